Source: an optimization exercise on an open RTL-to-GDS flow (aim: small area). Production flows keep margins and buffers that such runs may drop.
RTL that was checked went through simulation tests only; none was proved equivalent to the original.
Order is by start time. A run may have started before the one above it ended, and the first run may already hold edits.
Not every run is shown, and edits may drop behaviour that the tests do not exercise.
Only the layout flow was run in runs 2 to 7, 17, 18, 20, 21, 26, 30 and 36; the RTL was not checked for function there.
The clock cells of runs 13, 14, 16 to 21, 23 and 25 to 36 come from the design's own scripts or RTL, not from TritonCTS.
No driver is modelled on the clock port, so clock power and skew are understated where the tree is cut down; a real chip needs a root buffer or a tree.

### config.mk
export PLATFORM = sky130hd
export DESIGN_NAME = seg_595_dynamic
export DESIGN_NICKNAME = seg_595_dynamic
export VERILOG_FILES = /design/flow/design.v
export SDC_FILE = /design/flow/constraint.sdc
export NUM_CORES = 4
export LEC_CHECK = 0
export CAP_MARGIN = 20
export CORE_MARGIN = 2
export CORE_UTILIZATION = 40
export SLEW_MARGIN = 20
### design.v
module bcd_8421 (
    input wire sys_clk,
    input wire sys_rst_n,
    input wire [13:0] data,
    output reg [3:0] unit,
    output reg [3:0] ten,
    output reg [3:0] hun,
    output reg [3:0] tho
);
reg [3:0] cnt_shift;  
reg [29:0] data_shift;  
reg shift_flag;
always@(posedge sys_clk or negedge sys_rst_n)
    if(sys_rst_n == 1'b0)
        cnt_shift <= 4'd0;
    else if((cnt_shift == 4'd15) && (shift_flag == 1'b1))
        cnt_shift <= 4'd0;
    else if(shift_flag == 1'b1)
        cnt_shift <= cnt_shift + 1'b1;
    else 
        cnt_shift <= cnt_shift;
always@(posedge sys_clk or negedge sys_rst_n)
    if(sys_rst_n == 1'b0)
        data_shift <= 30'b0;
    else if(cnt_shift == 4'd0)
        data_shift <= {16'b0,data};
    else if((cnt_shift <= 14) && (shift_flag == 1'b0))
        begin 
            data_shift[17:14] <= (data_shift[17:14] > 4) ? (data_shift[17:14] + 2'd3) : (data_shift[17:14]);
            data_shift[21:18] <= (data_shift[21:18] > 4) ? (data_shift[21:18] + 2'd3) : (data_shift[21:18]);
            data_shift[25:22] <= (data_shift[25:22] > 4) ? (data_shift[25:22] + 2'd3) : (data_shift[25:22]);
            data_shift[29:26] <= (data_shift[29:26] > 4) ? (data_shift[29:26] + 2'd3) : (data_shift[29:26]);
        end
    else if((cnt_shift <= 14) && (shift_flag == 1'b1))
        data_shift <= data_shift << 1;
    else 
        data_shift <= data_shift;
always@(posedge sys_clk or negedge sys_rst_n)
    if(sys_rst_n == 1'b0)
        shift_flag <= 1'b0;
    else
        shift_flag <= ~shift_flag;
always@(posedge sys_clk or negedge sys_rst_n)
    if(sys_rst_n ==1'b0)
        begin 
            unit <= 4'b0;
            ten <= 4'b0;
            hun <= 4'b0;
            tho <= 4'b0;
        end
    else if(cnt_shift == 4'd15)
        begin
            unit <= data_shift[17:14];
            ten <= data_shift[21:18];
            hun <= data_shift[25:22];
            tho <= data_shift[29:26];
        end
endmodule
module seg_dynamic
(
    input wire sys_clk,
    input wire sys_rst_n,
    input wire [3:0] point,
    input wire [13:0] data,
    input wire sign,
    input wire seg_en,
    output reg [3:0] sel,
    output reg [7:0] seg
);
parameter CNT_MAX = 16'd49_999;
wire [3:0] unit;
wire [3:0] ten;
wire [3:0] hun;
wire [3:0] tho;
reg [15:0] data_reg;
reg [15:0] cnt_1ms;
reg flag_1ms;
reg [2:0] cnt_sel;
reg [3:0] sel_reg;
reg [3:0] data_disp;
reg dot_disp;
always@(posedge sys_clk or negedge sys_rst_n)
    if(sys_rst_n == 1'b0)
        data_reg <= 15'b0;
    else if((tho) || point[3])  
        data_reg <= {tho,hun,ten,unit};
    else if(((hun) || point[2]) && (sign == 1'b1))
        data_reg <= {4'd10,hun,ten,unit};
    else if((hun) || point[2] && (sign == 1'b0))
        data_reg <= {4'd11,hun,ten,unit};
    else if(((ten) || point[1]) && (sign == 1'b1))
        data_reg <= {4'd11,4'd10,ten,unit};
    else if(((ten) || point[1]) && (sign == 1'b0))
        data_reg <= {4'd11,4'd11,ten,unit};
    else if(((unit) || point[0]) && (sign == 1'b1))
        data_reg <= {4'd11,4'd11,4'd10,unit};
    else
        data_reg <= {4'd11,4'd11,4'd11,unit};
always@(posedge sys_clk or negedge sys_rst_n)
    if(sys_rst_n == 1'b0)
        cnt_1ms <= 16'd0;
    else if(cnt_1ms == CNT_MAX)
        cnt_1ms <= 16'd0;
    else 
        cnt_1ms <= cnt_1ms + 1'b1;
always@(posedge sys_clk or negedge sys_rst_n)
    if(sys_rst_n == 1'b0)
        flag_1ms <= 1'b0;
    else if(cnt_1ms == CNT_MAX - 1'b1)
        flag_1ms <= 1'b1;
    else 
        flag_1ms <= 1'b0;
always@(posedge sys_clk or negedge sys_rst_n)
    if(sys_rst_n == 1'b0)
        cnt_sel <= 3'd0;
    else if((cnt_sel == 3'd5) && (flag_1ms == 1'b1))
        cnt_sel <= 3'd0;
    else if(flag_1ms == 1'b1)
        cnt_sel <= cnt_sel + 1'b1;
    else 
        cnt_sel <= cnt_sel;
always@(posedge sys_clk or negedge sys_rst_n)
    if(sys_rst_n == 1'b0)
        sel_reg <= 4'b0000;
    else if((cnt_sel == 3'd0) && (flag_1ms == 1'b1))
        sel_reg <= 4'b0001;
    else if(flag_1ms == 1'b1)
        sel_reg <= sel_reg << 1;
    else 
        sel_reg <= sel_reg;
always@(posedge sys_clk or negedge sys_rst_n)
    if(sys_rst_n == 1'b0)
        data_disp <= 4'b0;
    else if((seg_en == 1'b1) && (flag_1ms == 1'b1))
        case(cnt_sel)
        3'd0: data_disp <= data_reg[3:0];
        3'd1: data_disp <= data_reg[7:4];
        3'd2: data_disp <= data_reg[11:8];
        3'd3: data_disp <= data_reg[15:12];
        default : data_disp <= 4'b0;
        endcase
    else 
        data_disp <= data_disp;
always@(posedge sys_clk or negedge sys_rst_n)
    if(sys_rst_n == 1'b0)
        dot_disp <= 1'b1;
    else if(flag_1ms == 1'b1)
        dot_disp <= (cnt_sel < 3'd4) ? ~point[cnt_sel[1:0]] : 1'b1;
    else 
        dot_disp <= dot_disp;
always@(posedge sys_clk or negedge sys_rst_n)
    if(sys_rst_n == 1'b0)
        seg <= 8'b1111_1111;
    else 
        case(data_disp)
            4'd0: seg <= {dot_disp,7'b100_0000};
            4'd1: seg <= {dot_disp,7'b111_1001};
            4'd2: seg <= {dot_disp,7'b010_0100};
            4'd3: seg <= {dot_disp,7'b011_0000};
            4'd4: seg <= {dot_disp,7'b001_1001};
            4'd5: seg <= {dot_disp,7'b001_0010};
            4'd6: seg <= {dot_disp,7'b000_0010};
            4'd7: seg <= {dot_disp,7'b111_1000};
            4'd8: seg <= {dot_disp,7'b000_0000};
            4'd9: seg <= {dot_disp,7'b001_0000};
            4'd10: seg <= 8'b1011_1111;  
            4'd11: seg <= 8'b1111_1111;  
            default: seg <= 8'b1100_0000;
        endcase
always@(posedge sys_clk or negedge sys_rst_n)
    if(sys_rst_n == 1'b0)
        sel <= 4'b0000;
    else 
        sel <= sel_reg;
bcd_8421 bcd_8421_inst
(
    .sys_clk(sys_clk),
    .sys_rst_n(sys_rst_n),
    .data(data),
    .unit(unit),
    .ten(ten),
    .hun(hun),
    .tho(tho)
);
endmodule
module hc595_ctrl
(
    input wire sys_clk,
    input wire sys_rst_n,
    input wire [3:0] sel,
    input wire [7:0] seg,
    output reg stcp,
    output reg shcp,
    output reg ds,
    output wire oe
);
reg [1:0] cnt_4;
reg [3:0] cnt_bit;
wire [11:0] data;
assign data = {seg[0],seg[1],seg[2],seg[3],seg[4],seg[5],seg[6],seg[7],sel};
assign oe = ~sys_rst_n;
always@(posedge sys_clk or negedge sys_rst_n)
    if(sys_rst_n == 1'b0)
        cnt_4 <= 2'b0;
    else if(cnt_4 == 2'd3)
        cnt_4 <= 2'd0;
    else 
        cnt_4 <= cnt_4 + 1'b1;
always@(posedge sys_clk or negedge sys_rst_n)
    if(sys_rst_n == 1'b0)
        cnt_bit <= 4'd0;
    else if(cnt_4 == 2'd3 && cnt_bit == 4'd11)
        cnt_bit <= 4'd0;
    else if(cnt_4 == 2'd3)
        cnt_bit <= cnt_bit + 1'b1;
    else 
        cnt_bit <= cnt_bit;
always@(posedge sys_clk or negedge sys_rst_n)
    if(sys_rst_n == 1'b0)
        stcp <= 1'b0;
    else if(cnt_bit == 4'd11 && cnt_4 == 2'd3)
        stcp <= 1'b1;
    else 
        stcp <= 1'b0;
always@(posedge sys_clk or negedge sys_rst_n)
    if(sys_rst_n == 1'b0)
        shcp <= 1'b0;
    else if(cnt_4 >= 4'd2)
        shcp <= 1'b1;
    else 
        shcp <= 1'b0;
always@(posedge sys_clk or negedge sys_rst_n)
    if(sys_rst_n == 1'b0)
        ds <= 1'b0;
    else if(cnt_4 == 2'd0)
        ds <= data[cnt_bit];
    else
        ds <= ds;
endmodule
module seg_595_dynamic 
(
    input wire sys_clk,
    input wire sys_rst_n,
    input wire [13:0] data,
    input wire [3:0] point,
    input wire seg_en,
    input wire sign,
    output wire stcp,
    output wire shcp,
    output wire ds,
    output wire oe
);
wire [3:0] sel;
wire [7:0] seg;
seg_dynamic seg_dynamic_inst
(
    .sys_clk(sys_clk),
    .sys_rst_n(sys_rst_n),
    .data(data),
    .point(point),
    .seg_en(seg_en),
    .sign(sign),
    .sel(sel),
    .seg(seg)
);
hc595_ctrl hc595_ctrl_inst
(
    .sys_clk(sys_clk),
    .sys_rst_n(sys_rst_n),
    .sel(sel),
    .seg(seg),
    .stcp(stcp),
    .shcp(shcp),
    .ds(ds),
    .oe(oe)
);
endmodule
### run.sh
#!/bin/bash
# synth_recipe.tcl (not shown) runs the flow's synth.tcl, then flattens the netlist and writes it again
# the make line also repeats each setting of config.mk as NAME=value (left out here)
make -C /OpenROAD-flow-scripts/flow DESIGN_CONFIG=/design/flow/config.mk WORK_HOME=/design/flow/orfs CLKGATE_MAP_FILE= SYNTH_SCRIPT=/design/flow/synth_recipe.tcl finish
### constraint.sdc
create_clock -name core_clock -period 10.0 [get_ports {sys_clk}]
set_input_delay 2.0000 -clock core_clock [delete_from_list [all_inputs] [get_ports {sys_clk}]]
set_output_delay 2.0000 -clock core_clock [all_outputs]
set_load 0.01 [all_outputs]
==> results.py, run 1 <==
metrics = {
    "status": {
        "status": "timing/DRC/antenna clean",
    },
    "synth": {
        "syn-num-nets": 574,
        "netlist_area_um2": 5600,
        "avgSynthCellArea_um2": 10.5,
        "yosysTopAreaCell": "dfrtp_1",
        "synth-seq-cells": 117,
        "async_flop_share_pct": 100,
        "synth_edf_count": 0,
        "synthTopCellsByArea": "dfrtp_1 48%, o21ai_0 4.8%, ha_1 4.7%, dfstp_2 4.2%, nand2_1 3.5%",
        "yosysSeqAreaShare_pct": 52.5,
        "synthCells": 531,
        "synthFlopType": "dfrtp_1",
        "yosys.area.top_type_share_pct": 48.3,
        "synth-warning-count": 3,
        "synth_cell_type_count": 57,
    },
    "route": {
        "drc": 0,
        "wl_per_cell_um": 14.6,
        "finalWirelength_mm": 10.9,
        "vias": 3934,
        "ant_nets": 0,
        "first_pass_iters": 5,
        "drt_iter0_drc": 254,
        "vias_per_cell": 5.28,
    },
    "worst_setup_path": {
        "crit_path_end_kind": "primary output",
        "cpMaxStageDelayCell": "buf_4",
        "critical_path_class": "in -> out",
        "cp_cell_sequence": "buf_4 > inv_1 > clkdlybuf4s50_1",
        "arrival_ns": 3.07,
        "worst_setup_path_start_kind": "input pin",
        "reg2reg_from": "seg_dynamic_inst.bcd_8421_inst.cnt_shift[0]$_DFFE_PN0P_",
        "cp_num_buf_inv": 3,
        "worstPathRequired_ns": 8.00,
        "setup.worst_path.start": "sys_rst_n",
        "critical_path.max_fanout": 50,
        "crit_family": "buffers and inverters",
        "max_stage_delay_ns": 0.49,
    },
    "worst_hold_path": {
        "hp-class": "reg -> reg",
        "worstHoldStart": "seg_dynamic_inst.sel_reg[3]$_DFFE_PN0P_",
    },
    "final_layout": {
        "antennaDiodeCount": 0,
        "regArea_um2": 2940,
        "multiInputGateArea_um2": 2460,
        "fin_nets": 595,
        "mostFrequentLayoutCell": "dfrtp_1",
        "final_cell_mix": "108 x dfrtp_1, 54 x o21ai_0, 52 x nand2_1",
        "drive_gt1_share_pct": 13.5,
        "area_growth_pct": 18.3,
        "final.fill_count": 1287,
        "largest_reg_flops": 30,
    },
    "timing": {
        "tns_ns": 0,
        "hold_ws_ns": 0.388,
        "period_share_pct": 50.7,
        "tightest_slew_ns": 0.947,
        "fin_crit_ns": 5.07,
        "layout_setup_ws_ns": 4.93,
        "slew_headroom_pct": 36.7,
        "grt_setup_unrepaired": "false",
        "finalMaxSlewViolations": 0,
        "finalHoldViolations": 0,
        "skew_ns": 0.00843,
        "max_freq_mhz": 197,
        "setup_viol": 0,
    },
    "clock_network": {
        "ctsResizeCount": 0,
        "cts.sinks": 117,
        "cts_buffers": 17,
        "hold_buffers": 0,
        "post-cts-setup-buffers": 0,
        "root_buffer": "clkbuf_16",
        "clock_path_buffers": 2,
        "h-tree-depth": 4,
        "clk_latency_ns": 0.41,
        "clk_pin_slew_ns": 0.05,
        "cts_tree": "done",
    },
    "global_routing": {
        "grt_pass1_wl_mm": 18.5,
        "gr-total-overflow": 0,
        "grt_usage_pct": 15.8,
        "antenna_found_initial": 0,
        "grt_max_degree": 70,
        "grt_pass1_vias": 3876,
    },
    "floorplanning": {
        "fp.dieArea_um2": 15000,
        "num_rows": 43,
        "core_region_area_um2": 13800,
        "die_y_um": 122,
        "ios": 26,
        "start_util_pct": 40.7,
        "die_w_um": 122,
    },
    "placed_design": {
        "dpl.hpwl_mm": 7.25,
        "port-buffer-count": 25,
        "gp_congestion": 0.792,
        "place_ws_ns": 4.87,
    },
    "flow_run": {
        "maxCapViolations": 0,
    },
}
==> logic make-up after synthesis <==
kind of cell	synth area share [%]
and+or+nand+nor	15.7
AOI/OAI and AO/OA	15.1
DFF	52.5
buffers and inverters	3.66
muxes	6.06
adders and majority gates	4.69
xor gates and xnor gates	2.35
==> cell usage after synthesis (6+ instances only) <==
master,count
clkbuf_1,20
nand3_1,14
a31oi_1,6
xnor2_1,11
o22ai_1,7
mux2_2,11
nor2_1,31
or2_2,9
nor4_1,6
dfrtp_1,108
mux2i_1,17
ha_1,21
dfstp_2,9
nand2b_1,9
a21oi_1,20
nand2_1,52
a22o_1,7
nor3_1,11
o21ai_0,54
inv_1,26
==> per-layer routing <==
layer | vias to the layer above | routed length (µm) | GRT usage [%] | share of wire, %
met4 | 0 | 82 | 5.10 | 0.75
met5 | - | 0 | 0 | 0
met1 | 1904 | 5030 | 20.0 | 46
li1 | 1952 | - | - | -
met2 | 68 | 5400 | 25.9 | 50
met3 | 10 | 366 | 4.88 | 3.4
==> per-stage QoR <==
| stage | area, µm² | utilization, % | std cells |
|---|---|---|---|
| finish | 6630 | 48.1 | 745 |
| floorplan | 5600 | - | 531 |
| global route | 6630 | 48.1 | 745 |
| detailed placement | 5990 | 43.5 | 713 |
| CTS | 6630 | 48.1 | 745 |
| global placement | 5990 | 43.5 | 713 |
==> cell type report <==
cell class                      instances  area share (%)
Sequential cell                       117            44.4
Multi-Input combinational cell        362            37.1
Clock buffer                           22            7.31
Timing Repair Buffer                   28            4.08
Tap cell                              180            3.40
Clock inverter                         10            2.27
Inverter                               26            1.47
==> path summary, 6_finish.rpt <==
path / endpoint / slack, ns / cells after the start
setup / recovery: oe / 4.93 / 3
hold / removal: seg_dynamic_inst.sel[3]$_DFF_PN0_ / 0.39 / 0
setup reg to reg: seg_dynamic_inst.bcd_8421_inst.data_shift[19]$_DFFE_PN0P_ / 7.66 / 6
hold reg to reg: seg_dynamic_inst.sel[3]$_DFF_PN0_ / 0.39 / 0
max in group asynchronous: seg_dynamic_inst.cnt_1ms[3]$_DFF_PN0_ / 7.09 / 2
min in group asynchronous: seg_dynamic_inst.bcd_8421_inst.data_shift[3]$_DFFE_PN0P_ / 1.62 / 1
Power of run 1 is not shown: the default activity estimate is doubtful for this run.
==> inputs of run 2 (changes only) <==
==> design.v (replaced) <==
module seg_dynamic
(
    input wire sys_clk,
    input wire sys_rst_n,
    input wire [13:0] data,
    input wire [3:0] point,
    input wire seg_en,
    input wire sign,
    output wire stcp,
    output reg shcp,
    output reg ds
);
reg [3:0]  a;
reg [1:0]  q;
reg [11:0] w;
reg [2:0]  cs;     
wire wtop = w[11] & w[10] & w[5] & w[4];    
wire wend = wtop & w[2];                    
wire ewin = wtop & ~w[2];                   
wire [1:0] wl = w[1:0];
always @(posedge sys_clk or negedge sys_rst_n)
    if (!sys_rst_n) begin
        a <= 4'd1;
        q <= 2'd0;
        w <= 12'd3124;
    end else begin
        a <= a + 1'b1;
        if (a[1:0] == 2'd3)
            q <= (q == 2'd2) ? 2'd0 : q + 1'b1;
        if (a == 4'd15)
            w <= wend ? 12'd0 : w + 1'b1;
    end
wire flag = wend & (a == 4'd0);    
always @(posedge sys_clk or negedge sys_rst_n)
    if (!sys_rst_n)
        cs <= 3'd0;
    else if (flag)
        cs <= (cs == 3'd5) ? 3'd0 : cs + 1'b1;
wire codd = cs[0];
reg [13:0] r;
reg [3:0]  rem;
reg        qf;     
reg        pf;     
reg        pk;     
reg        pz;     
wire [1:0] v = codd ? wl : wl - 1'b1;
wire load  = ewin & (a == 4'd2) & (v == 2'd0) & (codd | wl[0]);
wire start = ewin & (((v == 2'd0) & (a == 4'd3)) | ((v == 2'd1) & (a == 4'd1)) |
                     ((v == 2'd1) & (a == 4'd15)) | ((v == 2'd2) & (a == 4'd13)));
reg  hold;
always @(*)
    case (cs[1:0])
        2'd0: hold = (wl == 2'd3) | ((wl == 2'd2) & (a != 4'd0));
        2'd1: hold = wl[1] | ((wl == 2'd1) & (a == 4'd15));
        2'd2: hold = (wl == 2'd3) & (a >= 4'd13);
        default: hold = (wl == 2'd3) & (a >= 4'd11);
    endcase
wire [3:0] rin  = start ? 4'd0 : rem;
wire [4:0] dbl  = {rin, r[13]};
wire       qbit = (dbl >= 5'd10);
wire [3:0] rnx  = qbit ? (dbl - 5'd10) : dbl[3:0];
always @(posedge sys_clk) begin
    r <= load ? data : {r[12:0], qbit};
    if (!(hold & ewin)) begin
        rem <= rnx;
        qf  <= start ? qbit : (qf | qbit);
        if (start)
            pf <= (rem != 4'd0);
    end
end
wire [3:0] pc;   
wire [3:0] pl;   
assign pc = {point[3], |point[3:2], |point[3:1], |point[3:0]};
reg  kc, kl;
always @(*)
    case (cs)
        3'd1: begin kc = pc[1]; kl = pc[0]; end
        3'd2: begin kc = pc[2]; kl = pc[1]; end
        default: begin kc = pc[3]; kl = pc[2]; end
    endcase
wire nzc = qf | (rem != 4'd0);
always @(posedge sys_clk) begin
    pk <= (cs[1:0] == 2'd0) | nzc | kc;
    pz <= (pf | kl) & sign;
end
wire [3:0] nib = cs[2] ? 4'd0 : pk ? rem : {3'b101, ~pz};
reg [3:0] dd;
reg       dot;
always @(posedge sys_clk or negedge sys_rst_n)
    if (!sys_rst_n) begin
        dd  <= 4'd0;
        dot <= 1'b1;
    end else if (flag) begin
        if (seg_en)
            dd <= nib;
        dot <= (cs[2]) ? 1'b1 : ~point[cs[1:0]];
    end
reg [7:0] seg;
always @(*)
    case (dd)
        4'd0: seg = {dot, 7'b100_0000};
        4'd1: seg = {dot, 7'b111_1001};
        4'd2: seg = {dot, 7'b010_0100};
        4'd3: seg = {dot, 7'b011_0000};
        4'd4: seg = {dot, 7'b001_1001};
        4'd5: seg = {dot, 7'b001_0010};
        4'd6: seg = {dot, 7'b000_0010};
        4'd7: seg = {dot, 7'b111_1000};
        4'd8: seg = {dot, 7'b000_0000};
        4'd9: seg = {dot, 7'b001_0000};
        4'd10: seg = 8'b1011_1111;
        4'd11: seg = 8'b1111_1111;
        default: seg = 8'b1100_0000;
    endcase
wire [3:0] sel = (cs == 3'd1) ? 4'b0001 :
                 (cs == 3'd2) ? 4'b0010 :
                 (cs == 3'd3) ? 4'b0100 :
                 (cs == 3'd4) ? 4'b1000 : 4'b0000;
wire [11:0] frame = {seg[0], seg[1], seg[2], seg[3], seg[4], seg[5], seg[6], seg[7], sel};
reg [3:0] idx;
always @(*)
    case ({a[3:2], q})
        4'b00_00: idx = 4'd0;
        4'b01_01: idx = 4'd1;
        4'b10_10: idx = 4'd2;
        4'b11_00: idx = 4'd3;
        4'b00_01: idx = 4'd4;
        4'b01_10: idx = 4'd5;
        4'b10_00: idx = 4'd6;
        4'b11_01: idx = 4'd7;
        4'b00_10: idx = 4'd8;
        4'b01_00: idx = 4'd9;
        4'b10_01: idx = 4'd10;
        default:  idx = 4'd11;
    endcase
reg ds_pre;
always @(posedge sys_clk or negedge sys_rst_n)
    if (!sys_rst_n) begin
        ds_pre <= 1'b0;
        ds     <= 1'b0;
        shcp   <= 1'b0;
    end else begin
        ds_pre <= frame[idx];
        if (a[1:0] == 2'd1)
            ds <= ds_pre;
        shcp <= a[1] ~^ a[0];
    end
assign stcp = shcp & (a == 4'd1) & (q == 2'd0);
endmodule
module seg_595_dynamic
(
    input wire sys_clk,
    input wire sys_rst_n,
    input wire [13:0] data,
    input wire [3:0] point,
    input wire seg_en,
    input wire sign,
    output wire stcp,
    output wire shcp,
    output wire ds,
    output wire oe
);
seg_dynamic seg_dynamic_inst
(
    .sys_clk(sys_clk),
    .sys_rst_n(sys_rst_n),
    .data(data),
    .point(point),
    .seg_en(seg_en),
    .sign(sign),
    .stcp(stcp),
    .shcp(shcp),
    .ds(ds)
);
assign oe = ~sys_rst_n;
endmodule
==> run 2 against run 1 <==
First-iteration DRC count shrank 72%. Register-to-register slack worse by 0.82 ns. Clock-buffer cell count shrank 17. Synthesized area is 48% lower. Utilization decreased by 0.24 points. Highest routed layer unchanged.
==> results.py, run 2 <==
metrics = {
    "timing": {
        "slew_headroom_pct": 52.8,
        "skew_ns": 0.00579,
        "tns_ns": 0,
        "period_share_pct": 53.7,
        "fin_crit_ns": 5.37,
        "finalHoldViolations": 0,
        "max_freq_mhz": 186,
        "setup_viol": 0,
        "tightest_slew_ns": 0.708,
        "grt_setup_unrepaired": "false",
        "finalMaxSlewViolations": 0,
    },
    "floorplanning": {
        "fp.dieArea_um2": 7910,
        "ios": 26,
        "start_util_pct": 42.0,
        "core_region_area_um2": 6870,
        "die_y_um": 88.9,
        "die_w_um": 88.9,
        "num_rows": 30,
    },
    "route": {
        "drc": 0,
        "finalWirelength_mm": 5.39,
        "ant_nets": 0,
        "wl_per_cell_um": 13.2,
        "vias": 2115,
        "vias_per_cell": 5.17,
        "first_pass_iters": 4,
        "drt_iter0_drc": 72,
    },
    "placed_design": {
        "dpl.hpwl_mm": 3.87,
        "port-buffer-count": 25,
        "gp_congestion": 0.794,
    },
    "worst_setup_path": {
        "critical_path_class": "in -> out",
        "cpMaxStageDelayCell": "clkdlybuf4s50_1",
        "crit_end": "oe",
        "reg2reg_slack_ns": 6.84,
        "max_stage_delay_ns": 0.48,
        "arrival_ns": 3.37,
        "crit_path_end_kind": "primary output",
        "cpMostUsedCell": "clkdlybuf4s50_1",
        "cp_cell_sequence": "clkdlybuf4s50_1 > buf_4 > inv_1 > clkdlybuf4s50_1",
        "critical_path.max_fanout": 30,
        "worstPathRequired_ns": 8.00,
        "timing.rr.end": "seg_dynamic_inst.rem[2]$_DFFE_PN_",
        "setup.worst_path.start": "sys_rst_n",
        "reg2reg_from": "seg_dynamic_inst.w[0]$_DFFE_PN0N_",
        "rr_worst_depth": 12,
        "worst_setup_path_start_kind": "input pin",
    },
    "global_routing": {
        "grt_usage_pct": 15.2,
        "gr-total-overflow": 0,
        "antenna_found_initial": 0,
        "grt_pass1_vias": 1993,
        "grt_max_degree": 31,
        "grt_pass1_wl_mm": 9.46,
    },
    "synth": {
        "yosys.area.top_type_share_pct": 19.1,
        "synth-seq-cells": 51,
        "synthTopCellsByArea": "dfrtp_1 19%, dfxtp_1 11%, ha_1 6.5%, dfstp_2 6.4%, edfxtp_1 6.2%",
        "syn-num-nets": 330,
        "synth_cell_type_count": 57,
        "yosysTopAreaCell": "dfrtp_1",
        "yosysSeqAreaShare_pct": 42.8,
        "synthCells": 293,
        "avgSynthCellArea_um2": 9.85,
        "async_flop_share_pct": 56.9,
        "synth.most_common_cell": "nand2_1",
        "synth_edf_count": 6,
        "netlist_area_um2": 2890,
        "synth_common_cells": "30 x nand2_1, 22 x dfrtp_1, 20 x nor2_1, 20 x o21ai_0, 17 x a21oi_1",
        "synth-warning-count": 1,
        "synthFlopType": "dfrtp_1",
    },
    "final_layout": {
        "drive_gt1_share_pct": 11.8,
        "final.fill_count": 641,
        "multiInputGateArea_um2": 1510,
        "regArea_um2": 1230,
        "mostFrequentLayoutCell": "nand2_1",
        "area_growth_pct": 14.0,
        "max_flop_register": "seg_dynamic_inst.r",
        "final_cell_mix": "30 x nand2_1, 25 x clkdlybuf4s50_1, 22 x dfrtp_1",
        "fin_nets": 349,
        "largest_reg_flops": 14,
        "antennaDiodeCount": 0,
    },
    "worst_hold_path": {
        "hp-class": "reg -> reg",
        "hold_depth": 1,
    },
    "clock_network": {
        "ctsResizeCount": 0,
        "clock_path_buffers": 2,
        "cts.sinks": 51,
        "root_buffer": "clkbuf_8",
        "h-tree-depth": 2,
        "clk_pin_slew_ns": 0.10,
        "hold_buffers": 0,
        "cts_buffers": 5,
        "post-cts-setup-buffers": 0,
        "clk_latency_ns": 0.31,
        "cts_tree": "done",
    },
    "flow_run": {
        "maxCapViolations": 0,
    },
    "status": {
        "status": "timing/DRC/antenna clean",
    },
}
-- run 2: cell count changes after synthesis, moves of 10 or more --
cell,previous run,this run
mux2i_1,17,3
nand2_1,52,30
nor2_1,31,20
dfxtp_1,0,16
clkbuf_1,20,6
inv_1,26,16
o21ai_0,54,20
mux2_4,0,10
dfrtp_1,108,22
-- run 2: cells by family (layout without fill, tap and decap cells) --
kind of cell / count (synthesis) / count (layout) / synth area share [%]
xor gates and xnor gates: 12 / 12 / 3.64
AOI/OAI and AO/OA: 66 / 66 / 14.6
buffers and inverters: 31 / 51 / 4.73
and+or+nand+nor: 97 / 97 / 18.0
DFF: 51 / 51 / 42.8
adders and majority gates: 15 / 15 / 6.50
muxes: 21 / 21 / 9.76
-- run 2: routing by layer --
| layer | GRT usage, % | vias up | wire, µm |
|---|---|---|---|
| met3 | 3.32 | 7 | 188 |
| li1 | - | 1077 | - |
| met4 | 5.16 | 0 | 78 |
| met2 | 24.1 | 38 | 2460 |
| met5 | 0 | - | 0 |
| met1 | 20.6 | 993 | 2660 |
-- run 2: layout make-up --
type	count	area share [%]
flip-flops and latches	51	37.6
clock buffers	5	2.09
clock inverters	3	0.875
inverters	17	1.94
repair buffers	26	7.84
well taps	96	3.65
multi-input cells	211	46.0
-- run 2: critical path: cells and delay by family --
family / cells / cell delay [ns]
buffers and inverters: 4 / 1.35
-- run 2: how the worst min path moves through the flow --
stage | start | endpoint | slack [ns]
CTS | seg_dynamic_inst.r[1]$_DFF_P_ | seg_dynamic_inst.r[2]$_DFF_P_ | 0.45
global placement | seg_dynamic_inst.r[1]$_DFF_P_ | seg_dynamic_inst.r[2]$_DFF_P_ | 0.43
detailed placement | seg_dynamic_inst.r[1]$_DFF_P_ | seg_dynamic_inst.r[2]$_DFF_P_ | 0.43
floorplan | seg_dynamic_inst.r[12]$_DFF_P_ | seg_dynamic_inst.r[13]$_DFF_P_ | 0.42
finish | seg_dynamic_inst.r[1]$_DFF_P_ | seg_dynamic_inst.r[2]$_DFF_P_ | 0.45
global route | seg_dynamic_inst.r[1]$_DFF_P_ | seg_dynamic_inst.r[2]$_DFF_P_ | 0.47
-- run 2: stage by stage --
step	worst slack (ns)	area [µm²]	hold slack [ns]	util, %	cells
final	4.63	3290	0.448	47.9	409
after CTS	4.61	3290	0.453	47.9	409
after global placement	4.61	3190	0.427	46.4	401
after detailed placement	4.61	3190	0.428	46.4	401
after floorplan	5.93	2890	0.417	-	293
after global routing	4.52	3290	0.473	47.9	409
Power of run 2 is not shown: the default activity estimate is doubtful for this run.
==> inputs of run 3 (changes only) <==
--- a/design.v
+++ b/design.v
@@ -56,10 +56,19 @@
         default: hold = (wl == 2'd3) & (a >= 4'd11);
     endcase
-wire [3:0] rin  = start ? 4'd0 : rem;
-wire [4:0] dbl  = {rin, r[13]};
-wire       qbit = (dbl >= 5'd10);
-wire [3:0] rnx  = qbit ? (dbl - 5'd10) : dbl[3:0];
+wire [3:0] rin  = (start | ~ewin) ? 4'd0 : rem;
+wire       qbit = rin[3] | (rin[2] & (rin[1] | rin[0]));    
+reg  [2:0] rm5;                                             
+always @(*)
+    case (rin)
+        4'd0, 4'd5: rm5 = 3'd0;
+        4'd1, 4'd6: rm5 = 3'd1;
+        4'd2, 4'd7: rm5 = 3'd2;
+        4'd3, 4'd8: rm5 = 3'd3;
+        4'd4, 4'd9: rm5 = 3'd4;
+        default:    rm5 = {1'b0, rin[1:0]};
+    endcase
+wire [3:0] rnx = {rm5, r[13]};
 always @(posedge sys_clk) begin
-    r <= load ? data : {r[12:0], qbit};
+    r <= {r[12:0], qbit} | ({14{load}} & data);
     if (!(hold & ewin)) begin
         rem <= rnx;
==> run 3 against run 2 <==
Still clean on timing, DRC and antenna. Maximum frequency rose by 0.32%. Setup slack improved by 0.017 ns. Via count rose by 1.9%. Global-route usage rose by 0.36 points. Design area fell by 1.9%. Wire length rose by 1.6%. Non-clock buffer count did not move. Critical path depth did not move. Clock-buffer cell count did not move. Die area fell by 1.5%.
==> results.py, run 3 <==
metrics = {
    "status": {
        "status": "timing/DRC/antenna clean",
    },
    "synth": {
        "synthCells": 297,
        "yosysTopAreaCell": "dfrtp_1",
        "async_flop_share_pct": 56.9,
        "synth_cell_type_count": 67,
        "synthFlopType": "dfrtp_1",
        "syn-num-nets": 333,
        "yosys.area.top_type_share_pct": 19.4,
        "synth-seq-cells": 51,
        "synthTopCellsByArea": "dfrtp_1 19%, dfxtp_1 11%, dfstp_2 6.5%, edfxtp_1 6.3%, ha_1 6.2%",
        "avgSynthCellArea_um2": 9.56,
        "synth_common_cells": "26 x nor2_1, 24 x nand2_1, 22 x dfrtp_1",
        "synth.most_common_cell": "nor2_1",
        "netlist_area_um2": 2840,
        "synth-warning-count": 1,
        "synth_edf_count": 6,
        "yosysSeqAreaShare_pct": 43.5,
    },
    "floorplanning": {
        "num_rows": 30,
        "ios": 26,
        "die_y_um": 88.2,
        "start_util_pct": 41.6,
        "die_w_um": 88.2,
        "core_region_area_um2": 6830,
        "fp.dieArea_um2": 7790,
    },
    "final_layout": {
        "max_flop_register": "seg_dynamic_inst.r",
        "fin_nets": 350,
        "multiInputGateArea_um2": 1470,
        "final_cell_mix": "26 x nor2_1, 25 x clkdlybuf4s50_1, 24 x nand2_1",
        "final.fill_count": 693,
        "antennaDiodeCount": 0,
        "instances_no_fill": 411,
        "drive_gt1_share_pct": 9.52,
        "largest_reg_flops": 14,
        "mostFrequentLayoutCell": "nor2_1",
        "area_growth_pct": 13.6,
        "final_area_um2": 3230,
        "regArea_um2": 1230,
    },
    "clock_network": {
        "post-cts-setup-buffers": 0,
        "cts_tree": "done",
        "clock_path_buffers": 2,
        "clk_pin_slew_ns": 0.10,
        "clk_latency_ns": 0.31,
        "ctsResizeCount": 0,
        "cts.sinks": 51,
        "cts_buffers": 5,
        "root_buffer": "clkbuf_8",
        "hold_buffers": 0,
        "h-tree-depth": 2,
    },
    "worst_setup_path": {
        "arrival_ns": 3.35,
        "critical_path.max_fanout": 30,
        "crit_path_end_kind": "primary output",
        "critical_path_class": "in -> out",
        "worst_setup_path_start_kind": "input pin",
        "worstPathRequired_ns": 8.00,
    },
    "placed_design": {
        "place_area_um2": 3130,
        "port-buffer-count": 25,
        "gp_congestion": 0.797,
        "dpl.hpwl_mm": 3.91,
        "dp.cells": 403,
    },
    "global_routing": {
        "grt_usage_pct": 15.5,
        "grt_pass1_vias": 2091,
        "antenna_found_initial": 0,
        "use_met3_pct": 3.26,
        "busiest_layer": "met2",
        "use_met1_pct": 20.3,
        "gr-total-overflow": 0,
        "grt_pass1_wl_mm": 9.67,
        "grt_max_degree": 31,
        "grt_util_met2_pct": 26.2,
    },
    "route": {
        "drt_iter0_drc": 70,
        "finalWirelength_mm": 5.48,
        "ant_nets": 0,
        "first_pass_iters": 4,
        "vias": 2155,
        "wl_per_cell_um": 13.3,
        "drc": 0,
        "vias_per_cell": 5.24,
    },
    "timing": {
        "setup_viol": 0,
        "grt_setup_unrepaired": "false",
        "hold_ws_ns": 0.411,
        "tns_ns": 0,
        "max_freq_mhz": 187,
        "finalHoldViolations": 0,
        "period_share_pct": 53.5,
        "tightest_slew_ns": 0.739,
        "finalMaxSlewViolations": 0,
        "skew_ns": 0.00898,
        "fin_crit_ns": 5.35,
        "slew_headroom_pct": 50.5,
    },
    "worst_hold_path": {
        "hp-class": "reg -> reg",
    },
    "flow_run": {
        "maxCapViolations": 0,
    },
}
-- run 3: cell types whose count changed in the layout (fill, tap and decap cells not counted), moves of 4 or more --
cell | previous run | this run
nor2_1 | 20 | 26
a21o_1 | 1 | 16
o21ai_1 | 0 | 7
o21ai_0 | 20 | 16
and3_1 | 2 | 6
nand4_1 | 7 | 2
nand2_1 | 30 | 24
mux2_4 | 10 | 1
o211ai_1 | 5 | 1
-- run 3: logic make-up after synthesis --
logic type               share of synthesized area (%)
AND/OR/NAND/NOR                                   20.0
XOR/XNOR                                          3.08
buffers and inverters                             4.89
adder cells (fa/ha/maj)                           6.17
AO/OA/AOI/OAI                                     19.2
multiplexers                                      3.22
flip-flops                                        43.5
-- run 3: worst max-delay path: stages --
cell and delay [ns]:
clkdlybuf4s50_1 0.45, buf_4 0.34, inv_1 0.07, clkdlybuf4s50_1 0.48
-- run 3: per-stage QoR --
step | utilization, % | setup slack (ns)
final | 47.2 | 4.65
after global placement | 45.8 | 4.61
after global routing | 47.2 | 4.54
after detailed placement | 45.8 | 4.60
after CTS | 47.2 | 4.60
after floorplan | - | 5.93
-- run 3: per-layer routing --
metal / vias up / part of all wire (%) / wire length [µm]
li1: 1095 / - / -
met1: 1019 / 48 / 2650
met5: - / 0 / 0
met4: 0 / 0.93 / 51
met3: 4 / 2.9 / 158
met2: 37 / 48 / 2620
-- run 3: final timing paths --
| kind | startpoint | end | slack, ns | depth (start not counted) |
|---|---|---|---|---|
| min in group asynchronous | sys_rst_n | seg_dynamic_inst.cs[0]$_DFFE_PN0P_ | 2.06 | 2 |
| hold / removal | seg_dynamic_inst.r[12]$_DFF_P_ | seg_dynamic_inst.r[13]$_DFF_P_ | 0.41 | 1 |
| setup reg to reg | seg_dynamic_inst.a[2]$_DFF_PN0_ | seg_dynamic_inst.pf$_DFFE_PP_ | 7.62 | 5 |
| setup / recovery | sys_rst_n | oe | 4.65 | 4 |
| hold reg to reg | seg_dynamic_inst.r[12]$_DFF_P_ | seg_dynamic_inst.r[13]$_DFF_P_ | 0.41 | 1 |
| max in group asynchronous | sys_rst_n | seg_dynamic_inst.w[10]$_DFFE_PN1N_ | 7.62 | 2 |
-- run 3: final cells by class --
type / count / area share, %
Clock buffer: 5 / 2.13
Clock inverter: 3 / 0.815
Inverter: 14 / 1.63
Multi-Input combinational cell: 216 / 45.4
Sequential cell: 51 / 38.3
Tap cell: 96 / 3.72
Timing Repair Buffer: 26 / 7.99
Power of run 3 is not shown: the default activity estimate is doubtful for this run.
==> inputs of run 4 (changes only) <==
--- a/design.v
+++ b/design.v
@@ -11,6 +11,7 @@
     output reg ds
 );
-reg [3:0]  a;
-reg [1:0]  q;
+reg [1:0]  a2;
+reg [3:0]  m;
+wire [3:0] a = {m[1:0], a2};    
 reg [11:0] w;
 reg [2:0]  cs;     
@@ -21,11 +22,11 @@
 always @(posedge sys_clk or negedge sys_rst_n)
     if (!sys_rst_n) begin
-        a <= 4'd1;
-        q <= 2'd0;
+        a2 <= 2'd1;
+        m <= 4'd0;
         w <= 12'd3124;
     end else begin
-        a <= a + 1'b1;
-        if (a[1:0] == 2'd3)
-            q <= (q == 2'd2) ? 2'd0 : q + 1'b1;
+        a2 <= a2 + 1'b1;
+        if (a2 == 2'd3)
+            m <= (m == 4'd11) ? 4'd0 : m + 1'b1;
         if (a == 4'd15)
             w <= wend ? 12'd0 : w + 1'b1;
@@ -127,20 +128,4 @@
                  (cs == 3'd4) ? 4'b1000 : 4'b0000;
 wire [11:0] frame = {seg[0], seg[1], seg[2], seg[3], seg[4], seg[5], seg[6], seg[7], sel};
-reg [3:0] idx;
-always @(*)
-    case ({a[3:2], q})
-        4'b00_00: idx = 4'd0;
-        4'b01_01: idx = 4'd1;
-        4'b10_10: idx = 4'd2;
-        4'b11_00: idx = 4'd3;
-        4'b00_01: idx = 4'd4;
-        4'b01_10: idx = 4'd5;
-        4'b10_00: idx = 4'd6;
-        4'b11_01: idx = 4'd7;
-        4'b00_10: idx = 4'd8;
-        4'b01_00: idx = 4'd9;
-        4'b10_01: idx = 4'd10;
-        default:  idx = 4'd11;
-    endcase
 reg ds_pre;
 always @(posedge sys_clk or negedge sys_rst_n)
@@ -150,10 +135,10 @@
         shcp   <= 1'b0;
     end else begin
-        ds_pre <= frame[idx];
+        ds_pre <= frame[m];
         if (a[1:0] == 2'd1)
             ds <= ds_pre;
         shcp <= a[1] ~^ a[0];
     end
-assign stcp = shcp & (a == 4'd1) & (q == 2'd0);
+assign stcp = shcp & (a2 == 2'd1) & (m == 4'd0);
 endmodule
 module seg_595_dynamic
==> flow/run.sh (new file) <==
#!/bin/bash
set -euo pipefail
export BUFFER_PORTS_ARGS="-buffer_cell sky130_fd_sc_hd__buf_1"
bash standard.sh > standard_flow.log 2>&1
==> standard.sh (new file) <==
#!/bin/bash
# synth_recipe.tcl (not shown) runs the flow's synth.tcl, then flattens the netlist and writes it again
# the make line also repeats each setting of config.mk as NAME=value (left out here)
make -C /OpenROAD-flow-scripts/flow DESIGN_CONFIG=/design/flow/config.mk WORK_HOME=/design/flow/orfs CLKGATE_MAP_FILE= SYNTH_SCRIPT=/design/flow/synth_recipe.tcl "${@:-finish}"
--- a/config.mk
+++ b/config.mk
@@ -8,4 +8,5 @@
 export CAP_MARGIN = 20
 export CORE_MARGIN = 2
-export CORE_UTILIZATION = 40
+export CORE_UTILIZATION = 60
+export CTS_BUF_LIST = sky130_fd_sc_hd__clkbuf_4 sky130_fd_sc_hd__clkbuf_8
 export SLEW_MARGIN = 20
removed: run.sh
==> run 4 against run 3 <==
Flip-flop and latch count unchanged. Final cell count down 14%. First-iteration DRC count is 130% higher. Via count down 6.5%. Clock-buffer cell count is the same. Sequential share of layout area increased by 3.9 points. Die area fell by 34%. Critical path depth is 1 lower. Clock skew down 0.0025 ns. Wire length decreased by 8.9%. Synthesized cell count down 5.4%. Utilization is 20 points higher.
==> results.py, run 4 <==
metrics = {
    "floorplanning": {
        "fp.dieArea_um2": 5110,
        "die_w_um": 71.5,
        "num_rows": 24,
        "start_util_pct": 62.7,
        "ios": 26,
        "core_region_area_um2": 4350,
        "die_y_um": 71.5,
    },
    "final_layout": {
        "largest_reg_flops": 14,
        "multiInputGateArea_um2": 1360,
        "antennaDiodeCount": 0,
        "final.fill_count": 368,
        "drive_gt1_share_pct": 10.3,
        "fin_nets": 334,
        "final_cell_mix": "28 x nor2_1, 24 x buf_1, 22 x dfrtp_1",
        "mostFrequentLayoutCell": "nor2_1",
        "max_flop_register": "seg_dynamic_inst.r",
        "area_growth_pct": 7.33,
        "regArea_um2": 1230,
    },
    "status": {
        "status": "timing/DRC/antenna clean",
    },
    "clock_network": {
        "root_buffer": "clkbuf_8",
        "post-cts-setup-buffers": 0,
        "cts.sinks": 51,
        "ctsResizeCount": 0,
        "cts_tree": "done",
        "h-tree-depth": 2,
        "cts_buffers": 5,
        "clk_latency_ns": 0.30,
        "hold_buffers": 0,
        "clock_path_buffers": 2,
        "clk_pin_slew_ns": 0.09,
    },
    "timing": {
        "skew_ns": 0.00648,
        "grt_setup_unrepaired": "false",
        "setup_viol": 0,
        "finalMaxSlewViolations": 0,
        "fin_crit_ns": 4.80,
        "slew_headroom_pct": 41.5,
        "finalHoldViolations": 0,
        "tightest_slew_ns": 0.871,
        "max_freq_mhz": 208,
        "period_share_pct": 48.0,
        "tns_ns": 0,
    },
    "synth": {
        "synthTopCellsByArea": "dfrtp_1 20%, dfxtp_1 12%, dfstp_2 6.7%, edfxtp_1 6.6%, ha_1 5.5%",
        "synth-seq-cells": 51,
        "synth_cell_type_count": 55,
        "async_flop_share_pct": 56.9,
        "synth_common_cells": "28 x nor2_1, 22 x dfrtp_1, 21 x nand2_1",
        "yosysTopAreaCell": "dfrtp_1",
        "synth-warning-count": 1,
        "syn-num-nets": 315,
        "synthFlopType": "dfrtp_1",
        "yosys.area.top_type_share_pct": 20.2,
        "synth.most_common_cell": "nor2_1",
        "synth_edf_count": 6,
        "synthCells": 281,
        "yosysSeqAreaShare_pct": 45.2,
        "netlist_area_um2": 2730,
        "avgSynthCellArea_um2": 9.72,
    },
    "worst_setup_path": {
        "crit_family": "buffers and inverters",
        "worst_setup_path_start_kind": "input pin",
        "arrival_ns": 2.80,
        "critical_path.max_fanout": 30,
        "max_stage_delay_ns": 0.56,
        "cp_cell_sequence": "clkbuf_2 > inv_1 > buf_1",
        "crit_path_end_kind": "primary output",
        "cp_num_buf_inv": 3,
        "worstPathRequired_ns": 8.00,
        "cpMaxStageDelayCell": "clkbuf_2",
        "critical_path_class": "in -> out",
    },
    "global_routing": {
        "antenna_found_initial": 0,
        "grt_usage_pct": 21.5,
        "grt_pass1_vias": 1900,
        "grt_max_degree": 31,
        "gr-total-overflow": 0,
        "grt_pass1_wl_mm": 8.63,
    },
    "placed_design": {
        "port-buffer-count": 25,
        "dpl.hpwl_mm": 3.56,
        "gp_congestion": 0.785,
    },
    "route": {
        "vias": 2015,
        "wl_per_cell_um": 14.1,
        "drt_iter0_drc": 159,
        "vias_per_cell": 5.71,
        "first_pass_iters": 4,
        "finalWirelength_mm": 4.99,
        "drc": 0,
        "ant_nets": 0,
    },
    "worst_hold_path": {
        "hp-class": "reg -> reg",
    },
    "flow_run": {
        "maxCapViolations": 0,
    },
}
## run 4: cell type report
class	instances	share of cell area (%)
Timing Repair Buffer	25	3.25
Clock inverter	3	1.49
Multi-Input combinational cell	199	46.2
Clock buffer	5	2.35
Inverter	18	2.31
Sequential cell	51	42.1
Tap cell	52	2.22
## run 4: worst reg2reg max path, delay by kind of cell, from the launching register on
| family | cells | cell delay, ns |
|---|---|---|
| and+or+nand+nor | 3 | 1.18 |
| DFF | 1 | 0.63 |
| adders and majority gates | 1 | 0.50 |
## run 4: final timing paths
kind                            cells after the start  slack [ns]                               from                                 end
worst max-delay path                                3        5.20                          sys_rst_n                                  oe
worst min-delay path                                1        0.41     seg_dynamic_inst.r[10]$_DFF_P_      seg_dynamic_inst.r[11]$_DFF_P_
worst max register to register                      4        7.55  seg_dynamic_inst.m[1]$_DFFE_PN0N_   seg_dynamic_inst.w[6]$_DFFE_PN0P_
worst min register to register                      1        0.41     seg_dynamic_inst.r[10]$_DFF_P_      seg_dynamic_inst.r[11]$_DFF_P_
max in group asynchronous                           1        7.79                          sys_rst_n  seg_dynamic_inst.cs[0]$_DFFE_PN0P_
min in group asynchronous                           1        1.74                          sys_rst_n   seg_dynamic_inst.w[9]$_DFFE_PN0P_
## run 4: kinds of logic (layout without fill, tap and decap cells)
group           count (synthesis)  count (layout)  synth area share, %
simple gates                   90              90                 17.2
compound gates                 77              77                 18.9
flops                          51              51                 45.2
mux                             9               9                 4.45
xor+xnor                       11              11                 3.53
buf+inv                        31              51                 5.13
fa+ha+maj                      12              12                 5.50
## run 4: metal layers
metal,share of wire [%],vias up,global-route usage (%)
met2,45,38,32.2
met5,0,-,0
met3,4.4,5,4.64
met1,49,939,30.8
met4,1.2,0,7.97
li1,-,1033,-
## run 4: through the flow
stage	hold slack, ns	util (%)	instances	instance area [µm²]	setup WS, ns
floorplan	0.382	-	281	2730	5.93
global placement	0.388	64.7	345	2820	5.16
detailed placement	0.392	64.7	345	2820	5.15
CTS	0.415	67.3	353	2930	5.15
global route	0.437	67.3	353	2930	5.06
finish	0.412	67.3	353	2930	5.20
Power of run 4 is not shown: the default activity estimate is doubtful for this run.
==> inputs of run 5 (changes only) <==
--- a/design.v
+++ b/design.v
@@ -39,22 +39,21 @@
         cs <= (cs == 3'd5) ? 3'd0 : cs + 1'b1;
 wire codd = cs[0];
-reg [13:0] r;
+reg [15:0] r;
 reg [3:0]  rem;
 reg        qf;     
 reg        pf;     
-reg        pk;     
-reg        pz;     
-wire [1:0] v = codd ? wl : wl - 1'b1;
-wire load  = ewin & (a == 4'd2) & (v == 2'd0) & (codd | wl[0]);
-wire start = ewin & (((v == 2'd0) & (a == 4'd3)) | ((v == 2'd1) & (a == 4'd1)) |
-                     ((v == 2'd1) & (a == 4'd15)) | ((v == 2'd2) & (a == 4'd13)));
-reg  hold;
+wire [1:0] W = wl;
+wire load  = ewin & (a == 4'd2) & (W == {1'b0, ~codd});
+wire start = ewin & (((W == 2'd0) & (a == 4'd3)) | ((W == 2'd1) & (a == 4'd3)) |
+                     ((W == 2'd2) & (a == 4'd2)) | ((W == 2'd3) & (a == 4'd1)));
+wire tap16 = ewin & ((W == 2'd0) | ((W == 2'd1) & (a < 4'd3)));
+reg  rot;
 always @(*)
-    case (cs[1:0])
-        2'd0: hold = (wl == 2'd3) | ((wl == 2'd2) & (a != 4'd0));
-        2'd1: hold = wl[1] | ((wl == 2'd1) & (a == 4'd15));
-        2'd2: hold = (wl == 2'd3) & (a >= 4'd13);
-        default: hold = (wl == 2'd3) & (a >= 4'd11);
+    case (cs)
+        3'd0: rot = ewin & ((W != 2'd3) | (a == 4'd0));
+        3'd1: rot = ewin & (~W[1] | ((W == 2'd2) & (a < 4'd2)));
+        default: rot = 1'b0;
     endcase
+wire       top  = tap16 ? r[15] : r[14];
 wire [3:0] rin  = (start | ~ewin) ? 4'd0 : rem;
 wire       qbit = rin[3] | (rin[2] & (rin[1] | rin[0]));    
@@ -69,17 +68,12 @@
         default:    rm5 = {1'b0, rin[1:0]};
     endcase
-wire [3:0] rnx = {rm5, r[13]};
 always @(posedge sys_clk) begin
-    r <= {r[12:0], qbit} | ({14{load}} & data);
-    if (!(hold & ewin)) begin
-        rem <= rnx;
-        qf  <= start ? qbit : (qf | qbit);
-        if (start)
-            pf <= (rem != 4'd0);
-    end
+    r   <= {r[14:0], rot ? top : qbit} | {2'b00, {14{load}} & data};
+    rem <= {rm5, top};
+    qf  <= start ? qbit : (qf | qbit);
+    if (start)
+        pf <= (rem != 4'd0);
 end
-wire [3:0] pc;   
-wire [3:0] pl;   
-assign pc = {point[3], |point[3:2], |point[3:1], |point[3:0]};
+wire [3:0] pc = {point[3], |point[3:2], |point[3:1], |point[3:0]};    
 reg  kc, kl;
 always @(*)
@@ -89,10 +83,12 @@
         default: begin kc = pc[3]; kl = pc[2]; end
     endcase
-wire nzc = qf | (rem != 4'd0);
+reg kc_d, kls_d, sg_d;
 always @(posedge sys_clk) begin
-    pk <= (cs[1:0] == 2'd0) | nzc | kc;
-    pz <= (pf | kl) & sign;
+    kc_d  <= kc;
+    kls_d <= kl & sign;
+    sg_d  <= sign;
 end
-wire [3:0] nib = cs[2] ? 4'd0 : pk ? rem : {3'b101, ~pz};
+wire show = (cs[1:0] == 2'd0) | qf | (rem != 4'd0) | kc_d;
+wire [3:0] nib = cs[2] ? 4'd0 : show ? rem : {3'b101, ~(kls_d | (pf & sg_d))};
 reg [3:0] dd;
 reg       dot;
==> flow/run.sh (replaced) <==
#!/bin/bash
set -euo pipefail
export BUFFER_PORTS_ARGS="-buffer_cell sky130_fd_sc_hd__buf_1"
export CTS_ARGS="-sink_clustering_enable -repair_clock_nets -dont_use_dummy_load -buf_list {sky130_fd_sc_hd__clkbuf_8}"
bash standard.sh > standard_flow.log 2>&1
--- a/config.mk
+++ b/config.mk
@@ -9,4 +9,3 @@
 export CORE_MARGIN = 2
 export CORE_UTILIZATION = 60
-export CTS_BUF_LIST = sky130_fd_sc_hd__clkbuf_4 sky130_fd_sc_hd__clkbuf_8
 export SLEW_MARGIN = 20
==> run 5 against run 4 <==
Flip-flop and latch count increased by 3. First-iteration DRC count decreased by 0.63%. Critical path depth increased by 1. Global-route usage increased by 0.41 points. Wire length increased by 2.1%. Utilization decreased by 1.3 points. Largest cell class unchanged.
==> results.py, run 5 <==
metrics = {
    "final_layout": {
        "mostFrequentLayoutCell": "nand2_1",
        "final_area_um2": 2850,
        "antennaDiodeCount": 0,
        "fin_nets": 331,
        "max_flop_register": "seg_dynamic_inst.r",
        "final_util_pct": 66.0,
        "area_growth_pct": 6.14,
        "largest_reg_flops": 16,
        "final_cell_mix": "28 x nand2_1, 26 x nor2_1, 25 x buf_1",
        "drive_gt1_share_pct": 10.5,
    },
    "route": {
        "wl_per_cell_um": 14.6,
        "vias_per_cell": 5.79,
        "vias": 2014,
        "drc": 0,
        "drt_iter0_drc": 158,
        "first_pass_iters": 4,
        "finalWirelength_mm": 5.10,
        "ant_nets": 0,
    },
    "synth": {
        "synthFlopType": "dfxtp_1",
        "yosys.area.top_type_share_pct": 20.5,
        "synth-seq-cells": 54,
        "yosysTopAreaCell": "dfrtp_1",
        "synthCells": 277,
        "syn-num-nets": 310,
        "netlist_area_um2": 2690,
        "avgSynthCellArea_um2": 9.71,
        "yosysSeqAreaShare_pct": 46.3,
        "async_flop_share_pct": 53.7,
        "synth_cell_type_count": 56,
        "synth-warning-count": 1,
        "synth.most_common_cell": "nand2_1",
        "synth_edf_count": 1,
        "synthTopCellsByArea": "dfrtp_1 20%, dfxtp_1 18%, dfstp_2 6.8%, ha_1 5.1%, nand2_1 3.9%",
        "synth_common_cells": "28 x nand2_1, 26 x nor2_1, 24 x dfxtp_1",
    },
    "clock_network": {
        "hold_buffers": 0,
        "clk_latency_ns": 0.31,
        "clk_pin_slew_ns": 0.09,
        "clock_path_buffers": 2,
        "cts.sinks": 54,
        "cts_buffers": 5,
        "cts_tree": "done",
        "post-cts-setup-buffers": 0,
        "root_buffer": "clkbuf_8",
        "ctsResizeCount": 0,
        "h-tree-depth": 2,
    },
    "timing": {
        "layout_setup_ws_ns": 5.37,
        "finalHoldViolations": 0,
        "setup_viol": 0,
        "max_freq_mhz": 216,
        "finalMaxSlewViolations": 0,
        "skew_ns": 0.0226,
        "tightest_slew_ns": 0.701,
        "period_share_pct": 46.3,
        "tns_ns": 0,
        "slew_headroom_pct": 53.1,
        "grt_setup_unrepaired": "false",
        "fin_crit_ns": 4.63,
    },
    "global_routing": {
        "grt_usage_pct": 21.9,
        "grt_max_degree": 31,
        "grt_pass1_vias": 1921,
        "busiest_layer": "met2",
        "use_met3_pct": 4.84,
        "grt_pass1_wl_mm": 8.73,
        "gr-total-overflow": 0,
        "grt_util_met2_pct": 36.8,
        "antenna_found_initial": 0,
        "use_met1_pct": 28.9,
    },
    "worst_setup_path": {
        "reg2reg_from": "seg_dynamic_inst.m[0]$_DFFE_PN0N_",
        "critical_path_class": "in -> out",
        "crit_path_end_kind": "primary output",
        "arrival_ns": 2.63,
        "worstPathRequired_ns": 8.00,
        "timing.rr.end": "seg_dynamic_inst.r[0]$_DFF_P_",
        "reg2reg_slack_ns": 7.83,
        "rr_worst_depth": 6,
        "worst_setup_path_start_kind": "input pin",
        "critical_path.max_fanout": 30,
    },
    "placed_design": {
        "dpl.hpwl_mm": 3.63,
        "place_area_um2": 2790,
        "place_ws_ns": 5.36,
        "port-buffer-count": 25,
        "gp_congestion": 0.819,
    },
    "floorplanning": {
        "start_util_pct": 62.2,
        "fp.dieArea_um2": 5030,
        "die_y_um": 70.9,
        "num_rows": 24,
        "ios": 26,
        "die_w_um": 70.9,
        "core_region_area_um2": 4320,
    },
    "worst_hold_path": {
        "worstHoldStart": "seg_dynamic_inst.r[13]$_DFF_P_",
        "hold_depth": 0,
        "hp-class": "reg -> reg",
        "hold_end": "seg_dynamic_inst.r[14]$_DFF_P_",
    },
    "flow_run": {
        "maxCapViolations": 0,
    },
    "status": {
        "status": "timing/DRC/antenna clean",
    },
}
run 5: area by class of cell:
type                       count  area [µm²]
clock buffer                   5        68.8
inverter                      13        48.8
multi-input combinational    198        1330
tap                           52        65.1
fill                         372        1470
sequential                    54        1240
timing repair buffer          26         101
run 5: worst max path at each step:
stage / endpoint / startpoint / slack [ns]
floorplan: oe / sys_rst_n / 5.93
global placement: oe / sys_rst_n / 5.36
detailed placement: oe / sys_rst_n / 5.36
CTS: oe / sys_rst_n / 5.35
global route: oe / sys_rst_n / 5.29
finish: oe / sys_rst_n / 5.37
run 5: logic make-up (layout without fill, tap and decap cells):
family | count (synthesis) | after routing | share of synthesized area, %
AND/OR/NAND/NOR | 96 | 96 | 19.0
multiplexers | 6 | 6 | 2.88
XOR/XNOR | 13 | 13 | 4.23
flip-flops | 54 | 54 | 46.3
AO/OA/AOI/OAI | 72 | 72 | 18.1
buffers and inverters | 25 | 44 | 4.42
adder cells (fa/ha/maj) | 11 | 11 | 5.12
run 5: critical path, cell delays in order:
cell and delay, ns:
buf_1 0.07, buf_4 0.34, inv_1 0.07, buf_1 0.13
run 5: per-stage QoR:
stage	instances	hold slack (ns)
2_1_floorplan	277	0.310
3_3_place_gp	343	0.311
3_5_place_dp	343	0.325
4_1_cts	348	0.342
5_1_grt	348	0.352
6_report	348	0.333
run 5: layer usage:
metal	vias up	part of all wire, %	wire length (µm)
li1	1015	-	-
met1	955	46	2340
met2	36	49	2510
met3	8	3.4	174
met4	0	1.5	74
met5	-	0	0
Power of run 5 is not shown: the default activity estimate is doubtful for this run.
==> inputs of run 6 (changes only) <==
==> flow/run.sh (replaced) <==
#!/bin/bash
set -euo pipefail
export BUFFER_PORTS_ARGS="-buffer_cell sky130_fd_sc_hd__buf_1"
export CTS_ARGS="-repair_clock_nets -dont_use_dummy_load -buf_list {sky130_fd_sc_hd__clkbuf_16}"
bash standard.sh > standard_flow.log 2>&1
==> run 6 against run 5 <==
Hold slack lost 0.0012 ns. Design area increased by 2.0%. Non-clock buffer count unchanged. Flip-flop and latch count unchanged. Clock-buffer cell count did not move. Synthesized cell count is the same. Register-to-register slack hardly changed. Via count rose by 0.55%. Die area stayed put. Sequential share of layout area shrank 0.84 points. Largest cell class unchanged. Highest routed layer unchanged.
==> results.py, run 6 <==
metrics = {
    "timing": {
        "setup_viol": 0,
        "grt_setup_unrepaired": "false",
        "period_share_pct": 46.2,
        "skew_ns": 0.0117,
        "slew_headroom_pct": 54.8,
        "finalHoldViolations": 0,
        "tightest_slew_ns": 0.675,
        "fin_crit_ns": 4.62,
        "tns_ns": 0,
        "max_freq_mhz": 216,
        "finalMaxSlewViolations": 0,
        "hold_ws_ns": 0.332,
    },
    "final_layout": {
        "drive_gt1_share_pct": 10.5,
        "mostFrequentLayoutCell": "nand2_1",
        "final_cell_mix": "28 x nand2_1, 26 x nor2_1, 25 x buf_1",
        "largest_reg_flops": 16,
        "fin_nets": 331,
        "max_flop_register": "seg_dynamic_inst.r",
        "area_growth_pct": 8.24,
        "final.fill_count": 364,
        "final_util_pct": 67.3,
        "antennaDiodeCount": 0,
    },
    "route": {
        "ant_nets": 0,
        "top_layer_used": "met4",
        "first_pass_iters": 4,
        "vias_per_cell": 5.82,
        "met3_length_um": 160,
        "wl_per_cell_um": 14.7,
        "drc": 0,
        "vias": 2025,
        "finalWirelength_mm": 5.12,
        "drt_iter0_drc": 166,
        "met1_length_mm": 2.34,
        "met2_length_mm": 2.56,
    },
    "floorplanning": {
        "fp.dieArea_um2": 5030,
        "die_y_um": 70.9,
        "start_util_pct": 62.2,
        "num_rows": 24,
        "ios": 26,
        "core_region_area_um2": 4320,
        "die_w_um": 70.9,
    },
    "global_routing": {
        "antenna_found_initial": 0,
        "gr-total-overflow": 0,
        "grt_pass1_vias": 1938,
        "grt_pass1_wl_mm": 8.80,
        "grt_usage_pct": 22.2,
        "grt_max_degree": 31,
    },
    "placed_design": {
        "gp_congestion": 0.819,
        "dpl.hpwl_mm": 3.63,
        "port-buffer-count": 25,
    },
    "worst_setup_path": {
        "timing.rr.end": "seg_dynamic_inst.r[0]$_DFF_P_",
        "worstPathRequired_ns": 8.00,
        "reg2reg_slack_ns": 7.82,
        "worst_setup_path_start_kind": "input pin",
        "crit_end": "oe",
        "critical_path.max_fanout": 30,
        "rr_worst_depth": 6,
        "critical_path_class": "in -> out",
        "arrival_ns": 2.62,
        "crit_path_end_kind": "primary output",
        "reg2reg_from": "seg_dynamic_inst.m[0]$_DFFE_PN0N_",
        "setup.worst_path.start": "sys_rst_n",
    },
    "clock_network": {
        "root_buffer": "clkbuf_16",
        "post-cts-setup-buffers": 0,
        "clk_latency_ns": 0.29,
        "clk_pin_slew_ns": 0.07,
        "cts.sinks": 54,
        "hold_buffers": 0,
        "cts_buffers": 5,
        "ctsResizeCount": 0,
        "clock_path_buffers": 2,
        "cts_tree": "done",
        "h-tree-depth": 2,
    },
    "synth": {
        "netlist_area_um2": 2690,
        "async_flop_share_pct": 53.7,
        "synth.most_common_cell": "nand2_1",
        "synth-warning-count": 1,
        "synth_common_cells": "28 x nand2_1, 26 x nor2_1, 24 x dfxtp_1",
        "synth_edf_count": 1,
        "yosys.area.top_type_share_pct": 20.5,
        "synth_cell_type_count": 56,
        "syn-num-nets": 310,
        "synthTopCellsByArea": "dfrtp_1 20%, dfxtp_1 18%, dfstp_2 6.8%, ha_1 5.1%, nand2_1 3.9%",
        "synth-seq-cells": 54,
        "yosysSeqAreaShare_pct": 46.3,
        "yosysTopAreaCell": "dfrtp_1",
        "synthFlopType": "dfxtp_1",
        "avgSynthCellArea_um2": 9.71,
        "synthCells": 277,
    },
    "worst_hold_path": {
        "hp-class": "reg -> reg",
    },
    "flow_run": {
        "maxCapViolations": 0,
    },
    "status": {
        "status": "timing/DRC/antenna clean",
    },
}
==> run 6: cell counts after synthesis <==
No cell type changed its count.
==> run 6: logic make-up (layout without fill, tap and decap cells) <==
kind of cell	after synthesis	in the layout	share of synthesized area, %
compound gates	72	72	18.1
mux	6	6	2.88
xor+xnor	13	13	4.23
simple gates	96	96	19.0
buf+inv	25	44	4.42
flops	54	54	46.3
fa+ha+maj	11	11	5.12
==> run 6: worst min path at each step <==
stage	start	end	slack [ns]	cells past startpoint
floorplan	seg_dynamic_inst.r[13]$_DFF_P_	seg_dynamic_inst.r[14]$_DFF_P_	0.31	0
global placement	seg_dynamic_inst.r[13]$_DFF_P_	seg_dynamic_inst.r[14]$_DFF_P_	0.31	0
detailed placement	seg_dynamic_inst.r[13]$_DFF_P_	seg_dynamic_inst.r[14]$_DFF_P_	0.32	0
CTS	seg_dynamic_inst.r[13]$_DFF_P_	seg_dynamic_inst.r[14]$_DFF_P_	0.34	0
global route	seg_dynamic_inst.r[13]$_DFF_P_	seg_dynamic_inst.r[14]$_DFF_P_	0.35	0
finish	seg_dynamic_inst.r[13]$_DFF_P_	seg_dynamic_inst.r[14]$_DFF_P_	0.33	0
==> run 6: layer usage <==
metal	vias to the layer above	track usage (%)
met1	973	28.9
met5	-	0
met4	0	8.39
li1	1018	-
met2	27	37.4
met3	7	3.56
==> run 6: final cells by class <==
type | count | area (µm²) | share of cell area (%)
clock buffer | 5 | 125 | 4.30
inverter | 13 | 48.8 | 1.68
multi-input combinational | 198 | 1330 | 45.5
sequential | 54 | 1240 | 42.8
tap | 52 | 65.1 | 2.24
timing repair buffer | 26 | 101 | 3.48
==> run 6: per-stage QoR <==
stage	area, µm²	std cells	worst slack [ns]
6_report	2910	348	5.38
3_5_place_dp	2790	343	5.36
2_1_floorplan	2690	277	5.93
4_1_cts	2910	348	5.35
3_3_place_gp	2790	343	5.36
5_1_grt	2910	348	5.29
==> run 6: critical path: stages <==
cell,delay (ns)
buf_1,0.07
buf_4,0.33
inv_1,0.07
buf_1,0.13
Power of run 6 is not shown: the default activity estimate is doubtful for this run.
==> inputs of run 7 (changes only) <==
--- a/design.v
+++ b/design.v
@@ -20,4 +20,5 @@
 wire ewin = wtop & ~w[2];                   
 wire [1:0] wl = w[1:0];
+wire [11:0] winc = w + 1'b1;    
 always @(posedge sys_clk or negedge sys_rst_n)
     if (!sys_rst_n) begin
@@ -30,5 +31,5 @@
             m <= (m == 4'd11) ? 4'd0 : m + 1'b1;
         if (a == 4'd15)
-            w <= wend ? 12'd0 : w + 1'b1;
+            w <= winc & ~({12{wend}} & 12'b1100_0011_0101);
     end
 wire flag = wend & (a == 4'd0);    
@@ -83,12 +84,11 @@
         default: begin kc = pc[3]; kl = pc[2]; end
     endcase
-reg kc_d, kls_d, sg_d;
+reg kc_d, z_d;
 always @(posedge sys_clk) begin
-    kc_d  <= kc;
-    kls_d <= kl & sign;
-    sg_d  <= sign;
+    kc_d <= kc;
+    z_d  <= (pf | kl) & sign;    
 end
 wire show = (cs[1:0] == 2'd0) | qf | (rem != 4'd0) | kc_d;
-wire [3:0] nib = cs[2] ? 4'd0 : show ? rem : {3'b101, ~(kls_d | (pf & sg_d))};
+wire [3:0] nib = cs[2] ? 4'd0 : show ? rem : {3'b101, ~z_d};
 reg [3:0] dd;
 reg       dot;
@@ -124,15 +124,15 @@
                  (cs == 3'd4) ? 4'b1000 : 4'b0000;
 wire [11:0] frame = {seg[0], seg[1], seg[2], seg[3], seg[4], seg[5], seg[6], seg[7], sel};
-reg ds_pre;
+reg ds_pre;    
+always @(posedge sys_clk)
+    ds_pre <= frame[m];
 always @(posedge sys_clk or negedge sys_rst_n)
     if (!sys_rst_n) begin
-        ds_pre <= 1'b0;
-        ds     <= 1'b0;
-        shcp   <= 1'b0;
+        ds   <= 1'b0;
+        shcp <= 1'b0;
     end else begin
-        ds_pre <= frame[m];
-        if (a[1:0] == 2'd1)
+        if ((a2 == 2'd1) & shcp)    
             ds <= ds_pre;
-        shcp <= a[1] ~^ a[0];
+        shcp <= a2[1] ~^ a2[0];    
     end
 assign stcp = shcp & (a2 == 2'd1) & (m == 4'd0);
==> flow/run.sh (replaced) <==
#!/bin/bash
set -euo pipefail
export BUFFER_PORTS_ARGS="-buffer_cell sky130_fd_sc_hd__buf_1"
export CTS_ARGS="-sink_clustering_enable -sink_clustering_size 60 -sink_clustering_max_diameter 500 -repair_clock_nets -dont_use_dummy_load -buf_list {sky130_fd_sc_hd__clkbuf_16}"
bash standard.sh > standard_flow.log 2>&1
==> run 7 against run 6 <==
Sequential share of layout area decreased by 0.40 points. Utilization decreased by 0.72 points. Hold slack got worse by 0.0034 ns. Wire length decreased by 7.1%. Via count decreased by 2.0%. Final cell count decreased by 1.1%. Maximum frequency about the same. First-iteration DRC count decreased by 42%. Flip-flop and latch count decreased by 1. Die area decreased by 0.62%. Largest cell class unchanged.
==> results.py, run 7 <==
metrics = {
    "final_layout": {
        "multiInputGateArea_um2": 1320,
        "final.fill_count": 383,
        "max_flop_register": "seg_dynamic_inst.r",
        "largest_reg_flops": 16,
        "mostFrequentLayoutCell": "nand2_1",
        "drive_gt1_share_pct": 8.90,
        "regArea_um2": 1220,
        "area_growth_pct": 7.78,
        "antennaDiodeCount": 0,
        "fin_nets": 327,
        "final_cell_mix": "28 x nand2_1, 25 x buf_1, 24 x dfxtp_1",
    },
    "worst_setup_path": {
        "critical_path_class": "in -> out",
        "worst_setup_path_start_kind": "input pin",
        "setup.worst_path.start": "sys_rst_n",
        "critical_path.max_fanout": 29,
        "arrival_ns": 2.62,
        "reg2reg_from": "seg_dynamic_inst.m[0]$_DFFE_PN0N_",
        "rr_worst_depth": 7,
        "cp_cell_sequence": "buf_1 > buf_4 > inv_1 > buf_1",
        "cpMostUsedCell": "buf_1",
        "worstPathRequired_ns": 8.00,
        "reg2reg_slack_ns": 7.91,
        "cpMaxStageDelayCell": "buf_4",
        "crit_path_end_kind": "primary output",
        "max_stage_delay_ns": 0.34,
        "timing.rr.end": "seg_dynamic_inst.r[0]$_DFF_P_",
    },
    "synth": {
        "synth-seq-cells": 53,
        "synth-xor-area-share_pct": 3.28,
        "syn-num-nets": 308,
        "synth-warning-count": 1,
        "synth.most_common_cell": "nand2_1",
        "avgSynthCellArea_um2": 9.71,
        "synthCells": 275,
        "synth_edf_count": 1,
        "yosys.area_share.simple_pct": 20.4,
        "synth_top_family_by_area": "simple AND/OR/NAND/NOR gates",
        "synthFlopType": "dfxtp_1",
        "async_flop_share_pct": 52.8,
        "synth_common_cells": "28 x nand2_1, 24 x dfxtp_1, 21 x dfrtp_1",
        "netlist_area_um2": 2670,
        "synth-compound-area-share_pct": 17.7,
        "synth_cell_type_count": 55,
        "synthTopCellsByArea": "dfrtp_1 20%, dfxtp_1 18%, dfstp_2 6.9%, ha_1 5.2%, a21o_1 4.5%",
        "synth_mux_area_share_pct": 2.95,
        "synthAdderAreaFrac_pct": 5.15,
        "yosys.area.top_type_share_pct": 19.7,
        "yosysTopAreaCell": "dfrtp_1",
        "yosysSeqAreaShare_pct": 45.7,
    },
    "global_routing": {
        "grt_max_degree": 30,
        "grt_pass1_vias": 1891,
        "gr-total-overflow": 0,
        "grt_pass1_wl_mm": 8.24,
        "grt_usage_pct": 20.6,
        "antenna_found_initial": 0,
    },
    "clock_network": {
        "clk_latency_ns": 0.28,
        "ctsResizeCount": 0,
        "post-cts-setup-buffers": 0,
        "h-tree-depth": 2,
        "cts_buffers": 5,
        "cts.sinks": 53,
        "clock_path_buffers": 2,
        "cts_tree": "done",
        "root_buffer": "clkbuf_16",
        "hold_buffers": 0,
        "clk_pin_slew_ns": 0.07,
    },
    "floorplanning": {
        "fp.dieArea_um2": 5000,
        "ios": 26,
        "core_region_area_um2": 4320,
        "start_util_pct": 61.8,
        "die_w_um": 70.7,
        "num_rows": 24,
        "die_y_um": 70.7,
    },
    "route": {
        "finalWirelength_mm": 4.76,
        "drc": 0,
        "vias_per_cell": 5.77,
        "vias": 1984,
        "met3_length_um": 128,
        "wl_per_cell_um": 13.8,
        "met1_length_mm": 2.22,
        "met2_length_mm": 2.35,
        "drt_iter0_drc": 96,
        "top_layer_used": "met4",
        "ant_nets": 0,
        "first_pass_iters": 4,
    },
    "placed_design": {
        "gp_congestion": 0.863,
        "port-buffer-count": 25,
        "dpl.hpwl_mm": 3.46,
    },
    "worst_hold_path": {
        "worstHoldStart": "seg_dynamic_inst.r[13]$_DFF_P_",
        "hold_end": "seg_dynamic_inst.r[14]$_DFF_P_",
        "hp-class": "reg -> reg",
        "hold_depth": 0,
    },
    "timing": {
        "max_freq_mhz": 217,
        "fin_crit_ns": 4.62,
        "grt_setup_unrepaired": "false",
        "finalHoldViolations": 0,
        "slew_headroom_pct": 52.8,
        "period_share_pct": 46.2,
        "setup_viol": 0,
        "finalMaxSlewViolations": 0,
        "tns_ns": 0,
        "skew_ns": 0.0150,
        "tightest_slew_ns": 0.703,
    },
    "flow_run": {
        "maxCapViolations": 0,
    },
    "status": {
        "status": "timing/DRC/antenna clean",
    },
}
-- run 7: final cells by class --
| cell class | count | area share, % |
|---|---|---|
| Sequential cell | 53 | 42.4 |
| Inverter | 12 | 1.56 |
| Timing Repair Buffer | 26 | 3.52 |
| Multi-Input combinational cell | 196 | 45.9 |
| Tap cell | 52 | 2.26 |
| Clock buffer | 5 | 4.35 |
-- run 7: critical path: cells and delay by family --
family / cells / cell delay, ns
buffers and inverters: 4 / 0.62
-- run 7: routing by layer --
metal,GRT usage (%),vias up
li1,-,1009
met2,35.6,35
met3,3.13,6
met1,26.1,934
met4,7.55,0
met5,0,-
-- run 7: worst max path at each step --
stage                     cells past startpoint  to
after floorplan                               1  oe
after global placement                        4  oe
after detailed placement                      4  oe
after CTS                                     4  oe
after global routing                          4  oe
final                                         4  oe
-- run 7: logic make-up (layout without fill, tap and decap cells) --
family / count (synthesis) / count (layout)
flip-flops: 53 / 53
buffers and inverters: 26 / 43
adder cells (fa/ha/maj): 11 / 11
AND/OR/NAND/NOR: 96 / 96
AO/OA/AOI/OAI: 73 / 73
XOR/XNOR: 10 / 10
multiplexers: 6 / 6
-- run 7: stage by stage --
stage	hold WS (ns)	setup slack, ns	utilization [%]	instance area (µm²)	cells
after floorplan	0.310	5.93	-	2670	275
after global placement	0.310	5.37	63.7	2750	339
after detailed placement	0.314	5.34	63.7	2750	339
after CTS	0.331	5.34	66.6	2880	344
after global routing	0.339	5.27	66.6	2880	344
final	0.328	5.38	66.6	2880	344
Power of run 7 is not shown: the default activity estimate is doubtful for this run.
==> inputs of run 8 (changes only) <==
--- a/design.v
+++ b/design.v
@@ -58,18 +58,24 @@
 wire       top  = tap16 ? r[15] : r[14];
 wire [3:0] rin  = (start | ~ewin) ? 4'd0 : rem;
-wire       qbit = rin[3] | (rin[2] & (rin[1] | rin[0]));    
-reg  [2:0] rm5;                                             
+wire [2:0] ru   = rin[3:1];
+wire       qbit = ru[0] ^ rin[0];                           
+reg  [2:0] un;                                              
 always @(*)
-    case (rin)
-        4'd0, 4'd5: rm5 = 3'd0;
-        4'd1, 4'd6: rm5 = 3'd1;
-        4'd2, 4'd7: rm5 = 3'd2;
-        4'd3, 4'd8: rm5 = 3'd3;
-        4'd4, 4'd9: rm5 = 3'd4;
-        default:    rm5 = {1'b0, rin[1:0]};
+    case ({ru, top})
+        4'b000_0: un = 3'd0;
+        4'b000_1: un = 3'd1;
+        4'b001_0: un = 3'd2;
+        4'b001_1: un = 3'd3;
+        4'b010_0: un = 3'd4;
+        4'b010_1: un = 3'd0;
+        4'b011_0: un = 3'd1;
+        4'b011_1: un = 3'd2;
+        4'b100_0: un = 3'd3;
+        4'b100_1: un = 3'd4;
+        default:  un = {2'b00, top};
     endcase
 always @(posedge sys_clk) begin
     r   <= {r[14:0], rot ? top : qbit} | {2'b00, {14{load}} & data};
-    rem <= {rm5, top};
+    rem <= {un, top};
     qf  <= start ? qbit : (qf | qbit);
     if (start)
@@ -90,5 +96,5 @@
 end
 wire show = (cs[1:0] == 2'd0) | qf | (rem != 4'd0) | kc_d;
-wire [3:0] nib = cs[2] ? 4'd0 : show ? rem : {3'b101, ~z_d};
+wire [3:0] nib = cs[2] ? 4'd0 : show ? rem : {3'b111, ~z_d};    
 reg [3:0] dd;
 reg       dot;
@@ -102,20 +108,19 @@
         dot <= (cs[2]) ? 1'b1 : ~point[cs[1:0]];
     end
-reg [7:0] seg;
+reg [7:0] seg;    
 always @(*)
     case (dd)
-        4'd0: seg = {dot, 7'b100_0000};
-        4'd1: seg = {dot, 7'b111_1001};
-        4'd2: seg = {dot, 7'b010_0100};
-        4'd3: seg = {dot, 7'b011_0000};
-        4'd4: seg = {dot, 7'b001_1001};
-        4'd5: seg = {dot, 7'b001_0010};
-        4'd6: seg = {dot, 7'b000_0010};
-        4'd7: seg = {dot, 7'b111_1000};
-        4'd8: seg = {dot, 7'b000_0000};
-        4'd9: seg = {dot, 7'b001_0000};
-        4'd10: seg = 8'b1011_1111;
-        4'd11: seg = 8'b1111_1111;
-        default: seg = 8'b1100_0000;
+        4'b0000: seg = {dot, 7'b100_0000};    
+        4'b0011: seg = {dot, 7'b111_1001};    
+        4'b0100: seg = {dot, 7'b010_0100};    
+        4'b0111: seg = {dot, 7'b011_0000};    
+        4'b1000: seg = {dot, 7'b001_1001};    
+        4'b0001: seg = {dot, 7'b001_0010};    
+        4'b0010: seg = {dot, 7'b000_0010};    
+        4'b0101: seg = {dot, 7'b111_1000};    
+        4'b0110: seg = {dot, 7'b000_0000};    
+        4'b1001: seg = {dot, 7'b001_0000};    
+        4'b1110: seg = 8'b1011_1111;          
+        default: seg = 8'b1111_1111;          
     endcase
 wire [3:0] sel = (cs == 3'd1) ? 4'b0001 :
==> flow/run.sh (replaced) <==
#!/bin/bash
set -euo pipefail
export BUFFER_PORTS_ARGS="-buffer_cell sky130_fd_sc_hd__buf_1"
export CTS_ARGS="-sink_clustering_enable -repair_clock_nets -dont_use_dummy_load -buf_list {sky130_fd_sc_hd__clkbuf_8}"
bash standard.sh > standard_flow.log 2>&1
==> run 8 against run 7 <==
Critical path type unchanged. Register-to-register slack got worse by 0.28 ns. Via count decreased by 2.6%. Clock-buffer cell count unchanged. Still clean. Utilization decreased by 0.96 points. Synthesized area decreased by 1.9%. First-iteration DRC count increased by 10%. Critical endpoint unchanged.
==> results.py, run 8 <==
metrics = {
    "synth": {
        "async_flop_share_pct": 52.8,
        "synthFlopType": "dfxtp_1",
        "netlist_area_um2": 2620,
        "synth_edf_count": 1,
        "synth.most_common_cell": "dfxtp_1",
        "synth_common_cells": "24 x dfxtp_1, 23 x nand2_1, 21 x dfrtp_1, 21 x o21ai_0, 19 x nor2_1",
        "synth-seq-cells": 53,
        "synth-compound-area-share_pct": 17.4,
        "yosys.area.top_type_share_pct": 20.0,
        "yosys.area_share.simple_pct": 19.8,
        "syn-num-nets": 307,
        "synth_cell_type_count": 53,
        "synth_top_family_by_area": "simple AND/OR/NAND/NOR gates",
        "yosysTopAreaCell": "dfrtp_1",
        "yosysSeqAreaShare_pct": 46.5,
        "synth-warning-count": 1,
        "synth_mux_area_share_pct": 3.01,
        "synth-xor-area-share_pct": 4.01,
        "avgSynthCellArea_um2": 9.57,
        "synthAdderAreaFrac_pct": 5.25,
        "synthTopCellsByArea": "dfrtp_1 20%, dfxtp_1 18%, dfstp_2 7.0%, ha_1 5.3%, a21o_1 4.3%",
        "synthCells": 274,
    },
    "placed_design": {
        "port-buffer-count": 25,
        "dpl.hpwl_mm": 3.44,
        "place_ws_ns": 5.37,
        "gp_congestion": 0.794,
    },
    "worst_setup_path": {
        "critical_path.max_fanout": 29,
        "arrival_ns": 2.62,
        "crit_path_end_kind": "primary output",
        "critical_path_class": "in -> out",
        "worstPathRequired_ns": 8.00,
        "worst_setup_path_start_kind": "input pin",
    },
    "route": {
        "first_pass_iters": 4,
        "vias_per_cell": 5.64,
        "vias": 1933,
        "finalWirelength_mm": 4.83,
        "wl_per_cell_um": 14.1,
        "ant_nets": 0,
        "drt_iter0_drc": 106,
        "drc": 0,
    },
    "final_layout": {
        "max_flop_register": "seg_dynamic_inst.r",
        "final_util_pct": 65.6,
        "final_cell_mix": "25 x buf_1, 24 x dfxtp_1, 23 x nand2_1",
        "antennaDiodeCount": 0,
        "drive_gt1_share_pct": 8.59,
        "area_growth_pct": 7.49,
        "multiInputGateArea_um2": 1310,
        "mostFrequentLayoutCell": "buf_1",
        "regArea_um2": 1220,
        "final.fill_count": 374,
        "fin_nets": 326,
        "largest_reg_flops": 16,
    },
    "clock_network": {
        "cts_tree": "done",
        "post-cts-setup-buffers": 0,
        "clk_latency_ns": 0.29,
        "cts_buffers": 5,
        "clk_pin_slew_ns": 0.08,
        "clock_path_buffers": 2,
        "ctsResizeCount": 0,
        "cts.sinks": 53,
        "hold_buffers": 0,
        "h-tree-depth": 2,
        "root_buffer": "clkbuf_8",
    },
    "floorplanning": {
        "ios": 26,
        "die_y_um": 70.1,
        "num_rows": 24,
        "core_region_area_um2": 4290,
        "die_w_um": 70.1,
        "start_util_pct": 61.0,
        "fp.dieArea_um2": 4910,
    },
    "timing": {
        "setup_viol": 0,
        "tightest_slew_ns": 0.668,
        "tns_ns": 0,
        "max_freq_mhz": 216,
        "grt_setup_unrepaired": "false",
        "slew_headroom_pct": 55.1,
        "layout_setup_ws_ns": 5.38,
        "finalHoldViolations": 0,
        "finalMaxSlewViolations": 0,
        "period_share_pct": 46.2,
        "hold_ws_ns": 0.332,
        "skew_ns": 0.00336,
        "fin_crit_ns": 4.62,
    },
    "status": {
        "status": "timing/DRC/antenna clean",
    },
    "flow_run": {
        "maxCapViolations": 0,
    },
    "global_routing": {
        "antenna_found_initial": 0,
        "grt_pass1_wl_mm": 8.50,
        "gr-total-overflow": 0,
        "grt_pass1_vias": 1877,
        "grt_max_degree": 30,
        "grt_usage_pct": 21.4,
    },
    "worst_hold_path": {
        "hp-class": "reg -> reg",
    },
}
[run 8: cell type report]
type	count	share of cell area, %
multi-input cells	193	46.5
flip-flops and latches	53	43.3
repair buffers	26	3.60
clock buffers	5	2.44
well taps	52	2.31
inverters	14	1.87
[run 8: through the flow]
step,area (µm²),cells
final,2820,343
after global routing,2820,343
after CTS,2810,343
after detailed placement,2740,338
after global placement,2740,338
after floorplan,2620,274
[run 8: worst max-delay path, stage by stage]
cell and delay, ns:
buf_1 0.07, buf_4 0.33, inv_1 0.07, buf_1 0.13
[run 8: kinds of logic after synthesis]
| group | after synthesis |
|---|---|
| adder cells (fa/ha/maj) | 11 |
| AO/OA/AOI/OAI | 68 |
| flip-flops | 53 |
| AND/OR/NAND/NOR | 96 |
| XOR/XNOR | 12 |
| buffers and inverters | 28 |
| multiplexers | 6 |
[run 8: final timing paths]
| kind | start | to | slack, ns | cells after the start |
|---|---|---|---|---|
| setup / recovery | sys_rst_n | oe | 5.38 | 4 |
| hold / removal | seg_dynamic_inst.r[13]$_DFF_P_ | seg_dynamic_inst.r[14]$_DFF_P_ | 0.33 | 0 |
| setup reg to reg | seg_dynamic_inst.m[0]$_DFFE_PN0N_ | seg_dynamic_inst.r[0]$_DFF_P_ | 7.63 | 7 |
| hold reg to reg | seg_dynamic_inst.r[13]$_DFF_P_ | seg_dynamic_inst.r[14]$_DFF_P_ | 0.33 | 0 |
| max in group asynchronous | sys_rst_n | seg_dynamic_inst.w[11]$_DFFE_PN1N_ | 7.98 | 2 |
| min in group asynchronous | sys_rst_n | seg_dynamic_inst.dd[0]$_DFFE_PN0P_ | 1.70 | 2 |
[run 8: per-layer routing]
metal	track usage [%]	vias to the layer above	routed length (µm)
met3	5.05	4	183
met1	29.4	902	2270
met5	0	-	0
met4	4.91	0	33
met2	34.7	32	2350
li1	-	995	-
Power of run 8 is not shown: the default activity estimate is doubtful for this run.
==> inputs of run 9 (changes only) <==
--- a/design.v
+++ b/design.v
@@ -38,6 +38,12 @@
         cs <= 3'd0;
     else if (flag)
-        cs <= (cs == 3'd5) ? 3'd0 : cs + 1'b1;
-wire codd = cs[0];
+        cs <= {cs[1:0], ~cs[2]};
+wire s0 = ~cs[2] & ~cs[0];
+wire s1 = ~cs[1] &  cs[0];
+wire s2 = ~cs[2] &  cs[1];
+wire s3 =  cs[2] &  cs[0];
+wire s4 =  cs[1] & ~cs[0];
+wire shi = cs[2] & ~cs[0];           
+wire codd = cs[2] ^ cs[1] ^ cs[0];
 reg [15:0] r;
 reg [3:0]  rem;
@@ -51,7 +57,7 @@
 reg  rot;
 always @(*)
-    case (cs)
-        3'd0: rot = ewin & ((W != 2'd3) | (a == 4'd0));
-        3'd1: rot = ewin & (~W[1] | ((W == 2'd2) & (a < 4'd2)));
+    case (1'b1)
+        s0: rot = ewin & ((W != 2'd3) | (a == 4'd0));
+        s1: rot = ewin & (~W[1] | ((W == 2'd2) & (a < 4'd2)));
         default: rot = 1'b0;
     endcase
@@ -85,7 +91,7 @@
 reg  kc, kl;
 always @(*)
-    case (cs)
-        3'd1: begin kc = pc[1]; kl = pc[0]; end
-        3'd2: begin kc = pc[2]; kl = pc[1]; end
+    case (1'b1)
+        s1: begin kc = pc[1]; kl = pc[0]; end
+        s2: begin kc = pc[2]; kl = pc[1]; end
         default: begin kc = pc[3]; kl = pc[2]; end
     endcase
@@ -95,6 +101,6 @@
     z_d  <= (pf | kl) & sign;    
 end
-wire show = (cs[1:0] == 2'd0) | qf | (rem != 4'd0) | kc_d;
-wire [3:0] nib = cs[2] ? 4'd0 : show ? rem : {3'b111, ~z_d};    
+wire show = s0 | qf | (rem != 4'd0) | kc_d;
+wire [3:0] nib = shi ? 4'd0 : show ? rem : {3'b111, ~z_d};    
 reg [3:0] dd;
 reg       dot;
@@ -106,5 +112,5 @@
         if (seg_en)
             dd <= nib;
-        dot <= (cs[2]) ? 1'b1 : ~point[cs[1:0]];
+        dot <= ~((s0 & point[0]) | (s1 & point[1]) | (s2 & point[2]) | (s3 & point[3]));
     end
 reg [7:0] seg;    
@@ -124,8 +130,5 @@
         default: seg = 8'b1111_1111;          
     endcase
-wire [3:0] sel = (cs == 3'd1) ? 4'b0001 :
-                 (cs == 3'd2) ? 4'b0010 :
-                 (cs == 3'd3) ? 4'b0100 :
-                 (cs == 3'd4) ? 4'b1000 : 4'b0000;
+wire [3:0] sel = {s4, s3, s2, s1};
 wire [11:0] frame = {seg[0], seg[1], seg[2], seg[3], seg[4], seg[5], seg[6], seg[7], sel};
 reg ds_pre;    
--- a/config.mk
+++ b/config.mk
@@ -6,4 +6,5 @@
 export NUM_CORES = 4
 export LEC_CHECK = 0
+export ABC_AREA = 1
 export CAP_MARGIN = 20
 export CORE_MARGIN = 2
==> run 9 against run 8 <==
Critical path depth stayed put. Non-clock buffer count stayed put. Utilization is 1.3 points higher. Design area is 3.5% higher. Clock skew is 0.024 ns higher. Global-route usage is 0.83 points higher. Synthesized cell count is 22% higher. Highest routed layer unchanged.
==> results.py, run 9 <==
metrics = {
    "timing": {
        "finalMaxSlewViolations": 0,
        "layout_setup_ws_ns": 5.38,
        "hold_ws_ns": 0.339,
        "grt_setup_unrepaired": "false",
        "period_share_pct": 46.2,
        "setup_viol": 0,
        "tightest_slew_ns": 0.800,
        "skew_ns": 0.0272,
        "tns_ns": 0,
        "fin_crit_ns": 4.62,
        "finalHoldViolations": 0,
        "max_freq_mhz": 217,
        "slew_headroom_pct": 46.4,
    },
    "clock_network": {
        "cts.sinks": 53,
        "root_buffer": "clkbuf_8",
        "post-cts-setup-buffers": 0,
        "clock_path_buffers": 2,
        "hold_buffers": 0,
        "clk_latency_ns": 0.31,
        "clk_pin_slew_ns": 0.10,
        "cts_buffers": 5,
        "h-tree-depth": 2,
        "cts_tree": "done",
        "ctsResizeCount": 0,
    },
    "global_routing": {
        "grt_pass1_wl_mm": 9.01,
        "antenna_found_initial": 0,
        "grt_usage_pct": 22.3,
        "grt_pass1_vias": 2139,
        "grt_max_degree": 30,
        "gr-total-overflow": 0,
    },
    "route": {
        "ant_nets": 0,
        "drc": 0,
        "drt_iter0_drc": 112,
        "finalWirelength_mm": 5.01,
        "vias": 2189,
        "wl_per_cell_um": 12.1,
        "first_pass_iters": 4,
        "vias_per_cell": 5.27,
    },
    "worst_hold_path": {
        "hp-class": "reg -> reg",
        "worstHoldStart": "seg_dynamic_inst.r[13]$_DFF_P_",
    },
    "final_layout": {
        "drive_gt1_share_pct": 9.92,
        "fin_nets": 398,
        "final_cell_mix": "65 x nand2_1, 51 x inv_1, 44 x nand3_1",
        "max_flop_register": "seg_dynamic_inst.r",
        "mostFrequentLayoutCell": "nand2_1",
        "antennaDiodeCount": 0,
        "area_growth_pct": 8.12,
        "largest_reg_flops": 16,
        "final_util_pct": 67.0,
    },
    "synth": {
        "synth-warning-count": 1,
        "syn-num-nets": 367,
        "synthTopCellsByArea": "dfrtp_1 19%, dfxtp_1 18%, nand2_1 9.0%, nand3_1 8.2%, inv_1 7.1%",
        "avgSynthCellArea_um2": 8.07,
        "yosys.area.top_type_share_pct": 19.5,
        "synthCells": 334,
        "yosysTopAreaCell": "dfrtp_1",
        "synth_cell_type_count": 37,
        "synthFlopType": "dfxtp_1",
        "netlist_area_um2": 2700,
        "synth.most_common_cell": "nand2_1",
        "synth-seq-cells": 53,
        "synth_edf_count": 1,
        "yosysSeqAreaShare_pct": 45.2,
        "synth_common_cells": "65 x nand2_1, 51 x inv_1, 44 x nand3_1",
        "async_flop_share_pct": 52.8,
    },
    "worst_setup_path": {
        "arrival_ns": 2.62,
        "reg2reg_from": "seg_dynamic_inst.m[0]$_DFFE_PN0N_",
        "crit_path_end_kind": "primary output",
        "critical_path.max_fanout": 29,
        "worst_setup_path_start_kind": "input pin",
        "critical_path_class": "in -> out",
        "worstPathRequired_ns": 8.00,
        "setup.worst_path.start": "sys_rst_n",
    },
    "floorplanning": {
        "start_util_pct": 61.9,
        "die_y_um": 71.0,
        "num_rows": 24,
        "die_w_um": 71.0,
        "fp.dieArea_um2": 5050,
        "core_region_area_um2": 4350,
        "ios": 26,
    },
    "placed_design": {
        "port-buffer-count": 25,
        "gp_congestion": 0.792,
        "dpl.hpwl_mm": 3.94,
        "place_ws_ns": 5.36,
    },
    "flow_run": {
        "maxCapViolations": 0,
    },
    "status": {
        "status": "timing/DRC/antenna clean",
    },
}
-- run 9: worst max-delay path: stages --
cell	delay (ns)
buf_1	0.07
buf_4	0.34
inv_1	0.07
buf_1	0.13
-- run 9: metrics by stage --
stage	area, µm²	cells
6_report	2920	415
5_1_grt	2920	415
4_1_cts	2920	415
3_5_place_dp	2850	410
3_3_place_gp	2850	410
2_1_floorplan	2700	334
-- run 9: cell families (layout without fill, tap and decap cells) --
kind of cell,Yosys count,count (layout),synth area share (%)
simple gates,159,159,27.5
buf+inv,57,86,8.31
flops,53,53,45.2
compound gates,44,44,10.5
fa+ha+maj,11,11,5.10
xor+xnor,9,9,2.92
mux,1,1,0.418
-- run 9: final cells by class --
type,instances,area [µm²]
tap,52,65.1
clock buffer,5,68.8
fill,389,1440
timing repair buffer,26,101
inverter,55,208
multi-input combinational,224,1250
sequential,53,1220
-- run 9: final timing paths --
check | to | slack [ns] | cells past startpoint
max | oe | 5.38 | 4
max in group asynchronous | seg_dynamic_inst.a2[0]$_DFF_PN1_ | 7.98 | 2
max reg2reg | seg_dynamic_inst.rem[1]$_DFF_P_ | 7.79 | 10
min reg2reg | seg_dynamic_inst.r[14]$_DFF_P_ | 0.34 | 0
min in group asynchronous | seg_dynamic_inst.a2[1]$_DFF_PN0_ | 1.69 | 2
min | seg_dynamic_inst.r[14]$_DFF_P_ | 0.34 | 0
-- run 9: metal layers --
| metal | global-route usage [%] | wire length, µm |
|---|---|---|
| met3 | 4.56 | 158 |
| met4 | 5.66 | 59 |
| met1 | 28.7 | 2290 |
| met2 | 38.4 | 2510 |
| met5 | 0 | 0 |
Power of run 9 is not shown: the default activity estimate is doubtful for this run.
==> inputs of run 10 (changes only) <==
--- a/config.mk
+++ b/config.mk
@@ -6,5 +6,4 @@
 export NUM_CORES = 4
 export LEC_CHECK = 0
-export ABC_AREA = 1
 export CAP_MARGIN = 20
 export CORE_MARGIN = 2
==> run 10 against run 9 <==
Still clean. Setup slack improved by 0.0089 ns. Via count shrank 11%. Non-clock buffer count unchanged. Die area shrank 5.3%. Flip-flop and latch count is the same. Utilization is 1.2 points higher. Critical path depth is the same. First-iteration DRC count shrank 28%. Clock skew shrank 0.0022 ns.
==> results.py, run 10 <==
metrics = {
    "status": {
        "status": "timing/DRC/antenna clean",
    },
    "floorplanning": {
        "num_rows": 23,
        "die_w_um": 69.1,
        "ios": 26,
        "fp.dieArea_um2": 4780,
        "start_util_pct": 63.1,
        "core_region_area_um2": 4030,
        "die_y_um": 69.1,
    },
    "final_layout": {
        "final.fill_count": 349,
        "final_cell_mix": "27 x nand2_1, 25 x o21ai_0, 25 x buf_1",
        "largest_reg_flops": 16,
        "antennaDiodeCount": 0,
        "drive_gt1_share_pct": 8.68,
        "max_flop_register": "seg_dynamic_inst.r",
        "area_growth_pct": 8.02,
        "mostFrequentLayoutCell": "nand2_1",
        "fin_nets": 323,
    },
    "clock_network": {
        "cts.sinks": 53,
        "h-tree-depth": 2,
        "ctsResizeCount": 0,
        "cts_tree": "done",
        "hold_buffers": 0,
        "root_buffer": "clkbuf_8",
        "post-cts-setup-buffers": 0,
        "clk_pin_slew_ns": 0.10,
        "clk_latency_ns": 0.31,
        "cts_buffers": 5,
        "clock_path_buffers": 2,
    },
    "synth": {
        "yosysTopAreaCell": "dfrtp_1",
        "synth_common_cells": "27 x nand2_1, 25 x o21ai_0, 24 x dfxtp_1, 24 x nor2_1, 21 x dfrtp_1",
        "yosys.area.top_type_share_pct": 20.7,
        "synth-warning-count": 1,
        "netlist_area_um2": 2540,
        "synthFlopType": "dfxtp_1",
        "synthCells": 266,
        "synth.most_common_cell": "nand2_1",
        "avgSynthCellArea_um2": 9.56,
        "yosysSeqAreaShare_pct": 48.0,
        "async_flop_share_pct": 52.8,
        "syn-num-nets": 299,
        "synthTopCellsByArea": "dfrtp_1 21%, dfxtp_1 19%, dfstp_2 7.2%, ha_1 5.4%, o21ai_0 4.9%",
        "synth_cell_type_count": 53,
        "synth-seq-cells": 53,
        "synth_edf_count": 1,
    },
    "worst_setup_path": {
        "critical_path_class": "in -> out",
        "max_stage_delay_ns": 0.33,
        "crit_path_end_kind": "primary output",
        "reg2reg_slack_ns": 7.55,
        "crit_family": "buffers and inverters",
        "worstPathRequired_ns": 8.00,
        "worst_setup_path_start_kind": "input pin",
        "cp_num_buf_inv": 4,
        "cpMostUsedCell": "buf_1",
        "critical_path.max_fanout": 29,
        "cp_cell_sequence": "buf_1 > buf_4 > inv_1 > buf_1",
        "cpMaxStageDelayCell": "buf_4",
        "arrival_ns": 2.61,
    },
    "route": {
        "drc": 0,
        "wl_per_cell_um": 13.5,
        "finalWirelength_mm": 4.56,
        "drt_iter0_drc": 81,
        "ant_nets": 0,
        "vias": 1943,
        "vias_per_cell": 5.75,
        "first_pass_iters": 4,
    },
    "placed_design": {
        "place_ws_ns": 5.38,
        "dpl.hpwl_mm": 3.33,
        "gp_congestion": 0.823,
        "port-buffer-count": 25,
    },
    "timing": {
        "skew_ns": 0.0250,
        "fin_crit_ns": 4.61,
        "finalHoldViolations": 0,
        "setup_viol": 0,
        "layout_setup_ws_ns": 5.39,
        "max_freq_mhz": 217,
        "tightest_slew_ns": 0.662,
        "tns_ns": 0,
        "period_share_pct": 46.1,
        "finalMaxSlewViolations": 0,
        "grt_setup_unrepaired": "false",
        "slew_headroom_pct": 55.5,
    },
    "flow_run": {
        "maxCapViolations": 0,
    },
    "worst_hold_path": {
        "hp-class": "reg -> reg",
    },
    "global_routing": {
        "grt_usage_pct": 20.6,
        "grt_max_degree": 30,
        "grt_pass1_vias": 1784,
        "gr-total-overflow": 0,
        "grt_pass1_wl_mm": 8.11,
        "antenna_found_initial": 0,
    },
}
run 10: cell families (layout without fill, tap and decap cells):
kind of cell | after synthesis | in the layout | synth area share [%]
and+or+nand+nor | 92 | 92 | 18.2
AOI/OAI and AO/OA | 69 | 69 | 18.1
DFF | 53 | 53 | 48.0
buffers and inverters | 23 | 45 | 3.54
xor gates and xnor gates | 12 | 12 | 4.13
adders and majority gates | 11 | 11 | 5.41
muxes | 6 | 6 | 2.71
run 10: metal layers:
layer	share of wire (%)	wire [µm]	vias to the layer above	global-route usage [%]
met2	46	2090	46	30.4
met3	3.8	175	7	4.97
met5	0	0	-	0
met1	49	2240	920	29.5
li1	-	-	970	-
met4	1.1	52	0	7.19
run 10: path summary, 6_finish.rpt:
path,start,to,depth (start not counted)
hold / removal,seg_dynamic_inst.r[13]$_DFF_P_,seg_dynamic_inst.r[14]$_DFF_P_,0
setup reg to reg,seg_dynamic_inst.m[1]$_DFFE_PN0N_,seg_dynamic_inst.rem[1]$_DFF_P_,9
setup / recovery,sys_rst_n,oe,4
max in group asynchronous,sys_rst_n,seg_dynamic_inst.w[2]$_DFFE_PN1N_,2
min in group asynchronous,sys_rst_n,seg_dynamic_inst.w[3]$_DFFE_PN0N_,2
hold reg to reg,seg_dynamic_inst.r[13]$_DFF_P_,seg_dynamic_inst.r[14]$_DFF_P_,0
run 10: area by class of cell:
class | count | area [µm²] | share of cell area, %
Multi-Input combinational cell | 190 | 1240 | 45.2
Sequential cell | 53 | 1220 | 44.4
Timing Repair Buffer | 26 | 101 | 3.69
Clock buffer | 5 | 68.8 | 2.50
Tap cell | 50 | 62.6 | 2.28
Inverter | 14 | 52.6 | 1.91
run 10: stage by stage:
stage	cell area (µm²)	utilization [%]	hold WS, ns	instances
after floorplan	2540	-	0.310	266
after global placement	2670	66.3	0.310	333
after detailed placement	2680	66.5	0.315	333
after CTS	2750	68.2	0.340	338
after global routing	2750	68.2	0.354	338
final	2750	68.2	0.337	338
run 10: worst reg2reg max path, cell delays in order, from the launching register on:
cell and delay (ns):
dfrtp_1 0.50, inv_1 0.19, ha_1 0.32, nand3b_1 0.17
a211oi_4 0.29, mux2i_2 0.43, inv_2 0.11, nor3b_1 0.22
o21ai_1 0.09, nand3_1 0.07
Power of run 10 is not shown: the default activity estimate is doubtful for this run.
==> inputs of run 11 (changes only) <==
==> flow/run.sh (replaced) <==
#!/bin/bash
set -euo pipefail
export BUFFER_PORTS_ARGS="-buffer_cell sky130_fd_sc_hd__buf_1"
export PRE_CTS_TCL="$(pwd)/flow/one_clkbuf.tcl"
bash standard.sh > standard_flow.log 2>&1
==> flow/one_clkbuf.tcl (new file) <==
# Sourced before CTS: the clock tree becomes a single clkbuf_16 placed at the
# centre of the registers, between the clock port and every register.
rename clock_tree_synthesis __std_clock_tree_synthesis
proc clock_tree_synthesis { args } {
  set block [ord::get_db_block]
  set net [$block findNet sys_clk]
  set n 0
  set sx 0
  set sy 0
  foreach it [$net getITerms] {
    set inst [$it getInst]
    set loc [$inst getLocation]
    incr n
    set sx [expr {$sx + [lindex $loc 0]}]
    set sy [expr {$sy + [lindex $loc 1]}]
  }
  set x [expr {$sx / $n / 1000.0}]
  set y [expr {$sy / $n / 1000.0}]
  puts "one_clkbuf: $n clock sinks, buffer at $x $y"
  insert_buffer -buffer_cell sky130_fd_sc_hd__clkbuf_16 -net sys_clk \
    -location [list $x $y] -buffer_name clkbuf_root -net_name clknet_root
  set cnet [$block findNet clknet_root]
  $cnet setSigType CLOCK
  set_propagated_clock [all_clocks]
}
==> run 11 against run 10 <==
The flow now stops in clock tree synthesis. Synthesized area unchanged. Synthesized cell count unchanged.
==> results.py, run 11 <==
metrics = {
    "synth": {
        "synthCells": 266,
        "avgSynthCellArea_um2": 9.56,
        "synth_common_cells": "27 x nand2_1, 25 x o21ai_0, 24 x dfxtp_1, 24 x nor2_1, 21 x dfrtp_1",
        "synth-seq-cells": 53,
        "async_flop_share_pct": 52.8,
        "synth-xor-area-share_pct": 4.13,
        "yosys.area.top_type_share_pct": 20.7,
        "synth_cell_type_count": 53,
        "synth-compound-area-share_pct": 18.1,
        "netlist_area_um2": 2540,
        "synth.most_common_cell": "nand2_1",
        "synthFlopType": "dfxtp_1",
        "synth-warning-count": 1,
        "synthTopCellsByArea": "dfrtp_1 21%, dfxtp_1 19%, dfstp_2 7.2%, ha_1 5.4%, o21ai_0 4.9%",
        "synth_mux_area_share_pct": 2.71,
        "syn-num-nets": 299,
        "synth_edf_count": 1,
        "yosysSeqAreaShare_pct": 48.0,
        "synthAdderAreaFrac_pct": 5.41,
        "yosysTopAreaCell": "dfrtp_1",
        "yosys.area_share.simple_pct": 18.2,
        "synth_top_family_by_area": "simple AND/OR/NAND/NOR gates",
    },
    "floorplanning": {
        "die_w_um": 69.1,
        "start_util_pct": 63.1,
        "num_rows": 23,
        "die_y_um": 69.1,
        "ios": 26,
    },
    "status": {
        "status": "aborted with a tool error",
        "firstError": "Error: cts.tcl, 36 invalid command name \"NULL\"",
        "haltStage": "clock tree synthesis",
    },
    "placed_design": {
        "port-buffer-count": 25,
        "gp_congestion": 0.823,
        "dpl.hpwl_mm": 3.33,
    },
}
run 11: cell counts after synthesis:
Identical to the previous run, type by type.
run 11: how the worst min path moves through the flow:
stage / start / endpoint / slack, ns
floorplan: seg_dynamic_inst.r[13]$_DFF_P_ / seg_dynamic_inst.r[14]$_DFF_P_ / 0.31
global placement: seg_dynamic_inst.r[13]$_DFF_P_ / seg_dynamic_inst.r[14]$_DFF_P_ / 0.31
detailed placement: seg_dynamic_inst.r[13]$_DFF_P_ / seg_dynamic_inst.r[14]$_DFF_P_ / 0.31
run 11: cell families after synthesis:
group | Yosys count
mux | 6
xor+xnor | 12
compound gates | 69
buf+inv | 23
flops | 53
fa+ha+maj | 11
simple gates | 92
run 11: metrics by stage:
step	util [%]	hold WS, ns	setup slack, ns	instance area (µm²)	instances
floorplan	-	0.310	5.93	2540	266
detailed placement	66.5	0.315	5.38	2680	333
global placement	66.3	0.310	5.38	2670	333
==> inputs of run 12 (changes only) <==
--- a/flow/one_clkbuf.tcl
+++ b/flow/one_clkbuf.tcl
@@ -20,6 +20,9 @@
   insert_buffer -buffer_cell sky130_fd_sc_hd__clkbuf_16 -net sys_clk \
     -location [list $x $y] -buffer_name clkbuf_root -net_name clknet_root
-  set cnet [$block findNet clknet_root]
-  $cnet setSigType CLOCK
+  set buf [$block findInst clkbuf_root]
+  foreach it [$buf getITerms] {
+    set bnet [$it getNet]
+    if { $bnet ne "NULL" } { $bnet setSigType CLOCK }
+  }
   set_propagated_clock [all_clocks]
 }
==> run 12 against run 11 <==
The run again fails in clock tree synthesis. Synthesized cell count unchanged. Synthesized area unchanged.
==> results.py, run 12 <==
metrics = {
    "status": {
        "status": "aborted with a tool error",
        "haltStage": "clock tree synthesis",
        "firstError": "Error: cts.tcl, 36 invalid command name \"NULL\"",
    },
    "synth": {
        "yosys.area.top_type_share_pct": 20.7,
        "synth_common_cells": "27 x nand2_1, 25 x o21ai_0, 24 x dfxtp_1, 24 x nor2_1, 21 x dfrtp_1",
        "synth-seq-cells": 53,
        "yosysSeqAreaShare_pct": 48.0,
        "yosysTopAreaCell": "dfrtp_1",
        "synthCells": 266,
        "netlist_area_um2": 2540,
        "async_flop_share_pct": 52.8,
        "synth_edf_count": 1,
        "synth_cell_type_count": 53,
        "synthTopCellsByArea": "dfrtp_1 21%, dfxtp_1 19%, dfstp_2 7.2%, ha_1 5.4%, o21ai_0 4.9%",
        "syn-num-nets": 299,
        "synth.most_common_cell": "nand2_1",
        "synth-warning-count": 1,
        "avgSynthCellArea_um2": 9.56,
        "synthFlopType": "dfxtp_1",
    },
    "floorplanning": {
        "start_util_pct": 63.1,
        "ios": 26,
        "die_y_um": 69.1,
        "die_w_um": 69.1,
        "num_rows": 23,
    },
    "placed_design": {
        "gp_congestion": 0.823,
        "port-buffer-count": 25,
        "dpl.hpwl_mm": 3.33,
    },
}
run 12: cell counts after synthesis:
Identical to the previous run, type by type.
run 12: logic make-up after synthesis:
family | count (synthesis) | synth area share (%)
AND/OR/NAND/NOR | 92 | 18.2
AO/OA/AOI/OAI | 69 | 18.1
flip-flops | 53 | 48.0
buffers and inverters | 23 | 3.54
XOR/XNOR | 12 | 4.13
adder cells (fa/ha/maj) | 11 | 5.41
multiplexers | 6 | 2.71
run 12: how the worst max path moves through the flow:
stage,end
after detailed placement,oe
after global placement,oe
after floorplan,oe
run 12: through the flow:
step | area, µm² | hold WS [ns] | worst slack (ns) | utilization [%] | std cells
3_5_place_dp | 2680 | 0.315 | 5.38 | 66.5 | 333
3_3_place_gp | 2670 | 0.310 | 5.38 | 66.3 | 333
2_1_floorplan | 2540 | 0.310 | 5.93 | - | 266
==> inputs of run 13 (changes only) <==
==> flow/run.sh (replaced) <==
#!/bin/bash
set -euo pipefail
export BUFFER_PORTS_ARGS="-buffer_cell sky130_fd_sc_hd__buf_1"
export CLK_GROUPS=2
export CLK_GROUP_CELL=sky130_fd_sc_hd__clkbuf_16
export PRE_CTS_TCL="$(pwd)/flow/clk_groups.tcl"
bash standard.sh > standard_flow.log 2>&1
==> flow/clk_groups.tcl (new file) <==
# Sourced before CTS: the clock tree becomes a few clock buffers driven
# straight from the clock port, each feeding one group of nearby registers.
# CLK_GROUPS (number of groups) and CLK_GROUP_CELL (buffer) come from run.sh.
rename clock_tree_synthesis __std_clock_tree_synthesis
proc clock_tree_synthesis { args } {
  set k $::env(CLK_GROUPS)
  set cell $::env(CLK_GROUP_CELL)
  set block [ord::get_db_block]
  set net [$block findNet sys_clk]
  set sinks {}
  foreach it [$net getITerms] {
    set inst [$it getInst]
    set loc [$inst getLocation]
    lappend sinks [list [lindex $loc 0] [lindex $loc 1] [$inst getName] [[$it getMTerm] getName]]
  }
  set n [llength $sinks]
  # groups: k stripes by x, or a 2x2 grid for k = 4
  set groups {}
  if { $k == 4 } {
    set byx [lsort -integer -index 0 $sinks]
    set half [expr {$n / 2}]
    foreach part [list [lrange $byx 0 [expr {$half - 1}]] [lrange $byx $half end]] {
      set byy [lsort -integer -index 1 $part]
      set h2 [expr {[llength $byy] / 2}]
      lappend groups [lrange $byy 0 [expr {$h2 - 1}]] [lrange $byy $h2 end]
    }
  } else {
    set byx [lsort -integer -index 0 $sinks]
    for {set g 0} {$g < $k} {incr g} {
      set lo [expr {$g * $n / $k}]
      set hi [expr {($g + 1) * $n / $k - 1}]
      lappend groups [lrange $byx $lo $hi]
    }
  }
  set g 0
  foreach grp $groups {
    set sx 0; set sy 0; set pins {}
    foreach s $grp {
      set sx [expr {$sx + [lindex $s 0]}]
      set sy [expr {$sy + [lindex $s 1]}]
      lappend pins [get_pins "[lindex $s 2]/[lindex $s 3]"]
    }
    set m [llength $grp]
    set x [expr {$sx / $m / 1000.0}]
    set y [expr {$sy / $m / 1000.0}]
    puts "clk_groups: group $g of $m registers, $cell at $x $y"
    insert_buffer -buffer_cell $cell -net sys_clk -load_pins $pins \
      -location [list $x $y] -buffer_name clkbuf_g$g -net_name clknet_g$g
    incr g
  }
  set_propagated_clock [all_clocks]
}
removed: flow/one_clkbuf.tcl
==> run 13 against run 12 <==
The run now finishes clean. Synthesized area unchanged. Synthesized cell count is the same.
==> results.py, run 13 <==
metrics = {
    "status": {
        "status": "timing/DRC/antenna clean",
    },
    "route": {
        "top_layer_used": "met4",
        "first_pass_iters": 4,
        "wl_per_cell_um": 13.3,
        "vias_per_cell": 5.70,
        "drc": 0,
        "drt_iter0_drc": 107,
        "met3_length_um": 131,
        "met1_length_mm": 2.22,
        "met2_length_mm": 2.06,
        "vias": 1910,
        "ant_nets": 0,
        "finalWirelength_mm": 4.47,
    },
    "worst_setup_path": {
        "cp_num_buf_inv": 4,
        "worst_setup_path_start_kind": "input pin",
        "crit_end": "oe",
        "cpMostUsedCell": "buf_1",
        "reg2reg_from": "seg_dynamic_inst.m[1]$_DFFE_PN0N_",
        "arrival_ns": 2.61,
        "rr_worst_depth": 9,
        "crit_family": "buffers and inverters",
        "crit_path_end_kind": "primary output",
        "worstPathRequired_ns": 8.00,
        "max_stage_delay_ns": 0.33,
        "cpMaxStageDelayCell": "buf_4",
        "timing.rr.end": "seg_dynamic_inst.rem[1]$_DFF_P_",
        "cp_cell_sequence": "buf_1 > buf_4 > inv_1 > buf_1",
        "critical_path_class": "in -> out",
        "cp_num_cells": 4,
        "critical_path.max_fanout": 29,
        "setup.worst_path.start": "sys_rst_n",
        "reg2reg_slack_ns": 7.53,
    },
    "timing": {
        "max_freq_mhz": 217,
        "skew_ns": 0.0153,
        "finalHoldViolations": 0,
        "tns_ns": 0,
        "fin_crit_ns": 4.61,
        "tightest_slew_ns": 0.669,
        "grt_setup_unrepaired": "false",
        "setup_viol": 0,
        "period_share_pct": 46.1,
        "hold_ws_ns": 0.334,
        "finalMaxSlewViolations": 0,
        "layout_setup_ws_ns": 5.39,
        "slew_headroom_pct": 55.0,
    },
    "synth": {
        "synth_edf_count": 1,
        "synth-seq-cells": 53,
        "synth.most_common_cell": "nand2_1",
        "yosys.area.top_type_share_pct": 20.7,
        "synth_cell_type_count": 53,
        "async_flop_share_pct": 52.8,
        "synth_common_cells": "27 x nand2_1, 25 x o21ai_0, 24 x dfxtp_1, 24 x nor2_1, 21 x dfrtp_1",
        "synthCells": 266,
        "yosysTopAreaCell": "dfrtp_1",
        "synthTopCellsByArea": "dfrtp_1 21%, dfxtp_1 19%, dfstp_2 7.2%, ha_1 5.4%, o21ai_0 4.9%",
        "netlist_area_um2": 2540,
        "synthFlopType": "dfxtp_1",
        "synth-warning-count": 1,
        "syn-num-nets": 299,
        "yosysSeqAreaShare_pct": 48.0,
        "avgSynthCellArea_um2": 9.56,
    },
    "clock_network": {
        "post-cts-setup-buffers": 0,
        "clk_pin_slew_ns": 0.09,
        "clk_latency_ns": 0.17,
        "ctsResizeCount": 0,
        "hold_buffers": 0,
    },
    "floorplanning": {
        "die_w_um": 69.1,
        "die_y_um": 69.1,
        "fp.dieArea_um2": 4780,
        "ios": 26,
        "core_region_area_um2": 4030,
        "num_rows": 23,
        "start_util_pct": 63.1,
    },
    "final_layout": {
        "max_flop_register": "seg_dynamic_inst.r",
        "fin_nets": 320,
        "drive_gt1_share_pct": 7.72,
        "regArea_um2": 1220,
        "multiInputGateArea_um2": 1240,
        "largest_reg_flops": 16,
        "final.fill_count": 350,
        "antennaDiodeCount": 0,
        "final_cell_mix": "27 x nand2_1, 25 x o21ai_0, 25 x buf_1",
        "mostFrequentLayoutCell": "nand2_1",
        "area_growth_pct": 7.28,
    },
    "worst_hold_path": {
        "hp-class": "reg -> reg",
        "worstHoldStart": "seg_dynamic_inst.r[13]$_DFF_P_",
    },
    "global_routing": {
        "gr-total-overflow": 0,
        "antenna_found_initial": 0,
        "grt_usage_pct": 19.1,
        "grt_pass1_wl_mm": 8.00,
        "grt_max_degree": 30,
        "grt_pass1_vias": 1768,
    },
    "placed_design": {
        "gp_congestion": 0.823,
        "dpl.hpwl_mm": 3.33,
        "port-buffer-count": 25,
        "place_ws_ns": 5.38,
    },
    "flow_run": {
        "maxCapViolations": 0,
    },
}
==> run 13: cell counts after synthesis <==
Identical to the previous run, type by type.
==> run 13: cell families (layout without fill, tap and decap cells) <==
| family | count (synthesis) | after routing | share of synthesized area, % |
|---|---|---|---|
| AOI/OAI and AO/OA | 69 | 69 | 18.1 |
| xor gates and xnor gates | 12 | 12 | 4.13 |
| adders and majority gates | 11 | 11 | 5.41 |
| buffers and inverters | 23 | 42 | 3.54 |
| DFF | 53 | 53 | 48.0 |
| muxes | 6 | 6 | 2.71 |
| and+or+nand+nor | 92 | 92 | 18.2 |
==> run 13: final cells by class, without the clock buffers <==
| cell class | instances | share of cell area [%] |
|---|---|---|
| multi-input cells | 190 | 45.5 |
| inverters | 14 | 1.93 |
| well taps | 50 | 2.29 |
| repair buffers | 26 | 3.71 |
| flip-flops and latches | 53 | 44.7 |
==> run 13: worst min path at each step <==
stage	end	slack [ns]	depth (start not counted)
final	seg_dynamic_inst.r[14]$_DFF_P_	0.33	0
after global routing	seg_dynamic_inst.r[14]$_DFF_P_	0.35	0
after CTS	seg_dynamic_inst.r[14]$_DFF_P_	0.34	0
after detailed placement	seg_dynamic_inst.r[14]$_DFF_P_	0.31	0
after global placement	seg_dynamic_inst.r[14]$_DFF_P_	0.31	0
after floorplan	seg_dynamic_inst.r[14]$_DFF_P_	0.31	0
==> run 13: metrics by stage <==
step                      util (%)  cell area [µm²]  cells
after floorplan                  -             2540    266
after global placement        66.3             2670    333
after detailed placement      66.5             2680    333
after CTS                     67.7             2730    335
after global routing          67.7             2730    335
final                         67.7             2730    335
==> run 13: worst register-to-register path, delay by kind of cell (launching register included) <==
kind                       cells  cell delay [ns]
adders and majority gates      1             0.32
DFF                            1             0.52
and+or+nand+nor                3             0.46
AOI/OAI and AO/OA              2             0.38
muxes                          1             0.44
buffers and inverters          2             0.30
==> run 13: routing by layer <==
layer	vias to the layer above	global-route usage, %
li1	964	-
met1	912	29.3
met2	28	30.8
met3	6	1.32
met4	0	2.18
met5	-	0
Power of run 13 is not shown: the default activity estimate is doubtful for this run.
==> inputs of run 14 (changes only) <==
==> flow/run.sh (replaced) <==
#!/bin/bash
set -euo pipefail
export BUFFER_PORTS_ARGS="-buffer_cell sky130_fd_sc_hd__buf_1"
export CLK_GROUPS=3
export CLK_GROUP_CELL=sky130_fd_sc_hd__clkbuf_8
export PRE_CTS_TCL="$(pwd)/flow/clk_groups.tcl"
bash standard.sh > standard_flow.log 2>&1
==> run 14 against run 13 <==
Register-to-register slack barely moved. Final cell count up 0.30%. Critical path depth is the same. Maximum frequency is essentially flat. Flip-flop and latch count unchanged. Sequential share of layout area grew 0.14 points. Critical path type unchanged.
==> results.py, run 14 <==
metrics = {
    "clock_network": {
        "hold_buffers": 0,
        "clk_pin_slew_ns": 0.09,
        "ctsResizeCount": 0,
        "clk_latency_ns": 0.17,
        "post-cts-setup-buffers": 0,
    },
    "synth": {
        "synthCells": 266,
        "synth_common_cells": "27 x nand2_1, 25 x o21ai_0, 24 x dfxtp_1, 24 x nor2_1, 21 x dfrtp_1",
        "syn-num-nets": 299,
        "async_flop_share_pct": 52.8,
        "synth-xor-area-share_pct": 4.13,
        "synth_cell_type_count": 53,
        "yosys.area.top_type_share_pct": 20.7,
        "synthAdderAreaFrac_pct": 5.41,
        "synth-warning-count": 1,
        "yosysTopAreaCell": "dfrtp_1",
        "avgSynthCellArea_um2": 9.56,
        "netlist_area_um2": 2540,
        "synth-seq-cells": 53,
        "synthTopCellsByArea": "dfrtp_1 21%, dfxtp_1 19%, dfstp_2 7.2%, ha_1 5.4%, o21ai_0 4.9%",
        "yosysSeqAreaShare_pct": 48.0,
        "synth_edf_count": 1,
        "synth_mux_area_share_pct": 2.71,
        "synth-compound-area-share_pct": 18.1,
        "synth.most_common_cell": "nand2_1",
        "synth_top_family_by_area": "simple AND/OR/NAND/NOR gates",
        "synthFlopType": "dfxtp_1",
        "yosys.area_share.simple_pct": 18.2,
    },
    "floorplanning": {
        "core_region_area_um2": 4030,
        "die_w_um": 69.1,
        "die_y_um": 69.1,
        "num_rows": 23,
        "start_util_pct": 63.1,
        "ios": 26,
        "fp.dieArea_um2": 4780,
    },
    "timing": {
        "grt_setup_unrepaired": "false",
        "setup_viol": 0,
        "fin_crit_ns": 4.61,
        "max_freq_mhz": 217,
        "tightest_slew_ns": 0.659,
        "finalHoldViolations": 0,
        "period_share_pct": 46.1,
        "finalMaxSlewViolations": 0,
        "skew_ns": 0.0165,
        "tns_ns": 0,
        "slew_headroom_pct": 55.7,
    },
    "final_layout": {
        "largest_reg_flops": 16,
        "antennaDiodeCount": 0,
        "max_flop_register": "seg_dynamic_inst.r",
        "fin_nets": 321,
        "final_cell_mix": "27 x nand2_1, 25 x o21ai_0, 25 x buf_1",
        "regArea_um2": 1220,
        "mostFrequentLayoutCell": "nand2_1",
        "multiInputGateArea_um2": 1240,
        "drive_gt1_share_pct": 8.04,
        "area_growth_pct": 6.94,
        "final.fill_count": 352,
    },
    "placed_design": {
        "dpl.hpwl_mm": 3.33,
        "port-buffer-count": 25,
        "gp_congestion": 0.823,
    },
    "global_routing": {
        "grt_usage_pct": 19.5,
        "grt_max_degree": 30,
        "antenna_found_initial": 0,
        "gr-total-overflow": 0,
        "grt_pass1_wl_mm": 8.13,
        "grt_pass1_vias": 1800,
    },
    "worst_setup_path": {
        "worstPathRequired_ns": 8.00,
        "worst_setup_path_start_kind": "input pin",
        "arrival_ns": 2.61,
        "max_stage_delay_ns": 0.33,
        "crit_path_end_kind": "primary output",
        "crit_family": "buffers and inverters",
        "cpMaxStageDelayCell": "buf_4",
        "cp_num_buf_inv": 4,
        "cp_cell_sequence": "buf_1 > buf_4 > inv_1 > buf_1",
        "critical_path.max_fanout": 29,
        "critical_path_class": "in -> out",
        "cpMostUsedCell": "buf_1",
    },
    "route": {
        "first_pass_iters": 5,
        "drc": 0,
        "drt_iter0_drc": 88,
        "wl_per_cell_um": 13.6,
        "vias": 1923,
        "finalWirelength_mm": 4.56,
        "ant_nets": 0,
        "vias_per_cell": 5.72,
    },
    "worst_hold_path": {
        "hp-class": "reg -> reg",
    },
    "status": {
        "status": "timing/DRC/antenna clean",
    },
    "flow_run": {
        "maxCapViolations": 0,
    },
}
[run 14: cell types whose count changed in the layout (fill, tap and decap cells not counted)]
| cell | before | now |
|---|---|---|
| clkbuf_8 | 0 | 3 |
| clkbuf_16 | 2 | 0 |
[run 14: metrics by stage]
stage	hold slack (ns)	setup WS (ns)	utilization, %	instance area [µm²]	instances
6_report	0.335	5.39	67.5	2720	336
5_1_grt	0.353	5.30	67.5	2720	336
4_1_cts	0.338	5.37	67.5	2720	336
3_5_place_dp	0.315	5.38	66.5	2680	333
3_3_place_gp	0.310	5.38	66.3	2670	333
2_1_floorplan	0.310	5.93	-	2540	266
[run 14: metal layers]
layer	track usage (%)	vias up	part of all wire (%)	routed length, µm
met5	0	-	0	0
met4	3.49	0	0.92	42
met3	1.46	4	2.9	130
met2	31.4	33	47	2140
met1	29.2	921	49	2250
li1	-	965	-	-
[run 14: kinds of logic after synthesis]
family | Yosys count
simple gates | 92
compound gates | 69
flops | 53
buf+inv | 23
xor+xnor | 12
fa+ha+maj | 11
mux | 6
[run 14: layout make-up, without the clock buffers]
cell class	instances	area share (%)
multi-input cells	190	45.7
well taps	50	2.30
repair buffers	26	3.73
flip-flops and latches	53	44.8
inverters	14	1.93
[run 14: worst paths after layout]
check                                                   from                                 end  slack [ns]  cells past startpoint
setup / recovery                                   sys_rst_n                                  oe        5.39                      4
hold / removal                seg_dynamic_inst.r[13]$_DFF_P_      seg_dynamic_inst.r[14]$_DFF_P_        0.33                      0
setup reg to reg           seg_dynamic_inst.m[1]$_DFFE_PN0N_     seg_dynamic_inst.rem[1]$_DFF_P_        7.53                      9
hold reg to reg               seg_dynamic_inst.r[13]$_DFF_P_      seg_dynamic_inst.r[14]$_DFF_P_        0.33                      0
max in group asynchronous                          sys_rst_n   seg_dynamic_inst.w[2]$_DFFE_PN1N_        7.87                      2
min in group asynchronous                          sys_rst_n  seg_dynamic_inst.dd[0]$_DFFE_PN0P_        1.81                      2
Power of run 14 is not shown: the default activity estimate is doubtful for this run.
==> inputs of run 15 (changes only) <==
--- a/config.mk
+++ b/config.mk
@@ -8,4 +8,4 @@
 export CAP_MARGIN = 20
 export CORE_MARGIN = 2
-export CORE_UTILIZATION = 60
+export CORE_UTILIZATION = 85
 export SLEW_MARGIN = 20
==> run 15 against run 14 <==
The run now fails in global placement. Synthesized area unchanged. Synthesized cell count unchanged.
==> results.py, run 15 <==
metrics = {
    "status": {
        "status": "aborted with a tool error",
        "haltStage": "global placement",
        "firstError": "[ERROR GPL-0301] Utilization 101.380 % exceeds 100%.",
    },
    "synth": {
        "avgSynthCellArea_um2": 9.56,
        "synth_top_family_by_area": "simple AND/OR/NAND/NOR gates",
        "synth-warning-count": 1,
        "async_flop_share_pct": 52.8,
        "synth.most_common_cell": "nand2_1",
        "synth_edf_count": 1,
        "synthFlopType": "dfxtp_1",
        "yosysSeqAreaShare_pct": 48.0,
        "synth_cell_type_count": 53,
        "syn-num-nets": 299,
        "synth_mux_area_share_pct": 2.71,
        "yosysTopAreaCell": "dfrtp_1",
        "synth-xor-area-share_pct": 4.13,
        "yosys.area.top_type_share_pct": 20.7,
        "synthCells": 266,
        "yosys.area_share.simple_pct": 18.2,
        "synthAdderAreaFrac_pct": 5.41,
        "synthTopCellsByArea": "dfrtp_1 21%, dfxtp_1 19%, dfstp_2 7.2%, ha_1 5.4%, o21ai_0 4.9%",
        "synth_common_cells": "27 x nand2_1, 25 x o21ai_0, 24 x dfxtp_1, 24 x nor2_1, 21 x dfrtp_1",
        "synth-compound-area-share_pct": 18.1,
        "netlist_area_um2": 2540,
        "synth-seq-cells": 53,
    },
    "floorplanning": {
        "die_y_um": 58.7,
        "die_w_um": 58.7,
        "ios": 26,
        "num_rows": 19,
        "start_util_pct": 90.7,
    },
    "placed_design": {
        "port-buffer-count": 25,
    },
}
-- run 15: cell counts after synthesis --
Identical to the previous run, type by type.
-- run 15: cells by family after synthesis --
logic type / after synthesis
AOI/OAI and AO/OA: 69
xor gates and xnor gates: 12
adders and majority gates: 11
buffers and inverters: 23
DFF: 53
muxes: 6
and+or+nand+nor: 92
==> inputs of run 16 (changes only) <==
--- a/config.mk
+++ b/config.mk
@@ -8,4 +8,4 @@
 export CAP_MARGIN = 20
 export CORE_MARGIN = 2
-export CORE_UTILIZATION = 85
+export CORE_UTILIZATION = 75
 export SLEW_MARGIN = 20
==> run 16 against run 15 <==
Synthesized cell count unchanged. The run now finishes clean. Synthesized area unchanged.
==> results.py, run 16 <==
metrics = {
    "status": {
        "status": "timing/DRC/antenna clean",
    },
    "synth": {
        "avgSynthCellArea_um2": 9.56,
        "yosysTopAreaCell": "dfrtp_1",
        "syn-num-nets": 299,
        "synth.most_common_cell": "nand2_1",
        "synthCells": 266,
        "yosys.area.top_type_share_pct": 20.7,
        "synthFlopType": "dfxtp_1",
        "synth-warning-count": 1,
        "synthTopCellsByArea": "dfrtp_1 21%, dfxtp_1 19%, dfstp_2 7.2%, ha_1 5.4%, o21ai_0 4.9%",
        "yosysSeqAreaShare_pct": 48.0,
        "async_flop_share_pct": 52.8,
        "synth_edf_count": 1,
        "synth_common_cells": "27 x nand2_1, 25 x o21ai_0, 24 x dfxtp_1, 24 x nor2_1, 21 x dfrtp_1",
        "netlist_area_um2": 2540,
        "synth-seq-cells": 53,
        "synth_cell_type_count": 53,
    },
    "placed_design": {
        "dpl.hpwl_mm": 3.31,
        "gp_congestion": 0.834,
        "place_area_um2": 2670,
        "port-buffer-count": 25,
    },
    "worst_setup_path": {
        "cp_cell_sequence": "buf_1 > buf_4 > inv_1 > buf_1",
        "crit_path_end_kind": "primary output",
        "reg2reg_slack_ns": 7.50,
        "cp_num_cells": 4,
        "worst_setup_path_start_kind": "input pin",
        "worstPathRequired_ns": 8.00,
        "critical_path.max_fanout": 29,
        "arrival_ns": 2.61,
        "setup.worst_path.start": "sys_rst_n",
        "crit_family": "buffers and inverters",
        "timing.rr.end": "seg_dynamic_inst.rem[1]$_DFF_P_",
        "crit_end": "oe",
        "max_stage_delay_ns": 0.33,
        "cpMostUsedCell": "buf_1",
        "rr_worst_depth": 9,
        "cp_num_buf_inv": 4,
        "reg2reg_from": "seg_dynamic_inst.m[1]$_DFFE_PN0N_",
        "critical_path_class": "in -> out",
        "cpMaxStageDelayCell": "buf_4",
    },
    "final_layout": {
        "drive_gt1_share_pct": 8.04,
        "max_flop_register": "seg_dynamic_inst.r",
        "fin_nets": 321,
        "final.fill_count": 210,
        "final_cell_mix": "27 x nand2_1, 25 x o21ai_0, 25 x buf_1",
        "antennaDiodeCount": 0,
        "multiInputGateArea_um2": 1240,
        "final_area_um2": 2720,
        "area_growth_pct": 6.74,
        "regArea_um2": 1220,
        "largest_reg_flops": 16,
        "mostFrequentLayoutCell": "nand2_1",
    },
    "clock_network": {
        "post-cts-setup-buffers": 0,
        "clk_latency_ns": 0.16,
        "hold_buffers": 0,
        "clk_pin_slew_ns": 0.09,
        "ctsResizeCount": 0,
    },
    "global_routing": {
        "grt_pass1_wl_mm": 8.00,
        "antenna_found_initial": 0,
        "gr-total-overflow": 0,
        "grt_usage_pct": 24.5,
        "grt_max_degree": 30,
        "grt_pass1_vias": 1782,
    },
    "timing": {
        "max_freq_mhz": 217,
        "grt_setup_unrepaired": "false",
        "period_share_pct": 46.1,
        "tns_ns": 0,
        "skew_ns": 0.0159,
        "finalHoldViolations": 0,
        "setup_viol": 0,
        "finalMaxSlewViolations": 0,
        "fin_crit_ns": 4.61,
        "slew_headroom_pct": 53.9,
        "tightest_slew_ns": 0.686,
    },
    "floorplanning": {
        "core_region_area_um2": 3280,
        "fp.dieArea_um2": 3870,
        "ios": 26,
        "start_util_pct": 77.4,
        "die_y_um": 62.2,
        "die_w_um": 62.2,
        "num_rows": 21,
    },
    "route": {
        "finalWirelength_mm": 4.49,
        "drt_iter0_drc": 149,
        "first_pass_iters": 4,
        "ant_nets": 0,
        "vias": 1934,
        "drc": 0,
        "vias_per_cell": 5.83,
        "wl_per_cell_um": 13.5,
    },
    "flow_run": {
        "maxCapViolations": 0,
    },
    "worst_hold_path": {
        "hp-class": "reg -> reg",
    },
}
run 16: per-stage QoR:
stage / setup WS (ns) / util (%) / instances / hold slack [ns]
floorplan: 5.93 / - / 266 / 0.310
global placement: 5.39 / 81.1 / 329 / 0.311
detailed placement: 5.38 / 81.1 / 329 / 0.315
finish: 5.39 / 82.7 / 332 / 0.336
global route: 5.29 / 82.7 / 332 / 0.346
CTS: 5.38 / 82.4 / 332 / 0.338
run 16: kinds of logic (layout without fill, tap and decap cells):
logic type,Yosys count,after routing,share of synthesized area [%]
and+or+nand+nor,92,92,18.2
muxes,6,6,2.71
DFF,53,53,48.0
buffers and inverters,23,43,3.54
adders and majority gates,11,11,5.41
xor gates and xnor gates,12,12,4.13
AOI/OAI and AO/OA,69,69,18.1
run 16: layer usage:
metal	vias to the layer above	wire length, µm	track usage, %
li1	972	-	-
met2	49	2220	41.4
met4	0	36	4.17
met1	904	2050	35.3
met5	-	0	0
met3	9	191	2.36
run 16: layout make-up, without the clock buffers:
type	count	area share, %
sequential	53	44.9
tap	46	2.12
timing repair buffer	26	3.73
multi-input combinational	190	45.8
inverter	14	1.94
run 16: worst min-delay path by stage:
stage	endpoint	slack, ns	startpoint	cells after the start
after global placement	seg_dynamic_inst.r[14]$_DFF_P_	0.31	seg_dynamic_inst.r[13]$_DFF_P_	0
after global routing	seg_dynamic_inst.r[14]$_DFF_P_	0.35	seg_dynamic_inst.r[13]$_DFF_P_	0
after floorplan	seg_dynamic_inst.r[14]$_DFF_P_	0.31	seg_dynamic_inst.r[13]$_DFF_P_	0
after CTS	seg_dynamic_inst.r[14]$_DFF_P_	0.34	seg_dynamic_inst.r[13]$_DFF_P_	0
after detailed placement	seg_dynamic_inst.r[14]$_DFF_P_	0.31	seg_dynamic_inst.r[13]$_DFF_P_	0
final	seg_dynamic_inst.r[14]$_DFF_P_	0.34	seg_dynamic_inst.r[13]$_DFF_P_	0
Power of run 16 is not shown: the default activity estimate is doubtful for this run.
==> inputs of run 17 (changes only) <==
--- a/design.v
+++ b/design.v
@@ -46,7 +46,8 @@
 wire shi = cs[2] & ~cs[0];           
 wire codd = cs[2] ^ cs[1] ^ cs[0];
-reg [15:0] r;
+reg  [15:0] rs;                           
+localparam [15:0] RINV = 16'hAAAA;         
+wire [15:0] r = rs ^ RINV;
 reg [3:0]  rem;
-reg        qf;     
 reg        pf;     
 wire [1:0] W = wl;
@@ -82,7 +83,6 @@
     endcase
 always @(posedge sys_clk) begin
-    r   <= {r[14:0], rot ? top : qbit} | {2'b00, {14{load}} & data};
+    rs  <= ({r[14:0], rot ? top : qbit} | {2'b00, {14{load}} & data}) ^ RINV;
     rem <= {un, top};
-    qf  <= start ? qbit : (qf | qbit);
     if (start)
         pf <= (rem != 4'd0);
@@ -101,5 +101,5 @@
     z_d  <= (pf | kl) & sign;    
 end
-wire show = s0 | qf | (rem != 4'd0) | kc_d;
+wire show = s0 | (r[6:0] != 7'd0) | (rem != 4'd0) | kc_d;
 wire [3:0] nib = shi ? 4'd0 : show ? rem : {3'b111, ~z_d};    
 reg [3:0] dd;
--- a/config.mk
+++ b/config.mk
@@ -8,4 +8,4 @@
 export CAP_MARGIN = 20
 export CORE_MARGIN = 2
-export CORE_UTILIZATION = 75
+export CORE_UTILIZATION = 60
 export SLEW_MARGIN = 20
==> run 17 against run 16 <==
Register-to-register slack got worse by 0.23 ns. Critical path depth did not move. Sequential share of layout area down 1.1 points. Hold slack gained 0.028 ns. Design area up 0.88%. Setup slack worse by 0.015 ns. Utilization down 15 points. Critical endpoint unchanged. First-iteration DRC count down 36%. Die area is 25% higher. Wire length up 8.7%.
==> results.py, run 17 <==
metrics = {
    "status": {
        "status": "timing/DRC/antenna clean",
    },
    "synth": {
        "synth_edf_count": 1,
        "synth.most_common_cell": "nand2_1",
        "synth_common_cells": "36 x nand2_1, 23 x dfxtp_1, 21 x dfrtp_1, 21 x o21ai_0, 18 x a21oi_1",
        "syn-num-nets": 311,
        "yosys.area.top_type_share_pct": 20.4,
        "synthTopCellsByArea": "dfrtp_1 20%, dfxtp_1 18%, dfstp_2 7.1%, ha_1 5.3%, nand2_1 5.3%",
        "netlist_area_um2": 2570,
        "synth_cell_type_count": 53,
        "synthFlopType": "dfxtp_1",
        "yosysTopAreaCell": "dfrtp_1",
        "synth-warning-count": 1,
        "async_flop_share_pct": 53.8,
        "avgSynthCellArea_um2": 9.26,
        "synthCells": 278,
        "synth-seq-cells": 52,
        "yosysSeqAreaShare_pct": 46.6,
    },
    "final_layout": {
        "instances_no_fill": 347,
        "final_util_pct": 67.5,
        "drive_gt1_share_pct": 8.08,
        "max_flop_register": "seg_dynamic_inst.rs",
        "regArea_um2": 1200,
        "multiInputGateArea_um2": 1270,
        "antennaDiodeCount": 0,
        "final.fill_count": 334,
        "area_growth_pct": 6.42,
        "final_cell_mix": "36 x nand2_1, 25 x buf_1, 23 x dfxtp_1",
        "fin_nets": 332,
        "largest_reg_flops": 16,
        "mostFrequentLayoutCell": "nand2_1",
    },
    "route": {
        "first_pass_iters": 4,
        "drc": 0,
        "ant_nets": 0,
        "vias": 1986,
        "wl_per_cell_um": 14.1,
        "finalWirelength_mm": 4.88,
        "drt_iter0_drc": 96,
        "vias_per_cell": 5.72,
    },
    "timing": {
        "finalHoldViolations": 0,
        "tns_ns": 0,
        "skew_ns": 0.0135,
        "slew_headroom_pct": 45.7,
        "finalMaxSlewViolations": 0,
        "fin_crit_ns": 4.62,
        "period_share_pct": 46.2,
        "grt_setup_unrepaired": "false",
        "setup_viol": 0,
        "tightest_slew_ns": 0.810,
        "max_freq_mhz": 216,
    },
    "floorplanning": {
        "start_util_pct": 63.4,
        "fp.dieArea_um2": 4830,
        "core_region_area_um2": 4060,
        "die_y_um": 69.5,
        "ios": 26,
        "die_w_um": 69.5,
        "num_rows": 23,
    },
    "placed_design": {
        "port-buffer-count": 25,
        "dpl.hpwl_mm": 3.63,
        "gp_congestion": 0.799,
        "dp.cells": 344,
    },
    "worst_setup_path": {
        "worstPathRequired_ns": 8.00,
        "critical_path_class": "in -> out",
        "arrival_ns": 2.62,
        "worst_setup_path_start_kind": "input pin",
        "critical_path.max_fanout": 29,
        "crit_path_end_kind": "primary output",
    },
    "flow_run": {
        "maxCapViolations": 0,
    },
    "clock_network": {
        "clk_pin_slew_ns": 0.10,
        "hold_buffers": 0,
        "clk_latency_ns": 0.16,
        "post-cts-setup-buffers": 0,
        "ctsResizeCount": 0,
    },
    "global_routing": {
        "grt_usage_pct": 20.1,
        "grt_pass1_wl_mm": 8.31,
        "gr-total-overflow": 0,
        "grt_max_degree": 30,
        "grt_pass1_vias": 1836,
        "antenna_found_initial": 0,
    },
    "worst_hold_path": {
        "hp-class": "reg -> reg",
    },
}
[run 17: cell count changes in the layout (fill, tap and decap cells not counted), moves of 4 or more]
cell	before	now
a21o_1	15	1
a21oi_1	7	18
nand2_1	27	36
nor2_1	24	15
inv_1	13	17
nand2b_1	4	8
o21ai_0	25	21
[run 17: layout make-up, without the clock buffers]
class                      instances  area share [%]
multi-input combinational        198            46.2
tap                               50            2.28
sequential                        52            43.8
inverter                          18            2.47
timing repair buffer              26            3.70
[run 17: cell families (layout without fill, tap and decap cells)]
kind of cell	count (synthesis)	after routing	synth area share [%]
DFF	52	52	46.6
adders and majority gates	11	11	5.35
muxes	8	8	3.45
and+or+nand+nor	100	100	20.2
buffers and inverters	28	47	4.18
AOI/OAI and AO/OA	67	67	16.1
xor gates and xnor gates	12	12	4.08
[run 17: through the flow]
step | hold slack (ns) | worst slack [ns] | area, µm²
floorplan | 0.338 | 5.93 | 2570
global placement | 0.339 | 5.37 | 2700
detailed placement | 0.346 | 5.34 | 2700
CTS | 0.369 | 5.34 | 2740
global route | 0.393 | 5.26 | 2740
finish | 0.364 | 5.38 | 2740
[run 17: final timing paths]
path / startpoint / to / slack, ns / cells past startpoint
setup / recovery: sys_rst_n / oe / 5.38 / 4
hold / removal: seg_dynamic_inst.rs[13]$_DFF_P_ / seg_dynamic_inst.rs[14]$_DFF_P_ / 0.36 / 1
setup reg to reg: seg_dynamic_inst.m[1]$_DFFE_PN0N_ / seg_dynamic_inst.rem[1]$_DFF_P_ / 7.27 / 8
hold reg to reg: seg_dynamic_inst.rs[13]$_DFF_P_ / seg_dynamic_inst.rs[14]$_DFF_P_ / 0.36 / 1
max in group asynchronous: sys_rst_n / seg_dynamic_inst.a2[0]$_DFF_PN1_ / 7.86 / 2
min in group asynchronous: sys_rst_n / seg_dynamic_inst.w[6]$_DFFE_PN0N_ / 1.81 / 2
[run 17: routing by layer]
metal	global-route usage, %	part of all wire, %	vias to the layer above
met5	0	0	-
met3	1.89	3.6	3
met1	28.2	49	942
met4	1.53	0.78	0
li1	-	-	1008
met2	35.4	46	33
[run 17: worst max-delay path: stages]
cell   delay (ns)
buf_1        0.07
buf_4        0.33
inv_1        0.08
buf_1        0.14
Power of run 17 is not shown: the default activity estimate is doubtful for this run.
==> inputs of run 18 (changes only) <==
--- a/design.v
+++ b/design.v
@@ -50,4 +50,5 @@
 wire [15:0] r = rs ^ RINV;
 reg [3:0]  rem;
+reg        qf;     
 reg        pf;     
 wire [1:0] W = wl;
@@ -85,4 +86,5 @@
     rs  <= ({r[14:0], rot ? top : qbit} | {2'b00, {14{load}} & data}) ^ RINV;
     rem <= {un, top};
+    qf  <= start ? qbit : (qf | qbit);
     if (start)
         pf <= (rem != 4'd0);
@@ -101,5 +103,5 @@
     z_d  <= (pf | kl) & sign;    
 end
-wire show = s0 | (r[6:0] != 7'd0) | (rem != 4'd0) | kc_d;
+wire show = s0 | qf | (rem != 4'd0) | kc_d;
 wire [3:0] nib = shi ? 4'd0 : show ? rem : {3'b111, ~z_d};    
 reg [3:0] dd;
==> run 18 against run 17 <==
Design area fell by 0.32%. Largest cell class unchanged. Sequential share of layout area increased by 0.87 points. Still clean. Critical path type unchanged. Global-route usage down 0.58 points. Maximum frequency about the same. Clock skew increased by 0.0010 ns. Highest routed layer unchanged. Final cell count shrank 2.0%. Die area decreased by 0.65%. Hold slack improved by 0.0042 ns.
==> results.py, run 18 <==
metrics = {
    "worst_setup_path": {
        "crit_path_end_kind": "primary output",
        "critical_path_class": "in -> out",
        "max_stage_delay_ns": 0.33,
        "arrival_ns": 2.62,
        "worstPathRequired_ns": 8.00,
        "worst_setup_path_start_kind": "input pin",
        "reg2reg_slack_ns": 7.62,
        "critical_path.max_fanout": 29,
        "crit_family": "buffers and inverters",
        "cpMostUsedCell": "buf_1",
        "cp_num_buf_inv": 4,
        "cpMaxStageDelayCell": "buf_4",
        "cp_cell_sequence": "buf_1 > buf_4 > inv_1 > buf_1",
    },
    "route": {
        "wl_per_cell_um": 13.2,
        "finalWirelength_mm": 4.48,
        "ant_nets": 0,
        "vias": 1873,
        "first_pass_iters": 4,
        "drt_iter0_drc": 97,
        "vias_per_cell": 5.51,
        "drc": 0,
    },
    "status": {
        "status": "timing/DRC/antenna clean",
    },
    "synth": {
        "syn-num-nets": 305,
        "synth_common_cells": "33 x nand2_1, 25 x o21ai_0, 24 x dfxtp_1",
        "async_flop_share_pct": 52.8,
        "synthCells": 272,
        "synth_cell_type_count": 56,
        "netlist_area_um2": 2560,
        "synth_edf_count": 1,
        "synth-warning-count": 1,
        "yosysSeqAreaShare_pct": 47.7,
        "avgSynthCellArea_um2": 9.40,
        "yosys.area.top_type_share_pct": 20.6,
        "synthTopCellsByArea": "dfrtp_1 21%, dfxtp_1 19%, dfstp_2 7.2%, ha_1 5.4%, o21ai_0 4.9%",
        "synth-seq-cells": 53,
        "yosysTopAreaCell": "dfrtp_1",
        "synthFlopType": "dfxtp_1",
        "synth.most_common_cell": "nand2_1",
    },
    "clock_network": {
        "post-cts-setup-buffers": 0,
        "clk_latency_ns": 0.16,
        "ctsResizeCount": 0,
        "clk_pin_slew_ns": 0.11,
        "hold_buffers": 0,
    },
    "timing": {
        "finalMaxSlewViolations": 0,
        "grt_setup_unrepaired": "false",
        "tightest_slew_ns": 0.651,
        "skew_ns": 0.0146,
        "period_share_pct": 46.2,
        "finalHoldViolations": 0,
        "max_freq_mhz": 217,
        "slew_headroom_pct": 56.3,
        "setup_viol": 0,
        "tns_ns": 0,
        "fin_crit_ns": 4.62,
    },
    "final_layout": {
        "final_cell_mix": "33 x nand2_1, 25 x o21ai_0, 25 x buf_1",
        "max_flop_register": "seg_dynamic_inst.rs",
        "antennaDiodeCount": 0,
        "instances_no_fill": 340,
        "drive_gt1_share_pct": 9.31,
        "largest_reg_flops": 16,
        "fin_nets": 325,
        "final.fill_count": 350,
        "mostFrequentLayoutCell": "nand2_1",
        "area_growth_pct": 6.80,
    },
    "floorplanning": {
        "fp.dieArea_um2": 4800,
        "die_w_um": 69.3,
        "die_y_um": 69.3,
        "core_region_area_um2": 4060,
        "num_rows": 23,
        "ios": 26,
        "start_util_pct": 63.0,
    },
    "placed_design": {
        "dp.cells": 337,
        "port-buffer-count": 25,
        "dpl.hpwl_mm": 3.30,
        "gp_congestion": 0.856,
    },
    "flow_run": {
        "maxCapViolations": 0,
    },
    "worst_hold_path": {
        "hp-class": "reg -> reg",
    },
    "global_routing": {
        "grt_usage_pct": 19.5,
        "grt_max_degree": 30,
        "grt_pass1_wl_mm": 8.09,
        "gr-total-overflow": 0,
        "antenna_found_initial": 0,
        "grt_pass1_vias": 1839,
    },
}
-- run 18: changes by cell type in the layout (fill, tap and decap cells not counted), moves of 3 or more --
cell and delta:
nand3_1 -3, o21ai_0 +4, nor2_1 +5, nand2_1 -3, xnor2_1 -3
-- run 18: cells by family (layout without fill, tap and decap cells) --
group | after synthesis | in the layout | synth area share, %
buffers and inverters | 28 | 46 | 4.31
muxes | 10 | 10 | 4.31
AOI/OAI and AO/OA | 65 | 65 | 15.8
DFF | 53 | 53 | 47.7
and+or+nand+nor | 94 | 94 | 18.7
xor gates and xnor gates | 11 | 11 | 3.77
adders and majority gates | 11 | 11 | 5.38
-- run 18: metal layers --
layer | GRT usage (%) | part of all wire [%] | vias up | wire (µm)
met4 | 4.58 | 2.7 | 0 | 119
met2 | 33.2 | 46 | 26 | 2070
met5 | 0 | 0 | - | 0
met3 | 1.31 | 3.0 | 11 | 136
met1 | 27.5 | 48 | 854 | 2160
li1 | - | - | 982 | -
-- run 18: layout make-up, without the clock buffers --
| class | instances | area [µm²] | share of cell area (%) |
|---|---|---|---|
| Timing Repair Buffer | 26 | 101 | 3.71 |
| Sequential cell | 53 | 1220 | 44.7 |
| Inverter | 17 | 63.8 | 2.34 |
| Multi-Input combinational cell | 191 | 1240 | 45.5 |
| Tap cell | 50 | 62.6 | 2.29 |
-- run 18: through the flow --
step                setup WS, ns  hold WS (ns)  area [µm²]  util, %
global placement            5.38         0.340        2680     66.1
finish                      5.38         0.368        2730     67.3
global route                5.26         0.385        2730     67.3
CTS                         5.36         0.376        2720     67.1
floorplan                   5.93         0.338        2560        -
detailed placement          5.37         0.345        2680     66.1
-- run 18: path summary, 6_finish.rpt --
| kind | start | end | cells past startpoint |
|---|---|---|---|
| hold reg to reg | seg_dynamic_inst.rs[13]$_DFF_P_ | seg_dynamic_inst.rs[14]$_DFF_P_ | 1 |
| setup reg to reg | seg_dynamic_inst.a2[0]$_DFF_PN1_ | seg_dynamic_inst.rem[1]$_DFF_P_ | 7 |
| min in group asynchronous | sys_rst_n | seg_dynamic_inst.dd[0]$_DFFE_PN0P_ | 2 |
| setup / recovery | sys_rst_n | oe | 4 |
| hold / removal | seg_dynamic_inst.rs[13]$_DFF_P_ | seg_dynamic_inst.rs[14]$_DFF_P_ | 1 |
| max in group asynchronous | sys_rst_n | seg_dynamic_inst.w[10]$_DFFE_PN1N_ | 2 |
-- run 18: worst register-to-register path: stages, from the launching register on --
cell     delay (ns)
dfstp_2        0.57
inv_1          0.07
ha_1           0.21
a22o_1         0.19
o21ai_0        0.42
nand2_1        0.20
o31a_2         0.37
a221o_1        0.25
Power of run 18 is not shown: the default activity estimate is doubtful for this run.
==> inputs of run 19 (changes only) <==
--- a/design.v
+++ b/design.v
@@ -20,5 +20,8 @@
 wire ewin = wtop & ~w[2];                   
 wire [1:0] wl = w[1:0];
-wire [11:0] winc = w + 1'b1;    
+wire mt = (a2 == 2'd3);                      
+wire wt = mt & (m[1:0] == 2'd3);             
+wire [3:0]  minc = m + mt;                   
+wire [11:0] winc = w + wt;                   
 always @(posedge sys_clk or negedge sys_rst_n)
     if (!sys_rst_n) begin
@@ -28,8 +31,6 @@
     end else begin
         a2 <= a2 + 1'b1;
-        if (a2 == 2'd3)
-            m <= (m == 4'd11) ? 4'd0 : m + 1'b1;
-        if (a == 4'd15)
-            w <= winc & ~({12{wend}} & 12'b1100_0011_0101);
+        m <= minc & ~({4{mt & m[3] & m[1] & m[0]}} & 4'b1100);
+        w <= winc & ~({12{wt & wend}} & 12'b1100_0011_0101);
     end
 wire flag = wend & (a == 4'd0);    
@@ -46,7 +47,5 @@
 wire shi = cs[2] & ~cs[0];           
 wire codd = cs[2] ^ cs[1] ^ cs[0];
-reg  [15:0] rs;                           
-localparam [15:0] RINV = 16'hAAAA;         
-wire [15:0] r = rs ^ RINV;
+reg [15:0] r;
 reg [3:0]  rem;
 reg        qf;     
@@ -84,5 +83,5 @@
     endcase
 always @(posedge sys_clk) begin
-    rs  <= ({r[14:0], rot ? top : qbit} | {2'b00, {14{load}} & data}) ^ RINV;
+    r   <= {r[14:0], rot ? top : qbit} | {2'b00, {14{load}} & data};
     rem <= {un, top};
     qf  <= start ? qbit : (qf | qbit);
==> run 19 against run 18 <==
Still clean on timing, DRC and antenna. Global-route usage shrank 0.60 points. Maximum frequency is essentially flat. Wire length shrank 5.9%. Die area shrank 2.5%. Design area shrank 3.3%. Sequential share of layout area grew 1.5 points. Clock skew shrank 0.0072 ns. Synthesized area shrank 2.6%. Register-to-register slack gained 0.24 ns. Setup slack gained 0.0034 ns. Critical endpoint unchanged.
==> results.py, run 19 <==
metrics = {
    "synth": {
        "synthTopCellsByArea": "dfrtp_1 21%, dfxtp_1 19%, dfstp_2 7.4%, ha_1 4.5%, a21o_1 3.9%",
        "synth_top_family_by_area": "simple AND/OR/NAND/NOR gates",
        "yosysSeqAreaShare_pct": 49.0,
        "synthCells": 249,
        "synth-warning-count": 1,
        "avgSynthCellArea_um2": 9.99,
        "synth-seq-cells": 53,
        "yosys.area_share.simple_pct": 17.6,
        "synth-compound-area-share_pct": 16.0,
        "synth.most_common_cell": "dfxtp_1",
        "syn-num-nets": 280,
        "synthAdderAreaFrac_pct": 4.52,
        "synth-xor-area-share_pct": 5.28,
        "synth_cell_type_count": 56,
        "yosysTopAreaCell": "dfrtp_1",
        "synth_common_cells": "24 x dfxtp_1, 21 x dfrtp_1, 21 x nand2_1",
        "netlist_area_um2": 2490,
        "synth_edf_count": 1,
        "async_flop_share_pct": 52.8,
        "yosys.area.top_type_share_pct": 21.1,
        "synth_mux_area_share_pct": 3.42,
        "synthFlopType": "dfxtp_1",
    },
    "clock_network": {
        "clk_latency_ns": 0.16,
        "hold_buffers": 0,
        "clk_pin_slew_ns": 0.10,
        "post-cts-setup-buffers": 0,
        "ctsResizeCount": 0,
    },
    "placed_design": {
        "port-buffer-count": 25,
        "dpl.hpwl_mm": 3.11,
        "gp_congestion": 0.779,
    },
    "worst_setup_path": {
        "critical_path.max_fanout": 29,
        "crit_path_end_kind": "primary output",
        "cp_cell_sequence": "buf_1 > buf_4 > inv_1 > buf_1",
        "cpMaxStageDelayCell": "buf_4",
        "worst_setup_path_start_kind": "input pin",
        "worstPathRequired_ns": 8.00,
        "arrival_ns": 2.61,
        "critical_path_class": "in -> out",
        "max_stage_delay_ns": 0.34,
        "cpMostUsedCell": "buf_1",
    },
    "timing": {
        "max_freq_mhz": 217,
        "fin_crit_ns": 4.61,
        "grt_setup_unrepaired": "false",
        "period_share_pct": 46.1,
        "skew_ns": 0.00738,
        "slew_headroom_pct": 68.4,
        "tightest_slew_ns": 0.474,
        "finalMaxSlewViolations": 0,
        "setup_viol": 0,
        "finalHoldViolations": 0,
        "tns_ns": 0,
    },
    "global_routing": {
        "gr-total-overflow": 0,
        "grt_max_degree": 30,
        "grt_pass1_wl_mm": 7.07,
        "antenna_found_initial": 0,
        "grt_pass1_vias": 1595,
        "grt_usage_pct": 18.9,
    },
    "final_layout": {
        "final.fill_count": 336,
        "regArea_um2": 1220,
        "multiInputGateArea_um2": 1160,
        "fin_nets": 299,
        "max_flop_register": "seg_dynamic_inst.r",
        "mostFrequentLayoutCell": "buf_1",
        "largest_reg_flops": 16,
        "final_cell_mix": "25 x buf_1, 24 x dfxtp_1, 21 x nand2_1, 21 x dfrtp_1, 18 x nor2_1",
        "area_growth_pct": 6.03,
        "drive_gt1_share_pct": 7.14,
        "antennaDiodeCount": 0,
    },
    "floorplanning": {
        "num_rows": 23,
        "die_y_um": 68.4,
        "fp.dieArea_um2": 4680,
        "core_region_area_um2": 4000,
        "start_util_pct": 62.2,
        "die_w_um": 68.4,
        "ios": 26,
    },
    "route": {
        "vias": 1776,
        "wl_per_cell_um": 13.3,
        "top_layer_used": "met4",
        "drc": 0,
        "met3_length_um": 140,
        "drt_iter0_drc": 114,
        "vias_per_cell": 5.62,
        "finalWirelength_mm": 4.22,
        "ant_nets": 0,
        "met2_length_mm": 1.94,
        "met1_length_mm": 2.11,
        "first_pass_iters": 4,
    },
    "flow_run": {
        "maxCapViolations": 0,
    },
    "status": {
        "status": "timing/DRC/antenna clean",
    },
    "worst_hold_path": {
        "hp-class": "reg -> reg",
    },
}
==> run 19: cell types whose count changed after synthesis, sizes merged, moves of 5 or more <==
cell / previous run / this run
nand2: 33 / 21
a21o: 2 / 13
a21oi: 16 / 5
o21ai: 25 / 17
xnor2: 6 / 11
==> run 19: kinds of logic (layout without fill, tap and decap cells) <==
logic type	count (synthesis)	count (layout)
buffers and inverters	25	42
flip-flops	53	53
AO/OA/AOI/OAI	57	57
adder cells (fa/ha/maj)	9	9
AND/OR/NAND/NOR	82	82
multiplexers	8	8
XOR/XNOR	15	15
==> run 19: worst paths after layout <==
check	from	cells past startpoint	slack, ns	to
setup / recovery	sys_rst_n	4	5.39	oe
max in group asynchronous	sys_rst_n	2	7.86	seg_dynamic_inst.dot$_DFFE_PN1P_
hold / removal	seg_dynamic_inst.r[13]$_DFF_P_	0	0.33	seg_dynamic_inst.r[14]$_DFF_P_
min in group asynchronous	sys_rst_n	2	1.83	seg_dynamic_inst.w[9]$_DFF_PN0_
hold reg to reg	seg_dynamic_inst.r[13]$_DFF_P_	0	0.33	seg_dynamic_inst.r[14]$_DFF_P_
setup reg to reg	seg_dynamic_inst.a2[0]$_DFF_PN1_	9	7.86	seg_dynamic_inst.w[10]$_DFF_PN1_
==> run 19: metal layers <==
metal	vias to the layer above	GRT usage [%]
met5	-	0
met4	0	1.50
met3	2	1.48
met2	31	31.9
met1	835	27.7
li1	908	-
==> run 19: cell type report, without the clock buffers <==
class | count | area share [%]
Inverter | 13 | 1.85
Multi-Input combinational cell | 171 | 44.1
Sequential cell | 53 | 46.2
Tap cell | 50 | 2.37
Timing Repair Buffer | 26 | 3.84
==> run 19: worst max-delay path, delay by kind of cell <==
| kind | cells | cell delay [ns] |
|---|---|---|
| buf+inv | 4 | 0.61 |
==> run 19: stage by stage <==
stage / std cells / instance area, µm² / util, % / setup WS (ns) / hold slack [ns]
floorplan: 249 / 2490 / - / 5.93 / 0.310
global placement: 313 / 2600 / 64.9 / 5.37 / 0.313
detailed placement: 313 / 2600 / 64.9 / 5.37 / 0.316
CTS: 316 / 2640 / 66.0 / 5.36 / 0.335
global route: 316 / 2640 / 66.0 / 5.26 / 0.342
finish: 316 / 2640 / 66.0 / 5.39 / 0.331
Power of run 19 is not shown: the default activity estimate is doubtful for this run.
==> inputs of run 20 (changes only) <==
--- a/design.v
+++ b/design.v
@@ -49,5 +49,4 @@
 reg [15:0] r;
 reg [3:0]  rem;
-reg        qf;     
 reg        pf;     
 wire [1:0] W = wl;
@@ -85,5 +84,4 @@
     r   <= {r[14:0], rot ? top : qbit} | {2'b00, {14{load}} & data};
     rem <= {un, top};
-    qf  <= start ? qbit : (qf | qbit);
     if (start)
         pf <= (rem != 4'd0);
@@ -102,5 +100,5 @@
     z_d  <= (pf | kl) & sign;    
 end
-wire show = s0 | qf | (rem != 4'd0) | kc_d;
+wire show = s0 | (r[6:0] != 7'd0) | (rem != 4'd0) | kc_d;
 wire [3:0] nib = shi ? 4'd0 : show ? rem : {3'b111, ~z_d};    
 reg [3:0] dd;
==> run 20 against run 19 <==
Final cell count is 2.8% higher. Critical path depth stayed put. Synthesized area is 3.5% higher. Synthesized cell count is 4.0% higher. Via count is 5.4% higher. Register-to-register slack worse by 0.02 ns. Utilization is 0.79 points higher. Clock skew is 0.011 ns higher.
==> results.py, run 20 <==
metrics = {
    "synth": {
        "synth_edf_count": 1,
        "synthCells": 259,
        "synth-warning-count": 1,
        "yosysTopAreaCell": "dfrtp_1",
        "synth.most_common_cell": "dfxtp_1",
        "synth-seq-cells": 52,
        "async_flop_share_pct": 53.8,
        "synthTopCellsByArea": "dfrtp_1 20%, dfxtp_1 18%, dfstp_2 7.1%, ha_1 4.4%, a21o_1 4.1%",
        "netlist_area_um2": 2580,
        "synth_cell_type_count": 61,
        "synthFlopType": "dfxtp_1",
        "avgSynthCellArea_um2": 9.95,
        "syn-num-nets": 290,
        "synth_common_cells": "23 x dfxtp_1, 21 x dfrtp_1, 20 x nand2_1",
        "yosys.area.top_type_share_pct": 20.4,
        "yosysSeqAreaShare_pct": 46.6,
    },
    "global_routing": {
        "grt_usage_pct": 19.6,
        "antenna_found_initial": 0,
        "gr-total-overflow": 0,
        "grt_pass1_wl_mm": 8.09,
        "grt_pass1_vias": 1759,
        "grt_max_degree": 30,
    },
    "clock_network": {
        "clk_latency_ns": 0.16,
        "post-cts-setup-buffers": 0,
        "ctsResizeCount": 0,
        "hold_buffers": 0,
        "clk_pin_slew_ns": 0.09,
    },
    "route": {
        "ant_nets": 0,
        "drt_iter0_drc": 65,
        "wl_per_cell_um": 13.9,
        "vias_per_cell": 5.76,
        "finalWirelength_mm": 4.53,
        "vias": 1872,
        "drc": 0,
        "first_pass_iters": 4,
    },
    "worst_setup_path": {
        "crit_end": "oe",
        "rr_worst_depth": 6,
        "critical_path_class": "in -> out",
        "worstPathRequired_ns": 8.00,
        "setup.worst_path.start": "sys_rst_n",
        "arrival_ns": 2.60,
        "reg2reg_slack_ns": 7.84,
        "reg2reg_from": "seg_dynamic_inst.cs[2]$_DFFE_PN0P_",
        "crit_path_end_kind": "primary output",
        "worst_setup_path_start_kind": "input pin",
        "critical_path.max_fanout": 29,
        "timing.rr.end": "seg_dynamic_inst.r[12]$_DFF_P_",
    },
    "placed_design": {
        "port-buffer-count": 25,
        "dp.cells": 322,
        "gp_congestion": 0.816,
        "dpl.hpwl_mm": 3.36,
    },
    "timing": {
        "slew_headroom_pct": 52.0,
        "grt_setup_unrepaired": "false",
        "setup_viol": 0,
        "max_freq_mhz": 217,
        "finalHoldViolations": 0,
        "fin_crit_ns": 4.60,
        "period_share_pct": 46.0,
        "tightest_slew_ns": 0.714,
        "tns_ns": 0,
        "finalMaxSlewViolations": 0,
        "skew_ns": 0.0187,
    },
    "floorplanning": {
        "core_region_area_um2": 4060,
        "num_rows": 23,
        "fp.dieArea_um2": 4830,
        "die_y_um": 69.5,
        "start_util_pct": 63.5,
        "die_w_um": 69.5,
        "ios": 26,
    },
    "final_layout": {
        "final_util_pct": 66.8,
        "instances_no_fill": 325,
        "final_cell_mix": "25 x buf_1, 23 x dfxtp_1, 21 x dfrtp_1",
        "area_growth_pct": 5.15,
        "max_flop_register": "seg_dynamic_inst.r",
        "drive_gt1_share_pct": 9.45,
        "fin_nets": 308,
        "largest_reg_flops": 16,
        "mostFrequentLayoutCell": "buf_1",
        "antennaDiodeCount": 0,
    },
    "flow_run": {
        "maxCapViolations": 0,
    },
    "worst_hold_path": {
        "hp-class": "reg -> reg",
    },
    "status": {
        "status": "timing/DRC/antenna clean",
    },
}
==> run 20: worst max-delay path, cell delays in order <==
cell	delay [ns]
buf_1	0.07
buf_4	0.33
inv_1	0.07
buf_1	0.13
==> run 20: final cells by class, without the clock buffers <==
type	count	area [µm²]
multi-input cells	180	1250
fillers	344	1350
repair buffers	26	101
inverters	14	57.6
well taps	50	62.6
flip-flops and latches	52	1200
==> run 20: how the worst min path moves through the flow <==
stage                                         from                        endpoint  slack [ns]  cells after the start
floorplan           seg_dynamic_inst.r[13]$_DFF_P_  seg_dynamic_inst.r[14]$_DFF_P_        0.31                      0
global placement    seg_dynamic_inst.r[13]$_DFF_P_  seg_dynamic_inst.r[14]$_DFF_P_        0.31                      0
detailed placement  seg_dynamic_inst.r[13]$_DFF_P_  seg_dynamic_inst.r[14]$_DFF_P_        0.32                      0
CTS                 seg_dynamic_inst.r[14]$_DFF_P_  seg_dynamic_inst.r[15]$_DFF_P_        0.34                      0
global route        seg_dynamic_inst.r[13]$_DFF_P_  seg_dynamic_inst.r[14]$_DFF_P_        0.34                      0
finish              seg_dynamic_inst.r[13]$_DFF_P_  seg_dynamic_inst.r[14]$_DFF_P_        0.33                      0
==> run 20: stage by stage <==
stage | instance area (µm²) | hold slack (ns) | worst slack (ns)
after detailed placement | 2670 | 0.317 | 5.37
final | 2710 | 0.334 | 5.40
after CTS | 2710 | 0.338 | 5.37
after floorplan | 2580 | 0.310 | 5.93
after global routing | 2710 | 0.342 | 5.30
after global placement | 2670 | 0.311 | 5.38
==> run 20: kinds of logic after synthesis <==
family                     count (synthesis)  synth area share (%)
DFF                                       52                  46.6
xor gates and xnor gates                  15                  5.10
and+or+nand+nor                           85                  19.6
adders and majority gates                  9                  4.37
muxes                                      3                  1.21
buffers and inverters                     27                  5.05
AOI/OAI and AO/OA                         68                  18.1
==> run 20: routing by layer <==
layer / up-vias / part of all wire [%] / global-route usage (%)
li1: 954 / - / -
met1: 892 / 49 / 28.4
met2: 21 / 48 / 33.2
met3: 5 / 2.8 / 1.60
met4: 0 / 0.93 / 2.18
met5: - / 0 / 0
Power of run 20 is not shown: the default activity estimate is doubtful for this run.
==> inputs of run 21 (changes only) <==
--- a/design.v
+++ b/design.v
@@ -49,4 +49,5 @@
 reg [15:0] r;
 reg [3:0]  rem;
+reg        qf;     
 reg        pf;     
 wire [1:0] W = wl;
@@ -54,4 +55,5 @@
 wire start = ewin & (((W == 2'd0) & (a == 4'd3)) | ((W == 2'd1) & (a == 4'd3)) |
                      ((W == 2'd2) & (a == 4'd2)) | ((W == 2'd3) & (a == 4'd1)));
+wire last  = ewin & (W == 2'd3) & (a == 4'd15);
 wire tap16 = ewin & ((W == 2'd0) | ((W == 2'd1) & (a < 4'd3)));
 reg  rot;
@@ -84,6 +86,9 @@
     r   <= {r[14:0], rot ? top : qbit} | {2'b00, {14{load}} & data};
     rem <= {un, top};
+    qf  <= start ? qbit : (qf | qbit | (last & kc));
     if (start)
         pf <= (rem != 4'd0);
+    else if (last)
+        pf <= (pf | kl) & sign;
 end
 wire [3:0] pc = {point[3], |point[3:2], |point[3:1], |point[3:0]};    
@@ -95,11 +100,6 @@
         default: begin kc = pc[3]; kl = pc[2]; end
     endcase
-reg kc_d, z_d;
-always @(posedge sys_clk) begin
-    kc_d <= kc;
-    z_d  <= (pf | kl) & sign;    
-end
-wire show = s0 | (r[6:0] != 7'd0) | (rem != 4'd0) | kc_d;
-wire [3:0] nib = shi ? 4'd0 : show ? rem : {3'b111, ~z_d};    
+wire show = s0 | qf | (rem != 4'd0);
+wire [3:0] nib = shi ? 4'd0 : show ? rem : {3'b111, ~pf};    
 reg [3:0] dd;
 reg       dot;
==> run 21 against run 20 <==
Final cell count fell by 1.5%. Global-route usage decreased by 0.82 points. Largest cell class unchanged. Hold slack worse by 0.010 ns. Maximum frequency is 0.16% higher. Wire length fell by 7.2%. Clock skew fell by 0.0083 ns. Design area decreased by 2.4%.
==> results.py, run 21 <==
metrics = {
    "route": {
        "vias": 1797,
        "wl_per_cell_um": 13.1,
        "first_pass_iters": 4,
        "ant_nets": 0,
        "vias_per_cell": 5.62,
        "drc": 0,
        "finalWirelength_mm": 4.21,
        "drt_iter0_drc": 111,
    },
    "timing": {
        "setup_viol": 0,
        "skew_ns": 0.0104,
        "slew_headroom_pct": 54.9,
        "finalHoldViolations": 0,
        "max_freq_mhz": 218,
        "grt_setup_unrepaired": "false",
        "tightest_slew_ns": 0.673,
        "hold_ws_ns": 0.324,
        "tns_ns": 0,
        "period_share_pct": 46.0,
        "fin_crit_ns": 4.60,
        "finalMaxSlewViolations": 0,
    },
    "global_routing": {
        "antenna_found_initial": 0,
        "grt_pass1_wl_mm": 6.91,
        "grt_pass1_vias": 1487,
        "gr-total-overflow": 0,
        "grt_usage_pct": 18.8,
        "grt_max_degree": 30,
    },
    "worst_setup_path": {
        "max_stage_delay_ns": 0.33,
        "arrival_ns": 2.60,
        "cpMostUsedCell": "buf_1",
        "worstPathRequired_ns": 8.00,
        "worst_setup_path_start_kind": "input pin",
        "cp_cell_sequence": "buf_1 > buf_4 > inv_1 > buf_1",
        "critical_path_class": "in -> out",
        "critical_path.max_fanout": 29,
        "cpMaxStageDelayCell": "buf_4",
        "crit_path_end_kind": "primary output",
    },
    "floorplanning": {
        "die_y_um": 68.3,
        "ios": 26,
        "fp.dieArea_um2": 4670,
        "die_w_um": 68.3,
        "start_util_pct": 62.1,
        "core_region_area_um2": 4000,
        "num_rows": 23,
    },
    "clock_network": {
        "post-cts-setup-buffers": 0,
        "hold_buffers": 0,
        "ctsResizeCount": 0,
        "clk_latency_ns": 0.16,
        "clk_pin_slew_ns": 0.10,
    },
    "final_layout": {
        "fin_nets": 303,
        "largest_reg_flops": 16,
        "antennaDiodeCount": 0,
        "drive_gt1_share_pct": 8.15,
        "area_growth_pct": 6.55,
        "final_cell_mix": "25 x buf_1, 23 x nand2_1, 22 x dfxtp_1",
        "final.fill_count": 346,
        "max_flop_register": "seg_dynamic_inst.r",
        "mostFrequentLayoutCell": "buf_1",
    },
    "synth": {
        "yosysTopAreaCell": "dfrtp_1",
        "yosysSeqAreaShare_pct": 47.5,
        "netlist_area_um2": 2480,
        "synth-seq-cells": 51,
        "synth_edf_count": 1,
        "yosys.area.top_type_share_pct": 21.2,
        "async_flop_share_pct": 54.9,
        "synthCells": 253,
        "synth_common_cells": "23 x nand2_1, 22 x dfxtp_1, 21 x dfrtp_1",
        "synthFlopType": "dfxtp_1",
        "synth-warning-count": 1,
        "synth_cell_type_count": 51,
        "synth.most_common_cell": "nand2_1",
        "synthTopCellsByArea": "dfrtp_1 21%, dfxtp_1 18%, dfstp_2 7.4%, ha_1 4.5%, a21o_1 3.9%",
        "syn-num-nets": 284,
        "avgSynthCellArea_um2": 9.81,
    },
    "placed_design": {
        "port-buffer-count": 25,
        "dpl.hpwl_mm": 3.16,
        "gp_congestion": 0.795,
    },
    "status": {
        "status": "timing/DRC/antenna clean",
    },
    "flow_run": {
        "maxCapViolations": 0,
    },
    "worst_hold_path": {
        "hp-class": "reg -> reg",
    },
}
## run 21: path summary, 6_finish.rpt
check / to / depth (start not counted) / slack, ns / startpoint
max: oe / 4 / 5.40 / sys_rst_n
min: seg_dynamic_inst.r[14]$_DFF_P_ / 0 / 0.32 / seg_dynamic_inst.r[13]$_DFF_P_
max reg2reg: seg_dynamic_inst.w[10]$_DFF_PN1_ / 9 / 7.50 / seg_dynamic_inst.a2[0]$_DFF_PN1_
min reg2reg: seg_dynamic_inst.r[14]$_DFF_P_ / 0 / 0.32 / seg_dynamic_inst.r[13]$_DFF_P_
max in group asynchronous: seg_dynamic_inst.dot$_DFFE_PN1P_ / 2 / 7.88 / sys_rst_n
min in group asynchronous: seg_dynamic_inst.w[7]$_DFF_PN0_ / 2 / 1.82 / sys_rst_n
## run 21: layout make-up, without the clock buffers
class                   instances  area, µm²  share of cell area [%]
multi-input cells             178       1210                    45.9
flip-flops and latches         51       1180                    44.6
repair buffers                 26        101                    3.83
well taps                      50       62.6                    2.37
inverters                      12       45.0                    1.70
## run 21: layer usage
metal,up-vias,track usage [%],wire length [µm]
met2,29,30.7,1890
met1,832,28.6,2140
met3,3,1.15,150
met4,0,1.00,29
met5,-,0,0
li1,933,-,-
## run 21: critical path, delay by kind of cell
family,cells,cell delay [ns]
buffers and inverters,4,0.59
## run 21: through the flow
step                utilization, %  cell area, µm²  std cells  setup WS, ns
global route                  66.1            2650        320          5.27
finish                        66.1            2650        320          5.40
CTS                           65.9            2640        320          5.37
detailed placement            64.9            2590        317          5.37
global placement              64.9            2590        317          5.38
floorplan                        -            2480        253          5.93
## run 21: cell families (layout without fill, tap and decap cells)
group | count (synthesis) | in the layout | share of synthesized area (%)
flip-flops | 51 | 51 | 47.5
AO/OA/AOI/OAI | 58 | 58 | 16.1
XOR/XNOR | 14 | 14 | 4.94
AND/OR/NAND/NOR | 88 | 88 | 18.9
multiplexers | 9 | 9 | 4.08
adder cells (fa/ha/maj) | 9 | 9 | 4.54
buffers and inverters | 24 | 41 | 3.88
Power of run 21 is not shown: the default activity estimate is doubtful for this run.
==> inputs of run 22 (changes only) <==
--- a/design.v
+++ b/design.v
@@ -55,5 +55,4 @@
 wire start = ewin & (((W == 2'd0) & (a == 4'd3)) | ((W == 2'd1) & (a == 4'd3)) |
                      ((W == 2'd2) & (a == 4'd2)) | ((W == 2'd3) & (a == 4'd1)));
-wire last  = ewin & (W == 2'd3) & (a == 4'd15);
 wire tap16 = ewin & ((W == 2'd0) | ((W == 2'd1) & (a < 4'd3)));
 reg  rot;
@@ -86,9 +85,7 @@
     r   <= {r[14:0], rot ? top : qbit} | {2'b00, {14{load}} & data};
     rem <= {un, top};
-    qf  <= start ? qbit : (qf | qbit | (last & kc));
+    qf  <= start ? qbit : (qf | qbit);
     if (start)
         pf <= (rem != 4'd0);
-    else if (last)
-        pf <= (pf | kl) & sign;
 end
 wire [3:0] pc = {point[3], |point[3:2], |point[3:1], |point[3:0]};    
@@ -100,6 +97,11 @@
         default: begin kc = pc[3]; kl = pc[2]; end
     endcase
-wire show = s0 | qf | (rem != 4'd0);
-wire [3:0] nib = shi ? 4'd0 : show ? rem : {3'b111, ~pf};    
+reg kc_d, z_d;
+always @(posedge sys_clk) begin
+    kc_d <= kc;
+    z_d  <= (pf | kl) & sign;    
+end
+wire show = s0 | qf | (rem != 4'd0) | kc_d;
+wire [3:0] nib = shi ? 4'd0 : show ? rem : {3'b111, ~z_d};    
 reg [3:0] dd;
 reg       dot;
--- a/flow/run.sh
+++ b/flow/run.sh
@@ -5,3 +5,4 @@
 export CLK_GROUP_CELL=sky130_fd_sc_hd__clkbuf_8
 export PRE_CTS_TCL="$(pwd)/flow/clk_groups.tcl"
+export POST_RESIZE_TCL="$(pwd)/flow/downsize.tcl"
 bash standard.sh > standard_flow.log 2>&1
==> flow/downsize.tcl (new file) <==
# Sourced after the placement resizing step: every logic gate that synthesis
# mapped to a stronger drive is set to the smallest-area cell of its family,
# as the design has several ns of setup slack. Later repair steps may size up again.
set saved 0.0
foreach inst [[ord::get_db_block] getInsts] {
  set master [$inst getMaster]
  set name [$master getName]
  if { ![regexp {^(sky130_fd_sc_hd__)([a-z0-9]+)_([0-9]+)$} $name -> pre fam drive] } { continue }
  if { [regexp {^(df|sdf|edf|dl|buf|clk|inv|conb|tap|fill|decap|diode)} $fam] } { continue }
  set best $name
  set best_area [expr {[$master getWidth] * [$master getHeight]}]
  foreach lc [get_lib_cells ${pre}${fam}_*] {
    set cname [get_name $lc]
    if { ![regexp "^${pre}${fam}_\[0-9\]+\$" $cname] } { continue }
    if { [sta::is_dont_use $lc] } { continue }
    set m [[ord::get_db] findMaster $cname]
    if { $m eq "NULL" } { continue }
    set ar [expr {[$m getWidth] * [$m getHeight]}]
    if { $ar < $best_area } { set best $cname; set best_area $ar }
  }
  if { $best ne $name } {
    set saved [expr {$saved + ([$master getWidth] * [$master getHeight] - $best_area) / 1e6}]
    replace_cell [$inst getName] $best
  }
}
puts "downsize: saved [format %.2f $saved] um2"
==> run 22 against run 21 <==
The run now fails in placement repair. Synthesized area grew 0.25%. Synthesized cell count shrank 1.6%.
==> results.py, run 22 <==
metrics = {
    "status": {
        "status": "aborted with a tool error",
        "haltStage": "placement repair",
        "firstError": "Error: resize.tcl, 39 invalid command name \"sta::is_dont_use\"",
    },
    "synth": {
        "yosys.area_share.simple_pct": 17.6,
        "synth_top_family_by_area": "simple AND/OR/NAND/NOR gates",
        "async_flop_share_pct": 52.8,
        "yosys.area.top_type_share_pct": 21.1,
        "synth-seq-cells": 53,
        "synth_cell_type_count": 56,
        "yosysSeqAreaShare_pct": 49.0,
        "yosysTopAreaCell": "dfrtp_1",
        "synth-warning-count": 1,
        "synthCells": 249,
        "synth_mux_area_share_pct": 3.42,
        "avgSynthCellArea_um2": 9.99,
        "syn-num-nets": 280,
        "synthAdderAreaFrac_pct": 4.52,
        "synth-xor-area-share_pct": 5.28,
        "synth_common_cells": "24 x dfxtp_1, 21 x dfrtp_1, 21 x nand2_1",
        "synth.most_common_cell": "dfxtp_1",
        "synth-compound-area-share_pct": 16.0,
        "synthFlopType": "dfxtp_1",
        "synth_edf_count": 1,
        "netlist_area_um2": 2490,
        "synthTopCellsByArea": "dfrtp_1 21%, dfxtp_1 19%, dfstp_2 7.4%, ha_1 4.5%, a21o_1 3.9%",
    },
    "floorplanning": {
        "start_util_pct": 62.2,
        "die_y_um": 68.4,
        "num_rows": 23,
        "die_w_um": 68.4,
        "ios": 26,
    },
    "placed_design": {
        "port-buffer-count": 25,
        "gp_congestion": 0.779,
    },
}
-- run 22: worst max path at each step --
stage | from | end | depth (start not counted)
3_3_place_gp | sys_rst_n | oe | 4
2_1_floorplan | sys_rst_n | oe | 1
-- run 22: cell families after synthesis --
logic type | Yosys count
simple gates | 82
compound gates | 57
flops | 53
buf+inv | 25
xor+xnor | 15
fa+ha+maj | 9
mux | 8
-- run 22: stage by stage --
stage | hold slack [ns] | instance area [µm²] | setup WS [ns] | instances
3_3_place_gp | 0.313 | 2600 | 5.37 | 313
2_1_floorplan | 0.310 | 2490 | 5.93 | 249
==> inputs of run 23 (changes only) <==
--- a/flow/downsize.tcl
+++ b/flow/downsize.tcl
@@ -13,5 +13,7 @@
     set cname [get_name $lc]
     if { ![regexp "^${pre}${fam}_\[0-9\]+\$" $cname] } { continue }
-    if { [sta::is_dont_use $lc] } { continue }
+    set barred 0
+    foreach pat $::env(DONT_USE_CELLS) { if { [string match $pat $cname] } { set barred 1 } }
+    if { $barred } { continue }
     set m [[ord::get_db] findMaster $cname]
     if { $m eq "NULL" } { continue }
==> run 23 against run 22 <==
The run now finishes clean. Synthesized area is the same. Synthesized cell count stayed put.
==> results.py, run 23 <==
metrics = {
    "final_layout": {
        "drive_gt1_share_pct": 6.02,
        "area_growth_pct": 5.03,
        "antennaDiodeCount": 0,
        "largest_reg_flops": 16,
        "mostFrequentLayoutCell": "buf_1",
        "fin_nets": 299,
        "final_area_um2": 2610,
        "final_cell_mix": "25 x buf_1, 24 x dfxtp_1, 21 x nand2_1, 21 x dfrtp_1, 18 x nor2_1",
        "final_util_pct": 65.3,
        "final.fill_count": 323,
        "max_flop_register": "seg_dynamic_inst.r",
    },
    "route": {
        "finalWirelength_mm": 4.11,
        "drc": 0,
        "ant_nets": 0,
        "first_pass_iters": 4,
        "drt_iter0_drc": 113,
        "wl_per_cell_um": 13.0,
        "vias_per_cell": 5.53,
        "vias": 1747,
    },
    "worst_hold_path": {
        "hp-class": "reg -> reg",
        "worstHoldStart": "seg_dynamic_inst.r[13]$_DFF_P_",
    },
    "floorplanning": {
        "fp.dieArea_um2": 4680,
        "die_y_um": 68.4,
        "ios": 26,
        "num_rows": 23,
        "die_w_um": 68.4,
        "start_util_pct": 62.2,
        "core_region_area_um2": 4000,
    },
    "timing": {
        "fin_crit_ns": 4.61,
        "max_freq_mhz": 217,
        "finalMaxSlewViolations": 0,
        "tns_ns": 0,
        "skew_ns": 0.00561,
        "grt_setup_unrepaired": "false",
        "tightest_slew_ns": 0.803,
        "slew_headroom_pct": 45.1,
        "period_share_pct": 46.1,
        "finalHoldViolations": 0,
        "setup_viol": 0,
    },
    "synth": {
        "synthFlopType": "dfxtp_1",
        "synth_common_cells": "24 x dfxtp_1, 21 x dfrtp_1, 21 x nand2_1",
        "synth-seq-cells": 53,
        "synth-warning-count": 1,
        "avgSynthCellArea_um2": 9.99,
        "synth_edf_count": 1,
        "synth_cell_type_count": 56,
        "synth.most_common_cell": "dfxtp_1",
        "yosysTopAreaCell": "dfrtp_1",
        "netlist_area_um2": 2490,
        "syn-num-nets": 280,
        "async_flop_share_pct": 52.8,
        "synthTopCellsByArea": "dfrtp_1 21%, dfxtp_1 19%, dfstp_2 7.4%, ha_1 4.5%, a21o_1 3.9%",
        "yosys.area.top_type_share_pct": 21.1,
        "synthCells": 249,
        "yosysSeqAreaShare_pct": 49.0,
    },
    "worst_setup_path": {
        "critical_path_class": "in -> out",
        "setup.worst_path.start": "sys_rst_n",
        "cp_num_buf_inv": 4,
        "crit_path_end_kind": "primary output",
        "reg2reg_from": "seg_dynamic_inst.a2[0]$_DFF_PN1_",
        "cpMostUsedCell": "buf_1",
        "worstPathRequired_ns": 8.00,
        "arrival_ns": 2.61,
        "critical_path.max_fanout": 29,
        "crit_family": "buffers and inverters",
        "cpMaxStageDelayCell": "buf_4",
        "reg2reg_slack_ns": 7.77,
        "worst_setup_path_start_kind": "input pin",
        "max_stage_delay_ns": 0.34,
        "cp_cell_sequence": "buf_1 > buf_4 > inv_1 > buf_1",
    },
    "global_routing": {
        "gr-total-overflow": 0,
        "antenna_found_initial": 0,
        "grt_usage_pct": 18.7,
        "grt_pass1_vias": 1592,
        "grt_max_degree": 30,
        "grt_pass1_wl_mm": 6.98,
    },
    "placed_design": {
        "dpl.hpwl_mm": 3.06,
        "place_area_um2": 2570,
        "gp_congestion": 0.779,
        "port-buffer-count": 25,
    },
    "status": {
        "status": "timing/DRC/antenna clean",
    },
    "clock_network": {
        "post-cts-setup-buffers": 0,
        "clk_pin_slew_ns": 0.10,
        "ctsResizeCount": 0,
        "clk_latency_ns": 0.16,
        "hold_buffers": 0,
    },
    "flow_run": {
        "maxCapViolations": 0,
    },
}
-- run 23: worst paths after layout --
check	endpoint	cells past startpoint
max	oe	4
min	seg_dynamic_inst.r[14]$_DFF_P_	0
max reg2reg	seg_dynamic_inst.qf$_DFF_P_	6
min reg2reg	seg_dynamic_inst.r[14]$_DFF_P_	0
max in group asynchronous	seg_dynamic_inst.dot$_DFFE_PN1P_	2
min in group asynchronous	seg_dynamic_inst.w[9]$_DFF_PN0_	2
-- run 23: routing by layer --
| metal | GRT usage [%] | vias to the layer above | wire (µm) |
|---|---|---|---|
| li1 | - | 907 | - |
| met1 | 27.0 | 806 | 2030 |
| met2 | 32.2 | 32 | 1910 |
| met3 | 1.48 | 2 | 153 |
| met4 | 1.00 | 0 | 27 |
| met5 | 0 | - | 0 |
-- run 23: logic make-up (layout without fill, tap and decap cells) --
family | Yosys count | after routing | synth area share, %
AOI/OAI and AO/OA | 57 | 57 | 16.0
xor gates and xnor gates | 15 | 15 | 5.28
adders and majority gates | 9 | 9 | 4.52
buffers and inverters | 25 | 42 | 4.17
DFF | 53 | 53 | 49.0
muxes | 8 | 8 | 3.42
and+or+nand+nor | 82 | 82 | 17.6
-- run 23: per-stage QoR --
| stage | setup WS [ns] | cells | hold slack (ns) |
|---|---|---|---|
| global placement | 5.37 | 313 | 0.313 |
| floorplan | 5.93 | 249 | 0.310 |
| CTS | 5.36 | 316 | 0.340 |
| finish | 5.39 | 316 | 0.333 |
| detailed placement | 5.37 | 313 | 0.316 |
| global route | 5.27 | 316 | 0.345 |
-- run 23: worst reg2reg max path, cell delays in order (launching register included) --
cell	delay, ns
dfstp_2	0.57
ha_1	0.21
nor2_1	0.05
a2111oi_0	0.73
nand2b_1	0.33
nor2_1	0.08
a2bb2oi_1	0.13
-- run 23: layout make-up, without the clock buffers --
cell class,count,area [µm²],area share [%]
inverters,13,48.8,1.87
multi-input cells,171,1140,43.6
flip-flops and latches,53,1220,46.7
well taps,50,62.6,2.39
repair buffers,26,101,3.88
Power of run 23 is not shown: the default activity estimate is doubtful for this run.
==> inputs of run 24 (changes only) <==
--- a/flow/run.sh
+++ b/flow/run.sh
@@ -6,3 +6,4 @@
 export PRE_CTS_TCL="$(pwd)/flow/clk_groups.tcl"
 export POST_RESIZE_TCL="$(pwd)/flow/downsize.tcl"
+export POST_FLOORPLAN_TCL="$(pwd)/flow/restructure.tcl"
 bash standard.sh > standard_flow.log 2>&1
==> flow/restructure.tcl (new file) <==
# Sourced after floorplanning: the combinational logic is re-mapped for area
# (OpenROAD's restructure); registers and their names are left as they are.
set lib [lindex $::env(LIB_FILES) 0]
set wd [file join [pwd] rmp_work]
file mkdir $wd
restructure -liberty_file $lib -target area -abc_logfile [file join $wd abc.log] \
  -tielo_port {sky130_fd_sc_hd__conb_1 LO} -tiehi_port {sky130_fd_sc_hd__conb_1 HI} -work_dir $wd
==> run 24 against run 23 <==
The flow now stops in floorplan. Synthesized area is the same. Synthesized cell count is the same.
==> results.py, run 24 <==
metrics = {
    "synth": {
        "yosys.area.top_type_share_pct": 21.1,
        "netlist_area_um2": 2490,
        "async_flop_share_pct": 52.8,
        "yosysSeqAreaShare_pct": 49.0,
        "synth-warning-count": 1,
        "synthFlopType": "dfxtp_1",
        "synth.most_common_cell": "dfxtp_1",
        "synth_cell_type_count": 56,
        "avgSynthCellArea_um2": 9.99,
        "synthTopCellsByArea": "dfrtp_1 21%, dfxtp_1 19%, dfstp_2 7.4%, ha_1 4.5%, a21o_1 3.9%",
        "synthCells": 249,
        "yosysTopAreaCell": "dfrtp_1",
        "synth_common_cells": "24 x dfxtp_1, 21 x dfrtp_1, 21 x nand2_1",
        "synth_edf_count": 1,
        "synth-seq-cells": 53,
        "syn-num-nets": 280,
    },
    "floorplanning": {
        "num_rows": 23,
        "die_y_um": 68.4,
        "start_util_pct": 62.2,
        "die_w_um": 68.4,
    },
    "status": {
        "firstError": "Error: floorplan.tcl, 161 can't create directory \"/OpenROAD-flow-scripts/flow/rmp_work\": read-only file system",
        "haltStage": "floorplan",
        "status": "aborted with a tool error",
    },
}
## run 24: cell counts after synthesis
No cell type changed its count.
## run 24: cell families after synthesis
logic type	Yosys count	synth area share [%]
buffers and inverters	25	4.17
AOI/OAI and AO/OA	57	16.0
adders and majority gates	9	4.52
and+or+nand+nor	82	17.6
DFF	53	49.0
muxes	8	3.42
xor gates and xnor gates	15	5.28
==> inputs of run 25 (changes only) <==
--- a/flow/restructure.tcl
+++ b/flow/restructure.tcl
@@ -2,5 +2,5 @@
 # (OpenROAD's restructure); registers and their names are left as they are.
 set lib [lindex $::env(LIB_FILES) 0]
-set wd [file join [pwd] rmp_work]
+set wd [file join $::env(WORK_HOME) rmp_work]
 file mkdir $wd
 restructure -liberty_file $lib -target area -abc_logfile [file join $wd abc.log] \
==> run 25 against run 24 <==
Now clean on timing, DRC and antenna. Synthesized cell count unchanged. Synthesized area unchanged.
==> results.py, run 25 <==
metrics = {
    "final_layout": {
        "final_util_pct": 60.7,
        "final_cell_mix": "37 x nor2_1, 31 x clkinv_1, 25 x buf_1",
        "regArea_um2": 1220,
        "fin_nets": 287,
        "final.fill_count": 353,
        "drive_gt1_share_pct": 4.56,
        "mostFrequentLayoutCell": "nor2_1",
        "largest_reg_flops": 16,
        "antennaDiodeCount": 0,
        "area_growth_pct": -2.46,
        "multiInputGateArea_um2": 878,
        "max_flop_register": "seg_dynamic_inst.r",
    },
    "floorplanning": {
        "fp.dieArea_um2": 4680,
        "die_w_um": 68.4,
        "num_rows": 23,
        "core_region_area_um2": 4000,
        "ios": 26,
        "start_util_pct": 62.2,
        "die_y_um": 68.4,
    },
    "synth": {
        "synthFlopType": "dfxtp_1",
        "synth_cell_type_count": 56,
        "synth.most_common_cell": "dfxtp_1",
        "async_flop_share_pct": 52.8,
        "syn-num-nets": 280,
        "synthTopCellsByArea": "dfrtp_1 21%, dfxtp_1 19%, dfstp_2 7.4%, ha_1 4.5%, a21o_1 3.9%",
        "yosysSeqAreaShare_pct": 49.0,
        "synth-seq-cells": 53,
        "synth-warning-count": 1,
        "yosys.area.top_type_share_pct": 21.1,
        "synth_edf_count": 1,
        "yosysTopAreaCell": "dfrtp_1",
        "synth_common_cells": "24 x dfxtp_1, 21 x dfrtp_1, 21 x nand2_1",
        "avgSynthCellArea_um2": 9.99,
        "synthCells": 249,
        "netlist_area_um2": 2490,
    },
    "global_routing": {
        "grt_pass1_vias": 1671,
        "grt_pass1_wl_mm": 7.33,
        "antenna_found_initial": 0,
        "gr-total-overflow": 0,
        "grt_max_degree": 30,
        "grt_usage_pct": 19.9,
    },
    "status": {
        "status": "timing/DRC/antenna clean",
    },
    "timing": {
        "fin_crit_ns": 4.65,
        "finalMaxSlewViolations": 0,
        "finalHoldViolations": 0,
        "max_freq_mhz": 215,
        "grt_setup_unrepaired": "false",
        "tns_ns": 0,
        "setup_viol": 0,
        "period_share_pct": 46.5,
        "slew_headroom_pct": 48.9,
        "skew_ns": 0.0153,
        "tightest_slew_ns": 0.747,
    },
    "worst_setup_path": {
        "crit_family": "buffers and inverters",
        "arrival_ns": 2.65,
        "worst_setup_path_start_kind": "input pin",
        "cpMostUsedCell": "buf_1",
        "cp_num_buf_inv": 4,
        "worstPathRequired_ns": 8.00,
        "crit_path_end_kind": "primary output",
        "max_stage_delay_ns": 0.33,
        "critical_path_class": "in -> out",
        "critical_path.max_fanout": 29,
        "cpMaxStageDelayCell": "buf_4",
        "cp_cell_sequence": "buf_1 > buf_4 > clkinv_1 > buf_1",
        "reg2reg_slack_ns": 6.80,
    },
    "route": {
        "wl_per_cell_um": 14.0,
        "drt_iter0_drc": 130,
        "vias_per_cell": 5.76,
        "ant_nets": 0,
        "finalWirelength_mm": 4.38,
        "first_pass_iters": 4,
        "drc": 0,
        "vias": 1802,
    },
    "placed_design": {
        "port-buffer-count": 25,
        "gp_congestion": 0.792,
        "dpl.hpwl_mm": 3.23,
    },
    "clock_network": {
        "clk_pin_slew_ns": 0.11,
        "hold_buffers": 0,
        "post-cts-setup-buffers": 0,
        "clk_latency_ns": 0.17,
        "ctsResizeCount": 0,
    },
    "flow_run": {
        "maxCapViolations": 0,
    },
    "worst_hold_path": {
        "hp-class": "reg -> reg",
    },
}
[run 25: cell counts after synthesis]
Identical to the previous run, type by type.
[run 25: final timing paths]
kind / start / endpoint / cells past startpoint
min: seg_dynamic_inst.r[13]$_DFF_P_ / seg_dynamic_inst.r[14]$_DFF_P_ / 0
max reg2reg: seg_dynamic_inst.a2[0]$_DFF_PN1_ / seg_dynamic_inst.w[10]$_DFF_PN1_ / 15
min in group asynchronous: sys_rst_n / seg_dynamic_inst.m[2]$_DFF_PN0_ / 2
min reg2reg: seg_dynamic_inst.r[13]$_DFF_P_ / seg_dynamic_inst.r[14]$_DFF_P_ / 0
max: sys_rst_n / oe / 4
max in group asynchronous: sys_rst_n / seg_dynamic_inst.w[10]$_DFF_PN1_ / 2
[run 25: cell type report, without the clock buffers]
type | instances | share of cell area (%)
Sequential cell | 53 | 50.3
Timing Repair Buffer | 27 | 4.48
Multi-Input combinational cell | 149 | 36.2
Tap cell | 50 | 2.58
Inverter | 31 | 4.79
[run 25: worst register-to-register path: cells and delay by family (launching register included)]
family,cells,cell delay [ns]
AO/OA/AOI/OAI,1,0.10
buffers and inverters,3,0.34
flip-flops,1,0.55
AND/OR/NAND/NOR,11,2.15
[run 25: per-stage QoR]
stage / cell area [µm²] / setup WS [ns] / instances / hold slack (ns)
after detailed placement: 2390 / 5.31 / 310 / 0.317
final: 2430 / 5.35 / 313 / 0.339
after floorplan: 2490 / 5.93 / 249 / 0.310
after global placement: 2390 / 5.32 / 310 / 0.314
after global routing: 2430 / 5.19 / 313 / 0.346
after CTS: 2430 / 5.31 / 313 / 0.344
[run 25: per-layer routing]
layer  track usage (%)  up-vias  wire length (µm)
li1                  -      911                 -
met1              27.3      844              1980
met2              35.2       42              2150
met3              1.48        5               208
met4              2.25        0                48
met5                 0        -                 0
[run 25: kinds of logic after synthesis]
group                      count (synthesis)  synth area share (%)
and+or+nand+nor                           82                  17.6
AOI/OAI and AO/OA                         57                  16.0
DFF                                       53                  49.0
buffers and inverters                     25                  4.17
xor gates and xnor gates                  15                  5.28
adders and majority gates                  9                  4.52
muxes                                      8                  3.42
Power of run 25 is not shown: the default activity estimate is doubtful for this run.
==> inputs of run 26 (changes only) <==
--- a/design.v
+++ b/design.v
@@ -55,4 +55,5 @@
 wire start = ewin & (((W == 2'd0) & (a == 4'd3)) | ((W == 2'd1) & (a == 4'd3)) |
                      ((W == 2'd2) & (a == 4'd2)) | ((W == 2'd3) & (a == 4'd1)));
+wire last  = ewin & (W == 2'd3) & (a == 4'd15);
 wire tap16 = ewin & ((W == 2'd0) | ((W == 2'd1) & (a < 4'd3)));
 reg  rot;
@@ -85,7 +86,9 @@
     r   <= {r[14:0], rot ? top : qbit} | {2'b00, {14{load}} & data};
     rem <= {un, top};
-    qf  <= start ? qbit : (qf | qbit);
+    qf  <= start ? qbit : (qf | qbit | (last & kc));
     if (start)
         pf <= (rem != 4'd0);
+    else if (last)
+        pf <= (pf | kl) & sign;
 end
 wire [3:0] pc = {point[3], |point[3:2], |point[3:1], |point[3:0]};    
@@ -97,11 +100,6 @@
         default: begin kc = pc[3]; kl = pc[2]; end
     endcase
-reg kc_d, z_d;
-always @(posedge sys_clk) begin
-    kc_d <= kc;
-    z_d  <= (pf | kl) & sign;    
-end
-wire show = s0 | qf | (rem != 4'd0) | kc_d;
-wire [3:0] nib = shi ? 4'd0 : show ? rem : {3'b111, ~z_d};    
+wire show = s0 | qf | (rem != 4'd0);
+wire [3:0] nib = shi ? 4'd0 : show ? rem : {3'b111, ~pf};    
 reg [3:0] dd;
 reg       dot;
==> run 26 against run 25 <==
Flip-flop and latch count is 2 lower. Via count increased by 0.94%. Maximum frequency down 0.13%. Die area down 0.23%. Register-to-register slack improved by 0.20 ns. Clock skew shrank 0.0038 ns. Sequential share of layout area fell by 2.8 points. Synthesized area fell by 0.25%. Critical path depth did not move. Setup slack got worse by 0.0062 ns.
==> results.py, run 26 <==
metrics = {
    "timing": {
        "skew_ns": 0.0115,
        "period_share_pct": 46.6,
        "finalHoldViolations": 0,
        "grt_setup_unrepaired": "false",
        "fin_crit_ns": 4.66,
        "max_freq_mhz": 215,
        "setup_viol": 0,
        "tns_ns": 0,
        "slew_headroom_pct": 55.5,
        "hold_ws_ns": 0.332,
        "finalMaxSlewViolations": 0,
        "tightest_slew_ns": 0.668,
    },
    "route": {
        "top_layer_used": "met4",
        "met3_length_um": 107,
        "first_pass_iters": 4,
        "drt_iter0_drc": 76,
        "met2_length_mm": 2.16,
        "wl_per_cell_um": 13.5,
        "drc": 0,
        "vias_per_cell": 5.60,
        "ant_nets": 0,
        "met1_length_mm": 2.08,
        "finalWirelength_mm": 4.38,
        "vias": 1819,
    },
    "floorplanning": {
        "die_w_um": 68.3,
        "fp.dieArea_um2": 4670,
        "ios": 26,
        "die_y_um": 68.3,
        "core_region_area_um2": 4000,
        "start_util_pct": 62.1,
        "num_rows": 23,
    },
    "synth": {
        "synthCells": 253,
        "synth_edf_count": 1,
        "netlist_area_um2": 2480,
        "yosysTopAreaCell": "dfrtp_1",
        "synth-seq-cells": 51,
        "async_flop_share_pct": 54.9,
        "synth.most_common_cell": "nand2_1",
        "yosys.area.top_type_share_pct": 21.2,
        "synth-warning-count": 1,
        "synthFlopType": "dfxtp_1",
        "synth_common_cells": "23 x nand2_1, 22 x dfxtp_1, 21 x dfrtp_1",
        "yosysSeqAreaShare_pct": 47.5,
        "synth_cell_type_count": 51,
        "synthTopCellsByArea": "dfrtp_1 21%, dfxtp_1 18%, dfstp_2 7.4%, ha_1 4.5%, a21o_1 3.9%",
        "syn-num-nets": 284,
        "avgSynthCellArea_um2": 9.81,
    },
    "worst_setup_path": {
        "worstPathRequired_ns": 8.00,
        "arrival_ns": 2.66,
        "critical_path_class": "in -> out",
        "critical_path.max_fanout": 29,
        "crit_path_end_kind": "primary output",
        "worst_setup_path_start_kind": "input pin",
    },
    "global_routing": {
        "antenna_found_initial": 0,
        "grt_usage_pct": 19.8,
        "grt_max_degree": 30,
        "grt_pass1_vias": 1664,
        "gr-total-overflow": 0,
        "grt_pass1_wl_mm": 7.27,
    },
    "final_layout": {
        "mostFrequentLayoutCell": "clkinv_1",
        "largest_reg_flops": 16,
        "drive_gt1_share_pct": 4.36,
        "antennaDiodeCount": 0,
        "instances_no_fill": 325,
        "max_flop_register": "seg_dynamic_inst.r",
        "fin_nets": 299,
        "multiInputGateArea_um2": 915,
        "final.fill_count": 358,
        "area_growth_pct": 0.202,
        "final_cell_mix": "50 x clkinv_1, 26 x nor2_1, 25 x buf_1",
        "regArea_um2": 1180,
    },
    "status": {
        "status": "timing/DRC/antenna clean",
    },
    "flow_run": {
        "maxCapViolations": 0,
    },
    "placed_design": {
        "dp.cells": 322,
        "port-buffer-count": 25,
        "dpl.hpwl_mm": 3.30,
        "gp_congestion": 0.861,
    },
    "worst_hold_path": {
        "hp-class": "reg -> reg",
    },
    "clock_network": {
        "ctsResizeCount": 0,
        "clk_pin_slew_ns": 0.10,
        "post-cts-setup-buffers": 0,
        "hold_buffers": 0,
        "clk_latency_ns": 0.16,
    },
}
==> run 26: per-stage QoR <==
stage               utilization, %  setup slack, ns  cell area (µm²)
floorplan                        -             5.93             2480
global placement              61.0             5.32             2440
detailed placement            61.0             5.31             2440
CTS                           62.0             5.31             2480
global route                  62.2             5.22             2490
finish                        62.2             5.34             2490
==> run 26: path summary, 6_finish.rpt <==
check                                                     end                             start  slack (ns)  cells past startpoint
setup / recovery                                           oe                         sys_rst_n        5.34                      4
hold / removal                 seg_dynamic_inst.r[14]$_DFF_P_    seg_dynamic_inst.r[13]$_DFF_P_        0.33                      0
setup reg to reg              seg_dynamic_inst.w[9]$_DFF_PN0_  seg_dynamic_inst.a2[0]$_DFF_PN1_        7.00                     11
hold reg to reg                seg_dynamic_inst.r[14]$_DFF_P_    seg_dynamic_inst.r[13]$_DFF_P_        0.33                      0
max in group asynchronous    seg_dynamic_inst.a2[0]$_DFF_PN1_                         sys_rst_n        7.85                      2
min in group asynchronous  seg_dynamic_inst.dd[1]$_DFFE_PN0P_                         sys_rst_n        1.82                      2
==> run 26: cell families (layout without fill, tap and decap cells) <==
| group | count (synthesis) | in the layout | share of synthesized area [%] |
|---|---|---|---|
| buffers and inverters | 24 | 79 | 3.88 |
| xor gates and xnor gates | 14 | 1 | 4.94 |
| DFF | 51 | 51 | 47.5 |
| AOI/OAI and AO/OA | 58 | 87 | 16.1 |
| adders and majority gates | 9 | 0 | 4.54 |
| and+or+nand+nor | 88 | 56 | 18.9 |
| muxes | 9 | 1 | 4.08 |
==> run 26: worst max-delay path, stage by stage <==
cell      delay, ns
buf_1          0.07
buf_4          0.33
clkinv_1       0.10
buf_1          0.14
==> run 26: final cells by class, without the clock buffers <==
cell class | count | area share [%]
sequential | 51 | 47.4
inverter | 50 | 7.55
timing repair buffer | 26 | 4.07
multi-input combinational | 145 | 36.8
tap | 50 | 2.52
==> run 26: routing by layer <==
layer / vias up / track usage [%]
li1: 948 / -
met1: 847 / 26.1
met2: 19 / 36.8
met3: 5 / 0.987
met4: 0 / 2.00
met5: - / 0
Power of run 26 is not shown: the default activity estimate is doubtful for this run.
==> inputs of run 27 (changes only) <==
--- a/design.v
+++ b/design.v
@@ -55,5 +55,4 @@
 wire start = ewin & (((W == 2'd0) & (a == 4'd3)) | ((W == 2'd1) & (a == 4'd3)) |
                      ((W == 2'd2) & (a == 4'd2)) | ((W == 2'd3) & (a == 4'd1)));
-wire last  = ewin & (W == 2'd3) & (a == 4'd15);
 wire tap16 = ewin & ((W == 2'd0) | ((W == 2'd1) & (a < 4'd3)));
 reg  rot;
@@ -86,9 +85,7 @@
     r   <= {r[14:0], rot ? top : qbit} | {2'b00, {14{load}} & data};
     rem <= {un, top};
-    qf  <= start ? qbit : (qf | qbit | (last & kc));
+    qf  <= start ? qbit : (qf | qbit);
     if (start)
         pf <= (rem != 4'd0);
-    else if (last)
-        pf <= (pf | kl) & sign;
 end
 wire [3:0] pc = {point[3], |point[3:2], |point[3:1], |point[3:0]};    
@@ -100,6 +97,11 @@
         default: begin kc = pc[3]; kl = pc[2]; end
     endcase
-wire show = s0 | qf | (rem != 4'd0);
-wire [3:0] nib = shi ? 4'd0 : show ? rem : {3'b111, ~pf};    
+reg kc_d, z_d;
+always @(posedge sys_clk) begin
+    kc_d <= kc;
+    z_d  <= (pf | kl) & sign;    
+end
+wire show = s0 | qf | (rem != 4'd0) | kc_d;
+wire [3:0] nib = shi ? 4'd0 : show ? rem : {3'b111, ~z_d};    
 reg [3:0] dd;
 reg       dot;
--- a/flow/restructure.tcl
+++ b/flow/restructure.tcl
@@ -6,2 +6,4 @@
 restructure -liberty_file $lib -target area -abc_logfile [file join $wd abc.log] \
   -tielo_port {sky130_fd_sc_hd__conb_1 LO} -tiehi_port {sky130_fd_sc_hd__conb_1 HI} -work_dir $wd
+restructure -liberty_file $lib -target area -abc_logfile [file join $wd abc2.log] \
+  -tielo_port {sky130_fd_sc_hd__conb_1 LO} -tiehi_port {sky130_fd_sc_hd__conb_1 HI} -work_dir $wd
==> run 27 against run 26 <==
Clock skew rose by 0.0060 ns. Synthesized cell count shrank 1.6%. Hold slack improved by 0.0053 ns. Via count increased by 0.66%. Utilization is 1.3 points lower. Die area up 0.23%. Global-route usage up 0.38 points. Synthesized area is 0.25% higher. Setup slack worse by 0.0082 ns. Maximum frequency decreased by 0.18%. Largest cell class unchanged. Highest routed layer unchanged.
==> results.py, run 27 <==
metrics = {
    "route": {
        "drt_iter0_drc": 88,
        "finalWirelength_mm": 4.36,
        "first_pass_iters": 4,
        "vias": 1831,
        "wl_per_cell_um": 13.7,
        "drc": 0,
        "ant_nets": 0,
        "vias_per_cell": 5.78,
    },
    "floorplanning": {
        "die_y_um": 68.4,
        "ios": 26,
        "num_rows": 23,
        "start_util_pct": 62.2,
        "core_region_area_um2": 4000,
        "fp.dieArea_um2": 4680,
        "die_w_um": 68.4,
    },
    "global_routing": {
        "use_met1_pct": 27.8,
        "grt_usage_pct": 20.1,
        "antenna_found_initial": 0,
        "grt_pass1_vias": 1705,
        "grt_util_met2_pct": 35.8,
        "grt_pass1_wl_mm": 7.38,
        "grt_max_degree": 30,
        "use_met3_pct": 1.15,
        "gr-total-overflow": 0,
        "busiest_layer": "met2",
    },
    "worst_setup_path": {
        "critical_path_class": "in -> out",
        "arrival_ns": 2.67,
        "crit_path_end_kind": "primary output",
        "worst_setup_path_start_kind": "input pin",
        "worstPathRequired_ns": 8.00,
        "critical_path.max_fanout": 29,
    },
    "clock_network": {
        "clk_pin_slew_ns": 0.10,
        "ctsResizeCount": 0,
        "clk_latency_ns": 0.17,
        "post-cts-setup-buffers": 0,
        "hold_buffers": 0,
    },
    "timing": {
        "grt_setup_unrepaired": "false",
        "max_freq_mhz": 214,
        "finalHoldViolations": 0,
        "setup_viol": 0,
        "period_share_pct": 46.7,
        "tns_ns": 0,
        "hold_ws_ns": 0.337,
        "fin_crit_ns": 4.67,
        "slew_headroom_pct": 68.2,
        "finalMaxSlewViolations": 0,
        "skew_ns": 0.0175,
        "tightest_slew_ns": 0.465,
    },
    "final_layout": {
        "largest_reg_flops": 16,
        "final_cell_mix": "36 x nor2_1, 33 x clkinv_1, 25 x buf_1",
        "max_flop_register": "seg_dynamic_inst.r",
        "antennaDiodeCount": 0,
        "mostFrequentLayoutCell": "nor2_1",
        "drive_gt1_share_pct": 4.87,
        "fin_nets": 291,
        "area_growth_pct": -2.06,
    },
    "synth": {
        "synthFlopType": "dfxtp_1",
        "synth_common_cells": "24 x dfxtp_1, 21 x dfrtp_1, 21 x nand2_1",
        "synthCells": 249,
        "avgSynthCellArea_um2": 9.99,
        "async_flop_share_pct": 52.8,
        "synthTopCellsByArea": "dfrtp_1 21%, dfxtp_1 19%, dfstp_2 7.4%, ha_1 4.5%, a21o_1 3.9%",
        "yosys.area.top_type_share_pct": 21.1,
        "netlist_area_um2": 2490,
        "synth.most_common_cell": "dfxtp_1",
        "synth_cell_type_count": 56,
        "yosysSeqAreaShare_pct": 49.0,
        "synth-warning-count": 1,
        "synth_edf_count": 1,
        "synth-seq-cells": 53,
        "syn-num-nets": 280,
        "yosysTopAreaCell": "dfrtp_1",
    },
    "placed_design": {
        "port-buffer-count": 25,
        "gp_congestion": 0.866,
        "dpl.hpwl_mm": 3.27,
    },
    "worst_hold_path": {
        "hp-class": "reg -> reg",
    },
    "flow_run": {
        "maxCapViolations": 0,
    },
    "status": {
        "status": "timing/DRC/antenna clean",
    },
}
[run 27: cell types whose count changed after synthesis, sizes merged, moves of 3 or more]
| cell | change |
|---|---|
| nand2b | -9 |
| a211oi | -3 |
| a31oi | -4 |
| nor2 | +3 |
[run 27: layout make-up, without the clock buffers]
| cell class | instances | area, µm² |
|---|---|---|
| sequential | 53 | 1220 |
| multi-input combinational | 150 | 873 |
| fill | 366 | 1560 |
| tap | 50 | 62.6 |
| inverter | 33 | 124 |
| timing repair buffer | 28 | 116 |
[run 27: per-stage QoR]
step	instance area [µm²]	util (%)	std cells	worst slack (ns)
finish	2440	60.9	317	5.33
global route	2440	60.9	317	5.18
CTS	2440	60.9	317	5.30
detailed placement	2400	59.9	314	5.30
global placement	2400	60.1	314	5.32
floorplan	2490	-	249	5.93
[run 27: worst paths after layout]
kind	from	end	slack (ns)	cells after the start
setup reg to reg	seg_dynamic_inst.a2[0]$_DFF_PN1_	seg_dynamic_inst.w[10]$_DFF_PN1_	7.17	13
setup / recovery	sys_rst_n	oe	5.33	4
min in group asynchronous	sys_rst_n	seg_dynamic_inst.m[3]$_DFF_PN0_	1.82	2
hold / removal	seg_dynamic_inst.r[13]$_DFF_P_	seg_dynamic_inst.r[14]$_DFF_P_	0.34	0
max in group asynchronous	sys_rst_n	seg_dynamic_inst.w[11]$_DFF_PN1_	7.85	2
hold reg to reg	seg_dynamic_inst.r[13]$_DFF_P_	seg_dynamic_inst.r[14]$_DFF_P_	0.34	0
[run 27: worst max-delay path, stage by stage]
cell      delay (ns)
buf_1           0.07
buf_4           0.34
clkinv_1        0.11
buf_1           0.14
[run 27: per-layer routing]
layer | share of wire [%] | vias to the layer above
met5 | 0 | -
met4 | 0.71 | 0
met3 | 3.2 | 3
met2 | 49 | 33
met1 | 47 | 870
li1 | - | 925
[run 27: logic make-up (layout without fill, tap and decap cells)]
kind of cell             Yosys count  after routing  synth area share, %
AND/OR/NAND/NOR                   82             67                 17.6
multiplexers                       8              1                 3.42
buffers and inverters             25             64                 4.17
XOR/XNOR                          15              0                 5.28
AO/OA/AOI/OAI                     57             82                 16.0
adder cells (fa/ha/maj)            9              0                 4.52
flip-flops                        53             53                 49.0
Power of run 27 is not shown: the default activity estimate is doubtful for this run.
==> inputs of run 28 (changes only) <==
==> flow/restructure.tcl (replaced) <==
# Sourced after floorplanning: the combinational logic is re-mapped for area
# (OpenROAD's restructure); registers and their names are left as they are.
set lib [lindex $::env(LIB_FILES) 0]
set wd [file join $::env(WORK_HOME) rmp_work]
file mkdir $wd
restructure -liberty_file $lib -target area -depth_threshold 1000 -abc_logfile [file join $wd abc.log] \
  -tielo_port {sky130_fd_sc_hd__conb_1 LO} -tiehi_port {sky130_fd_sc_hd__conb_1 HI} -work_dir $wd
==> run 28 against run 27 <==
Clock skew is 0.0022 ns lower. Global-route usage is 0.24 points lower. Die area stayed put. Design area is 0.41% lower. Critical path depth stayed put. Synthesized cell count stayed put. Final cell count is 1.3% lower. Maximum frequency is 0.31% higher. Register-to-register slack worse by 0.37 ns. Critical path type unchanged.
==> results.py, run 28 <==
metrics = {
    "placed_design": {
        "port-buffer-count": 25,
        "gp_congestion": 0.792,
        "dpl.hpwl_mm": 3.23,
        "dp.cells": 310,
        "place_ws_ns": 5.31,
        "place_area_um2": 2390,
    },
    "timing": {
        "finalHoldViolations": 0,
        "layout_setup_ws_ns": 5.35,
        "tightest_slew_ns": 0.747,
        "skew_ns": 0.0153,
        "period_share_pct": 46.5,
        "tns_ns": 0,
        "max_freq_mhz": 215,
        "fin_crit_ns": 4.65,
        "setup_viol": 0,
        "finalMaxSlewViolations": 0,
        "slew_headroom_pct": 48.9,
        "grt_setup_unrepaired": "false",
    },
    "route": {
        "finalWirelength_mm": 4.38,
        "vias_per_cell": 5.76,
        "drc": 0,
        "vias": 1802,
        "ant_nets": 0,
        "first_pass_iters": 4,
        "drt_iter0_drc": 130,
        "wl_per_cell_um": 14.0,
    },
    "synth": {
        "syn-num-nets": 280,
        "synth_edf_count": 1,
        "synthFlopType": "dfxtp_1",
        "synth-xor-area-share_pct": 5.28,
        "synth-seq-cells": 53,
        "synth.most_common_cell": "dfxtp_1",
        "synth-compound-area-share_pct": 16.0,
        "avgSynthCellArea_um2": 9.99,
        "yosys.area.top_type_share_pct": 21.1,
        "netlist_area_um2": 2490,
        "synth_common_cells": "24 x dfxtp_1, 21 x dfrtp_1, 21 x nand2_1",
        "async_flop_share_pct": 52.8,
        "yosysTopAreaCell": "dfrtp_1",
        "synth_mux_area_share_pct": 3.42,
        "synthCells": 249,
        "synthTopCellsByArea": "dfrtp_1 21%, dfxtp_1 19%, dfstp_2 7.4%, ha_1 4.5%, a21o_1 3.9%",
        "synth-warning-count": 1,
        "synthAdderAreaFrac_pct": 4.52,
        "yosysSeqAreaShare_pct": 49.0,
        "synth_cell_type_count": 56,
        "yosys.area_share.simple_pct": 17.6,
        "synth_top_family_by_area": "simple AND/OR/NAND/NOR gates",
    },
    "worst_setup_path": {
        "cp_cell_sequence": "buf_1 > buf_4 > clkinv_1 > buf_1",
        "critical_path.max_fanout": 29,
        "worstPathRequired_ns": 8.00,
        "max_stage_delay_ns": 0.33,
        "crit_family": "buffers and inverters",
        "cpMaxStageDelayCell": "buf_4",
        "cpMostUsedCell": "buf_1",
        "crit_path_end_kind": "primary output",
        "worst_setup_path_start_kind": "input pin",
        "critical_path_class": "in -> out",
        "arrival_ns": 2.65,
        "cp_num_buf_inv": 4,
    },
    "final_layout": {
        "max_flop_register": "seg_dynamic_inst.r",
        "final_cell_mix": "37 x nor2_1, 31 x clkinv_1, 25 x buf_1",
        "area_growth_pct": -2.46,
        "instances_no_fill": 313,
        "multiInputGateArea_um2": 878,
        "antennaDiodeCount": 0,
        "regArea_um2": 1220,
        "fin_nets": 287,
        "drive_gt1_share_pct": 4.56,
        "final.fill_count": 353,
        "mostFrequentLayoutCell": "nor2_1",
        "final_area_um2": 2430,
        "largest_reg_flops": 16,
    },
    "clock_network": {
        "clk_pin_slew_ns": 0.11,
        "clk_latency_ns": 0.17,
        "post-cts-setup-buffers": 0,
        "ctsResizeCount": 0,
        "hold_buffers": 0,
    },
    "global_routing": {
        "grt_usage_pct": 19.9,
        "antenna_found_initial": 0,
        "gr-total-overflow": 0,
        "grt_pass1_vias": 1671,
        "grt_max_degree": 30,
        "grt_pass1_wl_mm": 7.33,
    },
    "worst_hold_path": {
        "hp-class": "reg -> reg",
    },
    "status": {
        "status": "timing/DRC/antenna clean",
    },
    "flow_run": {
        "maxCapViolations": 0,
    },
    "floorplanning": {
        "fp.dieArea_um2": 4680,
        "core_region_area_um2": 4000,
        "num_rows": 23,
        "ios": 26,
        "die_w_um": 68.4,
        "start_util_pct": 62.2,
        "die_y_um": 68.4,
    },
}
==> run 28: cell type report, without the clock buffers <==
class | count | share of cell area [%]
sequential | 53 | 50.3
multi-input combinational | 149 | 36.2
inverter | 31 | 4.79
timing repair buffer | 27 | 4.48
tap | 50 | 2.58
==> run 28: layer usage <==
layer	GRT usage [%]	routed length [µm]	vias to the layer above
met5	0	0	-
met4	2.25	48	0
met3	1.48	208	5
met2	35.2	2150	42
met1	27.3	1980	844
li1	-	-	911
==> run 28: through the flow <==
stage | hold WS (ns) | utilization, %
CTS | 0.344 | 60.7
floorplan | 0.310 | -
finish | 0.339 | 60.7
detailed placement | 0.317 | 59.6
global placement | 0.314 | 59.8
global route | 0.346 | 60.7
==> run 28: path summary, 6_finish.rpt <==
kind | startpoint | end | slack [ns] | cells after the start
setup / recovery | sys_rst_n | oe | 5.35 | 4
hold reg to reg | seg_dynamic_inst.r[13]$_DFF_P_ | seg_dynamic_inst.r[14]$_DFF_P_ | 0.34 | 0
setup reg to reg | seg_dynamic_inst.a2[0]$_DFF_PN1_ | seg_dynamic_inst.w[10]$_DFF_PN1_ | 6.80 | 15
hold / removal | seg_dynamic_inst.r[13]$_DFF_P_ | seg_dynamic_inst.r[14]$_DFF_P_ | 0.34 | 0
min in group asynchronous | sys_rst_n | seg_dynamic_inst.m[2]$_DFF_PN0_ | 1.81 | 2
max in group asynchronous | sys_rst_n | seg_dynamic_inst.w[10]$_DFF_PN1_ | 7.86 | 2
==> run 28: cell families after synthesis <==
group           count (synthesis)
simple gates                   82
mux                             8
flops                          53
xor+xnor                       15
buf+inv                        25
fa+ha+maj                       9
compound gates                 57
Power of run 28 is not shown: the default activity estimate is doubtful for this run.
==> inputs of run 29 (changes only) <==
--- a/flow/restructure.tcl
+++ b/flow/restructure.tcl
@@ -4,4 +4,4 @@
 set wd [file join $::env(WORK_HOME) rmp_work]
 file mkdir $wd
-restructure -liberty_file $lib -target area -depth_threshold 1000 -abc_logfile [file join $wd abc.log] \
+restructure -liberty_file $lib -target area -depth_threshold 1 -abc_logfile [file join $wd abc.log] \
   -tielo_port {sky130_fd_sc_hd__conb_1 LO} -tiehi_port {sky130_fd_sc_hd__conb_1 HI} -work_dir $wd
==> run 29 against run 28 <==
Still clean on timing, DRC and antenna. Clock skew unchanged. Synthesized area unchanged. First-iteration DRC count unchanged. Global-route usage unchanged. Sequential share of layout area unchanged. Final cell count unchanged. Via count unchanged. Design area unchanged. Utilization unchanged. Die area unchanged. Largest cell class unchanged. Highest routed layer unchanged.
==> results.py, run 29 <==
metrics = {
    "status": {
        "status": "timing/DRC/antenna clean",
    },
    "timing": {
        "finalHoldViolations": 0,
        "finalMaxSlewViolations": 0,
        "tightest_slew_ns": 0.747,
        "max_freq_mhz": 215,
        "period_share_pct": 46.5,
        "tns_ns": 0,
        "hold_ws_ns": 0.339,
        "slew_headroom_pct": 48.9,
        "setup_viol": 0,
        "skew_ns": 0.0153,
        "fin_crit_ns": 4.65,
        "grt_setup_unrepaired": "false",
    },
    "final_layout": {
        "drive_gt1_share_pct": 4.56,
        "area_growth_pct": -2.46,
        "max_flop_register": "seg_dynamic_inst.r",
        "final_cell_mix": "37 x nor2_1, 31 x clkinv_1, 25 x buf_1",
        "final.fill_count": 353,
        "antennaDiodeCount": 0,
        "largest_reg_flops": 16,
        "fin_nets": 287,
        "mostFrequentLayoutCell": "nor2_1",
    },
    "synth": {
        "synthFlopType": "dfxtp_1",
        "synth-warning-count": 1,
        "synth-seq-cells": 53,
        "syn-num-nets": 280,
        "synthTopCellsByArea": "dfrtp_1 21%, dfxtp_1 19%, dfstp_2 7.4%, ha_1 4.5%, a21o_1 3.9%",
        "yosys.area.top_type_share_pct": 21.1,
        "async_flop_share_pct": 52.8,
        "synth_edf_count": 1,
        "yosysTopAreaCell": "dfrtp_1",
        "synth_cell_type_count": 56,
        "synth_common_cells": "24 x dfxtp_1, 21 x dfrtp_1, 21 x nand2_1",
        "synthCells": 249,
        "synth.most_common_cell": "dfxtp_1",
        "avgSynthCellArea_um2": 9.99,
        "yosysSeqAreaShare_pct": 49.0,
        "netlist_area_um2": 2490,
    },
    "route": {
        "vias_per_cell": 5.76,
        "drt_iter0_drc": 130,
        "ant_nets": 0,
        "first_pass_iters": 4,
        "finalWirelength_mm": 4.38,
        "wl_per_cell_um": 14.0,
        "drc": 0,
        "vias": 1802,
    },
    "clock_network": {
        "clk_pin_slew_ns": 0.11,
        "clk_latency_ns": 0.17,
        "ctsResizeCount": 0,
        "hold_buffers": 0,
        "post-cts-setup-buffers": 0,
    },
    "global_routing": {
        "grt_usage_pct": 19.9,
        "grt_pass1_vias": 1671,
        "antenna_found_initial": 0,
        "grt_pass1_wl_mm": 7.33,
        "gr-total-overflow": 0,
        "grt_max_degree": 30,
    },
    "worst_setup_path": {
        "worstPathRequired_ns": 8.00,
        "crit_path_end_kind": "primary output",
        "worst_setup_path_start_kind": "input pin",
        "setup.worst_path.start": "sys_rst_n",
        "critical_path_class": "in -> out",
        "reg2reg_from": "seg_dynamic_inst.a2[0]$_DFF_PN1_",
        "critical_path.max_fanout": 29,
        "arrival_ns": 2.65,
    },
    "floorplanning": {
        "die_w_um": 68.4,
        "num_rows": 23,
        "start_util_pct": 62.2,
        "fp.dieArea_um2": 4680,
        "core_region_area_um2": 4000,
        "die_y_um": 68.4,
        "ios": 26,
    },
    "placed_design": {
        "gp_congestion": 0.792,
        "port-buffer-count": 25,
        "dpl.hpwl_mm": 3.23,
    },
    "flow_run": {
        "maxCapViolations": 0,
    },
    "worst_hold_path": {
        "hp-class": "reg -> reg",
        "worstHoldStart": "seg_dynamic_inst.r[13]$_DFF_P_",
    },
}
[run 29: cell counts in the layout (fill, tap and decap cells not counted)]
No cell type changed its count.
[run 29: metrics by stage]
stage	std cells	setup WS, ns	area, µm²	util, %
detailed placement	310	5.31	2390	59.6
CTS	313	5.31	2430	60.7
global route	313	5.19	2430	60.7
global placement	310	5.32	2390	59.8
finish	313	5.35	2430	60.7
floorplan	249	5.93	2490	-
[run 29: final timing paths]
kind	slack [ns]	endpoint	depth (start not counted)
max reg2reg	6.80	seg_dynamic_inst.w[10]$_DFF_PN1_	15
min in group asynchronous	1.81	seg_dynamic_inst.m[2]$_DFF_PN0_	2
min reg2reg	0.34	seg_dynamic_inst.r[14]$_DFF_P_	0
max in group asynchronous	7.86	seg_dynamic_inst.w[10]$_DFF_PN1_	2
max	5.35	oe	4
min	0.34	seg_dynamic_inst.r[14]$_DFF_P_	0
[run 29: cell families (layout without fill, tap and decap cells)]
group	Yosys count	count (layout)	synth area share (%)
AND/OR/NAND/NOR	82	71	17.6
AO/OA/AOI/OAI	57	78	16.0
flip-flops	53	53	49.0
buffers and inverters	25	61	4.17
XOR/XNOR	15	0	5.28
adder cells (fa/ha/maj)	9	0	4.52
multiplexers	8	0	3.42
[run 29: cell type report, without the clock buffers]
class                           instances  area [µm²]  share of cell area, %
Inverter                               31         116                   4.79
Multi-Input combinational cell        149         878                   36.2
Sequential cell                        53        1220                   50.3
Tap cell                               50        62.6                   2.58
Timing Repair Buffer                   27         109                   4.48
[run 29: per-layer routing]
layer	wire, µm	vias to the layer above	track usage, %
met2	2150	42	35.2
li1	-	911	-
met3	208	5	1.48
met5	0	-	0
met4	48	0	2.25
met1	1980	844	27.3
[run 29: critical path: stages]
cell and delay (ns):
buf_1 0.07, buf_4 0.33, clkinv_1 0.10, buf_1 0.14
Power of run 29 is not shown: the default activity estimate is doubtful for this run.
==> inputs of run 30 (changes only) <==
--- a/design.v
+++ b/design.v
@@ -49,5 +49,4 @@
 reg [15:0] r;
 reg [3:0]  rem;
-reg        qf;     
 reg        pf;     
 wire [1:0] W = wl;
@@ -85,5 +84,4 @@
     r   <= {r[14:0], rot ? top : qbit} | {2'b00, {14{load}} & data};
     rem <= {un, top};
-    qf  <= start ? qbit : (qf | qbit);
     if (start)
         pf <= (rem != 4'd0);
@@ -102,5 +100,5 @@
     z_d  <= (pf | kl) & sign;    
 end
-wire show = s0 | qf | (rem != 4'd0) | kc_d;
+wire show = s0 | (r[6:0] != 7'd0) | (rem != 4'd0) | kc_d;
 wire [3:0] nib = shi ? 4'd0 : show ? rem : {3'b111, ~z_d};    
 reg [3:0] dd;
--- a/flow/restructure.tcl
+++ b/flow/restructure.tcl
@@ -4,4 +4,4 @@
 set wd [file join $::env(WORK_HOME) rmp_work]
 file mkdir $wd
-restructure -liberty_file $lib -target area -depth_threshold 1 -abc_logfile [file join $wd abc.log] \
+restructure -liberty_file $lib -target area -abc_logfile [file join $wd abc.log] \
   -tielo_port {sky130_fd_sc_hd__conb_1 LO} -tiehi_port {sky130_fd_sc_hd__conb_1 HI} -work_dir $wd
==> run 30 against run 29 <==
Still clean. Critical path depth unchanged. Synthesized area is 3.5% higher. Global-route usage is 1.4 points lower. Highest routed layer unchanged.
==> results.py, run 30 <==
metrics = {
    "status": {
        "status": "timing/DRC/antenna clean",
    },
    "flow_run": {
        "maxCapViolations": 0,
    },
    "floorplanning": {
        "start_util_pct": 63.5,
        "core_region_area_um2": 4060,
        "die_w_um": 69.5,
        "die_y_um": 69.5,
        "fp.dieArea_um2": 4830,
        "num_rows": 23,
        "ios": 26,
    },
    "worst_setup_path": {
        "cpMaxStageDelayCell": "buf_4",
        "arrival_ns": 2.67,
        "cp_cell_sequence": "buf_1 > buf_4 > clkinv_1 > buf_1",
        "timing.rr.end": "seg_dynamic_inst.w[10]$_DFF_PN1_",
        "crit_path_end_kind": "primary output",
        "rr_worst_depth": 12,
        "worstPathRequired_ns": 8.00,
        "worst_setup_path_start_kind": "input pin",
        "max_stage_delay_ns": 0.34,
        "critical_path_class": "in -> out",
        "crit_end": "oe",
        "reg2reg_from": "seg_dynamic_inst.a2[0]$_DFF_PN1_",
        "cpMostUsedCell": "buf_1",
        "critical_path.max_fanout": 29,
        "setup.worst_path.start": "sys_rst_n",
        "reg2reg_slack_ns": 6.82,
    },
    "synth": {
        "synth-warning-count": 1,
        "yosysSeqAreaShare_pct": 46.6,
        "synthCells": 259,
        "yosysTopAreaCell": "dfrtp_1",
        "netlist_area_um2": 2580,
        "async_flop_share_pct": 53.8,
        "yosys.area.top_type_share_pct": 20.4,
        "syn-num-nets": 290,
        "synth.most_common_cell": "dfxtp_1",
        "synth-seq-cells": 52,
        "synthTopCellsByArea": "dfrtp_1 20%, dfxtp_1 18%, dfstp_2 7.1%, ha_1 4.4%, a21o_1 4.1%",
        "avgSynthCellArea_um2": 9.95,
        "synth_cell_type_count": 61,
        "synth_common_cells": "23 x dfxtp_1, 21 x dfrtp_1, 20 x nand2_1",
        "synth_edf_count": 1,
        "synthFlopType": "dfxtp_1",
    },
    "timing": {
        "skew_ns": 0.0142,
        "finalMaxSlewViolations": 0,
        "max_freq_mhz": 214,
        "fin_crit_ns": 4.67,
        "period_share_pct": 46.7,
        "tns_ns": 0,
        "slew_headroom_pct": 62.0,
        "setup_viol": 0,
        "finalHoldViolations": 0,
        "tightest_slew_ns": 0.565,
        "grt_setup_unrepaired": "false",
    },
    "placed_design": {
        "port-buffer-count": 25,
        "dpl.hpwl_mm": 3.31,
        "gp_congestion": 0.827,
        "dp.cells": 314,
    },
    "final_layout": {
        "drive_gt1_share_pct": 4.49,
        "fin_nets": 291,
        "regArea_um2": 1200,
        "final.fill_count": 365,
        "instances_no_fill": 317,
        "largest_reg_flops": 16,
        "antennaDiodeCount": 0,
        "area_growth_pct": -5.83,
        "final_util_pct": 59.8,
        "multiInputGateArea_um2": 901,
        "final_cell_mix": "32 x nor2_1, 30 x clkinv_1, 25 x buf_1",
        "max_flop_register": "seg_dynamic_inst.r",
        "mostFrequentLayoutCell": "nor2_1",
    },
    "route": {
        "ant_nets": 0,
        "drt_iter0_drc": 96,
        "finalWirelength_mm": 4.44,
        "vias": 1825,
        "first_pass_iters": 4,
        "wl_per_cell_um": 14.0,
        "drc": 0,
        "vias_per_cell": 5.76,
    },
    "worst_hold_path": {
        "hp-class": "reg -> reg",
    },
    "global_routing": {
        "grt_pass1_wl_mm": 7.71,
        "grt_pass1_vias": 1755,
        "grt_usage_pct": 18.5,
        "gr-total-overflow": 0,
        "grt_max_degree": 30,
        "antenna_found_initial": 0,
    },
    "clock_network": {
        "clk_latency_ns": 0.16,
        "clk_pin_slew_ns": 0.10,
        "ctsResizeCount": 0,
        "hold_buffers": 0,
        "post-cts-setup-buffers": 0,
    },
}
run 30: worst max-delay path, delay by kind of cell:
kind                   cells  cell delay, ns
buffers and inverters      4            0.66
run 30: layout make-up, without the clock buffers:
class                   count  share of cell area, %
flip-flops and latches     52                   49.5
multi-input cells         155                   37.1
inverters                  30                   4.64
repair buffers             27                   4.49
well taps                  50                   2.58
run 30: cells by family (layout without fill, tap and decap cells):
family	Yosys count	after routing	synth area share, %
AND/OR/NAND/NOR	85	67	19.6
AO/OA/AOI/OAI	68	87	18.1
flip-flops	52	52	46.6
buffers and inverters	27	60	5.05
XOR/XNOR	15	1	5.10
adder cells (fa/ha/maj)	9	0	4.37
multiplexers	3	0	1.21
run 30: worst min-delay path by stage:
stage,from,endpoint,slack (ns),depth (start not counted)
final,seg_dynamic_inst.r[13]$_DFF_P_,seg_dynamic_inst.r[14]$_DFF_P_,0.33,0
after detailed placement,seg_dynamic_inst.r[13]$_DFF_P_,seg_dynamic_inst.r[14]$_DFF_P_,0.32,0
after CTS,seg_dynamic_inst.r[13]$_DFF_P_,seg_dynamic_inst.r[14]$_DFF_P_,0.34,0
after floorplan,seg_dynamic_inst.r[13]$_DFF_P_,seg_dynamic_inst.r[14]$_DFF_P_,0.31,0
after global placement,seg_dynamic_inst.r[13]$_DFF_P_,seg_dynamic_inst.r[14]$_DFF_P_,0.31,0
after global routing,seg_dynamic_inst.r[13]$_DFF_P_,seg_dynamic_inst.r[14]$_DFF_P_,0.34,0
run 30: layer usage:
metal	part of all wire [%]	global-route usage [%]	up-vias	routed length, µm
met5	0	0	-	0
met4	1.2	3.05	0	53
met3	3.2	1.31	6	141
met2	48	32.8	38	2120
met1	48	25.3	849	2120
li1	-	-	932	-
run 30: per-stage QoR:
step / setup slack [ns] / cell area, µm² / hold WS [ns]
global placement: 5.32 / 2380 / 0.312
CTS: 5.32 / 2430 / 0.338
finish: 5.33 / 2430 / 0.334
detailed placement: 5.32 / 2380 / 0.316
floorplan: 5.93 / 2580 / 0.310
global route: 5.18 / 2430 / 0.345
Power of run 30 is not shown: the default activity estimate is doubtful for this run.
==> inputs of run 31 (changes only) <==
--- a/design.v
+++ b/design.v
@@ -49,4 +49,5 @@
 reg [15:0] r;
 reg [3:0]  rem;
+reg        qf;     
 reg        pf;     
 wire [1:0] W = wl;
@@ -84,4 +85,5 @@
     r   <= {r[14:0], rot ? top : qbit} | {2'b00, {14{load}} & data};
     rem <= {un, top};
+    qf  <= start ? qbit : (qf | qbit);
     if (start)
         pf <= (rem != 4'd0);
@@ -100,5 +102,5 @@
     z_d  <= (pf | kl) & sign;    
 end
-wire show = s0 | (r[6:0] != 7'd0) | (rem != 4'd0) | kc_d;
+wire show = s0 | qf | (rem != 4'd0) | kc_d;
 wire [3:0] nib = shi ? 4'd0 : show ? rem : {3'b111, ~z_d};    
 reg [3:0] dd;
==> flow/restructure.tcl (replaced) <==
# Sourced after floorplanning: the combinational logic is re-mapped for area
# (OpenROAD's restructure); registers and their names are left as they are.
# ABC gets a copy of the library without the platform's don't-use cells.
set wd [file join $::env(WORK_HOME) rmp_work]
file mkdir $wd
set src [lindex $::env(LIB_FILES) 0]
set lib [file join $wd restructure.lib]
set f [open $src r]
set text [read $f]
close $f
foreach cell $::env(DONT_USE_CELLS) {
  set start [string first "cell (\"$cell\")" $text]
  if { $start < 0 } { set start [string first "cell (\"$cell\" )" $text] }
  if { $start < 0 } { continue }
  set open [string first "\{" $text $start]
  set depth 0
  set i $open
  set n [string length $text]
  while { $i < $n } {
    set c [string index $text $i]
    if { $c eq "\{" } { incr depth } elseif { $c eq "\}" } { incr depth -1; if { $depth == 0 } { break } }
    incr i
  }
  set text [string replace $text $start $i ""]
}
set f [open $lib w]
puts -nonewline $f $text
close $f
restructure -liberty_file $lib -target area -abc_logfile [file join $wd abc.log] \
  -tielo_port {sky130_fd_sc_hd__conb_1 LO} -tiehi_port {sky130_fd_sc_hd__conb_1 HI} -work_dir $wd
--- a/config.mk
+++ b/config.mk
@@ -6,4 +6,5 @@
 export NUM_CORES = 4
 export LEC_CHECK = 0
+export ABC_AREA = 1
 export CAP_MARGIN = 20
 export CORE_MARGIN = 2
==> run 31 against run 30 <==
Critical endpoint unchanged. Flip-flop and latch count grew 1. First-iteration DRC count grew 9.4%. Synthesized area increased by 4.3%. Global-route usage fell by 0.46 points. Setup slack better by 0.0026 ns. Utilization is 2.5 points lower. Hold slack about the same. Clock skew decreased by 0.0015 ns. Register-to-register slack improved by 0.14 ns. Largest cell class unchanged. Sequential share of layout area fell by 0.22 points. Die area grew 4.1%. Still clean.
==> results.py, run 31 <==
metrics = {
    "status": {
        "status": "timing/DRC/antenna clean",
    },
    "timing": {
        "finalMaxSlewViolations": 0,
        "max_freq_mhz": 214,
        "tightest_slew_ns": 0.831,
        "fin_crit_ns": 4.66,
        "tns_ns": 0,
        "period_share_pct": 46.6,
        "slew_headroom_pct": 44.1,
        "skew_ns": 0.0127,
        "grt_setup_unrepaired": "false",
        "setup_viol": 0,
        "finalHoldViolations": 0,
    },
    "placed_design": {
        "port-buffer-count": 25,
        "dp.cells": 325,
        "dpl.hpwl_mm": 3.33,
        "gp_congestion": 0.871,
        "place_area_um2": 2420,
    },
    "synth": {
        "synth-seq-cells": 53,
        "yosysTopAreaCell": "dfrtp_1",
        "yosys.area.top_type_share_pct": 19.6,
        "synth_cell_type_count": 44,
        "avgSynthCellArea_um2": 8.70,
        "synthCells": 309,
        "synthFlopType": "dfxtp_1",
        "syn-num-nets": 340,
        "yosysSeqAreaShare_pct": 45.4,
        "synth_edf_count": 1,
        "async_flop_share_pct": 52.8,
        "synth-warning-count": 1,
        "synth_common_cells": "45 x nand2_1, 39 x inv_1, 25 x nor2_1",
        "synthTopCellsByArea": "dfrtp_1 20%, dfxtp_1 18%, dfstp_2 6.8%, nand2_1 6.3%, inv_1 5.4%",
        "synth.most_common_cell": "nand2_1",
        "netlist_area_um2": 2690,
    },
    "worst_setup_path": {
        "crit_path_end_kind": "primary output",
        "worstPathRequired_ns": 8.00,
        "critical_path.max_fanout": 29,
        "arrival_ns": 2.66,
        "rr_worst_depth": 9,
        "worst_setup_path_start_kind": "input pin",
        "critical_path_class": "in -> out",
    },
    "global_routing": {
        "grt_usage_pct": 18.0,
        "grt_pass1_wl_mm": 7.66,
        "grt_pass1_vias": 1764,
        "grt_max_degree": 30,
        "antenna_found_initial": 0,
        "gr-total-overflow": 0,
    },
    "worst_hold_path": {
        "hp-class": "reg -> reg",
        "hold_depth": 0,
    },
    "route": {
        "ant_nets": 0,
        "drt_iter0_drc": 105,
        "drc": 0,
        "vias": 1803,
        "finalWirelength_mm": 4.37,
        "first_pass_iters": 4,
        "vias_per_cell": 5.48,
        "wl_per_cell_um": 13.3,
    },
    "floorplanning": {
        "num_rows": 24,
        "fp.dieArea_um2": 5030,
        "die_y_um": 70.9,
        "start_util_pct": 62.2,
        "ios": 26,
        "core_region_area_um2": 4320,
        "die_w_um": 70.9,
    },
    "clock_network": {
        "clk_latency_ns": 0.16,
        "clk_pin_slew_ns": 0.11,
        "hold_buffers": 0,
        "ctsResizeCount": 0,
        "post-cts-setup-buffers": 0,
    },
    "final_layout": {
        "fin_nets": 301,
        "final_cell_mix": "41 x clkinv_1, 29 x nor2_1, 25 x buf_1",
        "final_area_um2": 2480,
        "mostFrequentLayoutCell": "clkinv_1",
        "max_flop_register": "seg_dynamic_inst.r",
        "drive_gt1_share_pct": 4.69,
        "area_growth_pct": -7.82,
        "largest_reg_flops": 16,
        "instances_no_fill": 329,
        "antennaDiodeCount": 0,
    },
    "flow_run": {
        "maxCapViolations": 0,
    },
}
[run 31: changes by cell type after synthesis, moves of 9 or more]
| cell | change |
|---|---|
| nor2_1 | +9 |
| xnor2_1 | -9 |
| nand2_1 | +25 |
| inv_1 | +26 |
| nand3_1 | +10 |
[run 31: metal layers]
layer,share of wire (%),up-vias,track usage [%]
met1,47,813,24.5
li1,-,951,-
met2,48,31,32.3
met3,2.8,8,1.28
met4,1.7,0,2.94
met5,0,-,0
[run 31: critical path, cell delays in order]
cell and delay [ns]:
buf_1 0.07, buf_4 0.34, clkinv_1 0.11, buf_1 0.14
[run 31: cell families (layout without fill, tap and decap cells)]
logic type,count (synthesis),in the layout,share of synthesized area (%)
compound gates,60,80,13.9
xor+xnor,8,2,2.61
fa+ha+maj,9,0,4.19
buf+inv,49,71,7.87
flops,53,53,45.4
mux,1,1,0.419
simple gates,129,70,25.6
[run 31: worst paths after layout]
kind	startpoint	end	slack [ns]
hold reg to reg	seg_dynamic_inst.r[13]$_DFF_P_	seg_dynamic_inst.r[14]$_DFF_P_	0.33
max in group asynchronous	sys_rst_n	seg_dynamic_inst.w[2]$_DFF_PN1_	7.85
setup reg to reg	seg_dynamic_inst.m[0]$_DFF_PN0_	seg_dynamic_inst.dd[1]$_DFFE_PN0P_	6.96
hold / removal	seg_dynamic_inst.r[13]$_DFF_P_	seg_dynamic_inst.r[14]$_DFF_P_	0.33
min in group asynchronous	sys_rst_n	seg_dynamic_inst.m[1]$_DFF_PN0_	1.82
setup / recovery	sys_rst_n	oe	5.34
[run 31: layout make-up, without the clock buffers]
| type | count | area [µm²] |
|---|---|---|
| fillers | 415 | 1850 |
| inverters | 41 | 154 |
| multi-input cells | 153 | 888 |
| flip-flops and latches | 53 | 1220 |
| well taps | 52 | 65.1 |
| repair buffers | 27 | 109 |
[run 31: stage by stage]
stage	hold WS [ns]	setup WS, ns	utilization, %
after floorplan	0.310	5.93	-
after global placement	0.312	5.32	56.2
after detailed placement	0.312	5.31	56.0
after CTS	0.340	5.30	57.0
after global routing	0.355	5.19	57.3
final	0.334	5.34	57.3
Power of run 31 is not shown: the default activity estimate is doubtful for this run.
==> inputs of run 32 (changes only) <==
--- a/config.mk
+++ b/config.mk
@@ -6,5 +6,4 @@
 export NUM_CORES = 4
 export LEC_CHECK = 0
-export ABC_AREA = 1
 export CAP_MARGIN = 20
 export CORE_MARGIN = 2
==> run 32 against run 31 <==
Setup slack got worse by 0.012 ns. Flip-flop and latch count did not move. Die area shrank 7.0%. Sequential share of layout area grew 1.0 points. Critical path type unchanged. Critical endpoint unchanged. Utilization increased by 3.4 points. Register-to-register slack got worse by 0.15 ns. Design area down 2.0%.
==> results.py, run 32 <==
metrics = {
    "status": {
        "status": "timing/DRC/antenna clean",
    },
    "timing": {
        "grt_setup_unrepaired": "false",
        "hold_ws_ns": 0.336,
        "period_share_pct": 46.7,
        "finalMaxSlewViolations": 0,
        "max_freq_mhz": 214,
        "setup_viol": 0,
        "skew_ns": 0.0141,
        "tightest_slew_ns": 0.787,
        "finalHoldViolations": 0,
        "tns_ns": 0,
        "fin_crit_ns": 4.67,
        "slew_headroom_pct": 46.2,
    },
    "clock_network": {
        "clk_latency_ns": 0.17,
        "ctsResizeCount": 0,
        "post-cts-setup-buffers": 0,
        "hold_buffers": 0,
        "clk_pin_slew_ns": 0.10,
    },
    "route": {
        "drc": 0,
        "vias_per_cell": 5.73,
        "vias": 1792,
        "finalWirelength_mm": 4.27,
        "wl_per_cell_um": 13.6,
        "drt_iter0_drc": 129,
        "first_pass_iters": 5,
        "ant_nets": 0,
    },
    "synth": {
        "synthFlopType": "dfxtp_1",
        "synth-warning-count": 1,
        "synth_edf_count": 1,
        "synthCells": 249,
        "avgSynthCellArea_um2": 9.99,
        "synth.most_common_cell": "dfxtp_1",
        "yosysTopAreaCell": "dfrtp_1",
        "yosys.area.top_type_share_pct": 21.1,
        "netlist_area_um2": 2490,
        "yosysSeqAreaShare_pct": 49.0,
        "syn-num-nets": 280,
        "synth-seq-cells": 53,
        "synth_cell_type_count": 56,
        "synthTopCellsByArea": "dfrtp_1 21%, dfxtp_1 19%, dfstp_2 7.4%, ha_1 4.5%, a21o_1 3.9%",
        "synth_common_cells": "24 x dfxtp_1, 21 x dfrtp_1, 21 x nand2_1",
        "async_flop_share_pct": 52.8,
    },
    "worst_setup_path": {
        "cpMostUsedCell": "buf_1",
        "max_stage_delay_ns": 0.34,
        "arrival_ns": 2.67,
        "worst_setup_path_start_kind": "input pin",
        "cpMaxStageDelayCell": "buf_4",
        "worstPathRequired_ns": 8.00,
        "cp_cell_sequence": "buf_1 > buf_4 > clkinv_1 > buf_1",
        "crit_path_end_kind": "primary output",
        "critical_path_class": "in -> out",
        "critical_path.max_fanout": 29,
    },
    "global_routing": {
        "grt_max_degree": 30,
        "gr-total-overflow": 0,
        "antenna_found_initial": 0,
        "grt_pass1_vias": 1623,
        "grt_usage_pct": 19.1,
        "grt_pass1_wl_mm": 7.09,
    },
    "final_layout": {
        "largest_reg_flops": 16,
        "mostFrequentLayoutCell": "nor2_1",
        "area_growth_pct": -2.46,
        "fin_nets": 287,
        "final_cell_mix": "37 x nor2_1, 31 x clkinv_1, 25 x buf_1",
        "antennaDiodeCount": 0,
        "max_flop_register": "seg_dynamic_inst.r",
        "final_util_pct": 60.7,
        "drive_gt1_share_pct": 4.56,
        "final_area_um2": 2430,
    },
    "floorplanning": {
        "num_rows": 23,
        "ios": 26,
        "fp.dieArea_um2": 4680,
        "start_util_pct": 62.2,
        "die_w_um": 68.4,
        "core_region_area_um2": 4000,
        "die_y_um": 68.4,
    },
    "placed_design": {
        "port-buffer-count": 25,
        "dpl.hpwl_mm": 3.13,
        "gp_congestion": 0.739,
        "place_area_um2": 2390,
    },
    "worst_hold_path": {
        "hp-class": "reg -> reg",
    },
    "flow_run": {
        "maxCapViolations": 0,
    },
}
==> run 32: cells by family (layout without fill, tap and decap cells) <==
family / count (synthesis) / count (layout) / share of synthesized area [%]
muxes: 8 / 0 / 3.42
xor gates and xnor gates: 15 / 0 / 5.28
AOI/OAI and AO/OA: 57 / 78 / 16.0
adders and majority gates: 9 / 0 / 4.52
and+or+nand+nor: 82 / 71 / 17.6
DFF: 53 / 53 / 49.0
buffers and inverters: 25 / 61 / 4.17
==> run 32: through the flow <==
| stage | setup slack, ns | std cells |
|---|---|---|
| final | 5.33 | 313 |
| after global routing | 5.18 | 313 |
| after CTS | 5.31 | 313 |
| after detailed placement | 5.31 | 310 |
| after global placement | 5.32 | 310 |
| after floorplan | 5.93 | 249 |
==> run 32: final timing paths <==
check,startpoint,end,slack [ns],cells past startpoint
hold / removal,seg_dynamic_inst.r[13]$_DFF_P_,seg_dynamic_inst.r[14]$_DFF_P_,0.34,0
min in group asynchronous,sys_rst_n,seg_dynamic_inst.m[2]$_DFF_PN0_,1.82,2
max in group asynchronous,sys_rst_n,seg_dynamic_inst.w[5]$_DFF_PN1_,7.85,2
hold reg to reg,seg_dynamic_inst.r[13]$_DFF_P_,seg_dynamic_inst.r[14]$_DFF_P_,0.34,0
setup reg to reg,seg_dynamic_inst.a2[0]$_DFF_PN1_,seg_dynamic_inst.w[10]$_DFF_PN1_,6.81,15
setup / recovery,sys_rst_n,oe,5.33,4
==> run 32: cell type report, without the clock buffers <==
| cell class | count | area (µm²) |
|---|---|---|
| inverters | 31 | 116 |
| well taps | 50 | 62.6 |
| flip-flops and latches | 53 | 1220 |
| multi-input cells | 149 | 878 |
| repair buffers | 27 | 109 |
| fillers | 349 | 1570 |
==> run 32: worst max-delay path: cells and delay by family <==
kind / cells / cell delay [ns]
buffers and inverters: 4 / 0.66
==> run 32: per-layer routing <==
layer / vias up / track usage [%] / part of all wire, %
met5: - / 0 / 0
met4: 0 / 0.750 / 0.33
met3: 3 / 0.987 / 2.9
met2: 40 / 33.4 / 49
met1: 846 / 27.4 / 48
li1: 903 / - / -
Power of run 32 is not shown: the default activity estimate is doubtful for this run.
==> inputs of run 33 (changes only) <==
--- a/design.v
+++ b/design.v
@@ -49,5 +49,4 @@
 reg [15:0] r;
 reg [3:0]  rem;
-reg        qf;     
 reg        pf;     
 wire [1:0] W = wl;
@@ -55,4 +54,5 @@
 wire start = ewin & (((W == 2'd0) & (a == 4'd3)) | ((W == 2'd1) & (a == 4'd3)) |
                      ((W == 2'd2) & (a == 4'd2)) | ((W == 2'd3) & (a == 4'd1)));
+wire last  = ewin & (W == 2'd3) & (a == 4'd15);
 wire tap16 = ewin & ((W == 2'd0) | ((W == 2'd1) & (a < 4'd3)));
 reg  rot;
@@ -85,7 +85,8 @@
     r   <= {r[14:0], rot ? top : qbit} | {2'b00, {14{load}} & data};
     rem <= {un, top};
-    qf  <= start ? qbit : (qf | qbit);
     if (start)
         pf <= (rem != 4'd0);
+    else if (last)
+        pf <= (pf | kl) & sign;    
 end
 wire [3:0] pc = {point[3], |point[3:2], |point[3:1], |point[3:0]};    
@@ -97,11 +98,9 @@
         default: begin kc = pc[3]; kl = pc[2]; end
     endcase
-reg kc_d, z_d;
-always @(posedge sys_clk) begin
+reg kc_d;
+always @(posedge sys_clk)
     kc_d <= kc;
-    z_d  <= (pf | kl) & sign;    
-end
-wire show = s0 | qf | (rem != 4'd0) | kc_d;
-wire [3:0] nib = shi ? 4'd0 : show ? rem : {3'b111, ~z_d};    
+wire show = s0 | (r[6:0] != 7'd0) | (rem != 4'd0) | kc_d;
+wire [3:0] nib = shi ? 4'd0 : show ? rem : {3'b111, ~pf};    
 reg [3:0] dd;
 reg       dot;
==> run 33 against run 32 <==
Still clean on timing, DRC and antenna. First-iteration DRC count up 22%. Synthesized area down 0.25%. Maximum frequency up 0.54%. Sequential share of layout area down 1.5 points. Hold slack better by 0.0032 ns. Flip-flop and latch count down 2. Utilization down 0.19 points. Via count up 0.89%. Critical path depth unchanged. Setup slack better by 0.025 ns. Highest routed layer unchanged.
==> results.py, run 33 <==
metrics = {
    "final_layout": {
        "mostFrequentLayoutCell": "clkinv_1",
        "largest_reg_flops": 16,
        "final_util_pct": 60.5,
        "area_growth_pct": -2.52,
        "antennaDiodeCount": 0,
        "max_flop_register": "seg_dynamic_inst.r",
        "drive_gt1_share_pct": 4.60,
        "fin_nets": 285,
        "instances_no_fill": 311,
        "final_cell_mix": "34 x clkinv_1, 28 x nor2_1, 25 x buf_1",
    },
    "synth": {
        "synth_edf_count": 1,
        "synthAdderAreaFrac_pct": 4.54,
        "synth_cell_type_count": 54,
        "netlist_area_um2": 2480,
        "synth-xor-area-share_pct": 4.94,
        "synthTopCellsByArea": "dfrtp_1 21%, dfxtp_1 18%, dfstp_2 7.4%, ha_1 4.5%, a21o_1 4.2%",
        "synth.most_common_cell": "dfxtp_1",
        "synthFlopType": "dfxtp_1",
        "synth-compound-area-share_pct": 18.2,
        "syn-num-nets": 283,
        "synth_mux_area_share_pct": 3.63,
        "synth-seq-cells": 51,
        "synth_common_cells": "22 x dfxtp_1, 21 x dfrtp_1, 20 x nand2_1, 20 x o21ai_0, 15 x inv_1",
        "yosys.area.top_type_share_pct": 21.2,
        "synth-warning-count": 1,
        "yosys.area_share.simple_pct": 16.5,
        "avgSynthCellArea_um2": 9.85,
        "synthCells": 252,
        "async_flop_share_pct": 54.9,
        "yosysTopAreaCell": "dfrtp_1",
        "synth_top_family_by_area": "compound AO/OA/AOI/OAI gates",
        "yosysSeqAreaShare_pct": 47.5,
    },
    "timing": {
        "setup_viol": 0,
        "fin_crit_ns": 4.65,
        "period_share_pct": 46.5,
        "grt_setup_unrepaired": "false",
        "tightest_slew_ns": 0.781,
        "max_freq_mhz": 215,
        "finalMaxSlewViolations": 0,
        "tns_ns": 0,
        "skew_ns": 0.00717,
        "finalHoldViolations": 0,
        "slew_headroom_pct": 47.4,
    },
    "floorplanning": {
        "die_y_um": 68.3,
        "num_rows": 23,
        "fp.dieArea_um2": 4670,
        "core_region_area_um2": 4000,
        "die_w_um": 68.3,
        "start_util_pct": 62.1,
        "ios": 26,
    },
    "placed_design": {
        "port-buffer-count": 25,
        "gp_congestion": 0.825,
        "dp.cells": 308,
        "dpl.hpwl_mm": 3.34,
    },
    "clock_network": {
        "hold_buffers": 0,
        "clk_pin_slew_ns": 0.09,
        "post-cts-setup-buffers": 0,
        "ctsResizeCount": 0,
        "clk_latency_ns": 0.16,
    },
    "global_routing": {
        "antenna_found_initial": 0,
        "grt_pass1_vias": 1551,
        "grt_usage_pct": 19.5,
        "grt_pass1_wl_mm": 7.14,
        "grt_max_degree": 30,
        "gr-total-overflow": 0,
    },
    "route": {
        "first_pass_iters": 5,
        "drc": 0,
        "vias": 1808,
        "finalWirelength_mm": 4.33,
        "ant_nets": 0,
        "vias_per_cell": 5.81,
        "wl_per_cell_um": 13.9,
        "drt_iter0_drc": 157,
    },
    "worst_setup_path": {
        "worst_setup_path_start_kind": "input pin",
        "arrival_ns": 2.65,
        "crit_path_end_kind": "primary output",
        "reg2reg_from": "seg_dynamic_inst.m[0]$_DFF_PN0_",
        "setup.worst_path.start": "sys_rst_n",
        "rr_worst_depth": 9,
        "worstPathRequired_ns": 8.00,
        "critical_path.max_fanout": 29,
        "timing.rr.end": "seg_dynamic_inst.dd[1]$_DFFE_PN0P_",
        "reg2reg_slack_ns": 6.97,
        "critical_path_class": "in -> out",
    },
    "worst_hold_path": {
        "hold_depth": 0,
        "hold_end": "seg_dynamic_inst.r[14]$_DFF_P_",
        "hp-class": "reg -> reg",
        "worstHoldStart": "seg_dynamic_inst.r[13]$_DFF_P_",
    },
    "status": {
        "status": "timing/DRC/antenna clean",
    },
    "flow_run": {
        "maxCapViolations": 0,
    },
}
run 33: cell families (layout without fill, tap and decap cells):
family                     Yosys count  after routing
AOI/OAI and AO/OA                   65             85
and+or+nand+nor                     78             59
muxes                                7              1
xor gates and xnor gates            14              1
buffers and inverters               28             64
DFF                                 51             51
adders and majority gates            9              0
run 33: area by class of cell, without the clock buffers:
type                            count  area, µm²
Fill cell                         368       1580
Inverter                           34        128
Multi-Input combinational cell    146        900
Sequential cell                    51       1180
Tap cell                           50       62.6
Timing Repair Buffer               27        109
run 33: worst max-delay path by stage:
stage,slack [ns],endpoint
floorplan,5.93,oe
global placement,5.33,oe
CTS,5.30,oe
global route,5.17,oe
finish,5.35,oe
detailed placement,5.30,oe
run 33: metal layers:
metal / vias to the layer above / track usage (%) / wire length [µm]
met4: 0 / 1.50 / 34
li1: 926 / - / -
met3: 4 / 1.15 / 130
met1: 845 / 27.9 / 2120
met5: - / 0 / 0
met2: 33 / 33.9 / 2040
run 33: worst max-delay path, cell delays in order:
cell and delay (ns):
buf_1 0.07, buf_4 0.33, clkinv_1 0.11, buf_1 0.14
run 33: stage by stage:
step | cell area, µm² | worst slack, ns | hold WS (ns)
floorplan | 2480 | 5.93 | 0.310
global placement | 2380 | 5.33 | 0.314
detailed placement | 2380 | 5.30 | 0.320
CTS | 2420 | 5.30 | 0.343
global route | 2420 | 5.17 | 0.346
finish | 2420 | 5.35 | 0.339
Power of run 33 is not shown: the default activity estimate is doubtful for this run.
==> inputs of run 34 (changes only) <==
--- a/flow/run.sh
+++ b/flow/run.sh
@@ -1,3 +1,15 @@
 #!/bin/bash
+# The standard layout (standard.sh, standard synthesis unchanged) with four
+# changes made through ORFS hooks and variables:
+#  - port buffers use the smallest buffer cell (BUFFER_PORTS_ARGS);
+#  - after floorplanning, OpenROAD's restructure re-maps the combinational
+#    logic for area, with a library copy that leaves out the don't-use cells
+#    (flow/restructure.tcl); registers are not touched;
+#  - after placement resizing, logic gates are set to their smallest drive
+#    (flow/downsize.tcl);
+#  - the clock tree is 3 clkbuf_8, each fed from the clock port and driving
+#    one group of nearby registers (flow/clk_groups.tcl).
+# The make output goes to standard_flow.log; ORFS keeps each step's log
+# under orfs/logs.
 set -euo pipefail
 export BUFFER_PORTS_ARGS="-buffer_cell sky130_fd_sc_hd__buf_1"
==> run 34 against run 33 <==
Still clean on timing, DRC and antenna. Synthesized cell count did not move. Utilization unchanged. Sequential share of layout area stayed put. Flip-flop and latch count did not move. Design area is the same. Wire length unchanged. Highest routed layer unchanged.
==> results.py, run 34 <==
metrics = {
    "route": {
        "first_pass_iters": 5,
        "wl_per_cell_um": 13.9,
        "ant_nets": 0,
        "drc": 0,
        "vias_per_cell": 5.81,
        "vias": 1808,
        "drt_iter0_drc": 157,
        "finalWirelength_mm": 4.33,
    },
    "final_layout": {
        "mostFrequentLayoutCell": "clkinv_1",
        "final_area_um2": 2420,
        "area_growth_pct": -2.52,
        "largest_reg_flops": 16,
        "drive_gt1_share_pct": 4.60,
        "max_flop_register": "seg_dynamic_inst.r",
        "fin_nets": 285,
        "antennaDiodeCount": 0,
        "final_cell_mix": "34 x clkinv_1, 28 x nor2_1, 25 x buf_1",
    },
    "clock_network": {
        "clk_pin_slew_ns": 0.09,
        "clk_latency_ns": 0.16,
        "hold_buffers": 0,
        "ctsResizeCount": 0,
        "post-cts-setup-buffers": 0,
    },
    "synth": {
        "synthFlopType": "dfxtp_1",
        "synth_edf_count": 1,
        "yosys.area.top_type_share_pct": 21.2,
        "synth_common_cells": "22 x dfxtp_1, 21 x dfrtp_1, 20 x nand2_1, 20 x o21ai_0, 15 x inv_1",
        "synth-seq-cells": 51,
        "async_flop_share_pct": 54.9,
        "synthCells": 252,
        "yosysSeqAreaShare_pct": 47.5,
        "avgSynthCellArea_um2": 9.85,
        "synthTopCellsByArea": "dfrtp_1 21%, dfxtp_1 18%, dfstp_2 7.4%, ha_1 4.5%, a21o_1 4.2%",
        "yosysTopAreaCell": "dfrtp_1",
        "synth-warning-count": 1,
        "syn-num-nets": 283,
        "synth_cell_type_count": 54,
        "netlist_area_um2": 2480,
        "synth.most_common_cell": "dfxtp_1",
    },
    "timing": {
        "tightest_slew_ns": 0.781,
        "tns_ns": 0,
        "fin_crit_ns": 4.65,
        "slew_headroom_pct": 47.4,
        "max_freq_mhz": 215,
        "setup_viol": 0,
        "finalMaxSlewViolations": 0,
        "finalHoldViolations": 0,
        "grt_setup_unrepaired": "false",
        "period_share_pct": 46.5,
        "skew_ns": 0.00717,
    },
    "global_routing": {
        "grt_pass1_wl_mm": 7.14,
        "grt_pass1_vias": 1551,
        "antenna_found_initial": 0,
        "grt_usage_pct": 19.5,
        "gr-total-overflow": 0,
        "grt_max_degree": 30,
    },
    "worst_setup_path": {
        "rr_worst_depth": 9,
        "reg2reg_from": "seg_dynamic_inst.m[0]$_DFF_PN0_",
        "timing.rr.end": "seg_dynamic_inst.dd[1]$_DFFE_PN0P_",
        "critical_path.max_fanout": 29,
        "arrival_ns": 2.65,
        "critical_path_class": "in -> out",
        "crit_path_end_kind": "primary output",
        "worst_setup_path_start_kind": "input pin",
        "reg2reg_slack_ns": 6.97,
        "worstPathRequired_ns": 8.00,
    },
    "floorplanning": {
        "ios": 26,
        "fp.dieArea_um2": 4670,
        "core_region_area_um2": 4000,
        "start_util_pct": 62.1,
        "num_rows": 23,
        "die_w_um": 68.3,
        "die_y_um": 68.3,
    },
    "worst_hold_path": {
        "hp-class": "reg -> reg",
        "hold_end": "seg_dynamic_inst.r[14]$_DFF_P_",
        "hold_depth": 0,
        "worstHoldStart": "seg_dynamic_inst.r[13]$_DFF_P_",
    },
    "placed_design": {
        "port-buffer-count": 25,
        "place_area_um2": 2380,
        "gp_congestion": 0.825,
        "dpl.hpwl_mm": 3.34,
    },
    "status": {
        "status": "timing/DRC/antenna clean",
    },
    "flow_run": {
        "maxCapViolations": 0,
    },
}
[run 34: cell counts after synthesis]
Identical to the previous run, type by type.
[run 34: logic make-up after synthesis]
group / Yosys count / synth area share (%)
adder cells (fa/ha/maj): 9 / 4.54
XOR/XNOR: 14 / 4.94
AND/OR/NAND/NOR: 78 / 16.5
AO/OA/AOI/OAI: 65 / 18.2
multiplexers: 7 / 3.63
flip-flops: 51 / 47.5
buffers and inverters: 28 / 4.64
[run 34: cell type report, without the clock buffers]
type	instances	area, µm²
fillers	368	1580
multi-input cells	146	900
well taps	50	62.6
flip-flops and latches	51	1180
inverters	34	128
repair buffers	27	109
[run 34: through the flow]
stage               util (%)  setup slack (ns)  hold slack [ns]  instances
floorplan                  -              5.93            0.310        252
global placement        59.6              5.33            0.314        308
detailed placement      59.5              5.30            0.320        308
CTS                     60.5              5.30            0.343        311
global route            60.5              5.17            0.346        311
finish                  60.5              5.35            0.339        311
[run 34: critical path: stages]
cell      delay [ns]
buf_1           0.07
buf_4           0.33
clkinv_1        0.11
buf_1           0.14
[run 34: per-layer routing]
layer  up-vias  global-route usage [%]  routed length, µm
met5         -                       0                  0
met4         0                    1.50                 34
met3         4                    1.15                130
met2        33                    33.9               2040
met1       845                    27.9               2120
li1        926                       -                  -
[run 34: worst max-delay path by stage]
stage / startpoint / endpoint / slack [ns] / cells past startpoint
6_report: sys_rst_n / oe / 5.35 / 4
5_1_grt: sys_rst_n / oe / 5.17 / 4
4_1_cts: sys_rst_n / oe / 5.30 / 4
3_5_place_dp: sys_rst_n / oe / 5.30 / 4
3_3_place_gp: sys_rst_n / oe / 5.33 / 4
2_1_floorplan: sys_rst_n / oe / 5.93 / 1
Power of run 34 is not shown: the default activity estimate is doubtful for this run.
==> inputs of run 35 (changes only) <==
--- a/design.v
+++ b/design.v
@@ -51,9 +51,8 @@
 reg        pf;     
 wire [1:0] W = wl;
-wire load  = ewin & (a == 4'd2) & (W == {1'b0, ~codd});
-wire start = ewin & (((W == 2'd0) & (a == 4'd3)) | ((W == 2'd1) & (a == 4'd3)) |
-                     ((W == 2'd2) & (a == 4'd2)) | ((W == 2'd3) & (a == 4'd1)));
+wire load  = (a == 4'd2) & (W == {1'b0, ~codd});
+wire start = (~W[1] & (a == 4'd3)) | ((W == 2'd2) & (a == 4'd2)) | ((W == 2'd3) & (a == 4'd1));
 wire last  = ewin & (W == 2'd3) & (a == 4'd15);
-wire tap16 = ewin & ((W == 2'd0) | ((W == 2'd1) & (a < 4'd3)));
+wire tap16 = ~W[1] & (~W[0] | (a < 4'd3));
 reg  rot;
 always @(*)
==> run 35 against run 34 <==
Still clean. Sequential share of layout area up 0.18 points. Die area fell by 0.85%. Global-route usage decreased by 0.31 points. Flip-flop and latch count unchanged. Final cell count increased by 1.3%. Via count is 3.0% lower. Maximum frequency shrank 0.17%. Synthesized cell count unchanged. Register-to-register slack got worse by 0.21 ns. Setup slack got worse by 0.0080 ns. Wire length fell by 2.4%. Highest routed layer unchanged.
==> results.py, run 35 <==
metrics = {
    "floorplanning": {
        "fp.dieArea_um2": 4630,
        "num_rows": 23,
        "start_util_pct": 61.9,
        "die_w_um": 68.0,
        "die_y_um": 68.0,
        "core_region_area_um2": 3970,
        "ios": 26,
    },
    "route": {
        "first_pass_iters": 4,
        "met1_length_mm": 2.13,
        "top_layer_used": "met4",
        "drt_iter0_drc": 69,
        "met3_length_um": 116,
        "vias": 1754,
        "finalWirelength_mm": 4.22,
        "met2_length_mm": 1.91,
        "wl_per_cell_um": 13.4,
        "drc": 0,
        "vias_per_cell": 5.57,
        "ant_nets": 0,
    },
    "worst_setup_path": {
        "cpMostUsedCell": "buf_1",
        "cp_num_buf_inv": 4,
        "critical_path_class": "in -> out",
        "max_stage_delay_ns": 0.34,
        "cp_cell_sequence": "buf_1 > buf_4 > clkinv_1 > buf_1",
        "critical_path.max_fanout": 29,
        "worstPathRequired_ns": 8.00,
        "cpMaxStageDelayCell": "buf_4",
        "crit_path_end_kind": "primary output",
        "worst_setup_path_start_kind": "input pin",
        "arrival_ns": 2.66,
        "crit_family": "buffers and inverters",
    },
    "final_layout": {
        "final_area_um2": 2410,
        "drive_gt1_share_pct": 4.53,
        "max_flop_register": "seg_dynamic_inst.r",
        "area_growth_pct": -1.98,
        "antennaDiodeCount": 0,
        "fin_nets": 289,
        "mostFrequentLayoutCell": "clkinv_1",
        "final_util_pct": 60.7,
        "largest_reg_flops": 16,
        "final_cell_mix": "33 x clkinv_1, 29 x nor2_1, 25 x buf_1",
    },
    "global_routing": {
        "grt_usage_pct": 19.2,
        "gr-total-overflow": 0,
        "grt_pass1_wl_mm": 6.98,
        "grt_pass1_vias": 1494,
        "grt_max_degree": 30,
        "antenna_found_initial": 0,
    },
    "synth": {
        "syn-num-nets": 283,
        "synth_common_cells": "22 x dfxtp_1, 22 x nand2_1, 21 x dfrtp_1",
        "synthTopCellsByArea": "dfrtp_1 21%, dfxtp_1 18%, dfstp_2 7.5%, ha_1 4.6%, o21ai_0 4.1%",
        "async_flop_share_pct": 54.9,
        "yosysTopAreaCell": "dfrtp_1",
        "synth_edf_count": 1,
        "synth-seq-cells": 51,
        "synthFlopType": "dfxtp_1",
        "synth-warning-count": 1,
        "netlist_area_um2": 2460,
        "yosysSeqAreaShare_pct": 48.0,
        "avgSynthCellArea_um2": 9.76,
        "yosys.area.top_type_share_pct": 21.4,
        "synthCells": 252,
        "synth_cell_type_count": 49,
    },
    "timing": {
        "slew_headroom_pct": 25.5,
        "tightest_slew_ns": 1.11,
        "tns_ns": 0,
        "setup_viol": 0,
        "fin_crit_ns": 4.66,
        "finalHoldViolations": 0,
        "grt_setup_unrepaired": "false",
        "skew_ns": 0.0109,
        "period_share_pct": 46.6,
        "finalMaxSlewViolations": 0,
        "max_freq_mhz": 215,
    },
    "clock_network": {
        "clk_pin_slew_ns": 0.09,
        "clk_latency_ns": 0.16,
        "hold_buffers": 0,
        "post-cts-setup-buffers": 0,
        "ctsResizeCount": 0,
    },
    "placed_design": {
        "place_area_um2": 2370,
        "port-buffer-count": 25,
        "gp_congestion": 0.793,
        "dpl.hpwl_mm": 3.23,
    },
    "status": {
        "status": "timing/DRC/antenna clean",
    },
    "flow_run": {
        "maxCapViolations": 0,
    },
    "worst_hold_path": {
        "hp-class": "reg -> reg",
    },
}
run 35: cell count changes in the layout (fill, tap and decap cells not counted), moves of 3 or more:
cell	before	now
nand2_1	4	10
and2_0	1	4
o22ai_1	8	12
o221ai_1	6	2
nor3_1	8	1
o21ai_0	13	19
and3_1	1	4
run 35: kinds of logic (layout without fill, tap and decap cells):
| logic type | after synthesis | count (layout) | share of synthesized area, % |
|---|---|---|---|
| and+or+nand+nor | 84 | 64 | 18.4 |
| xor gates and xnor gates | 13 | 0 | 4.63 |
| muxes | 6 | 0 | 2.64 |
| AOI/OAI and AO/OA | 64 | 87 | 17.3 |
| DFF | 51 | 51 | 48.0 |
| adders and majority gates | 9 | 0 | 4.58 |
| buffers and inverters | 25 | 63 | 4.43 |
run 35: worst paths after layout:
path,from,end,slack (ns),cells after the start
setup / recovery,sys_rst_n,oe,5.34,4
hold / removal,seg_dynamic_inst.r[13]$_DFF_P_,seg_dynamic_inst.r[14]$_DFF_P_,0.34,0
setup reg to reg,seg_dynamic_inst.a2[0]$_DFF_PN1_,seg_dynamic_inst.w[11]$_DFF_PN1_,6.76,14
hold reg to reg,seg_dynamic_inst.r[13]$_DFF_P_,seg_dynamic_inst.r[14]$_DFF_P_,0.34,0
max in group asynchronous,sys_rst_n,seg_dynamic_inst.w[11]$_DFF_PN1_,7.85,2
min in group asynchronous,sys_rst_n,seg_dynamic_inst.m[3]$_DFF_PN0_,1.83,2
run 35: final cells by class, without the clock buffers:
type,count,area [µm²]
fillers,378,1560
inverters,33,124
multi-input cells,151,895
flip-flops and latches,51,1180
well taps,50,62.6
repair buffers,27,109
run 35: layer usage:
layer | up-vias | track usage, %
met1 | 797 | 29.4
met2 | 30 | 30.6
met5 | - | 0
met4 | 0 | 2.75
li1 | 919 | -
met3 | 8 | 1.15
run 35: stage by stage:
step | hold WS (ns) | std cells | setup WS [ns]
6_report | 0.338 | 315 | 5.34
5_1_grt | 0.355 | 315 | 5.24
4_1_cts | 0.346 | 315 | 5.31
3_5_place_dp | 0.316 | 312 | 5.32
3_3_place_gp | 0.313 | 312 | 5.32
2_1_floorplan | 0.310 | 252 | 5.93
Power of run 35 is not shown: the default activity estimate is doubtful for this run.
==> inputs of run 36 (changes only) <==
--- a/design.v
+++ b/design.v
@@ -82,5 +82,5 @@
     endcase
 always @(posedge sys_clk) begin
-    r   <= {r[14:0], rot ? top : qbit} | {2'b00, {14{load}} & data};
+    r   <= {r[14:0], rot ? top : (qbit | (last & kc))} | {2'b00, {14{load}} & data};
     rem <= {un, top};
     if (start)
@@ -97,8 +97,5 @@
         default: begin kc = pc[3]; kl = pc[2]; end
     endcase
-reg kc_d;
-always @(posedge sys_clk)
-    kc_d <= kc;
-wire show = s0 | (r[6:0] != 7'd0) | (rem != 4'd0) | kc_d;
+wire show = s0 | (r[6:0] != 7'd0) | (rem != 4'd0);
 wire [3:0] nib = shi ? 4'd0 : show ? rem : {3'b111, ~pf};    
 reg [3:0] dd;
==> run 36 against run 35 <==
Critical path depth is the same. Final cell count is 3.8% higher. Design area up 1.6%. Hold slack hardly changed. Synthesized area rose by 1.1%. Via count rose by 4.1%. Critical endpoint unchanged.
==> results.py, run 36 <==
metrics = {
    "status": {
        "status": "timing/DRC/antenna clean",
    },
    "synth": {
        "synth-warning-count": 1,
        "synthTopCellsByArea": "dfrtp_1 21%, dfxtp_1 17%, dfstp_2 7.4%, ha_1 4.5%, a21o_1 4.2%",
        "syn-num-nets": 291,
        "synthCells": 260,
        "async_flop_share_pct": 56.0,
        "synth-seq-cells": 50,
        "yosys.area.top_type_share_pct": 21.1,
        "synth_edf_count": 1,
        "synth.most_common_cell": "nand2_1",
        "synth_cell_type_count": 58,
        "synth_common_cells": "24 x nand2_1, 21 x dfrtp_1, 21 x dfxtp_1",
        "synthFlopType": "dfxtp_1",
        "netlist_area_um2": 2490,
        "yosysSeqAreaShare_pct": 46.7,
        "yosysTopAreaCell": "dfrtp_1",
        "avgSynthCellArea_um2": 9.56,
    },
    "final_layout": {
        "final_util_pct": 61.2,
        "instances_no_fill": 327,
        "drive_gt1_share_pct": 4.33,
        "max_flop_register": "seg_dynamic_inst.r",
        "mostFrequentLayoutCell": "clkinv_1",
        "fin_nets": 301,
        "largest_reg_flops": 16,
        "final_cell_mix": "52 x clkinv_1, 32 x nor2_1, 25 x buf_1",
        "final.fill_count": 390,
        "area_growth_pct": -1.46,
        "antennaDiodeCount": 0,
    },
    "timing": {
        "layout_setup_ws_ns": 5.35,
        "setup_viol": 0,
        "tns_ns": 0,
        "finalMaxSlewViolations": 0,
        "fin_crit_ns": 4.65,
        "max_freq_mhz": 215,
        "finalHoldViolations": 0,
        "slew_headroom_pct": 31.3,
        "grt_setup_unrepaired": "false",
        "period_share_pct": 46.5,
        "tightest_slew_ns": 1.02,
        "skew_ns": 0.0117,
    },
    "worst_setup_path": {
        "arrival_ns": 2.65,
        "max_stage_delay_ns": 0.34,
        "timing.rr.end": "seg_dynamic_inst.w[10]$_DFF_PN1_",
        "reg2reg_slack_ns": 6.74,
        "critical_path_class": "in -> out",
        "critical_path.max_fanout": 29,
        "rr_worst_depth": 14,
        "cp_cell_sequence": "buf_1 > buf_4 > clkinv_1 > buf_1",
        "cpMostUsedCell": "buf_1",
        "cpMaxStageDelayCell": "buf_4",
        "crit_path_end_kind": "primary output",
        "worst_setup_path_start_kind": "input pin",
        "reg2reg_from": "seg_dynamic_inst.a2[0]$_DFF_PN1_",
        "worstPathRequired_ns": 8.00,
        "setup.worst_path.start": "sys_rst_n",
    },
    "placed_design": {
        "dp.cells": 324,
        "dpl.hpwl_mm": 3.48,
        "port-buffer-count": 25,
        "gp_congestion": 0.789,
        "place_ws_ns": 5.32,
    },
    "route": {
        "vias_per_cell": 5.58,
        "wl_per_cell_um": 13.7,
        "first_pass_iters": 4,
        "drc": 0,
        "ant_nets": 0,
        "finalWirelength_mm": 4.48,
        "drt_iter0_drc": 111,
        "vias": 1826,
    },
    "worst_hold_path": {
        "worstHoldStart": "seg_dynamic_inst.r[13]$_DFF_P_",
        "hp-class": "reg -> reg",
        "hold_end": "seg_dynamic_inst.r[14]$_DFF_P_",
        "hold_depth": 0,
    },
    "global_routing": {
        "antenna_found_initial": 0,
        "grt_pass1_wl_mm": 7.30,
        "gr-total-overflow": 0,
        "grt_max_degree": 30,
        "grt_usage_pct": 20.1,
        "grt_pass1_vias": 1644,
    },
    "floorplanning": {
        "die_w_um": 68.4,
        "fp.dieArea_um2": 4670,
        "core_region_area_um2": 4000,
        "start_util_pct": 62.2,
        "die_y_um": 68.4,
        "num_rows": 23,
        "ios": 26,
    },
    "clock_network": {
        "clk_pin_slew_ns": 0.09,
        "hold_buffers": 0,
        "post-cts-setup-buffers": 0,
        "ctsResizeCount": 0,
        "clk_latency_ns": 0.16,
    },
    "flow_run": {
        "maxCapViolations": 0,
    },
}
run 36: cell families (layout without fill, tap and decap cells):
group / after synthesis / after routing / share of synthesized area [%]
simple gates: 89 / 65 / 19.2
mux: 5 / 1 / 2.21
compound gates: 64 / 80 / 17.3
fa+ha+maj: 9 / 0 / 4.53
xor+xnor: 14 / 0 / 4.93
flops: 50 / 50 / 46.7
buf+inv: 29 / 81 / 5.13
run 36: final cells by class, without the clock buffers:
type | count | area [µm²] | area share (%)
tap | 50 | 62.6 | 2.55
timing repair buffer | 26 | 101 | 4.14
inverter | 52 | 195 | 7.97
multi-input combinational | 146 | 890 | 36.3
sequential | 50 | 1160 | 47.3
run 36: worst max-delay path by stage:
| stage | endpoint | slack [ns] | cells past startpoint |
|---|---|---|---|
| 2_1_floorplan | oe | 5.93 | 1 |
| 3_3_place_gp | oe | 5.33 | 4 |
| 3_5_place_dp | oe | 5.32 | 4 |
| 4_1_cts | oe | 5.32 | 4 |
| 5_1_grt | oe | 5.23 | 4 |
| 6_report | oe | 5.35 | 4 |
run 36: routing by layer:
layer	global-route usage (%)	vias to the layer above	wire length (µm)
li1	-	951	-
met1	28.5	831	2240
met2	34.1	38	1970
met3	1.64	6	190
met4	3.25	0	81
met5	0	-	0
run 36: critical path, delay by kind of cell:
family / cells / cell delay [ns]
buffers and inverters: 4 / 0.64
run 36: per-stage QoR:
| stage | area [µm²] | hold WS (ns) |
|---|---|---|
| 2_1_floorplan | 2490 | 0.310 |
| 3_3_place_gp | 2400 | 0.318 |
| 3_5_place_dp | 2400 | 0.321 |
| 4_1_cts | 2440 | 0.345 |
| 5_1_grt | 2450 | 0.360 |
| 6_report | 2450 | 0.338 |
Power of run 36 is not shown: the default activity estimate is doubtful for this run.

-- re-timing with driven ports --
The flow's constraints put no driver on any port. The routed layouts listed below were extracted and timed again, unchanged, in two steps.
Step 1 (the two cells are an assumption about what drives the block):
set clk [get_ports {sys_clk}]
set_driving_cell -lib_cell sky130_fd_sc_hd__clkbuf_16 $clk
set_driving_cell -lib_cell sky130_fd_sc_hd__buf_2 [delete_from_list [all_inputs] $clk]
Step 2 adds t to the input delays and takes it off the output delays; t is the mean of the earliest and latest rising clock arrival at the registers after step 1. Input paths then give back, and output paths get back, about the clock's delay inside the block.
a / b / c = no drivers / after step 1 / after step 2; a / b = the first two.
| run | t (ns) | setup WS [ns] | hold WS [ns] | latest minus earliest clock arrival (ns) | cell pins on the clock port's net |
|---|---|---|---|---|---|
| run 1 | 0.442 | 4.931 / 4.875 / 4.875 | 0.388 / 0.388 / 0.388 | 0.012 / 0.012 | 1 |
| run 2 | 0.337 | 4.634 / 4.610 / 4.610 | 0.448 / 0.448 / 0.448 | 0.006 / 0.006 | 1 |
| run 3 | 0.337 | 4.651 / 4.629 / 4.629 | 0.411 / 0.411 / 0.411 | 0.009 / 0.010 | 1 |
| run 4 | 0.332 | 5.201 / 5.178 / 5.178 | 0.412 / 0.412 / 0.412 | 0.007 / 0.006 | 1 |
| run 5 | 0.321 | 5.375 / 5.352 / 5.352 | 0.333 / 0.333 / 0.333 | 0.023 / 0.022 | 1 |
| run 6 | 0.315 | 5.380 / 5.357 / 5.357 | 0.332 / 0.332 / 0.332 | 0.012 / 0.012 | 1 |
| run 7 | 0.307 | 5.384 / 5.362 / 5.362 | 0.328 / 0.328 / 0.328 | 0.015 / 0.015 | 1 |
| run 8 | 0.318 | 5.379 / 5.357 / 5.357 | 0.332 / 0.332 / 0.332 | 0.003 / 0.003 | 1 |
| run 9 | 0.324 | 5.384 / 5.360 / 5.360 | 0.339 / 0.339 / 0.339 | 0.027 / 0.028 | 1 |
| run 10 | 0.323 | 5.393 / 5.371 / 5.371 | 0.337 / 0.337 / 0.337 | 0.025 / 0.025 | 1 |
| run 13 | 0.206 | 5.393 / 5.371 / 5.371 | 0.334 / 0.334 / 0.334 | 0.015 / 0.015 | 2 |
| run 14 | 0.201 | 5.389 / 5.367 / 5.367 | 0.335 / 0.335 / 0.335 | 0.016 / 0.017 | 3 |
| run 16 | 0.199 | 5.393 / 5.371 / 5.371 | 0.336 / 0.336 / 0.336 | 0.016 / 0.016 | 3 |
| run 17 | 0.205 | 5.379 / 5.355 / 5.355 | 0.364 / 0.364 / 0.364 | 0.014 / 0.013 | 3 |
| run 18 | 0.203 | 5.382 / 5.360 / 5.360 | 0.368 / 0.368 / 0.368 | 0.015 / 0.015 | 3 |
| run 19 | 0.201 | 5.386 / 5.364 / 5.364 | 0.331 / 0.331 / 0.331 | 0.007 / 0.007 | 3 |
| run 20 | 0.201 | 5.395 / 5.372 / 5.372 | 0.334 / 0.334 / 0.334 | 0.019 / 0.019 | 3 |
| run 21 | 0.195 | 5.403 / 5.379 / 5.379 | 0.324 / 0.324 / 0.324 | 0.011 / 0.010 | 3 |
| run 23 | 0.199 | 5.388 / 5.366 / 5.366 | 0.333 / 0.333 / 0.333 | 0.006 / 0.005 | 3 |
| run 25 | 0.203 | 5.347 / 5.322 / 5.322 | 0.339 / 0.339 / 0.339 | 0.016 / 0.015 | 3 |
| run 26 | 0.201 | 5.341 / 5.318 / 5.318 | 0.332 / 0.332 / 0.332 | 0.012 / 0.012 | 3 |
| run 27 | 0.199 | 5.333 / 5.311 / 5.311 | 0.337 / 0.337 / 0.337 | 0.018 / 0.017 | 3 |
| run 28 | 0.203 | 5.347 / 5.322 / 5.322 | 0.339 / 0.339 / 0.339 | 0.016 / 0.015 | 3 |
| run 29 | 0.203 | 5.347 / 5.322 / 5.322 | 0.339 / 0.339 / 0.339 | 0.016 / 0.015 | 3 |
| run 30 | 0.198 | 5.334 / 5.312 / 5.312 | 0.334 / 0.334 / 0.334 | 0.014 / 0.014 | 3 |
| run 31 | 0.198 | 5.337 / 5.314 / 5.314 | 0.334 / 0.334 / 0.334 | 0.013 / 0.013 | 3 |
| run 32 | 0.197 | 5.325 / 5.301 / 5.301 | 0.336 / 0.336 / 0.336 | 0.014 / 0.014 | 3 |
| run 33 | 0.200 | 5.350 / 5.324 / 5.324 | 0.339 / 0.339 / 0.339 | 0.007 / 0.007 | 3 |
| run 34 | 0.200 | 5.350 / 5.324 / 5.324 | 0.339 / 0.339 / 0.339 | 0.007 / 0.007 | 3 |
| run 35 | 0.195 | 5.342 / 5.320 / 5.320 | 0.338 / 0.338 / 0.338 | 0.011 / 0.011 | 3 |
| run 36 | 0.191 | 5.353 / 5.329 / 5.329 | 0.338 / 0.338 / 0.338 | 0.012 / 0.012 | 3 |
After both steps setup and hold are still met in every run listed. For run 1, which loses most, drivers alone change the setup slack by -0.056 ns; drivers and shift together by -0.056 ns.
